From an optimization exercise on the open Yosys and OpenROAD flow, aimed at small area and a short achievable clock period; shortcuts taken in it are not production practice. RTL that was checked went through simulation tests only; none was proved equivalent to the original. The runs stand in the order in which they began. Some may have run side by side, so a run need not build on the results above it, and the first need not be the original design. Some runs may be left out. An edit can pass the tests and still lose a function that they never use. No functional check of the RTL was part of runs 2, 3, 6, 7, 9, 11, 16, 18 and 22 to 24.

### constraint.sdc
create_clock -name core_clock -period 11.0 [get_ports {clk}]
set_input_delay 2.2000 -clock core_clock [delete_from_list [all_inputs] [get_ports {clk}]]
set_output_delay 2.2000 -clock core_clock [all_outputs]
set_load 0.01 [all_outputs]
### config.mk
export PLATFORM = sky130hd
export DESIGN_NAME = inexact_filter
export DESIGN_NICKNAME = inexact_filter
export VERILOG_FILES = /design/flow/design.v
export SDC_FILE = /design/flow/constraint.sdc
export NUM_CORES = 4
export LEC_CHECK = 0
export CAP_MARGIN = 20
export CORE_MARGIN = 2
export CORE_UTILIZATION = 40
export SLEW_MARGIN = 20
### run.sh
#!/bin/bash
# synth_recipe.tcl (not shown) runs the flow's synth.tcl, then flattens the netlist and writes it again
# the make line also repeats each setting of config.mk as NAME=value (left out here)
make -C /OpenROAD-flow-scripts/flow DESIGN_CONFIG=/design/flow/config.mk WORK_HOME=/design/flow/orfs CLKGATE_MAP_FILE= SYNTH_SCRIPT=/design/flow/synth_recipe.tcl finish
### design.v
`timescale 1ns / 1ps
module EC(
input H0,L0,EC_prev,H1,  
output EC_out,EC_next 
    );
wire w;  
assign w = ~(H0 | L0);
assign EC_next = (w & EC_prev);
assign EC_out = (EC_next & H1);
endmodule
`timescale 1ns / 1ps
module TBC(
input X0,X1,Y0,Y1,  
output H,L  
    );
assign H = ((X0) & (!Y1)) | (X1 & (!Y1)) | (X1 & (!Y0));
assign L = (!X1) & Y1;
endmodule
`timescale 1ns / 1ps
module mux8bit(
input sel,
input [7:0]I1,I0,
output [7:0]Y
    );
assign Y = sel ? I1 : I0;
endmodule
`timescale 1ns / 1ps
module TDS(
input [7:0]P0,P1,P2,
output [7:0]Min,Med,Max
    );
wire [20:0]w;
wire [5:0]EC_next;
wire [8:0]EC_out;
wire [2:0]mux_sel;
wire [7:0]Temp_max,Temp_min_1,Temp_min_2;
TBC TBC_1_MSB_67(.X0(P0[6]),.X1(P0[7]),.Y0(P1[6]),.Y1(P1[7]),.H(w[0]),.L(w[1]));
TBC TBC_1_BITS45(.X0(P0[4]),.X1(P0[5]),.Y0(P1[4]),.Y1(P1[5]),.H(w[2]),.L(w[3]));
TBC TBC_1_BITS23(.X0(P0[2]),.X1(P0[3]),.Y0(P1[2]),.Y1(P1[3]),.H(w[4]),.L(w[5]));
TBC TBC_1_LSB_01(.X0(P0[0]),.X1(P0[1]),.Y0(P1[0]),.Y1(P1[1]),.H(w[6]),.L());
EC EC_1_MSB_45(.H0(w[0]),.L0(w[1]),.EC_prev(1'b1),.H1(w[2]),.EC_next(EC_next[0]),.EC_out(EC_out[0]));
EC EC_1_BITS23(.H0(w[2]),.L0(w[3]),.EC_prev(EC_next[0]),.H1(w[4]),.EC_next(EC_next[1]),.EC_out(EC_out[1]));
EC EC_1_LSB_01(.H0(w[4]),.L0(w[5]),.EC_prev(EC_next[1]),.H1(w[6]),.EC_next(),.EC_out(EC_out[2]));
assign mux_sel[0] = EC_out[0] | EC_out[1] | EC_out[2] | w[0];  
mux8bit m_1_min(.sel(mux_sel[0]),.I1(P1),.I0(P0),.Y(Temp_min_1));
mux8bit m_1_max(.sel(mux_sel[0]),.I1(P0),.I0(P1),.Y(Temp_max));
TBC TBC_2_MSB_67(.X0(Temp_max[6]),.X1(Temp_max[7]),.Y0(P2[6]),.Y1(P2[7]),.H(w[7]),.L(w[8]));
TBC TBC_2_BITS45(.X0(Temp_max[4]),.X1(Temp_max[5]),.Y0(P2[4]),.Y1(P2[5]),.H(w[9]),.L(w[10]));
TBC TBC_2_BITS23(.X0(Temp_max[2]),.X1(Temp_max[3]),.Y0(P2[2]),.Y1(P2[3]),.H(w[11]),.L(w[12]));
TBC TBC_2_LSB_01(.X0(Temp_max[0]),.X1(Temp_max[1]),.Y0(P2[0]),.Y1(P2[1]),.H(w[13]),.L());
EC EC_2_MSB_45(.H0(w[7]),.L0(w[8]),.EC_prev(1'b1),.H1(w[9]),.EC_next(EC_next[2]),.EC_out(EC_out[3]));
EC EC_2_BITS23(.H0(w[9]),.L0(w[10]),.EC_prev(EC_next[2]),.H1(w[11]),.EC_next(EC_next[3]),.EC_out(EC_out[4]));
EC EC_2_LSB_01(.H0(w[11]),.L0(w[12]),.EC_prev(EC_next[3]),.H1(w[13]),.EC_next(),.EC_out(EC_out[5]));
assign mux_sel[1] = EC_out[3] | EC_out[4] | EC_out[5] | w[7];
mux8bit m_2_min(.sel(mux_sel[1]),.I1(P2),.I0(Temp_max),.Y(Temp_min_2));
mux8bit m_2_max(.sel(mux_sel[1]),.I1(Temp_max),.I0(P2),.Y(Max));  
TBC TBC_3_MSB_67(.X0(Temp_min_1[6]),.X1(Temp_min_1[7]),.Y0(Temp_min_2[6]),.Y1(Temp_min_2[7]),.H(w[14]),.L(w[15]));
TBC TBC_3_BITS45(.X0(Temp_min_1[4]),.X1(Temp_min_1[5]),.Y0(Temp_min_2[4]),.Y1(Temp_min_2[5]),.H(w[16]),.L(w[17]));
TBC TBC_3_BITS23(.X0(Temp_min_1[2]),.X1(Temp_min_1[3]),.Y0(Temp_min_2[2]),.Y1(Temp_min_2[3]),.H(w[18]),.L(w[19]));
TBC TBC_3_LSB_01(.X0(Temp_min_1[0]),.X1(Temp_min_1[1]),.Y0(Temp_min_2[0]),.Y1(Temp_min_2[1]),.H(w[20]),.L());
EC EC_3_MSB_45(.H0(w[14]),.L0(w[15]),.EC_prev(1'b1),.H1(w[16]),.EC_next(EC_next[4]),.EC_out(EC_out[6]));
EC EC_3_BITS23(.H0(w[16]),.L0(w[17]),.EC_prev(EC_next[4]),.H1(w[18]),.EC_next(EC_next[5]),.EC_out(EC_out[7]));
EC EC_3_LSB_01(.H0(w[18]),.L0(w[19]),.EC_prev(EC_next[5]),.H1(w[20]),.EC_next(),.EC_out(EC_out[8]));
assign mux_sel[2] = EC_out[6] | EC_out[7] | EC_out[8] | w[14];
mux8bit m_3_min(.sel(mux_sel[2]),.I1(Temp_min_2),.I0(Temp_min_1),.Y(Min));  
mux8bit m_3_max(.sel(mux_sel[2]),.I1(Temp_min_1),.I0(Temp_min_2),.Y(Med));  
endmodule
`timescale 1ns / 1ps
module inexact_filter
# (parameter COUNT= 256) 
(input [7:0] Pixel_in,
input  clk,
output [7:0] Median
);
    reg [7:0]  line_buff1 [COUNT-1:0];
    reg [7:0]  line_buff2 [COUNT-1:0];
    reg [7:0]  R1_Max,R1_Med,R1_Min,R2_Max,R2_Med,R2_Min,Buffer_reg;
    wire [7:0] Min,Max,Med,Last_Max,Last_Med,Last_Min;
    integer i;
    always @(posedge clk)begin
    Buffer_reg <= Pixel_in;
    end
    always @ (posedge clk)
    begin
    line_buff2[COUNT-1] <= Buffer_reg;
    line_buff1[COUNT-1] <= line_buff2[0];
    for ( i=0 ; i<COUNT-1; i=i+1 )
        line_buff2[i] <= line_buff2[i+1];
    for ( i=0 ; i<COUNT-1; i=i+1 )
         line_buff1[i] <= line_buff1[i+1];
    end 
    TDS tds1_1(.P0(line_buff1[0]),.P1(line_buff2[0]),.P2(Buffer_reg),.Min(Min),.Max(Max),.Med(Med));
    always @(posedge clk) begin
    R1_Max <= Max;
    R1_Med <= Med;
    R1_Min <= Min;
    end
    always @(posedge clk) begin
    R2_Max <= R1_Max;
    R2_Med <= R1_Med;
    R2_Min <= R1_Min;
    end
    TDS tds2_1(.P0(Max),.P1(R1_Max),.P2(R2_Max),.Min(Last_Min),.Max(),.Med());
    TDS tds2_2(.P0(Med),.P1(R1_Med),.P2(R2_Med),.Min(),.Max(),.Med(Last_Med));
    TDS tds2_3(.P0(Min),.P1(R1_Min),.P2(R2_Min),.Min(),.Max(Last_Max),.Med());
    TDS tds_f(.P0(Last_Min),.P1(Last_Med),.P2(Last_Max),.Min(),.Max(),.Med(Median));
    endmodule
==> key figures, run 1 <==
GRT
  – Global Route Usage Sum: 0.106
  – Grt total ovfl: 0
  – Initial antenna violation count: 1
  – Vias in the first global route: 35,800
  – Global-route wire length before repair: about 190,000 um
  – Largest net degree at the start of global routing: 17

Job
  – Max-cap violations: 0

Min path
  – Hold Crit Class: reg2reg

STA
  – # setup viols final: 0
  – Clock skew: between 0.07 and 0.08 ns
  – Final Cycle Share: 0.969
  – Fmax: approximately 94 MHz
  – Relative slew slack: 0.572
  – RSZ-0062 raised after global routing: true
  – Max Slew Vio Count: 0
  – Hold violation total from the final report: 0
  – Final critical-path required period: 10.66 ns
  – Measured slew at the worst slew-check pin: approximately 0.64 ns

Clock network
  – Hold_buf cts: 0
  – TritonCTS Sinks: 4,152
  – H-tree depth: 5
  – CTS tree: built
  – Worst skew pair latency: 0.92 ns
  – TritonCTS buffer count: approximately 380
  – Clock tree buffer depth: 4
  – Root Driver: clkbuf_16
  – Clk slew on worst S/H paths: about 0.060 ns

Final layout
  – Commonest non-fill, non-tap cell in the layout: dfxtp_1
  – Commonest cells after routing, fill and taps aside: dfxtp_1, clkbuf_16, buf_4
  – Total Nets Final: about 5,600
  – Share of cells above drive strength 1: 0.172
  – Fill cells: ~18,000
  – Post-route cell area: approximately 110,000 um^2
  – Area grow syn2layout: 21.1%

Synthesis
  – Post-Synth XOR/XNOR Area: 0.000198
  – Register bit total from synthesis: 4,152
  – Async SR Flop Fraction: 0
  – Synth Area in Simple Gates: 0.0185
  – Synth Area in Compound Gates: 0.0302
  – Syn avg cell area: roughly 18 um^2
  – Post-synth top flop: dfxtp_1
  – Main combinational cell family by area after synthesis: compound AO/OA/AOI/OAI gates
  – Count of different cell masters after synthesis: about 100
  – Ys Warns: 5
  – Mux share of post-synthesis cell area: 0.00775
  – Cell area after synthesis: a little under 90,000 um^2
  – Synth Instances: 5,008
  – Post-synth EDFFs: 0
  – Post-Synth Adder-Cell Area: 0.000113
  – Net Count, Synth: 5,017
  – Seq/Total Area, Yosys: 0.938

Critical path
  – Slowest-stage cell, CP: or4_1
  – Buf/Inv on CP: 10
  – CP dominant cell by count: buf_6
  – WP data arrival: around 8.5 ns
  – Worst path required time: 8.80 ns
  – Worst Setup Start Kind: register
  – Largest stage delay on the critical path: between 0.4 and 0.5 ns
  – Worst Setup End Kind: output pin
  – Maximum fanout along the worst path: 6
  – Cell class contributing the biggest share of worst-path delay: compound AO/OA/AOI/OAI gates
  – Worst Setup Path Type: reg2out

Die
  – Chip width: about 470 um
  – Starting Density: 0.403
  – Die height: 475 um
  – Core Region: 220,000 um^2
  – # rows: about 170
  – Full die area: 225,000 um^2
  – # IOs: 17

Route
  – Detailed-route DRC error count: 0
  – 1st-iter DRT viols: 1,417
  – Drt first pass iters: 5
  – Wire length per cell: between 10 and 15 um
  – Routed vias: 34,600
  – WL final: approximately 120,000 um
  – Routed Antenna Nets: 0
  – Via density per instance: 3.91

Run status
  – Status: timing/DRC/antenna clean

Place
  – GP Congestion: 0.764
  – DP HPWL: 63,800 um
  – Post-DP Area: 93,900 um^2
  – PortBufs: 16
final timing paths:
check                   startpoint                to  slack, ns  depth (start not counted)
hold / removal    line_buff2[2][0]  line_buff2[1][0]       0.26                          0
setup reg to reg  line_buff1[0][5]         R1_Min[2]       7.46                         15
hold reg to reg   line_buff2[2][0]  line_buff2[1][0]       0.26                          0
setup / recovery  line_buff1[0][5]         Median[6]       0.34                         35
timing repair:
| item | in CTS | in global routing |
|---|---|---|
| endpoints found under the setup margin | 7 | 7 |
| pin swaps | 13 | 34 |
| gates resized for setup | 45 | 98 |
| hold endpoints to repair | 0 | 0 |
| setup buffers | 11 | 24 |
layer usage:
layer | wire length (um) | global-route usage | up-vias | share of wire
met5 | 0 | 0 | - | 0
met4 | 3700 | 0.0434 | 0 | 0.031
met3 | 5500 | 0.0295 | 295 | 0.047
met2 | 46100 | 0.146 | 536 | 0.39
met1 | 62300 | 0.157 | 16400 | 0.53
li1 | - | - | 17400 | -
layout make-up:
class,count,area (um^2),share of cell area
Antenna cell,1,2.50,0.0000233
Clock buffer,532,10900,0.102
Clock inverter,133,1700,0.0158
Inverter,46,173,0.00161
Multi-Input combinational cell,757,5500,0.0513
Sequential cell,4152,83100,0.775
Tap cell,2958,3700,0.0345
Timing Repair Buffer,280,2200,0.0205
cells by family after synthesis:
group	after synthesis
and+or+nand+nor	331
buffers and inverters	99
adders and majority gates	1
xor gates and xnor gates	2
muxes	64
AOI/OAI and AO/OA	359
DFF	4152
Yosys cell counts (5+ instances only):
master,number,share of area
a211o_1,6,0.00059
a211oi_1,13,0.0011
a21o_1,7,0.00059
a21oi_1,63,0.0036
a221oi_1,10,0.00099
a22oi_1,9,0.00076
a311oi_1,5,0.00049
a31o_2,5,0.00049
a31oi_1,15,0.0011
and2_1,14,0.00099
and3_1,7,0.00049
buf_2,14,0.00079
clkbuf_1,28,0.0012
dfxtp_1,4152,0.94
inv_1,43,0.0018
mux2_2,19,0.0024
mux2i_1,40,0.0045
nand2_1,87,0.0037
nand2b_1,10,0.00071
nand3_1,29,0.0016
nand4_1,11,0.00078
nor2_1,81,0.0034
nor2b_1,8,0.00056
nor3_1,36,0.0020
nor3b_1,6,0.00051
nor4_1,6,0.00042
o211ai_1,18,0.0015
o21a_1,10,0.00085
o21ai_0,62,0.0035
o21ai_1,12,0.00068
o21ai_2,5,0.00049
o21bai_1,8,0.00068
o221ai_1,8,0.00079
o22ai_1,16,0.0011
o31ai_1,5,0.00042
o32ai_1,5,0.00049
or2_2,9,0.00064
or3_1,7,0.00049
or4_1,5,0.00042
through the flow:
step           TNS, ns  cells  hold slack [ns]   util  worst slack [ns]
2_1_floorplan        0   5008            0.310      -              1.63
3_3_place_gp         0   8159            0.310  0.427             0.134
3_5_place_dp         0   8159            0.312  0.427           0.00739
4_1_cts         -0.223   8835            0.260  0.485            -0.223
5_1_grt         -0.290   8859            0.262  0.488            -0.119
6_report             0   8859            0.256  0.488             0.339
Power of run 1 is not shown: the default activity estimate is doubtful for this run.
==> run 2, diff against run 1 <==
--- a/design.v
+++ b/design.v
@@ -67,41 +67,125 @@
 endmodule
 `timescale 1ns / 1ps
 module inexact_filter
-# (parameter COUNT= 256) 
+# (parameter COUNT = 256)  
 (input [7:0] Pixel_in,
 input  clk,
 output [7:0] Median
 );
-    reg [7:0]  line_buff1 [COUNT-1:0];
-    reg [7:0]  line_buff2 [COUNT-1:0];
-    reg [7:0]  R1_Max,R1_Med,R1_Min,R2_Max,R2_Med,R2_Min,Buffer_reg;
-    wire [7:0] Min,Max,Med,Last_Max,Last_Med,Last_Min;
+    function cmp;
+        input [7:0] X, Y;
+        reg [3:0] H, L;
+        integer k;
+        begin
+            for (k = 0; k < 4; k = k + 1) begin
+                H[k] = (X[2*k] & ~Y[2*k+1]) | (X[2*k+1] & ~Y[2*k+1]) | (X[2*k+1] & ~Y[2*k]);
+                L[k] = ~X[2*k+1] & Y[2*k+1];
+            end
+            cmp = H[3] | (~(H[3] | L[3]) & H[2])
+                       | (~(H[3] | L[3]) & ~(H[2] | L[2]) & H[1])
+                       | (~(H[3] | L[3]) & ~(H[2] | L[2]) & ~(H[1] | L[1]) & H[0]);
+        end
+    endfunction
+    reg [7:0] lb [0:2*COUNT-2];
     integer i;
-    always @(posedge clk)begin
-    Buffer_reg <= Pixel_in;
+    always @(posedge clk) begin
+        lb[0] <= Pixel_in;
+        for (i = 1; i < 2*COUNT-1; i = i + 1)
+            lb[i] <= lb[i-1];
     end
-    always @ (posedge clk)
-    begin
-    line_buff2[COUNT-1] <= Buffer_reg;
-    line_buff1[COUNT-1] <= line_buff2[0];
-    for ( i=0 ; i<COUNT-1; i=i+1 )
-        line_buff2[i] <= line_buff2[i+1];
-    for ( i=0 ; i<COUNT-1; i=i+1 )
-         line_buff1[i] <= line_buff1[i+1];
-    end 
-    TDS tds1_1(.P0(line_buff1[0]),.P1(line_buff2[0]),.P2(Buffer_reg),.Min(Min),.Max(Max),.Med(Med));
+    wire [7:0] A = lb[2*COUNT-2];
+    wire [7:0] B = lb[COUNT-2];
+    wire       s0 = cmp(A, B);
+    reg  [7:0] T1, Tx;   
     always @(posedge clk) begin
-    R1_Max <= Max;
-    R1_Med <= Med;
-    R1_Min <= Min;
+        T1 <= s0 ? B : A;
+        Tx <= s0 ? A : B;
     end
+    reg [7:0] M1, D1, N1, M2, D2, N2;
+    reg [7:0] Med_r;
+    wire [7:0] X = Pixel_in;
+    wire [7:0] v [0:8];
+    assign v[0] = X;  assign v[1] = T1; assign v[2] = Tx;
+    assign v[3] = M1; assign v[4] = M2; assign v[5] = D1;
+    assign v[6] = D2; assign v[7] = N1; assign v[8] = N2;
+    wire [80:0] G;   
+    genvar gi, gj;
+    generate
+        for (gi = 0; gi < 9; gi = gi + 1) begin : gr
+            for (gj = 0; gj < 9; gj = gj + 1) begin : gc
+                assign G[9*gi+gj] = cmp(v[gi], v[gj]);
+            end
+        end
+    endgenerate
+    function icmp;
+        input [8:0] u, w;
+        input [80:0] g;
+        integer a, b;
+        begin
+            icmp = 1'b0;
+            for (a = 0; a < 9; a = a + 1)
+                for (b = 0; b < 9; b = b + 1)
+                    icmp = icmp | (u[a] & w[b] & g[9*a+b]);
+        end
+    endfunction
+    function [8:0] isel;
+        input s;
+        input [8:0] u, w;
+        isel = s ? u : w;
+    endfunction
+    function [26:0] itds;   
+        input [8:0] P0, P1, P2;
+        input [80:0] g;
+        reg t0, t1, t2;
+        reg [8:0] m1, mx, m2, mn, md, mxo;
+        begin
+            t0  = icmp(P0, P1, g);
+            m1  = isel(t0, P1, P0);
+            mx  = isel(t0, P0, P1);
+            t1  = icmp(mx, P2, g);
+            m2  = isel(t1, P2, mx);
+            mxo = isel(t1, mx, P2);
+            t2  = icmp(m1, m2, g);
+            mn  = isel(t2, m2, m1);
+            md  = isel(t2, m1, m2);
+            itds = {mn, md, mxo};
+        end
+    endfunction
+    localparam [8:0] IX = 9'd1, IT1 = 9'd2, ITx = 9'd4, IM1 = 9'd8, IM2 = 9'd16,
+                     ID1 = 9'd32, ID2 = 9'd64, IN1 = 9'd128, IN2 = 9'd256;
+    wire p = G[9*2+0];   
+    wire [8:0] cmx = p ? ITx : IX;
+    wire [8:0] ct2 = p ? IX : ITx;
+    wire q  = icmp(IT1, ct2, G);
+    wire [8:0] cmn = q ? ct2 : IT1;
+    wire [8:0] cmd = q ? IT1 : ct2;
+    wire [26:0] ra = itds(cmx, IM1, IM2, G);
+    wire [26:0] rb = itds(cmd, ID1, ID2, G);
+    wire [26:0] rc = itds(cmn, IN1, IN2, G);
+    wire [8:0] ia = ra[26:18];   
+    wire [8:0] ib = rb[17:9];    
+    wire [8:0] ic = rc[8:0];     
+    wire [26:0] rf = itds(ia, ib, ic, G);
+    wire [8:0] im = rf[17:9];
+    function [7:0] ival;
+        input [8:0] u;
+        input [71:0] vv;
+        integer a;
+        begin
+            ival = 8'd0;
+            for (a = 0; a < 9; a = a + 1)
+                ival = ival | ({8{u[a]}} & vv[8*a +: 8]);
+        end
+    endfunction
+    wire [71:0] vall = {N2, N1, D2, D1, M2, M1, Tx, T1, X};
     always @(posedge clk) begin
-    R2_Max <= R1_Max;
-    R2_Med <= R1_Med;
-    R2_Min <= R1_Min;
+        M1 <= ival(cmx, vall);
+        D1 <= ival(cmd, vall);
+        N1 <= ival(cmn, vall);
+        M2 <= M1;
+        D2 <= D1;
+        N2 <= N1;
+        Med_r <= ival(im, vall);
     end
-    TDS tds2_1(.P0(Max),.P1(R1_Max),.P2(R2_Max),.Min(Last_Min),.Max(),.Med());
-    TDS tds2_2(.P0(Med),.P1(R1_Med),.P2(R2_Med),.Min(),.Max(),.Med(Last_Med));
-    TDS tds2_3(.P0(Min),.P1(R1_Min),.P2(R2_Min),.Min(),.Max(Last_Max),.Med());
-    TDS tds_f(.P0(Last_Min),.P1(Last_Med),.P2(Last_Max),.Min(),.Max(),.Med(Median));
-    endmodule
+    assign Median = Med_r;
+endmodule
==> key figures, run 2 <==
Synthesis
  – Top post-synthesis cells by area: dfxtp_1, nand2_1, o21ai_0
  – Synth Area in Compound Gates: 0.0441 (+0.0139)
  – Net Count, Synth: 5,323 (+6.1%)
  – Post-synth top area cell: dfxtp_1
  – Ys Warns: 2 (-3)
  – Seq/Total Area, Yosys: 0.921 (-0.0173)
  – Post-Synth Adder-Cell Area: 0 (-0.000113)
  – Commonest cells post-synth: dfxtp_1, nand2_1, o21ai_0
  – Post-synth top area share: 0.921 (-0.0173)
  – Syn avg cell area: 17.0 um^2 (-3.8%)
  – Synth Area in Simple Gates: 0.0239 (+0.00535)
  – Register bit total from synthesis: 4,160 (+0.19%)
  – Most numerous cell in the Yosys netlist: dfxtp_1
  – Main combinational cell family by area after synthesis: compound AO/OA/AOI/OAI gates
  – Synth Instances: 5,314 (+6.1%)
  – Post-synth top flop: dfxtp_1
  – Mux share of post-synthesis cell area: 0.00379 (-0.00396)
  – Count of different cell masters after synthesis: 105 (+1.9%)
  – Post-Synth XOR/XNOR Area: 0.000291 (+0.0000928)
  – Post-synth EDFFs: 0 (unchanged)
  – Cell area after synthesis: 90,400 um^2 (+2.1%)
  – Async SR Flop Fraction: 0 (unchanged)

Min path
  – Hold Crit Class: reg2reg
  – Worst Hold Path Cells: 0 (unchanged)

STA
  – Hold violation total from the final report: 0 (unchanged)
  – Final WS setup: 2.37 ns (+2.03 ns)
  – Relative slew slack: 0.206 (-0.366)
  – Max Slew Vio Count: 0 (unchanged)
  – Clock skew: 0.0970 ns (+0.0241 ns)
  – # setup viols final: 0 (unchanged)
  – TNS Setup: 0 ns (unchanged)
  – Fmax: 116 MHz (+24%)
  – Final critical-path required period: 8.63 ns (-2.03 ns)
  – Measured slew at the worst slew-check pin: 1.18 ns (+0.539 ns)
  – RSZ-0062 raised after global routing: false
  – Final Cycle Share: 0.784 (-0.185)

Final layout
  – Share of cells above drive strength 1: 0.126 (-0.0457)
  – Commonest cells after routing, fill and taps aside: dfxtp_1, clkbuf_16, nand2_1
  – Area grow syn2layout: 18.4%
  – Top reg by flops: lb
  – Layout Utilization: 0.477 (-0.0113)
  – Max FFs per register: 4,088
  – Post-route cell area: 107,000 um^2 (-0.22%)
  – Total Nets Final: 5,693 (+1.2%)
  – Commonest non-fill, non-tap cell in the layout: dfxtp_1
  – Fill cells: 18,800 (+2.1%)

Place
  – PortBufs: 16 (unchanged)
  – Post-Place Setup Slack: 1.38 ns (+1.37 ns)
  – DP HPWL: 92,700 um (+45%)
  – Post-DP Area: 94,500 um^2 (+0.58%)
  – GP Congestion: 0.879 (+15%)

Die
  – Starting Density: 0.402 (about the same)
  – # rows: 174 (+1.2%)
  – Core Region: 225,000 um^2 (+2.2%)
  – Chip width: 479 um (+1.0%)
  – # IOs: 17 (unchanged)
  – Full die area: 230,000 um^2 (+2.1%)
  – Die height: 479 um (+1.0%)

GRT
  – Initial antenna violation count: 12 (+11)
  – Global Route Usage Sum: 0.140 (+0.0338)
  – Vias in the first global route: 38,200 (+6.7%)
  – Grt total ovfl: 0 (unchanged)
  – Global-route wire length before repair: 243,000 um (+25%)
  – Largest net degree at the start of global routing: 28 (+11)

Critical path
  – Worst Setup Start Kind: input pin
  – WP data arrival: 9.45 ns (+0.99 ns)
  – Worst R2R Path Depth: 20 (+5)
  – Worst Setup Path Type: in2reg
  – Maximum fanout along the worst path: 17 (+11)
  – Worst path required time: 11.83 ns (+3.03 ns)
  – Worst Setup End Kind: register

Clock network
  – CTS tree: built
  – Worst skew pair latency: 0.95 ns (+0.03 ns)
  – Clk slew on worst S/H paths: 0.06 ns (about the same)
  – Hold_buf cts: 0 (unchanged)
  – Root Driver: clkbuf_16
  – Clock tree buffer depth: 4 (unchanged)
  – Post-CTS Repair Setup Buffers: 0 (-11)
  – TritonCTS buffer count: 377 (-0.53%)
  – H-tree depth: 5 (unchanged)
  – Post-cts resize count: 0 (-100%)
  – TritonCTS Sinks: 4,160 (+0.19%)

Route
  – Routed vias: 37,300 (+7.7%)
  – Drt first pass iters: 7 (+2)
  – WL final: 160,000 um (+36%)
  – 1st-iter DRT viols: 2,208 (+56%)
  – Wire length per cell: 17.9 um (+34%)
  – Via density per instance: 4.17 (+6.6%)
  – Routed Antenna Nets: 0 (unchanged)
  – Detailed-route DRC error count: 0 (unchanged)

Job
  – Max-cap violations: 0 (unchanged)

Run status
  – Status: timing/DRC/antenna clean
-- run 2: area by class of cell --
type	count	area (um^2)	area share
sequential	4160	83300	0.778
clock buffer	524	10800	0.101
multi-input combinational	1002	6520	0.0609
tap	2992	3740	0.0350
clock inverter	132	1760	0.0164
timing repair buffer	91	718	0.00671
inverter	52	195	0.00182
antenna	2	5.00	0.0000467
-- run 2: logic make-up after synthesis --
| logic type | after synthesis |
|---|---|
| AOI/OAI and AO/OA | 544 |
| DFF | 4160 |
| buffers and inverters | 152 |
| xor gates and xnor gates | 3 |
| and+or+nand+nor | 424 |
| muxes | 31 |
-- run 2: worst max-delay path: stages --
cell and delay, ns:
clkdlybuf4s50_1 0.71, and2_4 0.34, o2111ai_2 0.32, a31o_2 0.49
nor2_1 0.30, a32o_1 0.38, a2111oi_4 0.69, mux2i_1 0.38
mux2_2 0.48, and4_1 0.43, buf_4 0.26, nor3_2 0.72
o211ai_1 0.17, o31a_1 0.16, nor3_1 0.32, or2_1 0.24
buf_4 0.21, mux2_1 0.33, o21ai_1 0.14, a211o_1 0.12
-- run 2: final timing paths --
kind,from,endpoint,slack [ns]
max reg2reg,T1[3],Med_r[3],3.31
min reg2reg,lb[336][3],lb[337][3],0.25
max,Pixel_in[5],Med_r[3],2.37
min,lb[336][3],lb[337][3],0.25
-- run 2: stage by stage --
step,hold slack [ns],cells
6_report,0.254,8955
2_1_floorplan,0.310,5314
3_3_place_gp,0.310,8297
5_1_grt,0.256,8953
3_5_place_dp,0.312,8297
4_1_cts,0.241,8953
-- run 2: layer usage --
metal  part of all wire  up-vias  wire, um  track usage
met1               0.50    18000     79500        0.200
met2               0.42      831     66600        0.203
met5                  0        -         0            0
li1                   -    18100         -            -
met4              0.036        0      5770       0.0587
met3              0.050      353      8020       0.0324
Power of run 2 is not shown: the default activity estimate is doubtful for this run.
==> run 3, diff against run 2 <==
--- a/config.mk
+++ b/config.mk
@@ -5,7 +5,9 @@
 export SDC_FILE = /design/flow/constraint.sdc
 export NUM_CORES = 4
 export LEC_CHECK = 0
+export ABC_CLOCK_PERIOD_IN_PS = 2000
 export CAP_MARGIN = 20
 export CORE_MARGIN = 2
 export CORE_UTILIZATION = 40
+export SETUP_SLACK_MARGIN = 5
 export SLEW_MARGIN = 20
==> key figures, run 3 <==
Run status
  – Status: timing/DRC/antenna clean

Final layout
  – Area grow syn2layout: 19.9%
  – Sequential Area: 83,300 um^2 (unchanged)
  – Total Nets Final: 5,759 (+1.2%)
  – Top reg by flops: lb
  – Commonest non-fill, non-tap cell in the layout: dfxtp_1
  – Commonest cells after routing, fill and taps aside: dfxtp_1, clkbuf_16, nand2_1
  – Share of cells above drive strength 1: 0.147 (+0.0216)
  – Multi-input logic area: 7060 um^2 (+8.3%)
  – Fill cells: 18,800 (+0.075%)
  – Max FFs per register: 4,088 (unchanged)

Job
  – Max-cap violations: 0 (unchanged)

Clock network
  – Worst skew pair latency: 0.96 ns (about the same)
  – TritonCTS Sinks: 4,160 (unchanged)
  – TritonCTS buffer count: 382 (+1.3%)
  – Clk slew on worst S/H paths: 0.06 ns (about the same)
  – CTS tree: built
  – Root Driver: clkbuf_16
  – H-tree depth: 5 (unchanged)
  – Clock tree buffer depth: 4 (unchanged)

Synthesis
  – Ys Warns: 2 (unchanged)
  – Post-synth top area cell: dfxtp_1
  – Post-synth top flop: dfxtp_1
  – Top post-synthesis cells by area: dfxtp_1, nand2_1, o21ai_0
  – Commonest cells post-synth: dfxtp_1, nand2_1, o21ai_0
  – Seq/Total Area, Yosys: 0.921 (unchanged)
  – Count of different cell masters after synthesis: 105 (unchanged)
  – Async SR Flop Fraction: 0 (unchanged)
  – Synth Instances: 5,314 (unchanged)
  – Post-synth top area share: 0.921 (unchanged)
  – Most numerous cell in the Yosys netlist: dfxtp_1
  – Syn avg cell area: 17.0 um^2 (unchanged)
  – Cell area after synthesis: 90,400 um^2 (unchanged)
  – Net Count, Synth: 5,323 (unchanged)
  – Register bit total from synthesis: 4,160 (unchanged)
  – Post-synth EDFFs: 0 (unchanged)

Critical path
  – Worst Setup Path Type: in2reg
  – Worst Setup End Kind: register
  – Cell breakdown of the critical path: buf_4, buf_12, buf_4, a21boi_0, a2111oi_2, o22ai_4, buf_4, nand3_1, o211ai_1, mux2i_4, and2_4, buf_4, o31a_1, or2_2, o2111ai_1, mux2i_1, o221ai_4, a32oi_2, o2111ai_4, or2_4, o311a_4, a22o_1, a211o_1
  – Slowest-stage cell, CP: o31a_1
  – Buf/Inv on CP: 5 (+2)
  – Maximum fanout along the worst path: 7 (-10)
  – Largest stage delay on the critical path: 0.42 ns (-0.30 ns)
  – Worst Setup Start Kind: input pin
  – CP dominant cell by count: buf_4
  – Worst path required time: 11.75 ns (-0.08 ns)
  – WP data arrival: 7.37 ns (-2.08 ns)
  – Cell class contributing the biggest share of worst-path delay: compound AO/OA/AOI/OAI gates

STA
  – Relative slew slack: 0.302 (+0.0966)
  – # setup viols final: 0 (unchanged)
  – Hold violation total from the final report: 0 (unchanged)
  – Final WS setup: 4.38 ns (+2.01 ns)
  – TNS Setup: 0 ns (unchanged)
  – Max Slew Vio Count: 0 (unchanged)
  – Fmax: 151 MHz (+30%)
  – RSZ-0062 raised after global routing: true
  – Clock skew: 0.0971 ns (+0.000118 ns)
  – Final critical-path required period: 6.62 ns (-2.01 ns)
  – Measured slew at the worst slew-check pin: 1.05 ns (-0.132 ns)
  – Final Cycle Share: 0.602 (-0.182)
  – Worst hold margin: 0.247 ns (-0.00790 ns)

Place
  – GP Congestion: 0.857 (-2.5%)
  – Post-Place Setup Slack: 1.01 ns (-0.370 ns)
  – PortBufs: 16 (unchanged)
  – DP HPWL: 91,100 um (-1.7%)

Route
  – Routed Antenna Nets: 0 (unchanged)
  – 1st-iter DRT viols: 2,287 (+3.6%)
  – Drt first pass iters: 7 (unchanged)
  – WL final: 161,000 um (+0.52%)
  – Routed vias: 37,900 (+1.6%)
  – Via density per instance: 4.19 (+0.66%)
  – Wire length per cell: 17.8 um (-0.39%)
  – Detailed-route DRC error count: 0 (unchanged)

GRT
  – Global Route Usage Sum: 0.141 (+0.00116)
  – Vias in the first global route: 38,800 (+1.4%)
  – Grt total ovfl: 0 (unchanged)
  – Global-route wire length before repair: 246,000 um (+1.6%)
  – Largest net degree at the start of global routing: 26 (-7.1%)
  – Initial antenna violation count: 8 (-4)

Die
  – Full die area: 230,000 um^2 (unchanged)
  – # rows: 174 (unchanged)
  – # IOs: 17 (unchanged)
  – Die height: 479 um (unchanged)
  – Chip width: 479 um (unchanged)
  – Core Region: 225,000 um^2 (unchanged)
  – Starting Density: 0.402 (unchanged)

Min path
  – Hold Crit Class: reg2reg
-- run 3: cell counts after synthesis --
Identical to the previous run, type by type.
-- run 3: timing repair --
item | in CTS | in global routing
hold buffers | 0 | 0
setup buffers | 51 | 15
gates cloned | 1 | 1
setup endpoints to repair | 8 | 8
hold endpoints to repair | 0 | 0
pin swaps | 35 | 5
gates resized for setup | 152 | 17
-- run 3: final cells by class --
cell class,instances,share of cell area
clock inverter,120,0.0149
multi-input combinational,1003,0.0652
inverter,52,0.00185
clock buffer,557,0.103
antenna,2,0.0000462
timing repair buffer,151,0.0121
sequential,4160,0.768
tap,2992,0.0345
-- run 3: kinds of logic after synthesis --
logic type,count (synthesis),synth area share
xor gates and xnor gates,3,0.000291
DFF,4160,0.921
AOI/OAI and AO/OA,544,0.0441
and+or+nand+nor,424,0.0239
muxes,31,0.00379
buffers and inverters,152,0.00696
-- run 3: worst paths after layout --
path | depth (start not counted) | endpoint | slack (ns) | start
min reg2reg | 0 | lb[225][5] | 0.25 | lb[224][5]
max reg2reg | 20 | Med_r[6] | 4.55 | T1[7]
min | 0 | lb[225][5] | 0.25 | lb[224][5]
max | 23 | Med_r[6] | 4.38 | Pixel_in[1]
-- run 3: routing by layer --
layer	global-route usage	share of wire
met3	0.0324	0.053
met2	0.209	0.42
met1	0.198	0.48
met5	0	0.000075
met4	0.0616	0.038
-- run 3: through the flow --
step,area [um^2],cells,utilization
6_report,108000,9037,0.482
5_1_grt,108000,9035,0.482
4_1_cts,108000,9019,0.481
3_5_place_dp,94500,8290,0.421
3_3_place_gp,94500,8290,0.421
2_1_floorplan,90600,5314,-
Power of run 3 is not shown: the default activity estimate is doubtful for this run.
==> run 4, diff against run 3 <==
--- a/design.v
+++ b/design.v
@@ -97,9 +97,11 @@
     wire [7:0] B = lb[COUNT-2];
     wire       s0 = cmp(A, B);
     reg  [7:0] T1, Tx;   
+    reg        r;        
     always @(posedge clk) begin
         T1 <= s0 ? B : A;
         Tx <= s0 ? A : B;
+        r  <= s0 ? cmp(B, A) : cmp(A, B);
     end
     reg [7:0] M1, D1, N1, M2, D2, N2;
     reg [7:0] Med_r;
@@ -153,20 +155,42 @@
     endfunction
     localparam [8:0] IX = 9'd1, IT1 = 9'd2, ITx = 9'd4, IM1 = 9'd8, IM2 = 9'd16,
                      ID1 = 9'd32, ID2 = 9'd64, IN1 = 9'd128, IN2 = 9'd256;
-    wire p = G[9*2+0];   
+    wire p = G[9*2+0];
+    wire q = G[9*1+0];
     wire [8:0] cmx = p ? ITx : IX;
-    wire [8:0] ct2 = p ? IX : ITx;
-    wire q  = icmp(IT1, ct2, G);
-    wire [8:0] cmn = q ? ct2 : IT1;
-    wire [8:0] cmd = q ? IT1 : ct2;
-    wire [26:0] ra = itds(cmx, IM1, IM2, G);
-    wire [26:0] rb = itds(cmd, ID1, ID2, G);
-    wire [26:0] rc = itds(cmn, IN1, IN2, G);
-    wire [8:0] ia = ra[26:18];   
-    wire [8:0] ib = rb[17:9];    
-    wire [8:0] ic = rc[8:0];     
-    wire [26:0] rf = itds(ia, ib, ic, G);
-    wire [8:0] im = rf[17:9];
+    wire [8:0] cmd = p ? (q ? IT1 : IX) : (r ? IT1 : ITx);
+    wire [8:0] cmn = p ? (q ? IX : IT1) : (r ? ITx : IT1);
+    wire [8:0] md0 = r ? IT1 : ITx;
+    wire [8:0] mn0 = r ? ITx : IT1;
+    wire [26:0] raK  = itds(ITx, IM1, IM2, G);
+    wire [26:0] rbK0 = itds(md0, ID1, ID2, G);
+    wire [26:0] rcK0 = itds(mn0, IN1, IN2, G);
+    wire [26:0] rbK1 = itds(IT1, ID1, ID2, G);
+    wire [26:0] rcK1 = itds(IT1, IN1, IN2, G);
+    wire [8:0] aK  = raK[26:18];
+    wire [8:0] bK0 = rbK0[17:9];
+    wire [8:0] cK0 = rcK0[8:0];
+    wire [8:0] bK1 = rbK1[17:9];
+    wire [8:0] cK1 = rcK1[8:0];
+    wire [26:0] raX = itds(IX, IM1, IM2, G);
+    wire [26:0] rbX = itds(IX, ID1, ID2, G);
+    wire [26:0] rcX = itds(IX, IN1, IN2, G);
+    wire [8:0] aX = raX[26:18];
+    wire [8:0] bX = rbX[17:9];
+    wire [8:0] cX = rcX[8:0];
+    wire [26:0] f0X  = itds(IX,  bK0, cK0, G);
+    wire [26:0] f0M1 = itds(IM1, bK0, cK0, G);
+    wire [26:0] f0M2 = itds(IM2, bK0, cK0, G);
+    wire [8:0] m0 = aX[0] ? f0X[17:9] : (aX[3] ? f0M1[17:9] : f0M2[17:9]);
+    wire [26:0] f1X  = itds(aK, bK1, IX,  G);
+    wire [26:0] f1N1 = itds(aK, bK1, IN1, G);
+    wire [26:0] f1N2 = itds(aK, bK1, IN2, G);
+    wire [8:0] m1 = cX[0] ? f1X[17:9] : (cX[7] ? f1N1[17:9] : f1N2[17:9]);
+    wire [26:0] f2X  = itds(aK, IX,  cK1, G);
+    wire [26:0] f2D1 = itds(aK, ID1, cK1, G);
+    wire [26:0] f2D2 = itds(aK, ID2, cK1, G);
+    wire [8:0] m2 = bX[0] ? f2X[17:9] : (bX[5] ? f2D1[17:9] : f2D2[17:9]);
+    wire [8:0] im = p ? (q ? m1 : m2) : m0;
     function [7:0] ival;
         input [8:0] u;
         input [71:0] vv;
==> key figures, run 4 <==
Synthesis
  – Net Count, Synth: 5,718 (+7.4%)
  – Commonest cells post-synth: dfxtp_1, nand2_1, nor2_1
  – Synth Instances: 5,709 (+7.4%)
  – Post-synth top flop: dfxtp_1
  – Seq/Total Area, Yosys: 0.895 (-0.0261)
  – Ys Warns: 2 (unchanged)
  – Post-synth top area share: 0.895 (-0.0261)
  – Async SR Flop Fraction: 0 (unchanged)
  – Register bit total from synthesis: 4,161 (+0.024%)
  – Post-synth EDFFs: 0 (unchanged)
  – Post-synth top area cell: dfxtp_1
  – Cell area after synthesis: 93,100 um^2 (+2.9%)
  – Top post-synthesis cells by area: dfxtp_1, nand2_1, nor2_1
  – Syn avg cell area: 16.3 um^2 (-4.2%)
  – Most numerous cell in the Yosys netlist: dfxtp_1
  – Count of different cell masters after synthesis: 115 (+9.5%)

Final layout
  – Area grow syn2layout: 19.0%
  – Commonest cells after routing, fill and taps aside: dfxtp_1, clkbuf_16, nand2_1
  – Top reg by flops: lb
  – Max FFs per register: 4,088 (unchanged)
  – Commonest non-fill, non-tap cell in the layout: dfxtp_1
  – Total Nets Final: 6,131 (+6.5%)
  – Share of cells above drive strength 1: 0.144 (-0.00300)

STA
  – Max Slew Vio Count: 0 (unchanged)
  – Final Cycle Share: 0.537 (-0.0646)
  – Clock skew: 0.106 ns (+0.00885 ns)
  – RSZ-0062 raised after global routing: false
  – TNS Setup: 0 ns (unchanged)
  – Final critical-path required period: 5.91 ns (-0.711 ns)
  – Fmax: 169 MHz (+12%)
  – Hold violation total from the final report: 0 (unchanged)
  – Relative slew slack: 0.268 (-0.0343)
  – # setup viols final: 0 (unchanged)
  – Measured slew at the worst slew-check pin: 1.08 ns (+0.0372 ns)

Job
  – Max-cap violations: 0 (unchanged)

Route
  – Met2 WL: 77,000 um (+13%)
  – DR WL met3: 9800 um (+16%)
  – Routed Antenna Nets: 0 (unchanged)
  – Drt first pass iters: 6 (-1)
  – Routed vias: 41,800 (+10%)
  – Uppermost routed layer: met5
  – Via density per instance: 4.42 (+5.4%)
  – Detailed-route DRC error count: 0 (unchanged)
  – 1st-iter DRT viols: 2,651 (+16%)
  – Wire length per cell: 19.8 um (+11%)
  – WL final: 187,000 um (+16%)
  – Metal-1 WL: 93,700 um (+20%)

Critical path
  – Worst Setup Start Kind: register
  – Worst Setup Path Type: reg2reg
  – WP data arrival: 6.65 ns (-0.72 ns)
  – Worst path required time: 11.74 ns (about the same)
  – Maximum fanout along the worst path: 33 (+26)
  – Worst Setup End Kind: register

GRT
  – Global-route wire length before repair: 280,000 um (+14%)
  – Largest net degree at the start of global routing: 34 (+31%)
  – Global Route Usage Sum: 0.158 (+0.0172)
  – Grt total ovfl: 0 (unchanged)
  – Initial antenna violation count: 12 (+4)
  – Vias in the first global route: 42,700 (+10%)

Place
  – GP Congestion: 0.893 (+4.2%)
  – PortBufs: 16 (unchanged)
  – DP HPWL: 115,000 um (+27%)

Clock network
  – TritonCTS buffer count: 376 (-1.6%)
  – Root Driver: clkbuf_16
  – H-tree depth: 5 (unchanged)
  – Clk slew on worst S/H paths: 0.06 ns (about the same)
  – TritonCTS Sinks: 4,161 (+0.024%)
  – CTS tree: built
  – Hold_buf cts: 0 (unchanged)
  – Clock tree buffer depth: 4 (unchanged)
  – Worst skew pair latency: 0.97 ns (about the same)

Min path
  – Hold Crit Class: reg2reg

Die
  – # rows: 177 (+1.7%)
  – Full die area: 237,000 um^2 (+2.9%)
  – Core Region: 232,000 um^2 (+3.3%)
  – Die height: 486 um (+1.4%)
  – # IOs: 17 (unchanged)
  – Chip width: 486 um (+1.4%)
  – Starting Density: 0.401 (-0.00140)

Run status
  – Status: timing/DRC/antenna clean
==> run 4: final timing paths <==
check,from,end,slack [ns],cells after the start
hold / removal,lb[258][1],lb[259][1],0.26,0
hold reg to reg,lb[258][1],lb[259][1],0.26,0
setup reg to reg,T1[3],Med_r[4],5.09,17
setup / recovery,T1[3],Med_r[4],5.09,17
==> run 4: cell families (layout without fill, tap and decap cells) <==
| logic type | count (synthesis) | in the layout | synth area share |
|---|---|---|---|
| multiplexers | 24 | 24 | 0.00281 |
| buffers and inverters | 177 | 865 | 0.00790 |
| AO/OA/AOI/OAI | 721 | 721 | 0.0596 |
| AND/OR/NAND/NOR | 624 | 624 | 0.0346 |
| flip-flops | 4161 | 4161 | 0.895 |
| XOR/XNOR | 2 | 2 | 0.000188 |
| other | 0 | 6 | 0 |
==> run 4: final cells by class <==
cell class | count | area (um^2)
tap | 3043 | 3810
multi-input combinational | 1371 | 9680
clock inverter | 102 | 1270
timing repair buffer | 152 | 1260
inverter | 60 | 241
antenna | 6 | 15.0
clock buffer | 551 | 11100
fill | 19500 | 121000
sequential | 4161 | 83300
==> run 4: repair_timing <==
action,CTS,global route
pin swaps,15,11
gates resized for setup,88,61
buffers inserted,18,12
setup endpoints to repair,8,8
cloned,0,1
==> run 4: metrics by stage <==
step	hold WS, ns	worst slack (ns)	area [um^2]	util	std cells
floorplan	0.310	5.22	93100	-	5709
global placement	0.310	3.11	97400	0.420	8754
detailed placement	0.312	3.20	97400	0.420	8756
CTS	0.266	5.01	110000	0.475	9427
global route	0.256	5.00	111000	0.477	9441
finish	0.258	5.09	111000	0.477	9446
==> run 4: critical path: stages (launching register included) <==
cell	delay [ns]
dfxtp_2	0.33
buf_6	0.36
nand2_1	0.34
a2111oi_4	0.62
o21a_4	0.32
nor3_1	0.09
or4_4	0.47
a21o_1	0.27
or3_1	0.43
or4_4	0.47
a311oi_4	0.42
nand4b_2	0.24
a21oi_2	0.26
o2111a_1	0.25
nor4_2	0.05
buf_4	0.21
a2111oi_2	0.38
o221ai_1	0.20
==> run 4: metal layers <==
layer  up-vias  GRT usage
met5         -          0
li1      19900          -
met3       371     0.0334
met2      1045      0.229
met4         2     0.0584
met1     20500      0.233
Power of run 4 is not shown: the default activity estimate is doubtful for this run.
==> run 5, diff against run 4 <==
==> flow/run.sh (new file) <==
#!/bin/bash
set -euo pipefail
MARGIN=${MARGIN:-7.5}
bash standard.sh SETUP_SLACK_MARGIN=$MARGIN finish > standard_flow.log 2>&1
==> standard.sh (new file) <==
#!/bin/bash
# synth_recipe.tcl (not shown) runs the flow's synth.tcl, then flattens the netlist and writes it again
# the make line also repeats each setting of config.mk as NAME=value (left out here)
make -C /OpenROAD-flow-scripts/flow DESIGN_CONFIG=/design/flow/config.mk WORK_HOME=/design/flow/orfs CLKGATE_MAP_FILE= SYNTH_SCRIPT=/design/flow/synth_recipe.tcl "${@:-finish}"
removed: run.sh
==> key figures, run 5 <==
Run status
  – Status: timing/DRC/antenna clean

Clock network
  – Clk slew on worst S/H paths: 0.06 ns (about the same)
  – CTS tree: built
  – TritonCTS buffer count: 377 (+0.27%)
  – Worst skew pair latency: 0.96 ns (about the same)
  – Root Driver: clkbuf_16
  – Hold_buf cts: 0 (unchanged)
  – H-tree depth: 5 (unchanged)
  – Clock tree buffer depth: 4 (unchanged)
  – TritonCTS Sinks: 4,161 (unchanged)

Final layout
  – Max FFs per register: 4,088 (unchanged)
  – Area grow syn2layout: 21.3%
  – Commonest cells after routing, fill and taps aside: dfxtp_1, clkbuf_16, buf_4
  – Share of cells above drive strength 1: 0.178 (+0.0338)
  – Top reg by flops: lb
  – Post-route cell area: 113,000 um^2 (+2.0%)
  – Total Nets Final: 6,217 (+1.4%)
  – Commonest non-fill, non-tap cell in the layout: dfxtp_1

Synthesis
  – Most numerous cell in the Yosys netlist: dfxtp_1
  – Synth Area in Compound Gates: 0.0596 (unchanged)
  – Seq/Total Area, Yosys: 0.895 (unchanged)
  – Post-Synth XOR/XNOR Area: 0.000188 (unchanged)
  – Net Count, Synth: 5,718 (unchanged)
  – Post-synth top area cell: dfxtp_1
  – Mux share of post-synthesis cell area: 0.00281 (unchanged)
  – Synth Instances: 5,709 (unchanged)
  – Count of different cell masters after synthesis: 115 (unchanged)
  – Cell area after synthesis: 93,100 um^2 (unchanged)
  – Ys Warns: 2 (unchanged)
  – Post-Synth Adder-Cell Area: 0 (unchanged)
  – Async SR Flop Fraction: 0 (unchanged)
  – Post-synth top flop: dfxtp_1
  – Syn avg cell area: 16.3 um^2 (unchanged)
  – Post-synth EDFFs: 0 (unchanged)
  – Commonest cells post-synth: dfxtp_1, nand2_1, nor2_1
  – Register bit total from synthesis: 4,161 (unchanged)
  – Post-synth top area share: 0.895 (unchanged)
  – Synth Area in Simple Gates: 0.0346 (unchanged)
  – Top post-synthesis cells by area: dfxtp_1, nand2_1, nor2_1
  – Main combinational cell family by area after synthesis: compound AO/OA/AOI/OAI gates

STA
  – TNS Setup: 0 ns (unchanged)
  – Relative slew slack: 0.233 (-0.0353)
  – Worst hold margin: 0.246 ns (-0.0115 ns)
  – RSZ-0062 raised after global routing: true
  – Hold violation total from the final report: 0 (unchanged)
  – Measured slew at the worst slew-check pin: 1.15 ns (+0.0673 ns)
  – Final critical-path required period: 5.42 ns (-0.484 ns)
  – Fmax: 184 MHz (+8.9%)
  – # setup viols final: 0 (unchanged)
  – Max Slew Vio Count: 0 (unchanged)
  – Final Cycle Share: 0.493 (-0.0440)
  – Clock skew: 0.104 ns (-0.00197 ns)

Critical path
  – Worst R2R Path Depth: 18 (+1)
  – R2R Path End: Med_r[4]
  – CP endpoint: Med_r[3]
  – Flop-to-flop setup slack: 5.65 ns (+0.56 ns)
  – WP data arrival: 6.18 ns (-0.47 ns)
  – Maximum fanout along the worst path: 7 (-79%)
  – Worst path required time: 11.75 ns (about the same)
  – Crit path from: Pixel_in[1]
  – Worst Setup End Kind: register
  – Worst Setup Start Kind: input pin
  – Worst Setup Path Type: in2reg
  – Reg2reg start: T1[1]

Place
  – Post-DP Area: 97,400 um^2 (about the same)
  – DP HPWL: 113,000 um (-1.9%)
  – PortBufs: 16 (unchanged)
  – GP Congestion: 0.883 (-1.2%)

GRT
  – Initial antenna violation count: 8 (-4)
  – Grt total ovfl: 0 (unchanged)
  – Global-route wire length before repair: 279,000 um (-0.14%)
  – Largest net degree at the start of global routing: 34 (unchanged)
  – Vias in the first global route: 42,700 (-0.089%)
  – Global Route Usage Sum: 0.157 (-0.000919)

Die
  – Full die area: 237,000 um^2 (unchanged)
  – Chip width: 486 um (unchanged)
  – Die height: 486 um (unchanged)
  – Core Region: 232,000 um^2 (unchanged)
  – Starting Density: 0.401 (unchanged)
  – # rows: 177 (unchanged)
  – # IOs: 17 (unchanged)

Min path
  – Start point of the worst hold path: lb[491][3]
  – Hold Crit Class: reg2reg

Route
  – Wire length per cell: 19.5 um (-1.5%)
  – Detailed-route DRC error count: 0 (unchanged)
  – Routed Antenna Nets: 0 (unchanged)
  – Via density per instance: 4.41 (-0.26%)
  – 1st-iter DRT viols: 2,494 (-5.9%)
  – Drt first pass iters: 5 (-1)
  – Routed vias: 42,100 (+0.78%)
  – WL final: 186,000 um (-0.46%)

Job
  – Max-cap violations: 0 (unchanged)
## run 5: cell types whose count changed in the layout (fill, tap and decap cells not counted), moves of 8 or more
cell / previous run / this run
a2111oi_4: 5 / 13
buf_4: 126 / 165
buf_6: 6 / 31
buf_12: 3 / 24
inv_6: 16 / 7
clkinv_2: 43 / 60
clkinvlp_4: 14 / 28
inv_1: 51 / 42
nand2_1: 158 / 145
o22ai_2: 0 / 8
clkdlybuf4s50_1: 14 / 0
dfxtp_4: 0 / 9
o22ai_1: 37 / 29
dfxtp_1: 4146 / 4134
## run 5: kinds of logic after synthesis
family                 after synthesis
flip-flops                        4161
AO/OA/AOI/OAI                      721
AND/OR/NAND/NOR                    624
buffers and inverters              177
multiplexers                        24
XOR/XNOR                             2
## run 5: final cells by class
type	count	area [um^2]
fill	19400	119000
sequential	4161	83400
timing repair buffer	236	2320
tap	3043	3810
clock inverter	119	1410
clock buffer	550	11200
multi-input combinational	1372	10500
antenna	3	7.51
inverter	60	280
## run 5: worst min-delay path by stage
stage | to | cells past startpoint
CTS | lb[245][6] | 0
global placement | lb[483][7] | 0
global route | lb[496][1] | 0
finish | lb[492][3] | 0
floorplan | lb[100][0] | 0
detailed placement | lb[156][7] | 0
## run 5: what timing repair did
action | CTS | global route
endpoints found under the hold margin | 0 | 0
setup endpoints to repair | 39 | 36
gates cloned | 3 | 2
pin swaps | 69 | 38
gates resized for setup | 389 | 71
buffers inserted | 105 | 20
## run 5: critical path, cell delays in order
cell and delay, ns:
buf_8 0.10, buf_12 0.13, a21boi_4 0.13, or4_1 0.54, a22o_1 0.22, a22oi_2 0.17
buf_6 0.17, nor2_4 0.05, buf_4 0.16, nand2_1 0.10, and3_4 0.24, nand4_1 0.14
a31oi_2 0.25, and2_4 0.20, and4_4 0.22, nor4_4 0.04, buf_12 0.14, buf_12 0.12
a221o_1 0.36, a2111oi_2 0.30, o221ai_1 0.17
## run 5: through the flow
step / setup WS, ns / util / cells
6_report: 5.58 / 0.486 / 9544
3_5_place_dp: 3.31 / 0.420 / 8742
5_1_grt: 5.49 / 0.486 / 9541
2_1_floorplan: 5.42 / - / 5709
3_3_place_gp: 3.08 / 0.419 / 8741
4_1_cts: 5.70 / 0.484 / 9519
## run 5: metal layers
| layer | up-vias | wire, um | GRT usage |
|---|---|---|---|
| li1 | 20100 | - | - |
| met1 | 20600 | 93900 | 0.233 |
| met2 | 1031 | 74900 | 0.221 |
| met3 | 384 | 10000 | 0.0356 |
| met4 | 2 | 7030 | 0.0654 |
| met5 | - | 13 | 0 |
Power of run 5 is not shown: the default activity estimate is doubtful for this run.
==> run 6, diff against run 5 <==
==> design.v (replaced) <==
`timescale 1ns / 1ps
module EC(
input H0,L0,EC_prev,H1,  
output EC_out,EC_next 
    );
wire w;  
assign w = ~(H0 | L0);
assign EC_next = (w & EC_prev);
assign EC_out = (EC_next & H1);
endmodule
`timescale 1ns / 1ps
module TBC(
input X0,X1,Y0,Y1,  
output H,L  
    );
assign H = ((X0) & (!Y1)) | (X1 & (!Y1)) | (X1 & (!Y0));
assign L = (!X1) & Y1;
endmodule
`timescale 1ns / 1ps
module mux8bit(
input sel,
input [7:0]I1,I0,
output [7:0]Y
    );
assign Y = sel ? I1 : I0;
endmodule
`timescale 1ns / 1ps
module TDS(
input [7:0]P0,P1,P2,
output [7:0]Min,Med,Max
    );
wire [20:0]w;
wire [5:0]EC_next;
wire [8:0]EC_out;
wire [2:0]mux_sel;
wire [7:0]Temp_max,Temp_min_1,Temp_min_2;
TBC TBC_1_MSB_67(.X0(P0[6]),.X1(P0[7]),.Y0(P1[6]),.Y1(P1[7]),.H(w[0]),.L(w[1]));
TBC TBC_1_BITS45(.X0(P0[4]),.X1(P0[5]),.Y0(P1[4]),.Y1(P1[5]),.H(w[2]),.L(w[3]));
TBC TBC_1_BITS23(.X0(P0[2]),.X1(P0[3]),.Y0(P1[2]),.Y1(P1[3]),.H(w[4]),.L(w[5]));
TBC TBC_1_LSB_01(.X0(P0[0]),.X1(P0[1]),.Y0(P1[0]),.Y1(P1[1]),.H(w[6]),.L());
EC EC_1_MSB_45(.H0(w[0]),.L0(w[1]),.EC_prev(1'b1),.H1(w[2]),.EC_next(EC_next[0]),.EC_out(EC_out[0]));
EC EC_1_BITS23(.H0(w[2]),.L0(w[3]),.EC_prev(EC_next[0]),.H1(w[4]),.EC_next(EC_next[1]),.EC_out(EC_out[1]));
EC EC_1_LSB_01(.H0(w[4]),.L0(w[5]),.EC_prev(EC_next[1]),.H1(w[6]),.EC_next(),.EC_out(EC_out[2]));
assign mux_sel[0] = EC_out[0] | EC_out[1] | EC_out[2] | w[0];  
mux8bit m_1_min(.sel(mux_sel[0]),.I1(P1),.I0(P0),.Y(Temp_min_1));
mux8bit m_1_max(.sel(mux_sel[0]),.I1(P0),.I0(P1),.Y(Temp_max));
TBC TBC_2_MSB_67(.X0(Temp_max[6]),.X1(Temp_max[7]),.Y0(P2[6]),.Y1(P2[7]),.H(w[7]),.L(w[8]));
TBC TBC_2_BITS45(.X0(Temp_max[4]),.X1(Temp_max[5]),.Y0(P2[4]),.Y1(P2[5]),.H(w[9]),.L(w[10]));
TBC TBC_2_BITS23(.X0(Temp_max[2]),.X1(Temp_max[3]),.Y0(P2[2]),.Y1(P2[3]),.H(w[11]),.L(w[12]));
TBC TBC_2_LSB_01(.X0(Temp_max[0]),.X1(Temp_max[1]),.Y0(P2[0]),.Y1(P2[1]),.H(w[13]),.L());
EC EC_2_MSB_45(.H0(w[7]),.L0(w[8]),.EC_prev(1'b1),.H1(w[9]),.EC_next(EC_next[2]),.EC_out(EC_out[3]));
EC EC_2_BITS23(.H0(w[9]),.L0(w[10]),.EC_prev(EC_next[2]),.H1(w[11]),.EC_next(EC_next[3]),.EC_out(EC_out[4]));
EC EC_2_LSB_01(.H0(w[11]),.L0(w[12]),.EC_prev(EC_next[3]),.H1(w[13]),.EC_next(),.EC_out(EC_out[5]));
assign mux_sel[1] = EC_out[3] | EC_out[4] | EC_out[5] | w[7];
mux8bit m_2_min(.sel(mux_sel[1]),.I1(P2),.I0(Temp_max),.Y(Temp_min_2));
mux8bit m_2_max(.sel(mux_sel[1]),.I1(Temp_max),.I0(P2),.Y(Max));  
TBC TBC_3_MSB_67(.X0(Temp_min_1[6]),.X1(Temp_min_1[7]),.Y0(Temp_min_2[6]),.Y1(Temp_min_2[7]),.H(w[14]),.L(w[15]));
TBC TBC_3_BITS45(.X0(Temp_min_1[4]),.X1(Temp_min_1[5]),.Y0(Temp_min_2[4]),.Y1(Temp_min_2[5]),.H(w[16]),.L(w[17]));
TBC TBC_3_BITS23(.X0(Temp_min_1[2]),.X1(Temp_min_1[3]),.Y0(Temp_min_2[2]),.Y1(Temp_min_2[3]),.H(w[18]),.L(w[19]));
TBC TBC_3_LSB_01(.X0(Temp_min_1[0]),.X1(Temp_min_1[1]),.Y0(Temp_min_2[0]),.Y1(Temp_min_2[1]),.H(w[20]),.L());
EC EC_3_MSB_45(.H0(w[14]),.L0(w[15]),.EC_prev(1'b1),.H1(w[16]),.EC_next(EC_next[4]),.EC_out(EC_out[6]));
EC EC_3_BITS23(.H0(w[16]),.L0(w[17]),.EC_prev(EC_next[4]),.H1(w[18]),.EC_next(EC_next[5]),.EC_out(EC_out[7]));
EC EC_3_LSB_01(.H0(w[18]),.L0(w[19]),.EC_prev(EC_next[5]),.H1(w[20]),.EC_next(),.EC_out(EC_out[8]));
assign mux_sel[2] = EC_out[6] | EC_out[7] | EC_out[8] | w[14];
mux8bit m_3_min(.sel(mux_sel[2]),.I1(Temp_min_2),.I0(Temp_min_1),.Y(Min));  
mux8bit m_3_max(.sel(mux_sel[2]),.I1(Temp_min_1),.I0(Temp_min_2),.Y(Med));  
endmodule
`timescale 1ns / 1ps
module inexact_filter
# (parameter COUNT = 256)  
(input [7:0] Pixel_in,
input  clk,
output [7:0] Median
);
    function cmp;
        input [7:0] X, Y;
        reg [3:0] H, L;
        integer i;
        begin
            for (i = 0; i < 4; i = i + 1) begin
                H[i] = (X[2*i] & ~Y[2*i+1]) | (X[2*i+1] & ~Y[2*i+1]) | (X[2*i+1] & ~Y[2*i]);
                L[i] = ~X[2*i+1] & Y[2*i+1];
            end
            cmp = H[3] | (~(H[3] | L[3]) & H[2])
                       | (~(H[3] | L[3]) & ~(H[2] | L[2]) & H[1])
                       | (~(H[3] | L[3]) & ~(H[2] | L[2]) & ~(H[1] | L[1]) & H[0]);
        end
    endfunction
    function [2:0] tmin;
        input c01, c02, c12, c10;
        tmin = { c01 & c02 & c12 | ~c01 & c12 & c02,
                 c01 & c02 & ~c12 | c01 & ~c02 & ~c10,
                 c01 & ~c02 & c10 | ~c01 & c12 & ~c02 | ~c01 & ~c12 };
    endfunction
    function [2:0] tmed;
        input c01, c02, c12, c10;
        tmed = { c01 & c02 & ~c12 | ~c01 & c12 & ~c02,
                 c01 & c02 & c12 | c01 & ~c02 & c10 | ~c01 & ~c12,
                 c01 & ~c02 & ~c10 | ~c01 & c12 & c02 };
    endfunction
    function [2:0] tmax;
        input c01, c02, c12, c10;
        tmax = { c01 & ~c02 | ~c01 & ~c12,
                 ~c01 & c12,
                 c01 & c02 };
    endfunction
    localparam T1_ = 0, Tx_ = 1, M1_ = 2, M2_ = 3, D1_ = 4, D2_ = 5, N1_ = 6, N2_ = 7;
    function kk;
        input [7:0] u, w;
        input [63:0] k;
        integer i, j;
        begin
            kk = 1'b0;
            for (i = 0; i < 8; i = i + 1)
                for (j = 0; j < 8; j = j + 1)
                    if (i != j) kk = kk | (u[i] & w[j] & k[8*i+j]);
        end
    endfunction
    function kx;
        input [7:0] u, c;
        kx = |(u & c);
    endfunction
    function [7:0] val;
        input [7:0] u;
        input [63:0] v;
        integer i;
        begin
            val = 8'd0;
            for (i = 0; i < 8; i = i + 1)
                val = val | ({8{u[i]}} & v[8*i +: 8]);
        end
    endfunction
    function [7:0] pick;
        input [2:0] s;
        input [7:0] p0, p1, p2;
        pick = ({8{s[0]}} & p0) | ({8{s[1]}} & p1) | ({8{s[2]}} & p2);
    endfunction
    reg [7:0] lb [0:2*COUNT-2];
    integer li;
    always @(posedge clk) begin
        lb[0] <= Pixel_in;
        for (li = 1; li < 2*COUNT-1; li = li + 1)
            lb[li] <= lb[li-1];
    end
    reg [7:0] T1, Tx, M1, M2, D1, D2, N1, N2;
    reg [63:0] k;
    reg [7:0] Med_r;
    wire [7:0] X = Pixel_in;
    wire [63:0] vk = {N2, N1, D2, D1, M2, M1, Tx, T1};
    localparam [7:0] ET1 = 8'd1, ETx = 8'd2, EM1 = 8'd4, EM2 = 8'd8,
                     ED1 = 8'd16, ED2 = 8'd32, EN1 = 8'd64, EN2 = 8'd128;
    wire [7:0] xg, gx;   
    genvar gi;
    generate
        for (gi = 0; gi < 8; gi = gi + 1) begin : gxc
            assign xg[gi] = cmp(X, vk[8*gi +: 8]);
            assign gx[gi] = cmp(vk[8*gi +: 8], X);
        end
    endgenerate
    wire p = gx[Tx_];          
    wire q = gx[T1_];          
    wire r = k[8*T1_+Tx_];     
    wire [7:0] md0 = r ? ET1 : ETx;    
    wire [7:0] mn0 = r ? ETx : ET1;    
    wire [7:0] aK  = pick(tmin(k[8*Tx_+M1_], k[8*Tx_+M2_], k[8*M1_+M2_], k[8*M1_+Tx_]), ETx, EM1, EM2);
    wire [7:0] bK1 = pick(tmed(k[8*T1_+D1_], k[8*T1_+D2_], k[8*D1_+D2_], k[8*D1_+T1_]), ET1, ED1, ED2);
    wire [7:0] cK1 = pick(tmax(k[8*T1_+N1_], k[8*T1_+N2_], k[8*N1_+N2_], k[8*N1_+T1_]), ET1, EN1, EN2);
    wire [7:0] bK0 = pick(tmed(kk(md0, ED1, k), kk(md0, ED2, k), k[8*D1_+D2_], kk(ED1, md0, k)), md0, ED1, ED2);
    wire [7:0] cK0 = pick(tmax(kk(mn0, EN1, k), kk(mn0, EN2, k), k[8*N1_+N2_], kk(EN1, mn0, k)), mn0, EN1, EN2);
    wire [2:0] aX = tmin(xg[M1_], xg[M2_], k[8*M1_+M2_], gx[M1_]);
    wire [2:0] bX = tmed(xg[D1_], xg[D2_], k[8*D1_+D2_], gx[D1_]);
    wire [2:0] cX = tmax(xg[N1_], xg[N2_], k[8*N1_+N2_], gx[N1_]);
    wire [2:0] f0X  = tmed(kx(bK0, xg), kx(cK0, xg), kk(bK0, cK0, k), kx(bK0, gx));
    wire [2:0] f0M1 = tmed(kk(EM1, bK0, k), kk(EM1, cK0, k), kk(bK0, cK0, k), kk(bK0, EM1, k));
    wire [2:0] f0M2 = tmed(kk(EM2, bK0, k), kk(EM2, cK0, k), kk(bK0, cK0, k), kk(bK0, EM2, k));
    wire [2:0] f1X  = tmed(kk(aK, bK1, k), kx(aK, gx), kx(bK1, gx), kk(bK1, aK, k));
    wire [2:0] f1N1 = tmed(kk(aK, bK1, k), kk(aK, EN1, k), kk(bK1, EN1, k), kk(bK1, aK, k));
    wire [2:0] f1N2 = tmed(kk(aK, bK1, k), kk(aK, EN2, k), kk(bK1, EN2, k), kk(bK1, aK, k));
    wire [2:0] f2X  = tmed(kx(aK, gx), kk(aK, cK1, k), kx(cK1, xg), kx(aK, xg));
    wire [2:0] f2D1 = tmed(kk(aK, ED1, k), kk(aK, cK1, k), kk(ED1, cK1, k), kk(ED1, aK, k));
    wire [2:0] f2D2 = tmed(kk(aK, ED2, k), kk(aK, cK1, k), kk(ED2, cK1, k), kk(ED2, aK, k));
    wire [7:0] VaK  = val(aK, vk);
    wire [7:0] VbK0 = val(bK0, vk);
    wire [7:0] VcK0 = val(cK0, vk);
    wire [7:0] VbK1 = val(bK1, vk);
    wire [7:0] VcK1 = val(cK1, vk);
    wire [7:0] R0M1 = val(pick(f0M1, EM1, bK0, cK0), vk);
    wire [7:0] R0M2 = val(pick(f0M2, EM2, bK0, cK0), vk);
    wire [7:0] R1N1 = val(pick(f1N1, aK, bK1, EN1), vk);
    wire [7:0] R1N2 = val(pick(f1N2, aK, bK1, EN2), vk);
    wire [7:0] R2D1 = val(pick(f2D1, aK, ED1, cK1), vk);
    wire [7:0] R2D2 = val(pick(f2D2, aK, ED2, cK1), vk);
    wire c0 = ~p, c1 = p & q, c2 = p & ~q;
    wire sX    = c0 & aX[0] & f0X[0] | c1 & cX[0] & f1X[2] | c2 & bX[0] & f2X[1];
    wire sbK0  = c0 & aX[0] & f0X[1];
    wire scK0  = c0 & aX[0] & f0X[2];
    wire sR0M1 = c0 & aX[1];
    wire sR0M2 = c0 & aX[2];
    wire saK   = c1 & cX[0] & f1X[0] | c2 & bX[0] & f2X[0];
    wire sbK1  = c1 & cX[0] & f1X[1];
    wire sR1N1 = c1 & cX[1];
    wire sR1N2 = c1 & cX[2];
    wire scK1  = c2 & bX[0] & f2X[2];
    wire sR2D1 = c2 & bX[1];
    wire sR2D2 = c2 & bX[2];
    wire [7:0] med = {8{sX}} & X | {8{sbK0}} & VbK0 | {8{scK0}} & VcK0
                   | {8{sR0M1}} & R0M1 | {8{sR0M2}} & R0M2
                   | {8{saK}} & VaK | {8{sbK1}} & VbK1 | {8{sR1N1}} & R1N1 | {8{sR1N2}} & R1N2
                   | {8{scK1}} & VcK1 | {8{sR2D1}} & R2D1 | {8{sR2D2}} & R2D2;
    wire [7:0] A = lb[2*COUNT-2];
    wire [7:0] B = lb[COUNT-2];
    wire       s0 = cmp(A, B);
    wire [7:0] T1n = s0 ? B : A;
    wire [7:0] Txn = s0 ? A : B;
    wire [2:0] cmx = p ? 3'b100 : 3'b001;
    wire [2:0] cmd = p ? (q ? 3'b010 : 3'b001) : (r ? 3'b010 : 3'b100);
    wire [2:0] cmn = p ? (q ? 3'b001 : 3'b010) : (r ? 3'b100 : 3'b010);
    wire [63:0] vn = {Txn, T1n, N1, D1, M1, Tx, T1, X};
    wire [63:0] cn;
    genvar ga, gb;
    generate
        for (ga = 0; ga < 8; ga = ga + 1) begin : gna
            for (gb = 0; gb < 8; gb = gb + 1) begin : gnb
                if (ga == gb) begin : gd
                    assign cn[8*ga+gb] = 1'b0;
                end else if (ga == 0 && gb <= 5) begin : gxa
                    assign cn[8*ga+gb] = xg[gb == 1 ? T1_ : gb == 2 ? Tx_ : gb == 3 ? M1_ : gb == 4 ? D1_ : N1_];
                end else if (gb == 0 && ga <= 5) begin : gxb
                    assign cn[8*ga+gb] = gx[ga == 1 ? T1_ : ga == 2 ? Tx_ : ga == 3 ? M1_ : ga == 4 ? D1_ : N1_];
                end else if (ga >= 1 && ga <= 5 && gb >= 1 && gb <= 5) begin : gkk
                    localparam integer KA = ga == 1 ? T1_ : ga == 2 ? Tx_ : ga == 3 ? M1_ : ga == 4 ? D1_ : N1_;
                    localparam integer KB = gb == 1 ? T1_ : gb == 2 ? Tx_ : gb == 3 ? M1_ : gb == 4 ? D1_ : N1_;
                    assign cn[8*ga+gb] = k[8*KA+KB];
                end else begin : gnew
                    assign cn[8*ga+gb] = cmp(vn[8*ga +: 8], vn[8*gb +: 8]);
                end
            end
        end
    endgenerate
    wire [7:0] nsel [0:7];
    assign nsel[T1_] = 8'b0100_0000;
    assign nsel[Tx_] = 8'b1000_0000;
    assign nsel[M1_] = {5'd0, cmx};
    assign nsel[M2_] = 8'b0000_1000;
    assign nsel[D1_] = {5'd0, cmd};
    assign nsel[D2_] = 8'b0001_0000;
    assign nsel[N1_] = {5'd0, cmn};
    assign nsel[N2_] = 8'b0010_0000;
    function nc;
        input [7:0] u, w;
        input [63:0] c;
        integer i, j;
        begin
            nc = 1'b0;
            for (i = 0; i < 8; i = i + 1)
                for (j = 0; j < 8; j = j + 1)
                    if (i != j) nc = nc | (u[i] & w[j] & c[8*i+j]);
        end
    endfunction
    wire [63:0] kn;
    genvar gu, gw;
    generate
        for (gu = 0; gu < 8; gu = gu + 1) begin : gku
            for (gw = 0; gw < 8; gw = gw + 1) begin : gkw
                if (gu == gw) begin : gd
                    assign kn[8*gu+gw] = 1'b0;
                end else begin : gc
                    assign kn[8*gu+gw] = nc(nsel[gu], nsel[gw], cn);
                end
            end
        end
    endgenerate
    always @(posedge clk) begin
        T1 <= T1n;
        Tx <= Txn;
        M1 <= p ? Tx : X;
        D1 <= p ? (q ? T1 : X) : (r ? T1 : Tx);
        N1 <= p ? (q ? X : T1) : (r ? Tx : T1);
        M2 <= M1;
        D2 <= D1;
        N2 <= N1;
        k  <= kn;
        Med_r <= med;
    end
    assign Median = Med_r;
endmodule
==> run.sh (new file) <==
#!/bin/bash
# synth_recipe.tcl (not shown) runs the flow's synth.tcl, then flattens the netlist and writes it again
# the make line also repeats each setting of config.mk as NAME=value (left out here)
make -C /OpenROAD-flow-scripts/flow DESIGN_CONFIG=/design/flow/config.mk WORK_HOME=/design/flow/orfs CLKGATE_MAP_FILE= SYNTH_SCRIPT=/design/flow/synth_recipe.tcl finish
removed: flow/run.sh
removed: standard.sh
==> key figures, run 6 <==
Run status
  – Status: timing/DRC/antenna clean

Final layout
  – Commonest cells after routing, fill and taps aside: dfxtp_1, clkbuf_16, nand2_1
  – Share of cells above drive strength 1: 0.125 (-0.0528)
  – Top reg by flops: lb
  – Commonest non-fill, non-tap cell in the layout: dfxtp_1
  – Area grow syn2layout: 18.7%
  – Total Nets Final: 6,029 (-3.0%)
  – Max FFs per register: 4,088 (unchanged)

Critical path
  – Worst Setup Start Kind: input pin
  – Largest stage delay on the critical path: 0.76 ns (+0.22 ns)
  – WP data arrival: 6.79 ns (+0.61 ns)
  – Cell breakdown of the critical path: clkdlybuf4s50_1, buf_4, o21ba_2, a2111oi_1, o21ai_1, o21ai_0, o221a_2, a2111oi_1, o21ai_1, nand3_1, a2111oi_0, nand4_1
  – Cell class contributing the biggest share of worst-path delay: compound AO/OA/AOI/OAI gates
  – Worst Setup Path Type: in2reg
  – Slowest-stage cell, CP: a2111oi_0
  – Worst path required time: 11.83 ns (+0.08 ns)
  – Buf/Inv on CP: 2 (-4)
  – Worst Setup End Kind: register
  – Maximum fanout along the worst path: 17 (+10)

Synthesis
  – Ys Warns: 2 (unchanged)
  – Register bit total from synthesis: 4,201 (+0.96%)
  – Seq/Total Area, Yosys: 0.904 (+0.00928)
  – Post-synth EDFFs: 0 (unchanged)
  – Commonest cells post-synth: dfxtp_1, nand2_1, nor2_1
  – Count of different cell masters after synthesis: 91 (-21%)
  – Net Count, Synth: 5,647 (-1.2%)
  – Synth Instances: 5,638 (-1.2%)
  – Most numerous cell in the Yosys netlist: dfxtp_1
  – Cell area after synthesis: 93,000 um^2 (about the same)
  – Post-synth top flop: dfxtp_1
  – Syn avg cell area: 16.5 um^2 (+1.2%)
  – Post-synth top area cell: dfxtp_1
  – Async SR Flop Fraction: 0 (unchanged)
  – Top post-synthesis cells by area: dfxtp_1, nand2_1, a21oi_1
  – Post-synth top area share: 0.904 (+0.00928)

Clock network
  – TritonCTS Sinks: 4,201 (+0.96%)
  – CTS tree: built
  – Hold_buf cts: 0 (unchanged)
  – Root Driver: clkbuf_16
  – Clk slew on worst S/H paths: 0.06 ns (about the same)
  – Worst skew pair latency: 0.98 ns (+0.02 ns)
  – H-tree depth: 5 (unchanged)
  – TritonCTS buffer count: 387 (+2.7%)
  – Post-CTS Repair Setup Buffers: 0 (-100%)
  – Clock tree buffer depth: 4 (unchanged)

STA
  – Relative slew slack: 0.204 (-0.0289)
  – # setup viols final: 0 (unchanged)
  – Fmax: 168 MHz (-8.9%)
  – TNS Setup: 0 ns (unchanged)
  – Max Slew Vio Count: 0 (unchanged)
  – RSZ-0062 raised after global routing: true
  – Final Cycle Share: 0.542 (+0.0485)
  – Final critical-path required period: 5.96 ns (+0.533 ns)
  – Clock skew: 0.125 ns (+0.0209 ns)
  – Measured slew at the worst slew-check pin: 1.19 ns (+0.0381 ns)
  – Hold violation total from the final report: 0 (unchanged)

GRT
  – Grt total ovfl: 0 (unchanged)
  – Global Route Usage Sum: 0.162 (+0.00429)
  – Vias in the first global route: 41,200 (-3.5%)
  – Global-route wire length before repair: 281,000 um (+0.64%)
  – Initial antenna violation count: 14 (+6)
  – Largest net degree at the start of global routing: 30 (-12%)

Route
  – Routed vias: 40,900 (-2.8%)
  – Drt first pass iters: 10 (+5)
  – Routed Antenna Nets: 0 (unchanged)
  – Via density per instance: 4.37 (-0.98%)
  – WL final: 191,000 um (+3.0%)
  – Detailed-route DRC error count: 0 (unchanged)
  – 1st-iter DRT viols: 2,491 (-0.12%)
  – Wire length per cell: 20.4 um (+5.0%)

Die
  – Full die area: 236,000 um^2 (about the same)
  – Chip width: 486 um (about the same)
  – # rows: 177 (unchanged)
  – Starting Density: 0.401 (about the same)
  – Die height: 486 um (about the same)
  – # IOs: 17 (unchanged)
  – Core Region: 232,000 um^2 (about the same)

Place
  – GP Congestion: 0.856 (-3.0%)
  – PortBufs: 16 (unchanged)
  – DP HPWL: 119,000 um (+5.4%)

Min path
  – Hold Crit Class: reg2reg

Job
  – Max-cap violations: 0 (unchanged)
[run 6: repair_timing]
| action | CTS | global route |
|---|---|---|
| endpoints found under the setup margin | 8 | 6 |
| resized for setup | 12 | 8 |
| endpoints found under the hold margin | 0 | 0 |
| pin swaps | 0 | 0 |
[run 6: area by class of cell]
type / instances / area (um^2)
fillers: 19600 / 121000
clock inverters: 142 / 1770
flip-flops and latches: 4201 / 84100
diodes: 8 / 20.0
clock buffers: 542 / 11200
well taps: 3043 / 3810
inverters: 46 / 173
repair buffers: 127 / 973
multi-input cells: 1257 / 8360
[run 6: layer usage]
metal  wire length, um  vias up  global-route usage
met5                13        -                   0
met1             95600    20100               0.234
li1                  -    19500                   -
met4              5990        2              0.0595
met3              7770      388              0.0288
met2             82200      916               0.243
[run 6: kinds of logic after synthesis]
logic type | after synthesis | share of synthesized area
flops | 4201 | 0.904
compound gates | 676 | 0.0536
simple gates | 527 | 0.0285
buf+inv | 180 | 0.00759
mux | 53 | 0.00604
fa+ha+maj | 1 | 0.000108
[run 6: path summary, 6_finish.rpt]
| path | to | start | slack, ns | depth (start not counted) |
|---|---|---|---|---|
| worst max-delay path | Med_r[6] | Pixel_in[0] | 5.04 | 12 |
| worst max register to register | Med_r[6] | cn[10] | 5.33 | 10 |
| worst min register to register | lb[497][5] | lb[496][5] | 0.25 | 0 |
| worst min-delay path | lb[497][5] | lb[496][5] | 0.25 | 0 |
[run 6: stage by stage]
| stage | area [um^2] | utilization | instances | hold WS (ns) | worst slack (ns) |
|---|---|---|---|---|---|
| 6_report | 110000 | 0.476 | 9366 | 0.246 | 5.04 |
| 5_1_grt | 110000 | 0.476 | 9359 | 0.237 | 4.99 |
| 4_1_cts | 110000 | 0.476 | 9358 | 0.231 | 5.01 |
| 3_5_place_dp | 97400 | 0.420 | 8674 | 0.312 | 3.16 |
| 3_3_place_gp | 97400 | 0.420 | 8674 | 0.310 | 3.11 |
| 2_1_floorplan | 93000 | - | 5638 | 0.310 | 5.46 |
Power of run 6 is not shown: the default activity estimate is doubtful for this run.
==> run 7, diff against run 6 <==
==> flow/run.sh (new file) <==
#!/bin/bash
set -euo pipefail
MARGIN=${MARGIN:-7.5}
bash standard.sh SETUP_SLACK_MARGIN=$MARGIN finish > standard_flow.log 2>&1
==> standard.sh (new file) <==
#!/bin/bash
# synth_recipe.tcl (not shown) runs the flow's synth.tcl, then flattens the netlist and writes it again
# the make line also repeats each setting of config.mk as NAME=value (left out here)
make -C /OpenROAD-flow-scripts/flow DESIGN_CONFIG=/design/flow/config.mk WORK_HOME=/design/flow/orfs CLKGATE_MAP_FILE= SYNTH_SCRIPT=/design/flow/synth_recipe.tcl "${@:-finish}"
removed: run.sh
==> key figures, run 7 <==
Critical path
  – Worst Setup End Kind: register
  – Worst R2R Path Depth: 12 (+2)
  – WP data arrival: 5.45 ns (-1.34 ns)
  – Flop-to-flop setup slack: 6.32 ns (+0.99 ns)
  – Worst Setup Path Type: in2reg
  – Reg2reg start: cn[10]
  – Maximum fanout along the worst path: 11 (-6)
  – Worst Setup Start Kind: input pin
  – R2R Path End: Med_r[3]
  – Worst path required time: 11.76 ns (-0.07 ns)

Run status
  – Status: timing/DRC/antenna clean

STA
  – Final critical-path required period: 4.69 ns (-1.26 ns)
  – Hold violation total from the final report: 0 (unchanged)
  – # setup viols final: 0 (unchanged)
  – Clock skew: 0.0794 ns (-0.0455 ns)
  – Max Slew Vio Count: 0 (unchanged)
  – Final Cycle Share: 0.427 (-0.115)
  – Relative slew slack: 0.208 (+0.00429)
  – RSZ-0062 raised after global routing: true
  – Measured slew at the worst slew-check pin: 1.19 ns (-0.00120 ns)
  – TNS Setup: 0 ns (unchanged)
  – Fmax: 213 MHz (+27%)

Place
  – DP HPWL: 118,000 um (-0.63%)
  – PortBufs: 16 (unchanged)
  – GP Congestion: 0.870 (+1.6%)

Clock network
  – Worst skew pair latency: 0.93 ns (-0.05 ns)
  – TritonCTS Sinks: 4,201 (unchanged)
  – H-tree depth: 5 (unchanged)
  – Root Driver: clkbuf_16
  – CTS tree: built
  – Hold_buf cts: 0 (unchanged)
  – Clock tree buffer depth: 4 (unchanged)
  – TritonCTS buffer count: 383 (-1.0%)
  – Clk slew on worst S/H paths: 0.06 ns (about the same)

Route
  – Routed vias: 41,600 (+1.7%)
  – Via density per instance: 4.40 (+0.85%)
  – WL final: 195,000 um (+2.0%)
  – Routed Antenna Nets: 0 (unchanged)
  – Detailed-route DRC error count: 0 (unchanged)
  – Drt first pass iters: 9 (-1)
  – Wire length per cell: 20.7 um (+1.2%)
  – 1st-iter DRT viols: 2,586 (+3.8%)

GRT
  – Global Route Usage Sum: 0.165 (+0.00335)
  – Initial antenna violation count: 15 (+1)
  – Grt total ovfl: 0 (unchanged)
  – Global-route wire length before repair: 288,000 um (+2.3%)
  – Vias in the first global route: 41,800 (+1.6%)
  – Largest net degree at the start of global routing: 29 (-3.3%)

Synthesis
  – Seq/Total Area, Yosys: 0.904 (unchanged)
  – Register bit total from synthesis: 4,201 (unchanged)
  – Post-synth top area share: 0.904 (unchanged)
  – Async SR Flop Fraction: 0 (unchanged)
  – Syn avg cell area: 16.5 um^2 (unchanged)
  – Post-synth top area cell: dfxtp_1
  – Net Count, Synth: 5,647 (unchanged)
  – Cell area after synthesis: 93,000 um^2 (unchanged)
  – Top post-synthesis cells by area: dfxtp_1, nand2_1, a21oi_1
  – Synth Instances: 5,638 (unchanged)
  – Ys Warns: 2 (unchanged)
  – Commonest cells post-synth: dfxtp_1, nand2_1, nor2_1
  – Post-synth top flop: dfxtp_1
  – Most numerous cell in the Yosys netlist: dfxtp_1
  – Post-synth EDFFs: 0 (unchanged)
  – Count of different cell masters after synthesis: 91 (unchanged)

Final layout
  – Max FFs per register: 4,088 (unchanged)
  – Commonest cells after routing, fill and taps aside: dfxtp_1, clkbuf_16, buf_4
  – Commonest non-fill, non-tap cell in the layout: dfxtp_1
  – Fill cells: 19,400 (-0.66%)
  – Total Nets Final: 6,116 (+1.4%)
  – Share of cells above drive strength 1: 0.164 (+0.0387)
  – Top reg by flops: lb
  – Area grow syn2layout: 21.0%

Job
  – Max-cap violations: 0 (unchanged)

Min path
  – Hold Crit Class: reg2reg
  – Min-Delay Endpoint: lb[472][2]
  – Start point of the worst hold path: lb[471][2]
  – Worst Hold Path Cells: 0 (unchanged)

Die
  – Full die area: 236,000 um^2 (unchanged)
  – # IOs: 17 (unchanged)
  – # rows: 177 (unchanged)
  – Starting Density: 0.401 (unchanged)
  – Chip width: 486 um (unchanged)
  – Die height: 486 um (unchanged)
  – Core Region: 232,000 um^2 (unchanged)
==> run 7: cell type report <==
| class | instances | area (um^2) | share of cell area |
|---|---|---|---|
| diodes | 8 | 20.0 | 0.000178 |
| clock buffers | 564 | 11400 | 0.101 |
| clock inverters | 107 | 1270 | 0.0113 |
| inverters | 46 | 185 | 0.00165 |
| multi-input cells | 1257 | 9580 | 0.0851 |
| flip-flops and latches | 4201 | 84100 | 0.748 |
| well taps | 3043 | 3810 | 0.0338 |
| repair buffers | 218 | 2140 | 0.0190 |
==> run 7: metal layers <==
layer  track usage  routed length (um)  share of wire  vias to the layer above
met5             0                  26        0.00013                        -
met1         0.243               97400           0.50                    20400
met2         0.235               79400           0.41                     1093
met3        0.0346               11100          0.057                      438
met4        0.0687                7460          0.038                        4
li1              -                   -              -                    19700
==> run 7: how the worst max path moves through the flow <==
stage                 from       end  slack, ns
6_report       Pixel_in[0]  Med_r[3]       6.31
3_3_place_gp   Pixel_in[5]  Med_r[3]       3.71
3_5_place_dp   Pixel_in[5]  Med_r[6]       3.62
4_1_cts             cn[10]  Med_r[3]       6.39
5_1_grt        Pixel_in[4]  Med_r[3]       6.26
2_1_floorplan  Pixel_in[4]  Med_r[3]       5.90
==> run 7: stage by stage <==
| stage | worst slack (ns) | area [um^2] | cells | util | hold slack (ns) |
|---|---|---|---|---|---|
| global placement | 3.71 | 97600 | 8659 | 0.421 | 0.310 |
| finish | 6.31 | 113000 | 9444 | 0.485 | 0.270 |
| CTS | 6.39 | 112000 | 9401 | 0.482 | 0.265 |
| floorplan | 5.90 | 93600 | 5638 | - | 0.310 |
| global route | 6.26 | 112000 | 9437 | 0.485 | 0.284 |
| detailed placement | 3.62 | 97600 | 8660 | 0.421 | 0.312 |
==> run 7: logic make-up after synthesis <==
| logic type | after synthesis | share of synthesized area |
|---|---|---|
| fa+ha+maj | 1 | 0.000108 |
| compound gates | 676 | 0.0536 |
| simple gates | 527 | 0.0285 |
| mux | 53 | 0.00604 |
| flops | 4201 | 0.904 |
| buf+inv | 180 | 0.00759 |
==> run 7: timing repair <==
| item | CTS | global route |
|---|---|---|
| pin swaps | 48 | 54 |
| resized for setup | 280 | 64 |
| setup endpoints to repair | 76 | 51 |
| setup buffers | 63 | 32 |
| cloned | 7 | 3 |
==> run 7: worst max-delay path, cell delays in order <==
cell	delay (ns)
buf_2	0.21
buf_12	0.19
nor2b_1	0.23
a2111oi_4	0.08
o41ai_4	0.53
nand2_1	0.19
and3_4	0.23
mux2i_4	0.21
o22a_2	0.20
o22ai_1	0.06
or4_1	0.57
or4b_4	0.52
Power of run 7 is not shown: the default activity estimate is doubtful for this run.
==> run 8, diff against run 7 <==
--- a/design.v
+++ b/design.v
@@ -170,20 +170,23 @@
     wire [2:0] aX = tmin(xg[M1_], xg[M2_], k[8*M1_+M2_], gx[M1_]);
     wire [2:0] bX = tmed(xg[D1_], xg[D2_], k[8*D1_+D2_], gx[D1_]);
     wire [2:0] cX = tmax(xg[N1_], xg[N2_], k[8*N1_+N2_], gx[N1_]);
-    wire [2:0] f0X  = tmed(kx(bK0, xg), kx(cK0, xg), kk(bK0, cK0, k), kx(bK0, gx));
-    wire [2:0] f0M1 = tmed(kk(EM1, bK0, k), kk(EM1, cK0, k), kk(bK0, cK0, k), kk(bK0, EM1, k));
-    wire [2:0] f0M2 = tmed(kk(EM2, bK0, k), kk(EM2, cK0, k), kk(bK0, cK0, k), kk(bK0, EM2, k));
-    wire [2:0] f1X  = tmed(kk(aK, bK1, k), kx(aK, gx), kx(bK1, gx), kk(bK1, aK, k));
-    wire [2:0] f1N1 = tmed(kk(aK, bK1, k), kk(aK, EN1, k), kk(bK1, EN1, k), kk(bK1, aK, k));
-    wire [2:0] f1N2 = tmed(kk(aK, bK1, k), kk(aK, EN2, k), kk(bK1, EN2, k), kk(bK1, aK, k));
-    wire [2:0] f2X  = tmed(kx(aK, gx), kk(aK, cK1, k), kx(cK1, xg), kx(aK, xg));
-    wire [2:0] f2D1 = tmed(kk(aK, ED1, k), kk(aK, cK1, k), kk(ED1, cK1, k), kk(ED1, aK, k));
-    wire [2:0] f2D2 = tmed(kk(aK, ED2, k), kk(aK, cK1, k), kk(ED2, cK1, k), kk(ED2, aK, k));
     wire [7:0] VaK  = val(aK, vk);
     wire [7:0] VbK0 = val(bK0, vk);
     wire [7:0] VcK0 = val(cK0, vk);
     wire [7:0] VbK1 = val(bK1, vk);
     wire [7:0] VcK1 = val(cK1, vk);
+    wire xbK0 = cmp(X, VbK0), bK0x = cmp(VbK0, X), xcK0 = cmp(X, VcK0);
+    wire aKx  = cmp(VaK, X),  xaK  = cmp(X, VaK);
+    wire bK1x = cmp(VbK1, X), xcK1 = cmp(X, VcK1);
+    wire [2:0] f0X  = tmed(xbK0, xcK0, kk(bK0, cK0, k), bK0x);
+    wire [2:0] f0M1 = tmed(kk(EM1, bK0, k), kk(EM1, cK0, k), kk(bK0, cK0, k), kk(bK0, EM1, k));
+    wire [2:0] f0M2 = tmed(kk(EM2, bK0, k), kk(EM2, cK0, k), kk(bK0, cK0, k), kk(bK0, EM2, k));
+    wire [2:0] f1X  = tmed(kk(aK, bK1, k), aKx, bK1x, kk(bK1, aK, k));
+    wire [2:0] f1N1 = tmed(kk(aK, bK1, k), kk(aK, EN1, k), kk(bK1, EN1, k), kk(bK1, aK, k));
+    wire [2:0] f1N2 = tmed(kk(aK, bK1, k), kk(aK, EN2, k), kk(bK1, EN2, k), kk(bK1, aK, k));
+    wire [2:0] f2X  = tmed(aKx, kk(aK, cK1, k), xcK1, xaK);
+    wire [2:0] f2D1 = tmed(kk(aK, ED1, k), kk(aK, cK1, k), kk(ED1, cK1, k), kk(ED1, aK, k));
+    wire [2:0] f2D2 = tmed(kk(aK, ED2, k), kk(aK, cK1, k), kk(ED2, cK1, k), kk(ED2, aK, k));
     wire [7:0] R0M1 = val(pick(f0M1, EM1, bK0, cK0), vk);
     wire [7:0] R0M2 = val(pick(f0M2, EM2, bK0, cK0), vk);
     wire [7:0] R1N1 = val(pick(f1N1, aK, bK1, EN1), vk);
==> key figures, run 8 <==
Run status
  – Status: timing/DRC/antenna clean

Clock network
  – CTS tree: built
  – H-tree depth: 5 (unchanged)
  – Clock tree buffer depth: 4 (unchanged)
  – TritonCTS Sinks: 4,201 (unchanged)
  – Clk slew on worst S/H paths: 0.06 ns (about the same)
  – Root Driver: clkbuf_16
  – TritonCTS buffer count: 382 (-0.26%)
  – Worst skew pair latency: 1.01 ns (+0.08 ns)

Critical path
  – Maximum fanout along the worst path: 15 (+4)
  – Worst Setup Path Type: reg2reg
  – WP data arrival: 5.10 ns (-0.35 ns)
  – Crit path from: cn[10]
  – Worst path required time: 11.88 ns (+0.12 ns)
  – Worst Setup End Kind: register
  – Flop-to-flop setup slack: 6.78 ns (+0.46 ns)
  – CP endpoint: Med_r[4]
  – Worst Setup Start Kind: register
  – Reg2reg start: cn[10]
  – Worst R2R Path Depth: 13 (+1)
  – R2R Path End: Med_r[4]

Synthesis
  – Main combinational cell family by area after synthesis: compound AO/OA/AOI/OAI gates
  – Top post-synthesis cells by area: dfxtp_1, nand2_1, o21ai_0
  – Synth Instances: 5,662 (+0.43%)
  – Post-synth top area share: 0.903 (-0.00154)
  – Commonest cells post-synth: dfxtp_1, nand2_1, o21ai_0
  – Post-synth EDFFs: 0 (unchanged)
  – Cell area after synthesis: 93,200 um^2 (+0.17%)
  – Post-Synth XOR/XNOR Area: 0 (unchanged)
  – Syn avg cell area: 16.5 um^2 (-0.25%)
  – Count of different cell masters after synthesis: 96 (+5.5%)
  – Register bit total from synthesis: 4,201 (unchanged)
  – Most numerous cell in the Yosys netlist: dfxtp_1
  – Ys Warns: 2 (unchanged)
  – Seq/Total Area, Yosys: 0.903 (-0.00154)
  – Async SR Flop Fraction: 0 (unchanged)
  – Net Count, Synth: 5,671 (+0.43%)
  – Post-Synth Adder-Cell Area: 0 (-0.000108)
  – Synth Area in Compound Gates: 0.0541 (+0.000473)
  – Post-synth top area cell: dfxtp_1
  – Mux share of post-synthesis cell area: 0.00748 (+0.00144)
  – Synth Area in Simple Gates: 0.0276 (-0.000962)
  – Post-synth top flop: dfxtp_1

STA
  – Hold violation total from the final report: 0 (unchanged)
  – Final critical-path required period: 4.22 ns (-0.479 ns)
  – Fmax: 237 MHz (+11%)
  – Final Cycle Share: 0.383 (-0.0435)
  – Max Slew Vio Count: 0 (unchanged)
  – Measured slew at the worst slew-check pin: 1.11 ns (-0.0748 ns)
  – TNS Setup: 0 ns (unchanged)
  – Clock skew: 0.140 ns (+0.0604 ns)
  – RSZ-0062 raised after global routing: true
  – # setup viols final: 0 (unchanged)
  – Relative slew slack: 0.258 (+0.0499)

Die
  – Chip width: 487 um (about the same)
  – # IOs: 17 (unchanged)
  – # rows: 177 (unchanged)
  – Die height: 487 um (about the same)
  – Full die area: 237,000 um^2 (+0.17%)
  – Core Region: 232,000 um^2 (about the same)
  – Starting Density: 0.401 (about the same)

Route
  – Via density per instance: 4.39 (-0.43%)
  – WL final: 197,000 um (+0.67%)
  – Wire length per cell: 20.6 um (-0.54%)
  – 1st-iter DRT viols: 2,355 (-8.9%)
  – Routed Antenna Nets: 0 (unchanged)
  – Routed vias: 41,900 (+0.78%)
  – Drt first pass iters: 9 (unchanged)
  – Detailed-route DRC error count: 0 (unchanged)

Place
  – GP Congestion: 0.858 (-1.4%)
  – DP HPWL: 118,000 um (-0.64%)
  – PortBufs: 16 (unchanged)

Final layout
  – Commonest non-fill, non-tap cell in the layout: dfxtp_1
  – Total Nets Final: 6,223 (+1.7%)
  – Top reg by flops: lb
  – Commonest cells after routing, fill and taps aside: dfxtp_1, clkbuf_16, buf_4
  – Area grow syn2layout: 22.4%
  – Max FFs per register: 4,088 (unchanged)
  – Share of cells above drive strength 1: 0.182 (+0.0183)

Min path
  – Worst Hold Path Cells: 0 (unchanged)
  – Hold Crit Class: reg2reg

Job
  – Max-cap violations: 0 (unchanged)

GRT
  – Global-route wire length before repair: 289,000 um (+0.50%)
  – Initial antenna violation count: 13 (-2)
  – Vias in the first global route: 42,000 (+0.53%)
  – Largest net degree at the start of global routing: 26 (-10%)
  – Grt total ovfl: 0 (unchanged)
  – Global Route Usage Sum: 0.166 (+0.00104)
## run 8: logic make-up (layout without fill, tap and decap cells)
| family | after synthesis | in the layout |
|---|---|---|
| other | 0 | 3 |
| DFF | 4201 | 4201 |
| and+or+nand+nor | 510 | 511 |
| AOI/OAI and AO/OA | 695 | 695 |
| buffers and inverters | 189 | 1039 |
| muxes | 67 | 67 |
## run 8: what timing repair did
| action | in CTS | in global routing |
|---|---|---|
| hold buffers | 0 | 0 |
| resized for setup | 369 | 111 |
| setup endpoints to repair | 76 | 63 |
| setup buffers | 140 | 28 |
| cloned | 19 | 0 |
| pin swaps | 82 | 71 |
## run 8: critical path, cell delays in order, from the launching register on
cell      delay [ns]
dfxtp_1         0.32
buf_6           0.27
inv_4           0.18
a32o_4          0.37
buf_12          0.16
a221oi_1        0.93
o21ai_0         0.22
a21oi_1         0.25
a21oi_2         0.09
a21boi_0        0.15
a22oi_1         0.35
o221ai_4        0.26
a221oi_1        0.58
nand2b_4        0.07
## run 8: per-layer routing
layer / global-route usage / wire [um] / up-vias / part of all wire
li1: - / - / 19900 / -
met2: 0.250 / 85000 / 961 / 0.43
met1: 0.235 / 95300 / 20600 / 0.48
met3: 0.0315 / 9200 / 386 / 0.047
met4: 0.0667 / 7210 / 0 / 0.037
met5: 0 / 0 / - / 0
## run 8: worst min-delay path by stage
stage / endpoint / start
floorplan: lb[100][0] / lb[99][0]
global placement: lb[346][7] / lb[345][7]
detailed placement: lb[114][3] / lb[113][3]
CTS: lb[297][7] / lb[296][7]
global route: lb[263][0] / lb[262][0]
finish: lb[297][7] / lb[296][7]
## run 8: layout make-up
type | instances | area [um^2]
multi-input combinational | 1273 | 9750
fill | 19400 | 118000
tap | 3043 | 3810
inverter | 54 | 233
clock inverter | 134 | 1640
clock buffer | 549 | 11200
sequential | 4201 | 84200
timing repair buffer | 302 | 3210
antenna | 3 | 7.51
## run 8: through the flow
| stage | instance area, um^2 | util | hold WS [ns] | worst slack [ns] | cells |
|---|---|---|---|---|---|
| floorplan | 93500 | - | 0.310 | 6.34 | 5662 |
| global placement | 97600 | 0.420 | 0.310 | 3.56 | 8686 |
| detailed placement | 97600 | 0.420 | 0.312 | 3.57 | 8686 |
| CTS | 113000 | 0.489 | 0.236 | 6.82 | 9528 |
| global route | 114000 | 0.491 | 0.253 | 6.70 | 9556 |
| finish | 114000 | 0.491 | 0.235 | 6.78 | 9559 |
Power of run 8 is not shown: the default activity estimate is doubtful for this run.
==> run 9, diff against run 8 <==
--- a/design.v
+++ b/design.v
@@ -170,23 +170,20 @@
     wire [2:0] aX = tmin(xg[M1_], xg[M2_], k[8*M1_+M2_], gx[M1_]);
     wire [2:0] bX = tmed(xg[D1_], xg[D2_], k[8*D1_+D2_], gx[D1_]);
     wire [2:0] cX = tmax(xg[N1_], xg[N2_], k[8*N1_+N2_], gx[N1_]);
+    wire [2:0] f0X  = tmed(kx(bK0, xg), kx(cK0, xg), kk(bK0, cK0, k), kx(bK0, gx));
+    wire [2:0] f0M1 = tmed(kk(EM1, bK0, k), kk(EM1, cK0, k), kk(bK0, cK0, k), kk(bK0, EM1, k));
+    wire [2:0] f0M2 = tmed(kk(EM2, bK0, k), kk(EM2, cK0, k), kk(bK0, cK0, k), kk(bK0, EM2, k));
+    wire [2:0] f1X  = tmed(kk(aK, bK1, k), kx(aK, gx), kx(bK1, gx), kk(bK1, aK, k));
+    wire [2:0] f1N1 = tmed(kk(aK, bK1, k), kk(aK, EN1, k), kk(bK1, EN1, k), kk(bK1, aK, k));
+    wire [2:0] f1N2 = tmed(kk(aK, bK1, k), kk(aK, EN2, k), kk(bK1, EN2, k), kk(bK1, aK, k));
+    wire [2:0] f2X  = tmed(kx(aK, gx), kk(aK, cK1, k), kx(cK1, xg), kx(aK, xg));
+    wire [2:0] f2D1 = tmed(kk(aK, ED1, k), kk(aK, cK1, k), kk(ED1, cK1, k), kk(ED1, aK, k));
+    wire [2:0] f2D2 = tmed(kk(aK, ED2, k), kk(aK, cK1, k), kk(ED2, cK1, k), kk(ED2, aK, k));
     wire [7:0] VaK  = val(aK, vk);
     wire [7:0] VbK0 = val(bK0, vk);
     wire [7:0] VcK0 = val(cK0, vk);
     wire [7:0] VbK1 = val(bK1, vk);
     wire [7:0] VcK1 = val(cK1, vk);
-    wire xbK0 = cmp(X, VbK0), bK0x = cmp(VbK0, X), xcK0 = cmp(X, VcK0);
-    wire aKx  = cmp(VaK, X),  xaK  = cmp(X, VaK);
-    wire bK1x = cmp(VbK1, X), xcK1 = cmp(X, VcK1);
-    wire [2:0] f0X  = tmed(xbK0, xcK0, kk(bK0, cK0, k), bK0x);
-    wire [2:0] f0M1 = tmed(kk(EM1, bK0, k), kk(EM1, cK0, k), kk(bK0, cK0, k), kk(bK0, EM1, k));
-    wire [2:0] f0M2 = tmed(kk(EM2, bK0, k), kk(EM2, cK0, k), kk(bK0, cK0, k), kk(bK0, EM2, k));
-    wire [2:0] f1X  = tmed(kk(aK, bK1, k), aKx, bK1x, kk(bK1, aK, k));
-    wire [2:0] f1N1 = tmed(kk(aK, bK1, k), kk(aK, EN1, k), kk(bK1, EN1, k), kk(bK1, aK, k));
-    wire [2:0] f1N2 = tmed(kk(aK, bK1, k), kk(aK, EN2, k), kk(bK1, EN2, k), kk(bK1, aK, k));
-    wire [2:0] f2X  = tmed(aKx, kk(aK, cK1, k), xcK1, xaK);
-    wire [2:0] f2D1 = tmed(kk(aK, ED1, k), kk(aK, cK1, k), kk(ED1, cK1, k), kk(ED1, aK, k));
-    wire [2:0] f2D2 = tmed(kk(aK, ED2, k), kk(aK, cK1, k), kk(ED2, cK1, k), kk(ED2, aK, k));
     wire [7:0] R0M1 = val(pick(f0M1, EM1, bK0, cK0), vk);
     wire [7:0] R0M2 = val(pick(f0M2, EM2, bK0, cK0), vk);
     wire [7:0] R1N1 = val(pick(f1N1, aK, bK1, EN1), vk);
--- a/config.mk
+++ b/config.mk
@@ -9,5 +9,7 @@
 export CAP_MARGIN = 20
 export CORE_MARGIN = 2
 export CORE_UTILIZATION = 40
+export CTS_CLUSTER_DIAMETER = 100
+export CTS_CLUSTER_SIZE = 32
 export SETUP_SLACK_MARGIN = 5
 export SLEW_MARGIN = 20
==> key figures, run 9 <==
Synthesis
  – Post-synth EDFFs: 0 (unchanged)
  – Post-synth top area share: 0.904 (+0.00154)
  – Count of different cell masters after synthesis: 91 (-5.2%)
  – Seq/Total Area, Yosys: 0.904 (+0.00154)
  – Most numerous cell in the Yosys netlist: dfxtp_1
  – Register bit total from synthesis: 4,201 (unchanged)
  – Synth Instances: 5,638 (-0.42%)
  – Async SR Flop Fraction: 0 (unchanged)
  – Cell area after synthesis: 93,000 um^2 (-0.17%)
  – Ys Warns: 2 (unchanged)
  – Top post-synthesis cells by area: dfxtp_1, nand2_1, a21oi_1
  – Syn avg cell area: 16.5 um^2 (+0.25%)
  – Post-synth top flop: dfxtp_1
  – Commonest cells post-synth: dfxtp_1, nand2_1, nor2_1
  – Post-synth top area cell: dfxtp_1
  – Net Count, Synth: 5,647 (-0.42%)

Die
  – # IOs: 17 (unchanged)
  – Chip width: 486 um (about the same)
  – Core Region: 232,000 um^2 (about the same)
  – Full die area: 236,000 um^2 (-0.17%)
  – # rows: 177 (unchanged)
  – Starting Density: 0.401 (about the same)
  – Die height: 486 um (about the same)

Route
  – WL final: 189,000 um (-3.6%)
  – 1st-iter DRT viols: 2,617 (+11%)
  – Detailed-route DRC error count: 0 (unchanged)
  – Drt first pass iters: 7 (-2)
  – Routed Antenna Nets: 0 (unchanged)
  – Routed vias: 40,000 (-4.7%)
  – Via density per instance: 4.45 (+1.4%)
  – Wire length per cell: 21.1 um (+2.5%)

Final layout
  – Final std cells w/o fill: 8,985 (-6.0%)
  – Multi-input logic area: 9650 um^2 (-1.0%)
  – Top reg by flops: lb
  – Fill cells: 20,100 (+3.5%)
  – Total Nets Final: 5,918 (-4.9%)
  – Share of cells above drive strength 1: 0.112 (-0.0707)
  – Sequential Area: 84,100 um^2 (about the same)
  – Commonest cells after routing, fill and taps aside: dfxtp_1, buf_4, clkbuf_16
  – Commonest non-fill, non-tap cell in the layout: dfxtp_1
  – Max FFs per register: 4,088 (unchanged)
  – Area grow syn2layout: 12.5%

Place
  – DP HPWL: 118,000 um (+0.64%)
  – GP Congestion: 0.870 (+1.4%)
  – Placed instance count: 8,660 (-0.30%)
  – PortBufs: 16 (unchanged)

GRT
  – Grt total ovfl: 0 (unchanged)
  – Top Usage Layer GRT: met1
  – Met2 usage: 0.229 (-0.0216)
  – Met1 Resource Use GR: 0.240 (+0.00482)
  – Initial antenna violation count: 12 (-1)
  – Met3 Use GR: 0.0274 (-0.00409)
  – Largest net degree at the start of global routing: 33 (+27%)
  – Global-route wire length before repair: 276,000 um (-4.6%)
  – Global Route Usage Sum: 0.159 (-0.00705)
  – Vias in the first global route: 39,100 (-6.9%)

Critical path
  – Worst path required time: 11.67 ns (-0.21 ns)
  – WP data arrival: 5.43 ns (+0.33 ns)
  – Slowest-stage cell, CP: or4_1
  – Maximum fanout along the worst path: 6 (-9)
  – Worst R2R Path Depth: 11 (-2)
  – Crit. path cell count: 14 (+1)
  – Reg2reg start: cn[10]
  – Flop-to-flop setup slack: 6.33 ns (-0.45 ns)
  – R2R Path End: Med_r[3]
  – Largest stage delay on the critical path: 0.57 ns (-0.36 ns)
  – Buf/Inv on CP: 4 (+1)
  – Worst Setup Start Kind: input pin
  – Cell class contributing the biggest share of worst-path delay: simple AND/OR/NAND/NOR gates
  – CP dominant cell by count: buf_12
  – Worst Setup Path Type: in2reg
  – Worst Setup End Kind: register
  – Cell breakdown of the critical path: buf_12, buf_12, buf_12, or2_4, a2111oi_4, buf_4, nor4_2, a211oi_2, a21oi_2, mux2i_4, o22a_2, o22ai_1, or4_1, or4b_4

Clock network
  – Clk slew on worst S/H paths: 0.10 ns (+0.04 ns)
  – Worst skew pair latency: 0.84 ns (-0.17 ns)
  – Root Driver: clkbuf_16
  – Clock tree buffer depth: 3 (-1)
  – H-tree depth: 4 (-1)
  – TritonCTS buffer count: 157 (-59%)
  – TritonCTS Sinks: 4,201 (unchanged)
  – CTS tree: built

STA
  – # setup viols final: 0 (unchanged)
  – Fmax: 210 MHz (-11%)
  – Measured slew at the worst slew-check pin: 1.19 ns (+0.0818 ns)
  – RSZ-0062 raised after global routing: true
  – Final Cycle Share: 0.432 (+0.0488)
  – Final critical-path required period: 4.75 ns (+0.537 ns)
  – Max Slew Vio Count: 0 (unchanged)
  – Hold violation total from the final report: 0 (unchanged)
  – Relative slew slack: 0.203 (-0.0545)
  – TNS Setup: 0 ns (unchanged)
  – Clock skew: 0.0562 ns (-0.0836 ns)

Min path
  – Start point of the worst hold path: lb[468][2]
  – Worst Hold Path Cells: 0 (unchanged)
  – Hold Crit Class: reg2reg
  – Min-Delay Endpoint: lb[469][2]

Job
  – Max-cap violations: 0 (unchanged)

Run status
  – Status: timing/DRC/antenna clean
[run 9: changes by cell type in the layout (fill, tap and decap cells not counted), sizes merged, moves of 23 or more]
cell    previous run  this run
clkbuf           550       167
buf              292       234
clkinv            74        16
o21ai            130        95
bufinv            31         0
a22oi             64        39
nor2              94       117
[run 9: timing repair]
action | in CTS | in global routing
pin swaps | 58 | 59
buffers inserted | 75 | 45
gates cloned | 7 | 6
setup endpoints to repair | 76 | 41
hold buffers | 0 | 0
gates resized for setup | 292 | 90
[run 9: kinds of logic (layout without fill, tap and decap cells)]
group,after synthesis,in the layout,share of synthesized area
flip-flops,4201,4201,0.904
AO/OA/AOI/OAI,676,676,0.0536
AND/OR/NAND/NOR,527,527,0.0285
buffers and inverters,180,475,0.00759
multiplexers,53,53,0.00604
adder cells (fa/ha/maj),1,1,0.000108
other,0,9,0
[run 9: worst max-delay path by stage]
stage,from,slack (ns),to
global route,Pixel_in[0],6.23,Med_r[3]
CTS,cn[10],6.31,Med_r[3]
global placement,Pixel_in[5],3.71,Med_r[3]
detailed placement,Pixel_in[5],3.62,Med_r[6]
finish,Pixel_in[4],6.25,Med_r[3]
floorplan,Pixel_in[4],5.90,Med_r[3]
[run 9: metrics by stage]
step           instance area (um^2)  setup WS (ns)  hold WS (ns)   util
2_1_floorplan                 93600           5.90         0.310      -
3_3_place_gp                  97600           3.71         0.310  0.421
3_5_place_dp                  97600           3.62         0.312  0.421
4_1_cts                      104000           6.31         0.311  0.447
5_1_grt                      105000           6.23         0.319  0.451
6_report                     105000           6.25         0.313  0.451
[run 9: area by class of cell]
cell class	count	share of cell area
inverter	46	0.00177
clock buffer	160	0.0382
clock inverter	23	0.00379
multi-input combinational	1257	0.0922
timing repair buffer	246	0.0238
tap	3043	0.0364
sequential	4201	0.804
antenna	9	0.000215
[run 9: routing by layer]
| layer | vias up | routed length (um) |
|---|---|---|
| met5 | - | 13 |
| met2 | 838 | 77000 |
| li1 | 19000 | - |
| met1 | 19800 | 97000 |
| met3 | 298 | 8850 |
| met4 | 2 | 6600 |
Power of run 9 is not shown: the default activity estimate is doubtful for this run.
==> run 10, diff against run 9 <==
--- a/design.v
+++ b/design.v
@@ -170,20 +170,23 @@
     wire [2:0] aX = tmin(xg[M1_], xg[M2_], k[8*M1_+M2_], gx[M1_]);
     wire [2:0] bX = tmed(xg[D1_], xg[D2_], k[8*D1_+D2_], gx[D1_]);
     wire [2:0] cX = tmax(xg[N1_], xg[N2_], k[8*N1_+N2_], gx[N1_]);
-    wire [2:0] f0X  = tmed(kx(bK0, xg), kx(cK0, xg), kk(bK0, cK0, k), kx(bK0, gx));
-    wire [2:0] f0M1 = tmed(kk(EM1, bK0, k), kk(EM1, cK0, k), kk(bK0, cK0, k), kk(bK0, EM1, k));
-    wire [2:0] f0M2 = tmed(kk(EM2, bK0, k), kk(EM2, cK0, k), kk(bK0, cK0, k), kk(bK0, EM2, k));
-    wire [2:0] f1X  = tmed(kk(aK, bK1, k), kx(aK, gx), kx(bK1, gx), kk(bK1, aK, k));
-    wire [2:0] f1N1 = tmed(kk(aK, bK1, k), kk(aK, EN1, k), kk(bK1, EN1, k), kk(bK1, aK, k));
-    wire [2:0] f1N2 = tmed(kk(aK, bK1, k), kk(aK, EN2, k), kk(bK1, EN2, k), kk(bK1, aK, k));
-    wire [2:0] f2X  = tmed(kx(aK, gx), kk(aK, cK1, k), kx(cK1, xg), kx(aK, xg));
-    wire [2:0] f2D1 = tmed(kk(aK, ED1, k), kk(aK, cK1, k), kk(ED1, cK1, k), kk(ED1, aK, k));
-    wire [2:0] f2D2 = tmed(kk(aK, ED2, k), kk(aK, cK1, k), kk(ED2, cK1, k), kk(ED2, aK, k));
     wire [7:0] VaK  = val(aK, vk);
     wire [7:0] VbK0 = val(bK0, vk);
     wire [7:0] VcK0 = val(cK0, vk);
     wire [7:0] VbK1 = val(bK1, vk);
     wire [7:0] VcK1 = val(cK1, vk);
+    wire xbK0 = cmp(X, VbK0), bK0x = cmp(VbK0, X), xcK0 = cmp(X, VcK0);
+    wire aKx  = cmp(VaK, X),  xaK  = cmp(X, VaK);
+    wire bK1x = cmp(VbK1, X), xcK1 = cmp(X, VcK1);
+    wire [2:0] f0X  = tmed(xbK0, xcK0, kk(bK0, cK0, k), bK0x);
+    wire [2:0] f0M1 = tmed(kk(EM1, bK0, k), kk(EM1, cK0, k), kk(bK0, cK0, k), kk(bK0, EM1, k));
+    wire [2:0] f0M2 = tmed(kk(EM2, bK0, k), kk(EM2, cK0, k), kk(bK0, cK0, k), kk(bK0, EM2, k));
+    wire [2:0] f1X  = tmed(kk(aK, bK1, k), aKx, bK1x, kk(bK1, aK, k));
+    wire [2:0] f1N1 = tmed(kk(aK, bK1, k), kk(aK, EN1, k), kk(bK1, EN1, k), kk(bK1, aK, k));
+    wire [2:0] f1N2 = tmed(kk(aK, bK1, k), kk(aK, EN2, k), kk(bK1, EN2, k), kk(bK1, aK, k));
+    wire [2:0] f2X  = tmed(aKx, kk(aK, cK1, k), xcK1, xaK);
+    wire [2:0] f2D1 = tmed(kk(aK, ED1, k), kk(aK, cK1, k), kk(ED1, cK1, k), kk(ED1, aK, k));
+    wire [2:0] f2D2 = tmed(kk(aK, ED2, k), kk(aK, cK1, k), kk(ED2, cK1, k), kk(ED2, aK, k));
     wire [7:0] R0M1 = val(pick(f0M1, EM1, bK0, cK0), vk);
     wire [7:0] R0M2 = val(pick(f0M2, EM2, bK0, cK0), vk);
     wire [7:0] R1N1 = val(pick(f1N1, aK, bK1, EN1), vk);
==> key figures, run 10 <==
STA
  – RSZ-0062 raised after global routing: true
  – Final critical-path required period: 4.41 ns (-0.343 ns)
  – Fmax: 227 MHz (+7.8%)
  – Clock skew: 0.0658 ns (+0.00953 ns)
  – Max Slew Vio Count: 0 (unchanged)
  – Hold violation total from the final report: 0 (unchanged)
  – # setup viols final: 0 (unchanged)
  – TNS Setup: 0 ns (unchanged)
  – Relative slew slack: 0.210 (+0.00643)
  – Measured slew at the worst slew-check pin: 1.19 ns (-0.00965 ns)
  – Final Cycle Share: 0.401 (-0.0312)

Final layout
  – Total Nets Final: 5,962 (+0.74%)
  – Top reg by flops: lb
  – Commonest cells after routing, fill and taps aside: dfxtp_1, buf_4, nand2_1, clkbuf_16, o21ai_0
  – Share of cells above drive strength 1: 0.117 (+0.00531)
  – Area grow syn2layout: 12.9%
  – Fill cells: 20,100 (+0.25%)
  – Max FFs per register: 4,088 (unchanged)
  – Commonest non-fill, non-tap cell in the layout: dfxtp_1

Synthesis
  – Post-synth top area cell: dfxtp_1
  – Synth Instances: 5,662 (+0.43%)
  – Async SR Flop Fraction: 0 (unchanged)
  – Seq/Total Area, Yosys: 0.903 (-0.00154)
  – Most numerous cell in the Yosys netlist: dfxtp_1
  – Commonest cells post-synth: dfxtp_1, nand2_1, o21ai_0
  – Count of different cell masters after synthesis: 96 (+5.5%)
  – Register bit total from synthesis: 4,201 (unchanged)
  – Net Count, Synth: 5,671 (+0.43%)
  – Ys Warns: 2 (unchanged)
  – Post-synth top flop: dfxtp_1
  – Cell area after synthesis: 93,200 um^2 (+0.17%)
  – Syn avg cell area: 16.5 um^2 (-0.25%)
  – Post-synth top area share: 0.903 (-0.00154)
  – Top post-synthesis cells by area: dfxtp_1, nand2_1, o21ai_0
  – Post-synth EDFFs: 0 (unchanged)

Route
  – Detailed-route DRC error count: 0 (unchanged)
  – Via density per instance: 4.43 (-0.44%)
  – Routed Antenna Nets: 0 (unchanged)
  – Drt first pass iters: 8 (+1)
  – Wire length per cell: 20.9 um (-0.68%)
  – Routed vias: 40,000 (+0.12%)
  – 1st-iter DRT viols: 2,458 (-6.1%)
  – WL final: 189,000 um (-0.11%)

Die
  – Core Region: 232,000 um^2 (about the same)
  – Chip width: 487 um (about the same)
  – Full die area: 237,000 um^2 (+0.17%)
  – Starting Density: 0.401 (about the same)
  – # rows: 177 (unchanged)
  – Die height: 487 um (about the same)
  – # IOs: 17 (unchanged)

GRT
  – Global Route Usage Sum: 0.159 (about the same)
  – Largest net degree at the start of global routing: 33 (unchanged)
  – Initial antenna violation count: 12 (unchanged)
  – Vias in the first global route: 39,300 (+0.41%)
  – Top Usage Layer GRT: met2
  – Met2 usage: 0.239 (+0.0106)
  – Met3 Use GR: 0.0262 (-0.00119)
  – Global-route wire length before repair: 275,000 um (-0.17%)
  – Grt total ovfl: 0 (unchanged)
  – Met1 Resource Use GR: 0.232 (-0.00862)

Critical path
  – Worst Setup End Kind: register
  – Worst Setup Start Kind: input pin
  – Slowest-stage cell, CP: a31oi_1
  – Worst path required time: 11.75 ns (+0.08 ns)
  – Maximum fanout along the worst path: 9 (+3)
  – Cell breakdown of the critical path: buf_6, buf_12, buf_4, buf_4, a21oi_1, a31oi_1, nor3_1, o21ai_1, buf_6, a41oi_1, a211oi_2, nand4_1, a2111o_1, a211o_1
  – WP data arrival: 5.16 ns (-0.27 ns)
  – Largest stage delay on the critical path: 0.40 ns (-0.17 ns)
  – Worst Setup Path Type: in2reg

Clock network
  – Clock tree buffer depth: 3 (unchanged)
  – CTS tree: built
  – H-tree depth: 4 (unchanged)
  – Clk slew on worst S/H paths: 0.11 ns (about the same)
  – Hold_buf cts: 0 (unchanged)
  – Root Driver: clkbuf_16
  – Worst skew pair latency: 0.87 ns (+0.03 ns)
  – TritonCTS buffer count: 157 (unchanged)
  – TritonCTS Sinks: 4,201 (unchanged)

Job
  – Max-cap violations: 0 (unchanged)

Place
  – DP HPWL: 118,000 um (-0.64%)
  – PortBufs: 16 (unchanged)
  – GP Congestion: 0.858 (-1.4%)

Min path
  – Hold Crit Class: reg2reg

Run status
  – Status: timing/DRC/antenna clean
[run 10: cell types whose count changed in the layout (fill, tap and decap cells not counted), moves of 9 or more]
cell	previous run	this run
o21ai_0	57	97
nor2_1	107	86
buf_6	25	44
a22oi_1	36	54
a221o_1	27	10
a22o_1	27	41
nand4_1	12	22
a2111oi_4	12	3
mux2i_1	27	36
o21bai_1	12	3
[run 10: final timing paths]
kind                             startpoint          to  slack, ns  cells after the start
worst max-delay path            Pixel_in[7]    Med_r[5]       6.59                     14
worst max register to register        k[19]    Med_r[3]       6.74                     13
worst min-delay path             lb[490][3]  lb[491][3]       0.31                      0
worst min register to register   lb[490][3]  lb[491][3]       0.31                      0
[run 10: what timing repair did]
action	CTS	global route
gates resized for setup	352	79
endpoints found under the setup margin	76	65
cloned	18	1
pin swaps	76	51
buffers inserted	104	28
[run 10: routing by layer]
| layer | up-vias | part of all wire |
|---|---|---|
| met5 | - | 0 |
| met4 | 0 | 0.033 |
| met3 | 303 | 0.043 |
| met2 | 759 | 0.43 |
| met1 | 19800 | 0.50 |
| li1 | 19100 | - |
[run 10: final cells by class]
cell class                      instances  area (um^2)  share of cell area
Antenna cell                           13         32.5            0.000309
Clock buffer                          158         3950              0.0376
Clock inverter                         28          567             0.00539
Timing Repair Buffer                  265         2870              0.0273
Inverter                               54          230             0.00219
Multi-Input combinational cell       1274         9550              0.0908
Tap cell                             3043         3810              0.0362
Sequential cell                      4201        84200               0.800
[run 10: worst max-delay path, delay by kind of cell]
kind                   cells  cell delay, ns
and+or+nand+nor            2            0.41
buffers and inverters      5            0.93
AOI/OAI and AO/OA          7            1.56
[run 10: cell families after synthesis]
| kind of cell | share of synthesized area |
|---|---|
| flip-flops | 0.903 |
| AO/OA/AOI/OAI | 0.0541 |
| multiplexers | 0.00748 |
| buffers and inverters | 0.00828 |
| AND/OR/NAND/NOR | 0.0276 |
[run 10: through the flow]
stage	area, um^2	utilization	hold WS [ns]	worst slack, ns	cells
detailed placement	97600	0.420	0.312	3.57	8686
global route	105000	0.453	0.299	6.53	9023
floorplan	93500	-	0.310	6.34	5662
global placement	97600	0.420	0.310	3.56	8686
CTS	105000	0.451	0.304	6.65	8994
finish	105000	0.453	0.307	6.59	9036
Power of run 10 is not shown: the default activity estimate is doubtful for this run.
==> run 11, diff against run 10 <==
==> design.v (replaced) <==
`timescale 1ns / 1ps
module EC(
input H0,L0,EC_prev,H1,  
output EC_out,EC_next 
    );
wire w;  
assign w = ~(H0 | L0);
assign EC_next = (w & EC_prev);
assign EC_out = (EC_next & H1);
endmodule
`timescale 1ns / 1ps
module TBC(
input X0,X1,Y0,Y1,  
output H,L  
    );
assign H = ((X0) & (!Y1)) | (X1 & (!Y1)) | (X1 & (!Y0));
assign L = (!X1) & Y1;
endmodule
`timescale 1ns / 1ps
module mux8bit(
input sel,
input [7:0]I1,I0,
output [7:0]Y
    );
assign Y = sel ? I1 : I0;
endmodule
`timescale 1ns / 1ps
module TDS(
input [7:0]P0,P1,P2,
output [7:0]Min,Med,Max
    );
wire [20:0]w;
wire [5:0]EC_next;
wire [8:0]EC_out;
wire [2:0]mux_sel;
wire [7:0]Temp_max,Temp_min_1,Temp_min_2;
TBC TBC_1_MSB_67(.X0(P0[6]),.X1(P0[7]),.Y0(P1[6]),.Y1(P1[7]),.H(w[0]),.L(w[1]));
TBC TBC_1_BITS45(.X0(P0[4]),.X1(P0[5]),.Y0(P1[4]),.Y1(P1[5]),.H(w[2]),.L(w[3]));
TBC TBC_1_BITS23(.X0(P0[2]),.X1(P0[3]),.Y0(P1[2]),.Y1(P1[3]),.H(w[4]),.L(w[5]));
TBC TBC_1_LSB_01(.X0(P0[0]),.X1(P0[1]),.Y0(P1[0]),.Y1(P1[1]),.H(w[6]),.L());
EC EC_1_MSB_45(.H0(w[0]),.L0(w[1]),.EC_prev(1'b1),.H1(w[2]),.EC_next(EC_next[0]),.EC_out(EC_out[0]));
EC EC_1_BITS23(.H0(w[2]),.L0(w[3]),.EC_prev(EC_next[0]),.H1(w[4]),.EC_next(EC_next[1]),.EC_out(EC_out[1]));
EC EC_1_LSB_01(.H0(w[4]),.L0(w[5]),.EC_prev(EC_next[1]),.H1(w[6]),.EC_next(),.EC_out(EC_out[2]));
assign mux_sel[0] = EC_out[0] | EC_out[1] | EC_out[2] | w[0];  
mux8bit m_1_min(.sel(mux_sel[0]),.I1(P1),.I0(P0),.Y(Temp_min_1));
mux8bit m_1_max(.sel(mux_sel[0]),.I1(P0),.I0(P1),.Y(Temp_max));
TBC TBC_2_MSB_67(.X0(Temp_max[6]),.X1(Temp_max[7]),.Y0(P2[6]),.Y1(P2[7]),.H(w[7]),.L(w[8]));
TBC TBC_2_BITS45(.X0(Temp_max[4]),.X1(Temp_max[5]),.Y0(P2[4]),.Y1(P2[5]),.H(w[9]),.L(w[10]));
TBC TBC_2_BITS23(.X0(Temp_max[2]),.X1(Temp_max[3]),.Y0(P2[2]),.Y1(P2[3]),.H(w[11]),.L(w[12]));
TBC TBC_2_LSB_01(.X0(Temp_max[0]),.X1(Temp_max[1]),.Y0(P2[0]),.Y1(P2[1]),.H(w[13]),.L());
EC EC_2_MSB_45(.H0(w[7]),.L0(w[8]),.EC_prev(1'b1),.H1(w[9]),.EC_next(EC_next[2]),.EC_out(EC_out[3]));
EC EC_2_BITS23(.H0(w[9]),.L0(w[10]),.EC_prev(EC_next[2]),.H1(w[11]),.EC_next(EC_next[3]),.EC_out(EC_out[4]));
EC EC_2_LSB_01(.H0(w[11]),.L0(w[12]),.EC_prev(EC_next[3]),.H1(w[13]),.EC_next(),.EC_out(EC_out[5]));
assign mux_sel[1] = EC_out[3] | EC_out[4] | EC_out[5] | w[7];
mux8bit m_2_min(.sel(mux_sel[1]),.I1(P2),.I0(Temp_max),.Y(Temp_min_2));
mux8bit m_2_max(.sel(mux_sel[1]),.I1(Temp_max),.I0(P2),.Y(Max));  
TBC TBC_3_MSB_67(.X0(Temp_min_1[6]),.X1(Temp_min_1[7]),.Y0(Temp_min_2[6]),.Y1(Temp_min_2[7]),.H(w[14]),.L(w[15]));
TBC TBC_3_BITS45(.X0(Temp_min_1[4]),.X1(Temp_min_1[5]),.Y0(Temp_min_2[4]),.Y1(Temp_min_2[5]),.H(w[16]),.L(w[17]));
TBC TBC_3_BITS23(.X0(Temp_min_1[2]),.X1(Temp_min_1[3]),.Y0(Temp_min_2[2]),.Y1(Temp_min_2[3]),.H(w[18]),.L(w[19]));
TBC TBC_3_LSB_01(.X0(Temp_min_1[0]),.X1(Temp_min_1[1]),.Y0(Temp_min_2[0]),.Y1(Temp_min_2[1]),.H(w[20]),.L());
EC EC_3_MSB_45(.H0(w[14]),.L0(w[15]),.EC_prev(1'b1),.H1(w[16]),.EC_next(EC_next[4]),.EC_out(EC_out[6]));
EC EC_3_BITS23(.H0(w[16]),.L0(w[17]),.EC_prev(EC_next[4]),.H1(w[18]),.EC_next(EC_next[5]),.EC_out(EC_out[7]));
EC EC_3_LSB_01(.H0(w[18]),.L0(w[19]),.EC_prev(EC_next[5]),.H1(w[20]),.EC_next(),.EC_out(EC_out[8]));
assign mux_sel[2] = EC_out[6] | EC_out[7] | EC_out[8] | w[14];
mux8bit m_3_min(.sel(mux_sel[2]),.I1(Temp_min_2),.I0(Temp_min_1),.Y(Min));  
mux8bit m_3_max(.sel(mux_sel[2]),.I1(Temp_min_1),.I0(Temp_min_2),.Y(Med));  
endmodule
`timescale 1ns / 1ps
module inexact_filter
# (parameter COUNT = 256)  
(input [7:0] Pixel_in,
input  clk,
output [7:0] Median
);
    function cmp;
        input [7:0] X, Y;
        reg [3:0] H, L;
        integer i;
        begin
            for (i = 0; i < 4; i = i + 1) begin
                H[i] = (X[2*i] & ~Y[2*i+1]) | (X[2*i+1] & ~Y[2*i+1]) | (X[2*i+1] & ~Y[2*i]);
                L[i] = ~X[2*i+1] & Y[2*i+1];
            end
            cmp = H[3] | (~(H[3] | L[3]) & H[2])
                       | (~(H[3] | L[3]) & ~(H[2] | L[2]) & H[1])
                       | (~(H[3] | L[3]) & ~(H[2] | L[2]) & ~(H[1] | L[1]) & H[0]);
        end
    endfunction
    function [2:0] tmin;
        input c01, c02, c12, c10;
        tmin = { c01 & c02 & c12 | ~c01 & c12 & c02,
                 c01 & c02 & ~c12 | c01 & ~c02 & ~c10,
                 c01 & ~c02 & c10 | ~c01 & c12 & ~c02 | ~c01 & ~c12 };
    endfunction
    function [2:0] tmed;
        input c01, c02, c12, c10;
        tmed = { c01 & c02 & ~c12 | ~c01 & c12 & ~c02,
                 c01 & c02 & c12 | c01 & ~c02 & c10 | ~c01 & ~c12,
                 c01 & ~c02 & ~c10 | ~c01 & c12 & c02 };
    endfunction
    function [2:0] tmax;
        input c01, c02, c12, c10;
        tmax = { c01 & ~c02 | ~c01 & ~c12,
                 ~c01 & c12,
                 c01 & c02 };
    endfunction
    function [7:0] pick;
        input [2:0] s;
        input [7:0] p0, p1, p2;
        pick = ({8{s[0]}} & p0) | ({8{s[1]}} & p1) | ({8{s[2]}} & p2);
    endfunction
    function [7:0] minv;
        input [7:0] p0, p1, p2;
        minv = pick(tmin(cmp(p0, p1), cmp(p0, p2), cmp(p1, p2), cmp(p1, p0)), p0, p1, p2);
    endfunction
    function [7:0] medv;
        input [7:0] p0, p1, p2;
        medv = pick(tmed(cmp(p0, p1), cmp(p0, p2), cmp(p1, p2), cmp(p1, p0)), p0, p1, p2);
    endfunction
    function [7:0] maxv;
        input [7:0] p0, p1, p2;
        maxv = pick(tmax(cmp(p0, p1), cmp(p0, p2), cmp(p1, p2), cmp(p1, p0)), p0, p1, p2);
    endfunction
    reg [7:0] lb [0:2*COUNT-3];
    integer li;
    always @(posedge clk) begin
        lb[0] <= Pixel_in;
        for (li = 1; li < 2*COUNT-2; li = li + 1)
            lb[li] <= lb[li-1];
    end
    reg [7:0] T1n, Txn;           
    reg [7:0] T1, Tx;             
    reg       r;                  
    reg [7:0] M1, D1, N1;         
    reg [7:0] M2, D2, N2;         
    reg [7:0] aK, bK0, cK0, bK1, cK1;
    reg [7:0] Med_r;
    wire [7:0] X = Pixel_in;
    wire p = cmp(Tx, X);
    wire q = cmp(T1, X);
    wire [2:0] aX = tmin(cmp(X, M1), cmp(X, M2), cmp(M1, M2), cmp(M1, X));
    wire [2:0] bX = tmed(cmp(X, D1), cmp(X, D2), cmp(D1, D2), cmp(D1, X));
    wire [2:0] cX = tmax(cmp(X, N1), cmp(X, N2), cmp(N1, N2), cmp(N1, X));
    wire [2:0] f0X  = tmed(cmp(X, bK0), cmp(X, cK0), cmp(bK0, cK0), cmp(bK0, X));
    wire [7:0] R0M1 = medv(M1, bK0, cK0);
    wire [7:0] R0M2 = medv(M2, bK0, cK0);
    wire [2:0] f1X  = tmed(cmp(aK, bK1), cmp(aK, X), cmp(bK1, X), cmp(bK1, aK));
    wire [7:0] R1N1 = medv(aK, bK1, N1);
    wire [7:0] R1N2 = medv(aK, bK1, N2);
    wire [2:0] f2X  = tmed(cmp(aK, X), cmp(aK, cK1), cmp(X, cK1), cmp(X, aK));
    wire [7:0] R2D1 = medv(aK, D1, cK1);
    wire [7:0] R2D2 = medv(aK, D2, cK1);
    wire c0 = ~p, c1 = p & q, c2 = p & ~q;
    wire sX    = c0 & aX[0] & f0X[0] | c1 & cX[0] & f1X[2] | c2 & bX[0] & f2X[1];
    wire sbK0  = c0 & aX[0] & f0X[1];
    wire scK0  = c0 & aX[0] & f0X[2];
    wire sR0M1 = c0 & aX[1];
    wire sR0M2 = c0 & aX[2];
    wire saK   = c1 & cX[0] & f1X[0] | c2 & bX[0] & f2X[0];
    wire sbK1  = c1 & cX[0] & f1X[1];
    wire sR1N1 = c1 & cX[1];
    wire sR1N2 = c1 & cX[2];
    wire scK1  = c2 & bX[0] & f2X[2];
    wire sR2D1 = c2 & bX[1];
    wire sR2D2 = c2 & bX[2];
    wire [7:0] med = {8{sX}} & X | {8{sbK0}} & bK0 | {8{scK0}} & cK0
                   | {8{sR0M1}} & R0M1 | {8{sR0M2}} & R0M2
                   | {8{saK}} & aK | {8{sbK1}} & bK1 | {8{sR1N1}} & R1N1 | {8{sR1N2}} & R1N2
                   | {8{scK1}} & cK1 | {8{sR2D1}} & R2D1 | {8{sR2D2}} & R2D2;
    wire [7:0] mx = p ? Tx : X;
    wire [7:0] md = p ? (q ? T1 : X) : (r ? T1 : Tx);
    wire [7:0] mn = p ? (q ? X : T1) : (r ? Tx : T1);
    wire md_X = p & ~q;              
    wire md_T = p | r;               
    wire mn_X = p & q;               
    wire mn_T = ~p & r;              
    wire       rn   = cmp(T1n, Txn);
    wire [7:0] md0n = rn ? T1n : Txn;
    wire [7:0] mn0n = rn ? Txn : T1n;
    wire [7:0] aKn  = p ? minv(Txn, Tx, M1) : minv(Txn, X, M1);
    wire [7:0] bK1n = md_X ? medv(T1n, X, D1) : md_T ? medv(T1n, T1, D1) : medv(T1n, Tx, D1);
    wire [7:0] cK1n = mn_X ? maxv(T1n, X, N1) : mn_T ? maxv(T1n, Tx, N1) : maxv(T1n, T1, N1);
    wire [7:0] bK0n = md_X ? medv(md0n, X, D1) : md_T ? medv(md0n, T1, D1) : medv(md0n, Tx, D1);
    wire [7:0] cK0n = mn_X ? maxv(mn0n, X, N1) : mn_T ? maxv(mn0n, Tx, N1) : maxv(mn0n, T1, N1);
    wire [7:0] A = lb[2*COUNT-3];
    wire [7:0] B = lb[COUNT-3];
    wire       s0 = cmp(A, B);
    always @(posedge clk) begin
        T1n <= s0 ? B : A;
        Txn <= s0 ? A : B;
        T1  <= T1n;
        Tx  <= Txn;
        r   <= rn;
        M1  <= mx;
        D1  <= md;
        N1  <= mn;
        M2  <= M1;
        D2  <= D1;
        N2  <= N1;
        aK  <= aKn;
        bK0 <= bK0n;
        cK0 <= cK0n;
        bK1 <= bK1n;
        cK1 <= cK1n;
        Med_r <= med;
    end
    assign Median = Med_r;
endmodule
==> key figures, run 11 <==
STA
  – Measured slew at the worst slew-check pin: 1.21 ns (+0.0234 ns)
  – Worst hold margin: 0.286 ns (-0.0208 ns)
  – Fmax: 229 MHz (+1.1%)
  – TNS Setup: 0 ns (unchanged)
  – Clock skew: 0.0803 ns (+0.0145 ns)
  – RSZ-0062 raised after global routing: true
  – # setup viols final: 0 (unchanged)
  – Final critical-path required period: 4.36 ns (-0.0477 ns)
  – Relative slew slack: 0.173 (-0.0365)
  – Hold violation total from the final report: 0 (unchanged)
  – Max Slew Vio Count: 0 (unchanged)
  – Final Cycle Share: 0.397 (-0.00433)

Route
  – WL final: 205,000 um (+8.2%)
  – Routed vias: 43,600 (+9.0%)
  – 1st-iter DRT viols: 3,102 (+26%)
  – Detailed-route DRC error count: 0 (unchanged)
  – Wire length per cell: 21.4 um (+2.1%)
  – Routed Antenna Nets: 0 (unchanged)
  – Drt first pass iters: 9 (+1)
  – Via density per instance: 4.55 (+2.8%)

GRT
  – Global Route Usage Sum: 0.167 (+0.00838)
  – Initial antenna violation count: 7 (-5)
  – Global-route wire length before repair: 299,000 um (+8.7%)
  – Largest net degree at the start of global routing: 33 (unchanged)
  – Grt total ovfl: 0 (unchanged)
  – Vias in the first global route: 42,800 (+8.8%)

Synthesis
  – Post-synth EDFFs: 0 (unchanged)
  – Commonest cells post-synth: dfxtp_1, nand2_1, clkbuf_1
  – Count of different cell masters after synthesis: 95 (-1.0%)
  – Register bit total from synthesis: 4,209 (+0.19%)
  – Post-synth top flop: dfxtp_1
  – Synth Instances: 6,019 (+6.3%)
  – Async SR Flop Fraction: 0 (unchanged)
  – Most numerous cell in the Yosys netlist: dfxtp_1
  – Cell area after synthesis: 95,400 um^2 (+2.4%)
  – Post-synth top area cell: dfxtp_1
  – Ys Warns: 2 (unchanged)
  – Syn avg cell area: 15.9 um^2 (-3.7%)
  – Net Count, Synth: 6,028 (+6.3%)
  – Post-synth top area share: 0.883 (-0.0194)
  – Seq/Total Area, Yosys: 0.883 (-0.0194)
  – Top post-synthesis cells by area: dfxtp_1, nand2_1, o21ai_0

Place
  – PortBufs: 16 (unchanged)
  – DP HPWL: 119,000 um (+1.1%)
  – GP Congestion: 0.870 (+1.4%)

Final layout
  – Area grow syn2layout: 14.7%
  – Sequential Area: 84,300 um^2 (+0.18%)
  – Fill cells: 20,500 (+1.8%)
  – Share of cells above drive strength 1: 0.144 (+0.0274)
  – Top reg by flops: lb
  – Layout Utilization: 0.460 (+0.00724)
  – Max FFs per register: 4,080 (-0.20%)
  – Commonest non-fill, non-tap cell in the layout: dfxtp_1
  – Multi-input logic area: 11,900 um^2 (+25%)
  – Total Nets Final: 6,388 (+7.1%)
  – Commonest cells after routing, fill and taps aside: dfxtp_1, buf_4, nand2_1

Critical path
  – Crit path from: Pixel_in[5]
  – WP data arrival: 5.05 ns (-0.11 ns)
  – Worst Setup Path Type: in2reg
  – Worst Setup End Kind: register
  – Worst path required time: 11.69 ns (-0.06 ns)
  – Worst Setup Start Kind: input pin
  – Reg2reg start: aK[1]
  – Maximum fanout along the worst path: 6 (-3)

Clock network
  – H-tree depth: 4 (unchanged)
  – CTS tree: built
  – Worst skew pair latency: 0.85 ns (-0.02 ns)
  – TritonCTS buffer count: 162 (+3.2%)
  – Root Driver: clkbuf_16
  – TritonCTS Sinks: 4,209 (+0.19%)
  – Clk slew on worst S/H paths: 0.11 ns (about the same)
  – Clock tree buffer depth: 3 (unchanged)

Die
  – Starting Density: 0.401 (about the same)
  – # rows: 179 (+1.1%)
  – Full die area: 242,000 um^2 (+2.4%)
  – # IOs: 17 (unchanged)
  – Die height: 492 um (+1.2%)
  – Chip width: 492 um (+1.2%)
  – Core Region: 238,000 um^2 (+2.4%)

Min path
  – Start point of the worst hold path: lb[249][6]
  – Hold Crit Class: reg2reg

Run status
  – Status: timing/DRC/antenna clean

Job
  – Max-cap violations: 0 (unchanged)
## run 11: cell count changes in the layout (fill, tap and decap cells not counted), moves of 25 or more
cell	delta
inv_1	+35
nand2_1	+25
a22o_1	-30
o21ai_0	-29
buf_4	+58
a221oi_2	+31
nor2_1	+36
## run 11: metrics by stage
step	area [um^2]	setup WS, ns	std cells
floorplan	96100	6.42	6019
global placement	99800	4.16	9106
detailed placement	99900	4.24	9107
CTS	109000	6.72	9542
global route	109000	6.57	9578
finish	109000	6.64	9581
## run 11: layout make-up
class / instances / area share
Clock inverter: 31 / 0.00598
Timing Repair inverter: 2 / 0.000160
Antenna cell: 3 / 0.0000686
Sequential cell: 4209 / 0.771
Inverter: 94 / 0.00364
Timing Repair Buffer: 370 / 0.0371
Tap cell: 3167 / 0.0362
Multi-Input combinational cell: 1540 / 0.109
Clock buffer: 165 / 0.0373
## run 11: cells by family (layout without fill, tap and decap cells)
family	Yosys count	after routing	synth area share
DFF	4209	4209	0.883
other	0	3	0
muxes	70	70	0.00817
and+or+nand+nor	635	639	0.0322
buffers and inverters	274	662	0.0114
AOI/OAI and AO/OA	831	831	0.0650
## run 11: layer usage
metal / track usage / part of all wire / wire, um / vias up
met2: 0.241 / 0.41 / 83200 / 1121
met3: 0.0331 / 0.056 / 11400 / 364
met1: 0.251 / 0.50 / 103000 / 21500
met4: 0.0546 / 0.034 / 6920 / 2
met5: 0 / 0.000063 / 13 / -
li1: - / - / - / 20700
## run 11: path summary, 6_finish.rpt
path / end / slack, ns / cells after the start
worst min register to register: lb[250][6] / 0.29 / 0
worst min-delay path: lb[250][6] / 0.29 / 0
worst max-delay path: Med_r[3] / 6.64 / 17
worst max register to register: Med_r[7] / 6.78 / 12
## run 11: timing repair
item / CTS / global route
setup buffers: 219 / 35
cloned: 20 / 1
endpoints found under the setup margin: 79 / 69
hold buffers: 0 / 0
gates resized for setup: 466 / 90
hold endpoints to repair: 0 / 0
pin swaps: 119 / 76
## run 11: critical path, stage by stage
cell,delay (ns)
buf_8,0.10
buf_12,0.12
buf_16,0.13
or2_4,0.25
buf_12,0.13
buf_6,0.11
a22oi_2,0.10
o21ai_1,0.10
o221ai_2,0.23
and3b_1,0.22
o21ai_2,0.21
buf_4,0.15
o31a_1,0.12
buf_6,0.14
o22ai_1,0.09
or3_1,0.30
or3_1,0.33
Power of run 11 is not shown: the default activity estimate is doubtful for this run.
==> run 12, diff against run 11 <==
--- a/design.v
+++ b/design.v
@@ -104,54 +104,96 @@
                  ~c01 & c12,
                  c01 & c02 };
     endfunction
+    localparam T1_ = 0, Tx_ = 1, M1_ = 2, M2_ = 3, D1_ = 4, D2_ = 5, N1_ = 6, N2_ = 7;
+    function kk;
+        input [7:0] u, w;
+        input [63:0] k;
+        integer i, j;
+        begin
+            kk = 1'b0;
+            for (i = 0; i < 8; i = i + 1)
+                for (j = 0; j < 8; j = j + 1)
+                    if (i != j) kk = kk | (u[i] & w[j] & k[8*i+j]);
+        end
+    endfunction
+    function kx;
+        input [7:0] u, c;
+        kx = |(u & c);
+    endfunction
+    function [7:0] val;
+        input [7:0] u;
+        input [63:0] v;
+        integer i;
+        begin
+            val = 8'd0;
+            for (i = 0; i < 8; i = i + 1)
+                val = val | ({8{u[i]}} & v[8*i +: 8]);
+        end
+    endfunction
     function [7:0] pick;
         input [2:0] s;
         input [7:0] p0, p1, p2;
         pick = ({8{s[0]}} & p0) | ({8{s[1]}} & p1) | ({8{s[2]}} & p2);
     endfunction
-    function [7:0] minv;
-        input [7:0] p0, p1, p2;
-        minv = pick(tmin(cmp(p0, p1), cmp(p0, p2), cmp(p1, p2), cmp(p1, p0)), p0, p1, p2);
-    endfunction
-    function [7:0] medv;
-        input [7:0] p0, p1, p2;
-        medv = pick(tmed(cmp(p0, p1), cmp(p0, p2), cmp(p1, p2), cmp(p1, p0)), p0, p1, p2);
-    endfunction
-    function [7:0] maxv;
-        input [7:0] p0, p1, p2;
-        maxv = pick(tmax(cmp(p0, p1), cmp(p0, p2), cmp(p1, p2), cmp(p1, p0)), p0, p1, p2);
-    endfunction
-    reg [7:0] lb [0:2*COUNT-3];
+    reg [7:0] lb [0:2*COUNT-2];
     integer li;
     always @(posedge clk) begin
         lb[0] <= Pixel_in;
-        for (li = 1; li < 2*COUNT-2; li = li + 1)
+        for (li = 1; li < 2*COUNT-1; li = li + 1)
             lb[li] <= lb[li-1];
     end
-    reg [7:0] T1n, Txn;           
-    reg [7:0] T1, Tx;             
-    reg       r;                  
-    reg [7:0] M1, D1, N1;         
-    reg [7:0] M2, D2, N2;         
-    reg [7:0] aK, bK0, cK0, bK1, cK1;
-    reg [7:0] Med_r;
+    reg [7:0] T1, Tx, M1, M2, D1, D2, N1, N2;
+    reg [63:0] k;
+    reg [7:0] MedA_r, MedB_r;
     wire [7:0] X = Pixel_in;
-    wire p = cmp(Tx, X);
-    wire q = cmp(T1, X);
-    wire [2:0] aX = tmin(cmp(X, M1), cmp(X, M2), cmp(M1, M2), cmp(M1, X));
-    wire [2:0] bX = tmed(cmp(X, D1), cmp(X, D2), cmp(D1, D2), cmp(D1, X));
-    wire [2:0] cX = tmax(cmp(X, N1), cmp(X, N2), cmp(N1, N2), cmp(N1, X));
-    wire [2:0] f0X  = tmed(cmp(X, bK0), cmp(X, cK0), cmp(bK0, cK0), cmp(bK0, X));
-    wire [7:0] R0M1 = medv(M1, bK0, cK0);
-    wire [7:0] R0M2 = medv(M2, bK0, cK0);
-    wire [2:0] f1X  = tmed(cmp(aK, bK1), cmp(aK, X), cmp(bK1, X), cmp(bK1, aK));
-    wire [7:0] R1N1 = medv(aK, bK1, N1);
-    wire [7:0] R1N2 = medv(aK, bK1, N2);
-    wire [2:0] f2X  = tmed(cmp(aK, X), cmp(aK, cK1), cmp(X, cK1), cmp(X, aK));
-    wire [7:0] R2D1 = medv(aK, D1, cK1);
-    wire [7:0] R2D2 = medv(aK, D2, cK1);
+    wire [63:0] vk = {N2, N1, D2, D1, M2, M1, Tx, T1};
+    localparam [7:0] ET1 = 8'd1, ETx = 8'd2, EM1 = 8'd4, EM2 = 8'd8,
+                     ED1 = 8'd16, ED2 = 8'd32, EN1 = 8'd64, EN2 = 8'd128;
+    wire [7:0] xg, gx;   
+    genvar gi;
+    generate
+        for (gi = 0; gi < 8; gi = gi + 1) begin : gxc
+            assign xg[gi] = cmp(X, vk[8*gi +: 8]);
+            assign gx[gi] = cmp(vk[8*gi +: 8], X);
+        end
+    endgenerate
+    wire p = gx[Tx_];          
+    wire q = gx[T1_];          
+    wire r = k[8*T1_+Tx_];     
+    wire [7:0] md0 = r ? ET1 : ETx;    
+    wire [7:0] mn0 = r ? ETx : ET1;    
+    wire [7:0] aK  = pick(tmin(k[8*Tx_+M1_], k[8*Tx_+M2_], k[8*M1_+M2_], k[8*M1_+Tx_]), ETx, EM1, EM2);
+    wire [7:0] bK1 = pick(tmed(k[8*T1_+D1_], k[8*T1_+D2_], k[8*D1_+D2_], k[8*D1_+T1_]), ET1, ED1, ED2);
+    wire [7:0] cK1 = pick(tmax(k[8*T1_+N1_], k[8*T1_+N2_], k[8*N1_+N2_], k[8*N1_+T1_]), ET1, EN1, EN2);
+    wire [7:0] bK0 = pick(tmed(kk(md0, ED1, k), kk(md0, ED2, k), k[8*D1_+D2_], kk(ED1, md0, k)), md0, ED1, ED2);
+    wire [7:0] cK0 = pick(tmax(kk(mn0, EN1, k), kk(mn0, EN2, k), k[8*N1_+N2_], kk(EN1, mn0, k)), mn0, EN1, EN2);
+    wire [2:0] aX = tmin(xg[M1_], xg[M2_], k[8*M1_+M2_], gx[M1_]);
+    wire [2:0] bX = tmed(xg[D1_], xg[D2_], k[8*D1_+D2_], gx[D1_]);
+    wire [2:0] cX = tmax(xg[N1_], xg[N2_], k[8*N1_+N2_], gx[N1_]);
+    wire [7:0] VaK  = val(aK, vk);
+    wire [7:0] VbK0 = val(bK0, vk);
+    wire [7:0] VcK0 = val(cK0, vk);
+    wire [7:0] VbK1 = val(bK1, vk);
+    wire [7:0] VcK1 = val(cK1, vk);
+    wire xbK0 = cmp(X, VbK0), bK0x = cmp(VbK0, X), xcK0 = cmp(X, VcK0);
+    wire aKx  = cmp(VaK, X),  xaK  = cmp(X, VaK);
+    wire bK1x = cmp(VbK1, X), xcK1 = cmp(X, VcK1);
+    wire [2:0] f0X  = tmed(xbK0, xcK0, kk(bK0, cK0, k), bK0x);
+    wire [2:0] f0M1 = tmed(kk(EM1, bK0, k), kk(EM1, cK0, k), kk(bK0, cK0, k), kk(bK0, EM1, k));
+    wire [2:0] f0M2 = tmed(kk(EM2, bK0, k), kk(EM2, cK0, k), kk(bK0, cK0, k), kk(bK0, EM2, k));
+    wire [2:0] f1X  = tmed(kk(aK, bK1, k), aKx, bK1x, kk(bK1, aK, k));
+    wire [2:0] f1N1 = tmed(kk(aK, bK1, k), kk(aK, EN1, k), kk(bK1, EN1, k), kk(bK1, aK, k));
+    wire [2:0] f1N2 = tmed(kk(aK, bK1, k), kk(aK, EN2, k), kk(bK1, EN2, k), kk(bK1, aK, k));
+    wire [2:0] f2X  = tmed(aKx, kk(aK, cK1, k), xcK1, xaK);
+    wire [2:0] f2D1 = tmed(kk(aK, ED1, k), kk(aK, cK1, k), kk(ED1, cK1, k), kk(ED1, aK, k));
+    wire [2:0] f2D2 = tmed(kk(aK, ED2, k), kk(aK, cK1, k), kk(ED2, cK1, k), kk(ED2, aK, k));
+    wire [7:0] R0M1 = val(pick(f0M1, EM1, bK0, cK0), vk);
+    wire [7:0] R0M2 = val(pick(f0M2, EM2, bK0, cK0), vk);
+    wire [7:0] R1N1 = val(pick(f1N1, aK, bK1, EN1), vk);
+    wire [7:0] R1N2 = val(pick(f1N2, aK, bK1, EN2), vk);
+    wire [7:0] R2D1 = val(pick(f2D1, aK, ED1, cK1), vk);
+    wire [7:0] R2D2 = val(pick(f2D2, aK, ED2, cK1), vk);
     wire c0 = ~p, c1 = p & q, c2 = p & ~q;
-    wire sX    = c0 & aX[0] & f0X[0] | c1 & cX[0] & f1X[2] | c2 & bX[0] & f2X[1];
     wire sbK0  = c0 & aX[0] & f0X[1];
     wire scK0  = c0 & aX[0] & f0X[2];
     wire sR0M1 = c0 & aX[1];
@@ -163,46 +205,88 @@
     wire scK1  = c2 & bX[0] & f2X[2];
     wire sR2D1 = c2 & bX[1];
     wire sR2D2 = c2 & bX[2];
-    wire [7:0] med = {8{sX}} & X | {8{sbK0}} & bK0 | {8{scK0}} & cK0
-                   | {8{sR0M1}} & R0M1 | {8{sR0M2}} & R0M2
-                   | {8{saK}} & aK | {8{sbK1}} & bK1 | {8{sR1N1}} & R1N1 | {8{sR1N2}} & R1N2
-                   | {8{scK1}} & cK1 | {8{sR2D1}} & R2D1 | {8{sR2D2}} & R2D2;
-    wire [7:0] mx = p ? Tx : X;
-    wire [7:0] md = p ? (q ? T1 : X) : (r ? T1 : Tx);
-    wire [7:0] mn = p ? (q ? X : T1) : (r ? Tx : T1);
-    wire md_X = p & ~q;              
-    wire md_T = p | r;               
-    wire mn_X = p & q;               
-    wire mn_T = ~p & r;              
-    wire       rn   = cmp(T1n, Txn);
-    wire [7:0] md0n = rn ? T1n : Txn;
-    wire [7:0] mn0n = rn ? Txn : T1n;
-    wire [7:0] aKn  = p ? minv(Txn, Tx, M1) : minv(Txn, X, M1);
-    wire [7:0] bK1n = md_X ? medv(T1n, X, D1) : md_T ? medv(T1n, T1, D1) : medv(T1n, Tx, D1);
-    wire [7:0] cK1n = mn_X ? maxv(T1n, X, N1) : mn_T ? maxv(T1n, Tx, N1) : maxv(T1n, T1, N1);
-    wire [7:0] bK0n = md_X ? medv(md0n, X, D1) : md_T ? medv(md0n, T1, D1) : medv(md0n, Tx, D1);
-    wire [7:0] cK0n = mn_X ? maxv(mn0n, X, N1) : mn_T ? maxv(mn0n, Tx, N1) : maxv(mn0n, T1, N1);
-    wire [7:0] A = lb[2*COUNT-3];
-    wire [7:0] B = lb[COUNT-3];
+    wire sX0  = c0 & aX[0] & f0X[0];
+    wire sX12 = c1 & cX[0] & f1X[2] | c2 & bX[0] & f2X[1];
+    wire [7:0] medA = {8{sX0}} & X | {8{sbK0}} & VbK0 | {8{scK0}} & VcK0
+                    | {8{sR0M1}} & R0M1 | {8{sR0M2}} & R0M2
+                    | {8{sR1N1}} & R1N1 | {8{sR1N2}} & R1N2;
+    wire [7:0] medB = {8{sX12}} & X | {8{saK}} & VaK | {8{sbK1}} & VbK1
+                    | {8{scK1}} & VcK1 | {8{sR2D1}} & R2D1 | {8{sR2D2}} & R2D2;
+    wire [7:0] A = lb[2*COUNT-2];
+    wire [7:0] B = lb[COUNT-2];
     wire       s0 = cmp(A, B);
+    wire [7:0] T1n = s0 ? B : A;
+    wire [7:0] Txn = s0 ? A : B;
+    wire [2:0] cmx = p ? 3'b100 : 3'b001;
+    wire [2:0] cmd = p ? (q ? 3'b010 : 3'b001) : (r ? 3'b010 : 3'b100);
+    wire [2:0] cmn = p ? (q ? 3'b001 : 3'b010) : (r ? 3'b100 : 3'b010);
+    wire [63:0] vn = {Txn, T1n, N1, D1, M1, Tx, T1, X};
+    wire [63:0] cn;
+    genvar ga, gb;
+    generate
+        for (ga = 0; ga < 8; ga = ga + 1) begin : gna
+            for (gb = 0; gb < 8; gb = gb + 1) begin : gnb
+                if (ga == gb) begin : gd
+                    assign cn[8*ga+gb] = 1'b0;
+                end else if (ga == 0 && gb <= 5) begin : gxa
+                    assign cn[8*ga+gb] = xg[gb == 1 ? T1_ : gb == 2 ? Tx_ : gb == 3 ? M1_ : gb == 4 ? D1_ : N1_];
+                end else if (gb == 0 && ga <= 5) begin : gxb
+                    assign cn[8*ga+gb] = gx[ga == 1 ? T1_ : ga == 2 ? Tx_ : ga == 3 ? M1_ : ga == 4 ? D1_ : N1_];
+                end else if (ga >= 1 && ga <= 5 && gb >= 1 && gb <= 5) begin : gkk
+                    localparam integer KA = ga == 1 ? T1_ : ga == 2 ? Tx_ : ga == 3 ? M1_ : ga == 4 ? D1_ : N1_;
+                    localparam integer KB = gb == 1 ? T1_ : gb == 2 ? Tx_ : gb == 3 ? M1_ : gb == 4 ? D1_ : N1_;
+                    assign cn[8*ga+gb] = k[8*KA+KB];
+                end else begin : gnew
+                    assign cn[8*ga+gb] = cmp(vn[8*ga +: 8], vn[8*gb +: 8]);
+                end
+            end
+        end
+    endgenerate
+    wire [7:0] nsel [0:7];
+    assign nsel[T1_] = 8'b0100_0000;
+    assign nsel[Tx_] = 8'b1000_0000;
+    assign nsel[M1_] = {5'd0, cmx};
+    assign nsel[M2_] = 8'b0000_1000;
+    assign nsel[D1_] = {5'd0, cmd};
+    assign nsel[D2_] = 8'b0001_0000;
+    assign nsel[N1_] = {5'd0, cmn};
+    assign nsel[N2_] = 8'b0010_0000;
+    function nc;
+        input [7:0] u, w;
+        input [63:0] c;
+        integer i, j;
+        begin
+            nc = 1'b0;
+            for (i = 0; i < 8; i = i + 1)
+                for (j = 0; j < 8; j = j + 1)
+                    if (i != j) nc = nc | (u[i] & w[j] & c[8*i+j]);
+        end
+    endfunction
+    wire [63:0] kn;
+    genvar gu, gw;
+    generate
+        for (gu = 0; gu < 8; gu = gu + 1) begin : gku
+            for (gw = 0; gw < 8; gw = gw + 1) begin : gkw
+                if (gu == gw) begin : gd
+                    assign kn[8*gu+gw] = 1'b0;
+                end else begin : gc
+                    assign kn[8*gu+gw] = nc(nsel[gu], nsel[gw], cn);
+                end
+            end
+        end
+    endgenerate
     always @(posedge clk) begin
-        T1n <= s0 ? B : A;
-        Txn <= s0 ? A : B;
-        T1  <= T1n;
-        Tx  <= Txn;
-        r   <= rn;
-        M1  <= mx;
-        D1  <= md;
-        N1  <= mn;
-        M2  <= M1;
-        D2  <= D1;
-        N2  <= N1;
-        aK  <= aKn;
-        bK0 <= bK0n;
-        cK0 <= cK0n;
-        bK1 <= bK1n;
-        cK1 <= cK1n;
-        Med_r <= med;
+        T1 <= T1n;
+        Tx <= Txn;
+        M1 <= p ? Tx : X;
+        D1 <= p ? (q ? T1 : X) : (r ? T1 : Tx);
+        N1 <= p ? (q ? X : T1) : (r ? Tx : T1);
+        M2 <= M1;
+        D2 <= D1;
+        N2 <= N1;
+        k  <= kn;
+        MedA_r <= medA;
+        MedB_r <= medB;
     end
-    assign Median = Med_r;
-endmodule
+    assign Median = MedA_r | MedB_r;
+endmodule
==> key figures, run 12 <==
Run status
  – Status: timing/DRC/antenna clean

Critical path
  – Reg2reg start: k[37]
  – Worst Setup End Kind: register
  – CP endpoint: MedA_r[2]
  – Worst Setup Start Kind: input pin
  – R2R Path End: MedA_r[2]
  – Maximum fanout along the worst path: 6 (unchanged)
  – Worst R2R Path Depth: 11 (-1)
  – Crit path from: Pixel_in[3]
  – WP data arrival: 5.13 ns (+0.08 ns)
  – Flop-to-flop setup slack: 6.71 ns (-0.07 ns)
  – Worst path required time: 11.74 ns (+0.05 ns)
  – Worst Setup Path Type: in2reg

STA
  – Clock skew: 0.0655 ns (-0.0148 ns)
  – # setup viols final: 0 (unchanged)
  – Max Slew Vio Count: 0 (unchanged)
  – Relative slew slack: 0.261 (+0.0879)
  – RSZ-0062 raised after global routing: true
  – TNS Setup: 0 ns (unchanged)
  – Fmax: 228 MHz (-0.64%)
  – Hold violation total from the final report: 0 (unchanged)
  – Final critical-path required period: 4.39 ns (+0.0281 ns)
  – Final Cycle Share: 0.399 (+0.00255)
  – Measured slew at the worst slew-check pin: 1.11 ns (-0.102 ns)

Die
  – Chip width: 487 um (-1.0%)
  – Starting Density: 0.402 (about the same)
  – Core Region: 233,000 um^2 (-2.1%)
  – # IOs: 17 (unchanged)
  – # rows: 177 (-1.1%)
  – Die height: 487 um (-1.0%)
  – Full die area: 237,000 um^2 (-2.0%)

Synthesis
  – Async SR Flop Fraction: 0 (unchanged)
  – Post-synth EDFFs: 0 (unchanged)
  – Mux share of post-synthesis cell area: 0.00619 (-0.00198)
  – Synth Instances: 5,660 (-6.0%)
  – Post-synth top area share: 0.902 (+0.0186)
  – Net Count, Synth: 5,669 (-6.0%)
  – Synth Area in Compound Gates: 0.0566 (-0.00833)
  – Seq/Total Area, Yosys: 0.902 (+0.0186)
  – Commonest cells post-synth: dfxtp_1, nor2_1, nand2_1
  – Most numerous cell in the Yosys netlist: dfxtp_1
  – Ys Warns: 2 (unchanged)
  – Cell area after synthesis: 93,400 um^2 (-2.1%)
  – Post-synth top area cell: dfxtp_1
  – Synth Area in Simple Gates: 0.0268 (-0.00549)
  – Main combinational cell family by area after synthesis: compound AO/OA/AOI/OAI gates
  – Post-Synth XOR/XNOR Area: 0 (unchanged)
  – Syn avg cell area: 16.5 um^2 (+4.1%)
  – Top post-synthesis cells by area: dfxtp_1, nor2_1, o21ai_0
  – Register bit total from synthesis: 4,209 (unchanged)
  – Post-synth top flop: dfxtp_1
  – Post-Synth Adder-Cell Area: 0 (unchanged)
  – Count of different cell masters after synthesis: 97 (+2.1%)

Final layout
  – Max FFs per register: 4,088 (+0.20%)
  – Fill cells: 20,200 (-1.5%)
  – Commonest non-fill, non-tap cell in the layout: dfxtp_1
  – Top reg by flops: lb
  – Area grow syn2layout: 13.1%
  – Share of cells above drive strength 1: 0.124 (-0.0201)
  – Total Nets Final: 5,978 (-6.4%)
  – Commonest cells after routing, fill and taps aside: dfxtp_1, buf_4, clkbuf_16
  – Sequential Area: 84,300 um^2 (about the same)
  – Multi-input logic area: 9790 um^2 (-18%)

Clock network
  – H-tree depth: 4 (unchanged)
  – CTS tree: built
  – Clk slew on worst S/H paths: 0.11 ns (about the same)
  – Hold_buf cts: 0 (unchanged)
  – Root Driver: clkbuf_16
  – Clock tree buffer depth: 3 (unchanged)
  – TritonCTS Sinks: 4,209 (unchanged)
  – TritonCTS buffer count: 160 (-1.2%)
  – Worst skew pair latency: 0.86 ns (about the same)

GRT
  – Largest net degree at the start of global routing: 33 (unchanged)
  – Initial antenna violation count: 12 (+5)
  – Vias in the first global route: 39,200 (-8.4%)
  – Global-route wire length before repair: 272,000 um (-9.3%)
  – Global Route Usage Sum: 0.157 (-0.0104)
  – Grt total ovfl: 0 (unchanged)

Place
  – DP HPWL: 117,000 um (-1.9%)
  – GP Congestion: 0.888 (+2.2%)
  – PortBufs: 16 (unchanged)

Job
  – Max-cap violations: 0 (unchanged)

Route
  – Routed vias: 40,000 (-8.3%)
  – Via density per instance: 4.42 (-2.9%)
  – Drt first pass iters: 6 (-3)
  – WL final: 188,000 um (-8.3%)
  – 1st-iter DRT viols: 2,700 (-13%)
  – Detailed-route DRC error count: 0 (unchanged)
  – Routed Antenna Nets: 0 (unchanged)
  – Wire length per cell: 20.8 um (-2.9%)

Min path
  – Hold Crit Class: reg2reg
[run 12: changes by cell type after synthesis, sizes merged, moves of 15 or more]
cell / previous run / this run
o21bai: 19 / 4
nor3: 50 / 18
a22oi: 67 / 45
inv: 87 / 61
clkbuf: 149 / 98
a22o: 14 / 29
o21ai: 132 / 110
o22a: 1 / 17
a221oi: 62 / 47
a21oi: 118 / 92
nand2: 198 / 135
nand3: 52 / 26
a222oi: 50 / 21
[run 12: worst min-delay path by stage]
stage,endpoint,from,depth (start not counted)
floorplan,lb[100][0],lb[99][0],0
global route,lb[487][3],lb[486][3],0
finish,lb[487][3],lb[486][3],0
CTS,lb[487][3],lb[486][3],0
detailed placement,lb[106][6],lb[105][6],0
global placement,lb[262][0],lb[261][0],0
[run 12: timing repair]
item	in CTS	in global routing
endpoints found under the hold margin	0	0
resized for setup	369	94
gates cloned	11	1
pin swaps	60	59
endpoints found under the setup margin	82	68
buffers inserted	131	35
[run 12: cell families (layout without fill, tap and decap cells)]
group / Yosys count / count (layout)
compound gates: 705 / 707
buf+inv: 191 / 526
flops: 4209 / 4209
mux: 54 / 54
other cells: 0 / 5
simple gates: 501 / 503
[run 12: metrics by stage]
step	hold slack, ns	setup slack [ns]	cell area [um^2]	cells	util
final	0.299	6.61	106000	9047	0.454
after global routing	0.291	6.63	106000	9043	0.454
after CTS	0.297	6.75	105000	9006	0.452
after detailed placement	0.312	3.96	97700	8672	0.420
after global placement	0.310	3.89	97700	8670	0.420
after floorplan	0.310	6.33	93800	5660	-
[run 12: worst max-delay path, cell delays in order]
cell and delay, ns:
buf_16 0.13, buf_12 0.15, buf_4 0.15, or3b_2 0.44
a21oi_1 0.20, o32ai_2 0.11, o21ai_2 0.17, buf_4 0.22
or4_4 0.15, buf_12 0.13, nor2_4 0.04, or2_4 0.28
a221o_1 0.34, or4_1 0.39
[run 12: layer usage]
metal	global-route usage	vias up	wire length, um
met5	0	-	0
met4	0.0634	0	7310
met3	0.0269	327	8250
met2	0.222	824	75600
met1	0.236	19700	96800
li1	-	19200	-
[run 12: layout make-up]
class,count,area share
flip-flops and latches,4209,0.798
clock buffers,166,0.0389
clock inverters,26,0.00512
repair buffers,272,0.0271
multi-input cells,1264,0.0926
diodes,5,0.000118
inverters,62,0.00234
well taps,3043,0.0360
Power of run 12 is not shown: the default activity estimate is doubtful for this run.
==> run 13, diff against run 12 <==
==> flow/run.sh (replaced) <==
#!/bin/bash
# Layout flow: the standard synthesis, then the combinational logic of the
# synthesized netlist is re-mapped by ABC for delay (the flip-flops are kept as
# they are: same instances, names and cells), then the standard layout
# (floorplan to final) with a larger setup margin for ORFS's timing repair.
# The SDC is the design's, unchanged. Each tool's output goes to a log here.
set -euo pipefail
MARGIN=${MARGIN:-7.5}
ABCSCRIPT=$(cat flow/abc.script)
RES=orfs/results/${FLOW_PLATFORM:-sky130hd}/inexact_filter/base
LIB=$FLOW_HOME/platforms/sky130hd/lib/sky130_fd_sc_hd__tt_025C_1v80.lib
YOSYS=$FLOW_HOME/../tools/install/yosys/bin/yosys
[[ -x $YOSYS ]] || YOSYS=yosys

bash standard.sh SETUP_SLACK_MARGIN=$MARGIN synth > 1_standard_synth.log 2>&1
cp $RES/1_2_yosys.v 1_2_yosys_standard.v

# cells the re-mapping may not use: the platform's don't-use cells, delay
# cells, and slow wide gates
DU=$(grep -o 'cell ("sky130_fd_sc_hd__[a-z0-9_]*")' $LIB | sed 's/cell ("//; s/")//' \
     | grep -E "__(probe|lpflow|clkdly|dlygate|dlymetal|einv|ebuf|or3|or4|nor4|and4|a2111|o2111|a222|a311|o311|a41|o41|a32|o32)" \
     | sed 's/^/-dont_use /' | tr '\n' ' ')
FLOPS=$(grep -o 'sky130_fd_sc_hd__df[a-z0-9_]*' 1_2_yosys_standard.v | sort -u | tr '\n' ' ')
cat > remap.ys <<EOS
read_liberty -ignore_miss_func $LIB
blackbox $FLOPS
read_verilog 1_2_yosys_standard.v
hierarchy -top $FLOW_TOP
flatten
opt_clean
abc -script +$ABCSCRIPT -liberty $LIB $DU -D 100
opt_clean -purge
stat -liberty $LIB
write_verilog -noattr -noexpr 1_2_yosys_remap.v
EOS
$YOSYS -s remap.ys > 2_remap_yosys.log 2>&1
cp 1_2_yosys_remap.v $RES/1_2_yosys.v

bash standard.sh SETUP_SLACK_MARGIN=$MARGIN finish > 3_standard_layout.log 2>&1
==> flow/abc.script (new file) <==
strash;dc2;dch,-f;map,-D,100;buffer,-c;upsize,-c;dnsize,-c
==> key figures, run 13 <==
Critical path
  – WP data arrival: 4.76 ns (-0.37 ns)
  – Flop-to-flop setup slack: 7.08 ns (+0.37 ns)
  – Worst Setup Start Kind: input pin
  – Maximum fanout along the worst path: 8 (+2)
  – R2R Path End: MedA_r[5]
  – Worst path required time: 11.72 ns (-0.02 ns)
  – Worst Setup Path Type: in2reg
  – Reg2reg start: cn[10]
  – Worst R2R Path Depth: 15 (+4)
  – Worst Setup End Kind: register

Synthesis
  – Syn avg cell area: 15.9 um^2 (-3.4%)
  – Synth Instances: 5,844 (+3.3%)
  – Ys Warns: 2 (unchanged)
  – Cell area after synthesis: 93,200 um^2 (-0.29%)
  – Net Count, Synth: 5,853 (+3.2%)

Die
  – Die height: 487 um (-0.14%)
  – Starting Density: 0.401 (about the same)
  – Core Region: 232,000 um^2 (-0.19%)
  – # IOs: 17 (unchanged)
  – Full die area: 237,000 um^2 (-0.29%)
  – Chip width: 487 um (-0.14%)
  – # rows: 177 (unchanged)

Route
  – WL final: 197,000 um (+4.7%)
  – Wire length per cell: 21.3 um (+2.3%)
  – Detailed-route DRC error count: 0 (unchanged)
  – Drt first pass iters: 5 (-1)
  – Via density per instance: 4.32 (-2.3%)
  – Routed vias: 40,000 (-0.028%)
  – 1st-iter DRT viols: 2,378 (-12%)
  – Routed Antenna Nets: 0 (unchanged)

Place
  – Post-DP Area: 97,400 um^2 (-0.37%)
  – DP HPWL: 129,000 um (+10%)
  – GP Congestion: 0.857 (-3.5%)
  – PortBufs: 16 (unchanged)
  – Post-Place Setup Slack: 5.03 ns (+1.07 ns)

Final layout
  – Total Nets Final: 6,189 (+3.5%)
  – Max FFs per register: 4,088 (unchanged)
  – Area grow syn2layout: 12.6%
  – Top reg by flops: lb
  – Commonest non-fill, non-tap cell in the layout: dfxtp_1
  – Commonest cells after routing, fill and taps aside: dfxtp_1, nand2_1, clkbuf_16
  – Share of cells above drive strength 1: 0.115 (-0.00934)
  – Post-route cell area: 105,000 um^2 (-0.76%)
  – Layout Utilization: 0.452 (-0.00261)

STA
  – # setup viols final: 0 (unchanged)
  – Relative slew slack: 0.223 (-0.0389)
  – Max Slew Vio Count: 0 (unchanged)
  – Final critical-path required period: 4.04 ns (-0.351 ns)
  – Final WS setup: 6.96 ns (+0.351 ns)
  – Fmax: 248 MHz (+8.7%)
  – RSZ-0062 raised after global routing: true
  – Final Cycle Share: 0.367 (-0.0319)
  – Clock skew: 0.0985 ns (+0.0330 ns)
  – Hold violation total from the final report: 0 (unchanged)
  – Measured slew at the worst slew-check pin: 1.16 ns (+0.0555 ns)
  – TNS Setup: 0 ns (unchanged)

Min path
  – Hold Crit Class: reg2reg
  – Start point of the worst hold path: lb[485][1]
  – Worst Hold Path Cells: 0 (unchanged)
  – Min-Delay Endpoint: lb[486][1]

Run status
  – Status: timing/DRC/antenna clean

GRT
  – Vias in the first global route: 39,700 (+1.2%)
  – Global-route wire length before repair: 284,000 um (+4.5%)
  – Grt total ovfl: 0 (unchanged)
  – Initial antenna violation count: 21 (+9)
  – Largest net degree at the start of global routing: 33 (unchanged)
  – Global Route Usage Sum: 0.166 (+0.00898)

Clock network
  – TritonCTS Sinks: 4,209 (unchanged)
  – Worst skew pair latency: 0.87 ns (about the same)
  – TritonCTS buffer count: 158 (-1.3%)
  – Clock tree buffer depth: 3 (unchanged)
  – Hold_buf cts: 0 (unchanged)
  – Clk slew on worst S/H paths: 0.11 ns (about the same)
  – Root Driver: clkbuf_16
  – H-tree depth: 4 (unchanged)
  – CTS tree: built

Job
  – Max-cap violations: 0 (unchanged)
run 13: worst max-delay path: stages:
cell	delay (ns)
buf_12	0.10
buf_16	0.15
buf_12	0.15
o21bai_1	0.12
o211ai_1	0.13
nand2_1	0.14
nand2_2	0.13
o211ai_4	0.16
nor3b_4	0.36
nand4_1	0.24
a31oi_2	0.27
a21oi_4	0.09
buf_12	0.15
o221a_1	0.25
nand3_1	0.08
run 13: layer usage:
| metal | global-route usage | wire (um) | up-vias |
|---|---|---|---|
| li1 | - | - | 19500 |
| met1 | 0.241 | 97600 | 19400 |
| met2 | 0.250 | 82900 | 778 |
| met5 | 0 | 0 | - |
| met4 | 0.0591 | 7740 | 0 |
| met3 | 0.0265 | 8450 | 327 |
run 13: final cells by class:
class	count	area (um^2)
well taps	3043	3810
fillers	20300	127000
repair buffers	209	2270
clock buffers	160	4000
repair inverters	1	8.76
diodes	6	15.0
inverters	190	800
multi-input cells	1411	9080
flip-flops and latches	4209	84300
clock inverters	28	598
run 13: how the worst max path moves through the flow:
stage	startpoint	to	slack (ns)
2_1_floorplan	Pixel_in[1]	MedB_r[4]	7.17
3_3_place_gp	Pixel_in[2]	MedA_r[1]	4.99
3_5_place_dp	Pixel_in[2]	MedA_r[1]	5.03
4_1_cts	Pixel_in[1]	MedA_r[7]	7.07
5_1_grt	Pixel_in[5]	MedA_r[7]	6.96
6_report	Pixel_in[1]	MedA_r[7]	6.96
run 13: through the flow:
stage                     hold slack [ns]  instances
after floorplan                     0.310       5844
after global placement              0.310       8914
after detailed placement            0.312       8914
after CTS                           0.266       9234
after global routing                0.276       9252
final                               0.271       9257
run 13: repair_timing:
| item | CTS | global route |
|---|---|---|
| cloned | 14 | 0 |
| buffers inserted | 118 | 17 |
| resized for setup | 330 | 66 |
| pin swaps | 73 | 36 |
| endpoints found under the setup margin | 78 | 68 |
Power of run 13 is not shown: the default activity estimate is doubtful for this run.
==> run 14, diff against run 13 <==
==> flow/abc.script (replaced) <==
strash;dch;map,-D,100;buffer,-c;upsize,-c;dnsize,-c
==> key figures, run 14 <==
STA
  – Fmax: 257 MHz (+3.9%)
  – # setup viols final: 0 (unchanged)
  – RSZ-0062 raised after global routing: true
  – Relative slew slack: 0.183 (-0.0400)
  – Clock skew: 0.0611 ns (-0.0375 ns)
  – Hold violation total from the final report: 0 (unchanged)
  – Final critical-path required period: 3.89 ns (-0.153 ns)
  – TNS Setup: 0 ns (unchanged)
  – Max Slew Vio Count: 0 (unchanged)
  – Worst hold margin: 0.304 ns (+0.0330 ns)
  – Measured slew at the worst slew-check pin: 1.22 ns (+0.0626 ns)
  – Final Cycle Share: 0.353 (-0.0139)

Die
  – Starting Density: 0.401 (about the same)
  – Core Region: 235,000 um^2 (+1.1%)
  – Full die area: 239,000 um^2 (+1.1%)
  – Chip width: 489 um (+0.55%)
  – # rows: 178 (+0.56%)
  – Die height: 489 um (+0.55%)
  – # IOs: 17 (unchanged)

Clock network
  – Root Driver: clkbuf_16
  – H-tree depth: 4 (unchanged)
  – Clock tree buffer depth: 3 (unchanged)
  – Worst skew pair latency: 0.85 ns (-0.02 ns)
  – Clk slew on worst S/H paths: 0.11 ns (about the same)
  – Hold_buf cts: 0 (unchanged)
  – TritonCTS Sinks: 4,209 (unchanged)
  – TritonCTS buffer count: 158 (unchanged)
  – CTS tree: built

Synthesis
  – Net Count, Synth: 6,009 (+2.7%)
  – Syn avg cell area: 15.7 um^2 (-1.5%)
  – Synth Instances: 6,000 (+2.7%)
  – Ys Warns: 2 (unchanged)
  – Cell area after synthesis: 94,200 um^2 (+1.1%)

Final layout
  – Commonest non-fill, non-tap cell in the layout: dfxtp_1
  – Share of cells above drive strength 1: 0.124 (+0.00924)
  – Total Nets Final: 6,371 (+2.9%)
  – Max FFs per register: 4,088 (unchanged)
  – Top reg by flops: lb
  – Commonest cells after routing, fill and taps aside: dfxtp_1, nand2_1, nand3_1
  – Post-route cell area: 107,000 um^2 (+1.8%)
  – Area grow syn2layout: 13.3%
  – Final std cells w/o fill: 9,545 (+3.1%)

Route
  – Routed Antenna Nets: 0 (unchanged)
  – WL final: 202,000 um (+2.6%)
  – 1st-iter DRT viols: 2,950 (+24%)
  – Via density per instance: 4.42 (+2.4%)
  – Routed vias: 42,200 (+5.6%)
  – Detailed-route DRC error count: 0 (unchanged)
  – Drt first pass iters: 6 (+1)
  – Wire length per cell: 21.1 um (-0.54%)

Critical path
  – Worst Setup Start Kind: input pin
  – Worst path required time: 11.67 ns (-0.05 ns)
  – Flop-to-flop setup slack: 7.18 ns (+0.10 ns)
  – Maximum fanout along the worst path: 5 (-3)
  – WP data arrival: 4.56 ns (-0.20 ns)
  – Worst Setup Path Type: in2reg
  – Worst Setup End Kind: register

Place
  – GP Congestion: 0.896 (+4.6%)
  – Placed instance count: 9,172 (+2.9%)
  – Post-DP Area: 98,500 um^2 (+1.1%)
  – PortBufs: 16 (unchanged)
  – DP HPWL: 132,000 um (+2.4%)

GRT
  – Initial antenna violation count: 12 (-43%)
  – Grt total ovfl: 0 (unchanged)
  – Largest net degree at the start of global routing: 37 (+12%)
  – Vias in the first global route: 41,300 (+4.2%)
  – Global Route Usage Sum: 0.169 (+0.00259)
  – Global-route wire length before repair: 293,000 um (+3.4%)

Run status
  – Status: timing/DRC/antenna clean

Job
  – Max-cap violations: 0 (unchanged)

Min path
  – Hold Crit Class: reg2reg
## run 14: layer usage
metal,vias up,GRT usage,part of all wire
met5,-,0,0
met4,0,0.0458,0.026
met3,273,0.0256,0.040
met2,900,0.251,0.42
met1,20800,0.254,0.51
li1,20200,-,-
## run 14: worst paths after layout
kind / start / end / cells after the start
hold / removal: lb[281][0] / lb[282][0] / 0
setup / recovery: Pixel_in[3] / MedA_r[6] / 17
hold reg to reg: lb[281][0] / lb[282][0] / 0
setup reg to reg: k[55] / MedB_r[1] / 11
## run 14: final cells by class
| class | count | area (um^2) |
|---|---|---|
| Fill cell | 20600 | 128000 |
| Sequential cell | 4209 | 84300 |
| Multi-Input combinational cell | 1566 | 10500 |
| Clock buffer | 159 | 3980 |
| Tap cell | 3150 | 3940 |
| Timing Repair Buffer | 242 | 2550 |
| Inverter | 184 | 812 |
| Clock inverter | 29 | 598 |
| Antenna cell | 5 | 12.5 |
| Timing Repair inverter | 1 | 8.76 |
## run 14: timing repair
action                                  4_1_cts  5_1_grt
gates cloned                                  7        2
pin swaps                                   123       70
endpoints found under the setup margin       76       54
resized for setup                           438       78
setup buffers                               135       36
hold endpoints to repair                      0        0
## run 14: per-stage QoR
step | utilization | setup WS (ns)
finish | 0.455 | 7.11
floorplan | - | 7.16
global route | 0.455 | 7.07
CTS | 0.452 | 7.10
detailed placement | 0.420 | 4.45
global placement | 0.420 | 4.46
## run 14: critical path: stages
cell     delay (ns)
buf_12         0.10
buf_12         0.13
buf_12         0.14
and2_4         0.16
o22ai_4        0.20
nand2_4        0.13
a31oi_4        0.21
buf_6          0.13
nor3b_4        0.03
buf_6          0.13
buf_4          0.15
nand3_1        0.08
nand3_1        0.11
nor2_2         0.20
nand3_2        0.13
nor3_4         0.20
nand4_1        0.09
Power of run 14 is not shown: the default activity estimate is doubtful for this run.
==> run 15, diff against run 14 <==
--- a/flow/run.sh
+++ b/flow/run.sh
@@ -5,7 +5,7 @@
 # (floorplan to final) with a larger setup margin for ORFS's timing repair.
 # The SDC is the design's, unchanged. Each tool's output goes to a log here.
 set -euo pipefail
-MARGIN=${MARGIN:-7.5}
+MARGIN=${MARGIN:-8.5}
 ABCSCRIPT=$(cat flow/abc.script)
 RES=orfs/results/${FLOW_PLATFORM:-sky130hd}/inexact_filter/base
 LIB=$FLOW_HOME/platforms/sky130hd/lib/sky130_fd_sc_hd__tt_025C_1v80.lib
==> key figures, run 15 <==
Final layout
  – Area grow syn2layout: 15.3%
  – Commonest cells after routing, fill and taps aside: dfxtp_1, nand2_1, buf_4
  – Commonest non-fill, non-tap cell in the layout: dfxtp_1
  – Total Nets Final: 6,456 (+1.3%)
  – Share of cells above drive strength 1: 0.160 (+0.0358)
  – Fill cells: 20,500 (-0.59%)
  – Top reg by flops: lb
  – Max FFs per register: 4,088 (unchanged)

STA
  – RSZ-0062 raised after global routing: true
  – TNS Setup: 0 ns (unchanged)
  – Fmax: 262 MHz (+2.0%)
  – # setup viols final: 0 (unchanged)
  – Clock skew: 0.0448 ns (-0.0163 ns)
  – Relative slew slack: 0.223 (+0.0405)
  – Hold violation total from the final report: 0 (unchanged)
  – Measured slew at the worst slew-check pin: 1.16 ns (-0.0607 ns)
  – Final critical-path required period: 3.81 ns (-0.0746 ns)
  – Max Slew Vio Count: 0 (unchanged)
  – Final Cycle Share: 0.347 (-0.00678)

Critical path
  – Worst path required time: 11.69 ns (+0.02 ns)
  – Worst Setup Path Type: in2reg
  – Worst Setup Start Kind: input pin
  – Maximum fanout along the worst path: 5 (unchanged)
  – Worst Setup End Kind: register
  – WP data arrival: 4.50 ns (-0.06 ns)

GRT
  – Grt total ovfl: 0 (unchanged)
  – Global-route wire length before repair: 295,000 um (+0.41%)
  – Vias in the first global route: 41,800 (+1.1%)
  – Largest net degree at the start of global routing: 33 (-11%)
  – Global Route Usage Sum: 0.169 (+0.000718)
  – Initial antenna violation count: 7 (-5)

Clock network
  – Clock tree buffer depth: 3 (unchanged)
  – Clk slew on worst S/H paths: 0.10 ns (about the same)
  – TritonCTS Sinks: 4,209 (unchanged)
  – TritonCTS buffer count: 160 (+1.3%)
  – H-tree depth: 4 (unchanged)
  – Root Driver: clkbuf_16
  – Hold_buf cts: 0 (unchanged)
  – CTS tree: built
  – Worst skew pair latency: 0.83 ns (-0.02 ns)

Synthesis
  – Cell area after synthesis: 94,200 um^2 (unchanged)
  – Synth Instances: 6,000 (unchanged)
  – Syn avg cell area: 15.7 um^2 (unchanged)
  – Net Count, Synth: 6,009 (unchanged)
  – Ys Warns: 2 (unchanged)

Route
  – Metal-1 WL: 100,000 um (-2.8%)
  – Via density per instance: 4.42 (about the same)
  – Wire length per cell: 21.1 um (-0.27%)
  – Drt first pass iters: 5 (-1)
  – Uppermost routed layer: met5
  – Met2 WL: 85,000 um (-0.17%)
  – WL final: 203,000 um (+0.63%)
  – Routed Antenna Nets: 0 (unchanged)
  – 1st-iter DRT viols: 2,905 (-1.5%)
  – Detailed-route DRC error count: 0 (unchanged)
  – Routed vias: 42,600 (+0.90%)
  – DR WL met3: 8660 um (+6.3%)

Place
  – PortBufs: 16 (unchanged)
  – DP HPWL: 131,000 um (-0.84%)
  – GP Congestion: 0.898 (+0.20%)

Die
  – Full die area: 239,000 um^2 (unchanged)
  – Die height: 489 um (unchanged)
  – # IOs: 17 (unchanged)
  – # rows: 178 (unchanged)
  – Chip width: 489 um (unchanged)
  – Starting Density: 0.401 (unchanged)
  – Core Region: 235,000 um^2 (unchanged)

Run status
  – Status: timing/DRC/antenna clean

Job
  – Max-cap violations: 0 (unchanged)

Min path
  – Hold Crit Class: reg2reg
run 15: worst paths after layout:
path	from	end	slack, ns	depth (start not counted)
min reg2reg	lb[412][0]	lb[413][0]	0.32	0
min	lb[412][0]	lb[413][0]	0.32	0
max	Pixel_in[5]	MedA_r[2]	7.19	15
max reg2reg	D1[7]	MedB_r[1]	7.27	13
run 15: final cells by class:
cell class	instances	area [um^2]	area share
multi-input cells	1572	11500	0.106
inverters	184	830	0.00764
flip-flops and latches	4209	84300	0.777
repair buffers	319	3440	0.0317
diodes	8	20.0	0.000184
well taps	3150	3940	0.0363
repair inverters	1	8.76	0.0000806
clock buffers	166	4130	0.0381
clock inverters	22	362	0.00333
run 15: repair_timing:
item                                    CTS  global route
endpoints found under the hold margin     0             0
cloned                                   19             1
pin swaps                               139           129
buffers inserted                        172            75
gates resized for setup                 589           214
endpoints found under the setup margin   88            84
run 15: critical path: stages:
cell and delay [ns]:
buf_12 0.11, buf_4 0.14, buf_16 0.14, nor2_4 0.11
o221ai_2 0.12, a21oi_2 0.26, nor2_4 0.10, nor3b_4 0.17
buf_6 0.13, buf_2 0.16, nand3_1 0.10, o211a_1 0.18
nand4_1 0.21, nor3_4 0.26, nand4_1 0.11
run 15: per-layer routing:
layer | track usage | vias up
met4 | 0.0650 | 2
met1 | 0.245 | 20900
met2 | 0.254 | 901
met3 | 0.0266 | 425
met5 | 0 | -
li1 | - | 20400
run 15: stage by stage:
step / hold WS [ns] / cells / worst slack (ns) / utilization / instance area [um^2]
final: 0.317 / 9631 / 7.19 / 0.463 / 109000
after global routing: 0.293 / 9623 / 7.16 / 0.463 / 109000
after CTS: 0.296 / 9547 / 7.15 / 0.456 / 107000
after detailed placement: 0.312 / 9168 / 4.63 / 0.420 / 98500
after global placement: 0.310 / 9168 / 4.52 / 0.420 / 98500
after floorplan: 0.310 / 6000 / 7.16 / - / 94400
Power of run 15 is not shown: the default activity estimate is doubtful for this run.
==> run 16, diff against run 15 <==
--- a/design.v
+++ b/design.v
@@ -160,13 +160,25 @@
     wire p = gx[Tx_];          
     wire q = gx[T1_];          
     wire r = k[8*T1_+Tx_];     
-    wire [7:0] md0 = r ? ET1 : ETx;    
-    wire [7:0] mn0 = r ? ETx : ET1;    
-    wire [7:0] aK  = pick(tmin(k[8*Tx_+M1_], k[8*Tx_+M2_], k[8*M1_+M2_], k[8*M1_+Tx_]), ETx, EM1, EM2);
-    wire [7:0] bK1 = pick(tmed(k[8*T1_+D1_], k[8*T1_+D2_], k[8*D1_+D2_], k[8*D1_+T1_]), ET1, ED1, ED2);
-    wire [7:0] cK1 = pick(tmax(k[8*T1_+N1_], k[8*T1_+N2_], k[8*N1_+N2_], k[8*N1_+T1_]), ET1, EN1, EN2);
-    wire [7:0] bK0 = pick(tmed(kk(md0, ED1, k), kk(md0, ED2, k), k[8*D1_+D2_], kk(ED1, md0, k)), md0, ED1, ED2);
-    wire [7:0] cK0 = pick(tmax(kk(mn0, EN1, k), kk(mn0, EN2, k), k[8*N1_+N2_], kk(EN1, mn0, k)), mn0, EN1, EN2);
+    function [39:0] stage2;
+        input [63:0] kv;
+        reg [7:0] md0, mn0;
+        begin
+            md0 = kv[8*T1_+Tx_] ? ET1 : ETx;    
+            mn0 = kv[8*T1_+Tx_] ? ETx : ET1;    
+            stage2[7:0]   = pick(tmin(kv[8*Tx_+M1_], kv[8*Tx_+M2_], kv[8*M1_+M2_], kv[8*M1_+Tx_]), ETx, EM1, EM2);
+            stage2[15:8]  = pick(tmed(kv[8*T1_+D1_], kv[8*T1_+D2_], kv[8*D1_+D2_], kv[8*D1_+T1_]), ET1, ED1, ED2);
+            stage2[23:16] = pick(tmax(kv[8*T1_+N1_], kv[8*T1_+N2_], kv[8*N1_+N2_], kv[8*N1_+T1_]), ET1, EN1, EN2);
+            stage2[31:24] = pick(tmed(kk(md0, ED1, kv), kk(md0, ED2, kv), kv[8*D1_+D2_], kk(ED1, md0, kv)), md0, ED1, ED2);
+            stage2[39:32] = pick(tmax(kk(mn0, EN1, kv), kk(mn0, EN2, kv), kv[8*N1_+N2_], kk(EN1, mn0, kv)), mn0, EN1, EN2);
+        end
+    endfunction
+    reg  [39:0] s2;
+    wire [7:0] aK  = s2[7:0];
+    wire [7:0] bK1 = s2[15:8];
+    wire [7:0] cK1 = s2[23:16];
+    wire [7:0] bK0 = s2[31:24];
+    wire [7:0] cK0 = s2[39:32];
     wire [2:0] aX = tmin(xg[M1_], xg[M2_], k[8*M1_+M2_], gx[M1_]);
     wire [2:0] bX = tmed(xg[D1_], xg[D2_], k[8*D1_+D2_], gx[D1_]);
     wire [2:0] cX = tmax(xg[N1_], xg[N2_], k[8*N1_+N2_], gx[N1_]);
@@ -187,31 +199,25 @@
     wire [2:0] f2X  = tmed(aKx, kk(aK, cK1, k), xcK1, xaK);
     wire [2:0] f2D1 = tmed(kk(aK, ED1, k), kk(aK, cK1, k), kk(ED1, cK1, k), kk(ED1, aK, k));
     wire [2:0] f2D2 = tmed(kk(aK, ED2, k), kk(aK, cK1, k), kk(ED2, cK1, k), kk(ED2, aK, k));
-    wire [7:0] R0M1 = val(pick(f0M1, EM1, bK0, cK0), vk);
-    wire [7:0] R0M2 = val(pick(f0M2, EM2, bK0, cK0), vk);
-    wire [7:0] R1N1 = val(pick(f1N1, aK, bK1, EN1), vk);
-    wire [7:0] R1N2 = val(pick(f1N2, aK, bK1, EN2), vk);
-    wire [7:0] R2D1 = val(pick(f2D1, aK, ED1, cK1), vk);
-    wire [7:0] R2D2 = val(pick(f2D2, aK, ED2, cK1), vk);
     wire c0 = ~p, c1 = p & q, c2 = p & ~q;
-    wire sbK0  = c0 & aX[0] & f0X[1];
-    wire scK0  = c0 & aX[0] & f0X[2];
-    wire sR0M1 = c0 & aX[1];
-    wire sR0M2 = c0 & aX[2];
-    wire saK   = c1 & cX[0] & f1X[0] | c2 & bX[0] & f2X[0];
-    wire sbK1  = c1 & cX[0] & f1X[1];
-    wire sR1N1 = c1 & cX[1];
-    wire sR1N2 = c1 & cX[2];
-    wire scK1  = c2 & bX[0] & f2X[2];
-    wire sR2D1 = c2 & bX[1];
-    wire sR2D2 = c2 & bX[2];
-    wire sX0  = c0 & aX[0] & f0X[0];
-    wire sX12 = c1 & cX[0] & f1X[2] | c2 & bX[0] & f2X[1];
+    wire sX0   = c0 & aX[0] & f0X[0];
+    wire sX12  = c1 & cX[0] & f1X[2] | c2 & bX[0] & f2X[1];
+    wire sbK0  = c0 & (aX[0] & f0X[1] | aX[1] & f0M1[1] | aX[2] & f0M2[1]);
+    wire scK0  = c0 & (aX[0] & f0X[2] | aX[1] & f0M1[2] | aX[2] & f0M2[2]);
+    wire sM1   = c0 & aX[1] & f0M1[0];
+    wire sM2   = c0 & aX[2] & f0M2[0];
+    wire saK   = c1 & (cX[0] & f1X[0] | cX[1] & f1N1[0] | cX[2] & f1N2[0])
+               | c2 & (bX[0] & f2X[0] | bX[1] & f2D1[0] | bX[2] & f2D2[0]);
+    wire sbK1  = c1 & (cX[0] & f1X[1] | cX[1] & f1N1[1] | cX[2] & f1N2[1]);
+    wire sN1   = c1 & cX[1] & f1N1[2];
+    wire sN2   = c1 & cX[2] & f1N2[2];
+    wire scK1  = c2 & (bX[0] & f2X[2] | bX[1] & f2D1[2] | bX[2] & f2D2[2]);
+    wire sD1   = c2 & bX[1] & f2D1[1];
+    wire sD2   = c2 & bX[2] & f2D2[1];
     wire [7:0] medA = {8{sX0}} & X | {8{sbK0}} & VbK0 | {8{scK0}} & VcK0
-                    | {8{sR0M1}} & R0M1 | {8{sR0M2}} & R0M2
-                    | {8{sR1N1}} & R1N1 | {8{sR1N2}} & R1N2;
+                    | {8{sM1}} & M1 | {8{sM2}} & M2 | {8{sN1}} & N1 | {8{sN2}} & N2;
     wire [7:0] medB = {8{sX12}} & X | {8{saK}} & VaK | {8{sbK1}} & VbK1
-                    | {8{scK1}} & VcK1 | {8{sR2D1}} & R2D1 | {8{sR2D2}} & R2D2;
+                    | {8{scK1}} & VcK1 | {8{sD1}} & D1 | {8{sD2}} & D2;
     wire [7:0] A = lb[2*COUNT-2];
     wire [7:0] B = lb[COUNT-2];
     wire       s0 = cmp(A, B);
@@ -285,6 +291,7 @@
         D2 <= D1;
         N2 <= N1;
         k  <= kn;
+        s2 <= stage2(kn);
         MedA_r <= medA;
         MedB_r <= medB;
     end
--- a/flow/run.sh
+++ b/flow/run.sh
@@ -5,7 +5,7 @@
 # (floorplan to final) with a larger setup margin for ORFS's timing repair.
 # The SDC is the design's, unchanged. Each tool's output goes to a log here.
 set -euo pipefail
-MARGIN=${MARGIN:-8.5}
+MARGIN=${MARGIN:-7.5}
 ABCSCRIPT=$(cat flow/abc.script)
 RES=orfs/results/${FLOW_PLATFORM:-sky130hd}/inexact_filter/base
 LIB=$FLOW_HOME/platforms/sky130hd/lib/sky130_fd_sc_hd__tt_025C_1v80.lib
==> key figures, run 16 <==
Run status
  – Status: timing/DRC/antenna clean

Die
  – Core Region: 229,000 um^2 (-2.2%)
  – Starting Density: 0.401 (about the same)
  – Full die area: 234,000 um^2 (-2.2%)
  – Chip width: 484 um (-1.1%)
  – Die height: 484 um (-1.1%)
  – # rows: 176 (-1.1%)
  – # IOs: 17 (unchanged)

Synthesis
  – Ys Warns: 2 (unchanged)
  – Synth Instances: 5,621 (-6.3%)
  – Net Count, Synth: 5,630 (-6.3%)
  – Cell area after synthesis: 92,100 um^2 (-2.2%)
  – Syn avg cell area: 16.4 um^2 (+4.3%)

Critical path
  – R2R Path End: MedB_r[4]
  – Worst Setup Start Kind: input pin
  – Buf/Inv on CP: 3 (-2)
  – Crit. path cell count: 16 (+1)
  – Flop-to-flop setup slack: 7.15 ns (-0.12 ns)
  – CP endpoint: MedB_r[1]
  – Worst Setup End Kind: register
  – Worst path required time: 11.66 ns (-0.03 ns)
  – Cell breakdown of the critical path: buf_6, buf_12, nor2_4, buf_12, o22ai_2, o22ai_1, nand2_1, o221ai_2, o21ai_2, a21oi_4, nand2_4, o211ai_1, a2bb2oi_2, nand4_4, nand2_2, nand4_1
  – Cell class contributing the biggest share of worst-path delay: compound AO/OA/AOI/OAI gates
  – Worst Setup Path Type: in2reg
  – Crit path from: Pixel_in[1]
  – Slowest-stage cell, CP: nand4_4
  – Maximum fanout along the worst path: 8 (+3)
  – Largest stage delay on the critical path: 0.24 ns (-0.02 ns)
  – WP data arrival: 4.58 ns (+0.08 ns)
  – Reg2reg start: s2[1]
  – Worst R2R Path Depth: 10 (-3)
  – CP dominant cell by count: buf_12

Route
  – Detailed-route DRC error count: 0 (unchanged)
  – 1st-iter DRT viols: 2,361 (-19%)
  – Routed Antenna Nets: 0 (unchanged)
  – Wire length per cell: 18.4 um (-13%)
  – WL final: 166,000 um (-18%)
  – Via density per instance: 4.23 (-4.3%)
  – Routed vias: 38,100 (-11%)
  – Drt first pass iters: 5 (unchanged)

STA
  – Final Cycle Share: 0.356 (+0.00988)
  – RSZ-0062 raised after global routing: true
  – Fmax: 255 MHz (-2.8%)
  – Hold violation total from the final report: 0 (unchanged)
  – # setup viols final: 0 (unchanged)
  – Final critical-path required period: 3.92 ns (+0.109 ns)
  – Clock skew: 0.0481 ns (+0.00333 ns)
  – Relative slew slack: 0.278 (+0.0552)
  – Measured slew at the worst slew-check pin: 1.08 ns (-0.0813 ns)
  – TNS Setup: 0 ns (unchanged)
  – Max Slew Vio Count: 0 (unchanged)

Clock network
  – Worst skew pair latency: 0.83 ns (about the same)
  – Root Driver: clkbuf_16
  – CTS tree: built
  – TritonCTS Sinks: 4,225 (+0.38%)
  – TritonCTS buffer count: 160 (unchanged)
  – Clk slew on worst S/H paths: 0.10 ns (about the same)
  – H-tree depth: 4 (unchanged)
  – Clock tree buffer depth: 3 (unchanged)
  – Hold_buf cts: 0 (unchanged)

Place
  – GP Congestion: 0.842 (-6.2%)
  – PortBufs: 16 (unchanged)
  – DP HPWL: 103,000 um (-21%)

Final layout
  – Share of cells above drive strength 1: 0.107 (-0.0526)
  – Commonest cells after routing, fill and taps aside: dfxtp_1, nand2_1, clkbuf_16
  – Top reg by flops: lb
  – Area grow syn2layout: 12.1%
  – Commonest non-fill, non-tap cell in the layout: dfxtp_1
  – Total Nets Final: 5,946 (-7.9%)
  – Max FFs per register: 4,088 (unchanged)

GRT
  – Global-route wire length before repair: 249,000 um (-16%)
  – Global Route Usage Sum: 0.141 (-0.0280)
  – Grt total ovfl: 0 (unchanged)
  – Initial antenna violation count: 6 (-1)
  – Largest net degree at the start of global routing: 50 (+52%)
  – Vias in the first global route: 37,600 (-10%)

Min path
  – Hold Crit Class: reg2reg

Job
  – Max-cap violations: 0 (unchanged)
run 16: routing by layer:
| layer | vias to the layer above | track usage | wire length [um] |
|---|---|---|---|
| met5 | - | 0 | 0 |
| met4 | 0 | 0.0472 | 5270 |
| met3 | 267 | 0.0226 | 6830 |
| met2 | 685 | 0.203 | 66800 |
| met1 | 18500 | 0.215 | 86700 |
| li1 | 18600 | - | - |
run 16: stage by stage:
step,instance area (um^2),setup WS [ns],hold slack [ns],util,instances
2_1_floorplan,92400,7.06,0.310,-,5621
3_3_place_gp,96300,4.57,0.309,0.420,8659
3_5_place_dp,96300,4.57,0.312,0.420,8659
4_1_cts,103000,7.12,0.311,0.447,8964
5_1_grt,103000,7.00,0.316,0.450,8990
6_report,103000,7.08,0.318,0.450,8993
run 16: layout make-up:
cell class	count	area [um^2]
Timing Repair inverter	1	8.76
Clock buffer	161	4030
Sequential cell	4225	84600
Tap cell	3026	3790
Clock inverter	28	474
Antenna cell	3	7.51
Multi-Input combinational cell	1180	7640
Timing Repair Buffer	183	1850
Inverter	186	790
Fill cell	20000	126000
run 16: what timing repair did:
action / CTS / global route
pin swaps: 83 / 63
setup endpoints to repair: 98 / 67
setup buffers: 112 / 25
gates resized for setup: 259 / 104
cloned: 4 / 1
run 16: how the worst min path moves through the flow:
stage,start,to,slack [ns],cells past startpoint
6_report,lb[344][3],lb[345][3],0.32,0
5_1_grt,lb[426][2],lb[427][2],0.32,0
2_1_floorplan,lb[99][0],lb[100][0],0.31,0
3_5_place_dp,lb[9][0],lb[10][0],0.31,0
3_3_place_gp,lb[417][1],lb[418][1],0.31,0
4_1_cts,lb[426][2],lb[427][2],0.31,0
Power of run 16 is not shown: the default activity estimate is doubtful for this run.
==> run 17, diff against run 16 <==
--- a/design.v
+++ b/design.v
@@ -199,25 +199,31 @@
     wire [2:0] f2X  = tmed(aKx, kk(aK, cK1, k), xcK1, xaK);
     wire [2:0] f2D1 = tmed(kk(aK, ED1, k), kk(aK, cK1, k), kk(ED1, cK1, k), kk(ED1, aK, k));
     wire [2:0] f2D2 = tmed(kk(aK, ED2, k), kk(aK, cK1, k), kk(ED2, cK1, k), kk(ED2, aK, k));
+    wire [7:0] R0M1 = val(pick(f0M1, EM1, bK0, cK0), vk);
+    wire [7:0] R0M2 = val(pick(f0M2, EM2, bK0, cK0), vk);
+    wire [7:0] R1N1 = val(pick(f1N1, aK, bK1, EN1), vk);
+    wire [7:0] R1N2 = val(pick(f1N2, aK, bK1, EN2), vk);
+    wire [7:0] R2D1 = val(pick(f2D1, aK, ED1, cK1), vk);
+    wire [7:0] R2D2 = val(pick(f2D2, aK, ED2, cK1), vk);
     wire c0 = ~p, c1 = p & q, c2 = p & ~q;
-    wire sX0   = c0 & aX[0] & f0X[0];
-    wire sX12  = c1 & cX[0] & f1X[2] | c2 & bX[0] & f2X[1];
-    wire sbK0  = c0 & (aX[0] & f0X[1] | aX[1] & f0M1[1] | aX[2] & f0M2[1]);
-    wire scK0  = c0 & (aX[0] & f0X[2] | aX[1] & f0M1[2] | aX[2] & f0M2[2]);
-    wire sM1   = c0 & aX[1] & f0M1[0];
-    wire sM2   = c0 & aX[2] & f0M2[0];
-    wire saK   = c1 & (cX[0] & f1X[0] | cX[1] & f1N1[0] | cX[2] & f1N2[0])
-               | c2 & (bX[0] & f2X[0] | bX[1] & f2D1[0] | bX[2] & f2D2[0]);
-    wire sbK1  = c1 & (cX[0] & f1X[1] | cX[1] & f1N1[1] | cX[2] & f1N2[1]);
-    wire sN1   = c1 & cX[1] & f1N1[2];
-    wire sN2   = c1 & cX[2] & f1N2[2];
-    wire scK1  = c2 & (bX[0] & f2X[2] | bX[1] & f2D1[2] | bX[2] & f2D2[2]);
-    wire sD1   = c2 & bX[1] & f2D1[1];
-    wire sD2   = c2 & bX[2] & f2D2[1];
+    wire sbK0  = c0 & aX[0] & f0X[1];
+    wire scK0  = c0 & aX[0] & f0X[2];
+    wire sR0M1 = c0 & aX[1];
+    wire sR0M2 = c0 & aX[2];
+    wire saK   = c1 & cX[0] & f1X[0] | c2 & bX[0] & f2X[0];
+    wire sbK1  = c1 & cX[0] & f1X[1];
+    wire sR1N1 = c1 & cX[1];
+    wire sR1N2 = c1 & cX[2];
+    wire scK1  = c2 & bX[0] & f2X[2];
+    wire sR2D1 = c2 & bX[1];
+    wire sR2D2 = c2 & bX[2];
+    wire sX0  = c0 & aX[0] & f0X[0];
+    wire sX12 = c1 & cX[0] & f1X[2] | c2 & bX[0] & f2X[1];
     wire [7:0] medA = {8{sX0}} & X | {8{sbK0}} & VbK0 | {8{scK0}} & VcK0
-                    | {8{sM1}} & M1 | {8{sM2}} & M2 | {8{sN1}} & N1 | {8{sN2}} & N2;
+                    | {8{sR0M1}} & R0M1 | {8{sR0M2}} & R0M2
+                    | {8{sR1N1}} & R1N1 | {8{sR1N2}} & R1N2;
     wire [7:0] medB = {8{sX12}} & X | {8{saK}} & VaK | {8{sbK1}} & VbK1
-                    | {8{scK1}} & VcK1 | {8{sD1}} & D1 | {8{sD2}} & D2;
+                    | {8{scK1}} & VcK1 | {8{sR2D1}} & R2D1 | {8{sR2D2}} & R2D2;
     wire [7:0] A = lb[2*COUNT-2];
     wire [7:0] B = lb[COUNT-2];
     wire       s0 = cmp(A, B);
==> key figures, run 17 <==
STA
  – Final Cycle Share: 0.341 (-0.0157)
  – Fmax: 267 MHz (+4.6%)
  – Relative slew slack: 0.270 (-0.00878)
  – Hold violation total from the final report: 0 (unchanged)
  – Measured slew at the worst slew-check pin: 1.09 ns (+0.00587 ns)
  – TNS Setup: 0 ns (unchanged)
  – Clock skew: 0.0600 ns (+0.0119 ns)
  – RSZ-0062 raised after global routing: true
  – Max Slew Vio Count: 0 (unchanged)
  – # setup viols final: 0 (unchanged)
  – Worst hold margin: 0.292 ns (-0.0261 ns)
  – Final critical-path required period: 3.75 ns (-0.173 ns)

Clock network
  – H-tree depth: 4 (unchanged)
  – Hold_buf cts: 0 (unchanged)
  – Root Driver: clkbuf_16
  – Clk slew on worst S/H paths: 0.11 ns (about the same)
  – Clock tree buffer depth: 3 (unchanged)
  – TritonCTS buffer count: 161 (+0.63%)
  – CTS tree: built
  – Worst skew pair latency: 0.84 ns (about the same)
  – TritonCTS Sinks: 4,225 (unchanged)

Route
  – WL final: 184,000 um (+11%)
  – Wire length per cell: 19.9 um (+8.2%)
  – 1st-iter DRT viols: 2,732 (+16%)
  – Detailed-route DRC error count: 0 (unchanged)
  – Via density per instance: 4.32 (+2.1%)
  – Drt first pass iters: 5 (unchanged)
  – Routed Antenna Nets: 0 (unchanged)
  – Routed vias: 39,900 (+4.7%)

Final layout
  – Top reg by flops: lb
  – Commonest non-fill, non-tap cell in the layout: dfxtp_1
  – Commonest cells after routing, fill and taps aside: dfxtp_1, nand2_1, clkbuf_16
  – Total Nets Final: 6,156 (+3.5%)
  – Share of cells above drive strength 1: 0.120 (+0.0121)
  – Post-route cell area: 105,000 um^2 (+2.0%)
  – Area grow syn2layout: 13.1%
  – Fill cells: 20,100 (+0.57%)
  – Max FFs per register: 4,088 (unchanged)

Critical path
  – Worst Setup Start Kind: register
  – Worst Setup End Kind: output pin
  – Reg2reg start: lb[510][3]
  – R2R Path End: s2[28]
  – WP data arrival: 1.55 ns (-3.03 ns)
  – Worst Setup Path Type: reg2out
  – Flop-to-flop setup slack: 7.55 ns (+0.40 ns)
  – Maximum fanout along the worst path: 1 (-7)
  – Worst R2R Path Depth: 13 (+3)
  – Worst path required time: 8.80 ns (-2.86 ns)

Place
  – PortBufs: 16 (unchanged)
  – GP Congestion: 0.868 (+3.1%)
  – Post-DP Area: 97,600 um^2 (+1.3%)
  – DP HPWL: 115,000 um (+11%)

Die
  – # IOs: 17 (unchanged)
  – Core Region: 232,000 um^2 (+1.1%)
  – Full die area: 237,000 um^2 (+1.1%)
  – Chip width: 486 um (+0.56%)
  – # rows: 177 (+0.57%)
  – Starting Density: 0.401 (about the same)
  – Die height: 486 um (+0.56%)

Min path
  – Min-Delay Endpoint: lb[2][4]
  – Start point of the worst hold path: lb[1][4]
  – Worst Hold Path Cells: 0 (unchanged)
  – Hold Crit Class: reg2reg

Synthesis
  – Ys Warns: 2 (unchanged)
  – Syn avg cell area: 16.1 um^2 (-1.8%)
  – Net Count, Synth: 5,798 (+3.0%)
  – Cell area after synthesis: 93,100 um^2 (+1.1%)
  – Synth Instances: 5,789 (+3.0%)

GRT
  – Largest net degree at the start of global routing: 46 (-8.0%)
  – Vias in the first global route: 39,400 (+4.5%)
  – Global-route wire length before repair: 270,000 um (+8.5%)
  – Global Route Usage Sum: 0.154 (+0.0127)
  – Initial antenna violation count: 6 (unchanged)
  – Grt total ovfl: 0 (unchanged)

Job
  – Max-cap violations: 0 (unchanged)

Run status
  – Status: timing/DRC/antenna clean
-- run 17: cell types whose count changed in the layout (fill, tap and decap cells not counted), moves of 11 or more --
cell | before | now
nand3_2 | 19 | 30
a21oi_1 | 62 | 90
o221ai_1 | 19 | 41
nand3_1 | 74 | 132
o22ai_1 | 61 | 48
nor2_1 | 127 | 115
o21ai_2 | 10 | 37
o211a_1 | 3 | 18
buf_4 | 128 | 158
nand2_2 | 25 | 12
-- run 17: stage by stage --
step	setup WS (ns)	utilization	cells
2_1_floorplan	7.33	-	5789
6_report	7.25	0.454	9224
4_1_cts	7.16	0.447	9145
5_1_grt	7.17	0.454	9223
3_5_place_dp	4.92	0.420	8864
3_3_place_gp	4.87	0.420	8864
-- run 17: layer usage --
| metal | part of all wire | wire length, um | up-vias | GRT usage |
|---|---|---|---|---|
| met1 | 0.52 | 94700 | 19400 | 0.233 |
| met3 | 0.047 | 8670 | 275 | 0.0297 |
| met4 | 0.030 | 5580 | 2 | 0.0486 |
| met5 | 0.000071 | 13 | - | 0 |
| li1 | - | - | 19400 | - |
| met2 | 0.41 | 74800 | 753 | 0.221 |
-- run 17: worst max-delay path, cell delays in order, from the launching register on --
cell and delay [ns]:
dfxtp_4 0.38, or2_4 0.25, buf_6 0.12
-- run 17: layout make-up --
class                   count  area [um^2]  area share
multi-input cells        1335         9070      0.0862
clock buffers             163         4060      0.0385
repair buffers            223         2260      0.0215
repair inverters            1         11.3    0.000107
inverters                 200          898     0.00853
diodes                      2         5.00   0.0000475
clock inverters            32          578     0.00549
flip-flops and latches   4225        84600       0.804
well taps                3043         3810      0.0361
-- run 17: worst max path at each step --
stage | slack (ns) | cells past startpoint | from | endpoint
after global routing | 7.17 | 2 | MedB_r[1] | Median[1]
after floorplan | 7.33 | 11 | Pixel_in[3] | MedB_r[0]
after global placement | 4.87 | 11 | Pixel_in[4] | MedB_r[3]
after CTS | 7.16 | 2 | MedB_r[7] | Median[7]
final | 7.25 | 2 | MedB_r[7] | Median[7]
after detailed placement | 4.92 | 11 | Pixel_in[4] | MedB_r[3]
-- run 17: timing repair --
action                                  CTS  global route
resized for setup                       279           154
setup buffers                            82            73
pin swaps                                47            87
gates cloned                              4             4
endpoints found under the setup margin   98            43
Power of run 17 is not shown: the default activity estimate is doubtful for this run.
==> run 18, diff against run 17 <==
--- a/design.v
+++ b/design.v
@@ -199,12 +199,12 @@
     wire [2:0] f2X  = tmed(aKx, kk(aK, cK1, k), xcK1, xaK);
     wire [2:0] f2D1 = tmed(kk(aK, ED1, k), kk(aK, cK1, k), kk(ED1, cK1, k), kk(ED1, aK, k));
     wire [2:0] f2D2 = tmed(kk(aK, ED2, k), kk(aK, cK1, k), kk(ED2, cK1, k), kk(ED2, aK, k));
-    wire [7:0] R0M1 = val(pick(f0M1, EM1, bK0, cK0), vk);
-    wire [7:0] R0M2 = val(pick(f0M2, EM2, bK0, cK0), vk);
-    wire [7:0] R1N1 = val(pick(f1N1, aK, bK1, EN1), vk);
-    wire [7:0] R1N2 = val(pick(f1N2, aK, bK1, EN2), vk);
-    wire [7:0] R2D1 = val(pick(f2D1, aK, ED1, cK1), vk);
-    wire [7:0] R2D2 = val(pick(f2D2, aK, ED2, cK1), vk);
+    wire [7:0] R0M1 = pick(f0M1, M1, VbK0, VcK0);
+    wire [7:0] R0M2 = pick(f0M2, M2, VbK0, VcK0);
+    wire [7:0] R1N1 = pick(f1N1, VaK, VbK1, N1);
+    wire [7:0] R1N2 = pick(f1N2, VaK, VbK1, N2);
+    wire [7:0] R2D1 = pick(f2D1, VaK, D1, VcK1);
+    wire [7:0] R2D2 = pick(f2D2, VaK, D2, VcK1);
     wire c0 = ~p, c1 = p & q, c2 = p & ~q;
     wire sbK0  = c0 & aX[0] & f0X[1];
     wire scK0  = c0 & aX[0] & f0X[2];
--- a/flow/run.sh
+++ b/flow/run.sh
@@ -6,7 +6,6 @@
 # The SDC is the design's, unchanged. Each tool's output goes to a log here.
 set -euo pipefail
 MARGIN=${MARGIN:-7.5}
-ABCSCRIPT=$(cat flow/abc.script)
 RES=orfs/results/${FLOW_PLATFORM:-sky130hd}/inexact_filter/base
 LIB=$FLOW_HOME/platforms/sky130hd/lib/sky130_fd_sc_hd__tt_025C_1v80.lib
 YOSYS=$FLOW_HOME/../tools/install/yosys/bin/yosys
@@ -21,6 +20,7 @@
      | grep -E "__(probe|lpflow|clkdly|dlygate|dlymetal|einv|ebuf|or3|or4|nor4|and4|a2111|o2111|a222|a311|o311|a41|o41|a32|o32)" \
      | sed 's/^/-dont_use /' | tr '\n' ' ')
 FLOPS=$(grep -o 'sky130_fd_sc_hd__df[a-z0-9_]*' 1_2_yosys_standard.v | sort -u | tr '\n' ' ')
+remap() {  # remap ABC_SCRIPT LOG
 cat > remap.ys <<EOS
 read_liberty -ignore_miss_func $LIB
 blackbox $FLOPS
@@ -28,12 +28,24 @@
 hierarchy -top $FLOW_TOP
 flatten
 opt_clean
-abc -script +$ABCSCRIPT -liberty $LIB $DU -D 100
+abc -script +$1 -liberty $LIB $DU -D 100
 opt_clean -purge
 stat -liberty $LIB
 write_verilog -noattr -noexpr 1_2_yosys_remap.v
 EOS
-$YOSYS -s remap.ys > 2_remap_yosys.log 2>&1
-cp 1_2_yosys_remap.v $RES/1_2_yosys.v
+$YOSYS -s remap.ys > $2 2>&1
+}
+# the ABC scripts to try, in order (flow/abc.script first); if none works the
+# standard netlist is kept
+mapfile -t SCRIPTS < <(cat flow/abc.script; echo; echo 'strash;dc2;dch,-f;map,-D,100;topo;buffer,-c;upsize,-c;dnsize,-c'; echo 'strash;dch;map,-D,100')
+i=0
+for sc in "${SCRIPTS[@]}"; do
+  [[ -n $sc ]] || continue
+  i=$((i+1))
+  if remap "$sc" 2_remap_yosys_$i.log; then
+    cp 1_2_yosys_remap.v $RES/1_2_yosys.v
+    break
+  fi
+done
 
 bash standard.sh SETUP_SLACK_MARGIN=$MARGIN finish > 3_standard_layout.log 2>&1
==> flow/abc.script (replaced) <==
strash;dch;map,-D,100;topo;buffer,-c;upsize,-c;dnsize,-c
==> key figures, run 18 <==
Run status
  – Status: timing/DRC/antenna clean

Place
  – GP Congestion: 0.877 (+1.0%)
  – PortBufs: 16 (unchanged)
  – DP HPWL: 114,000 um (-0.63%)

Critical path
  – Worst Setup End Kind: output pin
  – Slowest-stage cell, CP: dfxtp_4
  – Flop-to-flop setup slack: 7.59 ns (+0.04 ns)
  – Crit. path cell count: 2 (unchanged)
  – Worst Setup Start Kind: register
  – Worst path required time: 8.80 ns (about the same)
  – Largest stage delay on the critical path: 0.39 ns (about the same)
  – Buf/Inv on CP: 1 (unchanged)
  – Worst Setup Path Type: reg2out
  – Maximum fanout along the worst path: 1 (unchanged)
  – Worst R2R Path Depth: 12 (-1)
  – Reg2reg start: s2[2]
  – R2R Path End: MedA_r[5]
  – Cell breakdown of the critical path: or2_4, buf_6
  – Cell class contributing the biggest share of worst-path delay: flip-flops
  – WP data arrival: 1.63 ns (+0.08 ns)

STA
  – Final Cycle Share: 0.348 (+0.00747)
  – Max Slew Vio Count: 0 (unchanged)
  – # setup viols final: 0 (unchanged)
  – Final critical-path required period: 3.83 ns (+0.0822 ns)
  – Hold violation total from the final report: 0 (unchanged)
  – RSZ-0062 raised after global routing: true
  – Relative slew slack: 0.402 (+0.133)
  – TNS Setup: 0 ns (unchanged)
  – Measured slew at the worst slew-check pin: 0.887 ns (-0.201 ns)
  – Fmax: 261 MHz (-2.1%)
  – Clock skew: 0.0488 ns (-0.0112 ns)

Min path
  – Min-Delay Endpoint: lb[9][7]
  – Start point of the worst hold path: lb[8][7]
  – Worst Hold Path Cells: 0 (unchanged)
  – Hold Crit Class: reg2reg

GRT
  – Global-route wire length before repair: 266,000 um (-1.4%)
  – Global Route Usage Sum: 0.151 (-0.00285)
  – Grt total ovfl: 0 (unchanged)
  – Initial antenna violation count: 8 (+2)
  – Largest net degree at the start of global routing: 35 (-24%)
  – Vias in the first global route: 39,600 (+0.51%)

Die
  – Full die area: 238,000 um^2 (+0.54%)
  – Chip width: 488 um (+0.27%)
  – Starting Density: 0.402 (+0.00102)
  – # IOs: 17 (unchanged)
  – Core Region: 233,000 um^2 (+0.29%)
  – Die height: 488 um (+0.27%)
  – # rows: 177 (unchanged)

Synthesis
  – Net Count, Synth: 5,889 (+1.6%)
  – Syn avg cell area: 15.9 um^2 (-1.0%)
  – Cell area after synthesis: 93,600 um^2 (+0.54%)
  – Synth Instances: 5,880 (+1.6%)
  – Ys Warns: 2 (unchanged)

Final layout
  – Sequential Area: 84,600 um^2 (unchanged)
  – Area grow syn2layout: 12.1%
  – Multi-input logic area: 9030 um^2 (-0.44%)
  – Commonest cells after routing, fill and taps aside: dfxtp_1, nand2_1, inv_1, clkbuf_16, nand3_1
  – Top reg by flops: lb
  – Share of cells above drive strength 1: 0.109 (-0.0105)
  – Total Nets Final: 6,213 (+0.93%)
  – Commonest non-fill, non-tap cell in the layout: dfxtp_1
  – Max FFs per register: 4,088 (unchanged)
  – Fill cells: 20,300 (+0.72%)

Route
  – Routed vias: 40,200 (+0.92%)
  – WL final: 180,000 um (-2.1%)
  – Detailed-route DRC error count: 0 (unchanged)
  – Wire length per cell: 19.2 um (-3.7%)
  – Via density per instance: 4.29 (-0.66%)
  – Routed Antenna Nets: 0 (unchanged)
  – 1st-iter DRT viols: 2,724 (-0.29%)
  – Drt first pass iters: 6 (+1)

Clock network
  – Worst skew pair latency: 0.87 ns (+0.03 ns)
  – H-tree depth: 4 (unchanged)
  – Clock tree buffer depth: 3 (unchanged)
  – TritonCTS Sinks: 4,225 (unchanged)
  – Clk slew on worst S/H paths: 0.11 ns (about the same)
  – CTS tree: built
  – TritonCTS buffer count: 160 (-0.62%)
  – Root Driver: clkbuf_16

Job
  – Max-cap violations: 0 (unchanged)
-- run 18: cell types whose count changed in the layout (fill, tap and decap cells not counted), moves of 15 or more --
cell | previous run | this run
buf_4 | 158 | 141
o22ai_1 | 48 | 63
nand3_1 | 132 | 155
nand2_2 | 12 | 29
nand2_1 | 235 | 335
o221ai_1 | 41 | 21
nand4_1 | 47 | 85
-- run 18: worst max-delay path by stage --
stage | startpoint | to | slack (ns)
after detailed placement | Pixel_in[2] | MedB_r[4] | 4.86
after CTS | MedA_r[5] | Median[5] | 7.08
final | MedA_r[5] | Median[5] | 7.17
after global routing | MedA_r[5] | Median[5] | 7.09
after floorplan | Pixel_in[4] | s2[28] | 7.20
after global placement | Pixel_in[2] | MedB_r[4] | 4.84
-- run 18: cell type report --
cell class              count  share of cell area
diodes                      6            0.000143
clock buffers             161              0.0384
clock inverters            30             0.00458
inverters                 196             0.00816
multi-input cells        1425              0.0861
flip-flops and latches   4225               0.807
well taps                3132              0.0374
repair buffers            195              0.0184
repair inverters            1           0.0000835
-- run 18: worst register-to-register path, delay by kind of cell (launching register included) --
family	cells	cell delay (ns)
AO/OA/AOI/OAI	3	1.19
flip-flops	1	0.69
buffers and inverters	1	0.29
AND/OR/NAND/NOR	8	1.17
-- run 18: stage by stage --
stage / utilization / setup slack [ns] / hold WS, ns / cells / cell area (um^2)
final: 0.451 / 7.17 / 0.300 / 9371 / 105000
after global routing: 0.451 / 7.09 / 0.304 / 9366 / 105000
after CTS: 0.448 / 7.08 / 0.294 / 9334 / 104000
after detailed placement: 0.421 / 4.86 / 0.312 / 9033 / 97900
after global placement: 0.421 / 4.84 / 0.309 / 9033 / 97900
after floorplan: - / 7.20 / 0.310 / 5880 / 93800
-- run 18: per-layer routing --
| layer | global-route usage | vias to the layer above | wire length [um] |
|---|---|---|---|
| li1 | - | 19600 | - |
| met5 | 0 | - | 33 |
| met3 | 0.0293 | 297 | 8330 |
| met1 | 0.227 | 19600 | 92500 |
| met4 | 0.0455 | 6 | 5180 |
| met2 | 0.219 | 735 | 73900 |
-- run 18: timing repair --
action,CTS,global route
pin swaps,55,74
cloned,5,1
hold buffers,0,0
buffers inserted,105,30
setup endpoints to repair,99,41
gates resized for setup,294,84
Power of run 18 is not shown: the default activity estimate is doubtful for this run.
==> run 19, diff against run 18 <==
--- a/design.v
+++ b/design.v
@@ -199,12 +199,12 @@
     wire [2:0] f2X  = tmed(aKx, kk(aK, cK1, k), xcK1, xaK);
     wire [2:0] f2D1 = tmed(kk(aK, ED1, k), kk(aK, cK1, k), kk(ED1, cK1, k), kk(ED1, aK, k));
     wire [2:0] f2D2 = tmed(kk(aK, ED2, k), kk(aK, cK1, k), kk(ED2, cK1, k), kk(ED2, aK, k));
-    wire [7:0] R0M1 = pick(f0M1, M1, VbK0, VcK0);
-    wire [7:0] R0M2 = pick(f0M2, M2, VbK0, VcK0);
-    wire [7:0] R1N1 = pick(f1N1, VaK, VbK1, N1);
-    wire [7:0] R1N2 = pick(f1N2, VaK, VbK1, N2);
-    wire [7:0] R2D1 = pick(f2D1, VaK, D1, VcK1);
-    wire [7:0] R2D2 = pick(f2D2, VaK, D2, VcK1);
+    wire [7:0] R0M1 = val(pick(f0M1, EM1, bK0, cK0), vk);
+    wire [7:0] R0M2 = val(pick(f0M2, EM2, bK0, cK0), vk);
+    wire [7:0] R1N1 = val(pick(f1N1, aK, bK1, EN1), vk);
+    wire [7:0] R1N2 = val(pick(f1N2, aK, bK1, EN2), vk);
+    wire [7:0] R2D1 = val(pick(f2D1, aK, ED1, cK1), vk);
+    wire [7:0] R2D2 = val(pick(f2D2, aK, ED2, cK1), vk);
     wire c0 = ~p, c1 = p & q, c2 = p & ~q;
     wire sbK0  = c0 & aX[0] & f0X[1];
     wire scK0  = c0 & aX[0] & f0X[2];
==> key figures, run 19 <==
Critical path
  – Worst path required time: 8.80 ns (about the same)
  – WP data arrival: 1.55 ns (-0.08 ns)
  – Slowest-stage cell, CP: dfxtp_4
  – Crit. path cell count: 2 (unchanged)
  – Worst Setup Path Type: reg2out
  – Worst R2R Path Depth: 13 (+1)
  – Cell class contributing the biggest share of worst-path delay: flip-flops
  – Maximum fanout along the worst path: 1 (unchanged)
  – Worst Setup Start Kind: register
  – Largest stage delay on the critical path: 0.38 ns (about the same)
  – Buf/Inv on CP: 1 (unchanged)
  – Cell breakdown of the critical path: or2_4, buf_6
  – Worst Setup End Kind: output pin
  – Flop-to-flop setup slack: 7.55 ns (-0.04 ns)

Final layout
  – Share of cells above drive strength 1: 0.120 (+0.0105)
  – Fill cells: 20,100 (-0.72%)
  – Area grow syn2layout: 13.1%
  – Commonest cells after routing, fill and taps aside: dfxtp_1, nand2_1, clkbuf_16
  – Top reg by flops: lb
  – Final std cells w/o fill: 9,224 (-1.6%)
  – Sequential Area: 84,600 um^2 (unchanged)
  – Max FFs per register: 4,088 (unchanged)
  – Total Nets Final: 6,156 (-0.92%)
  – Commonest non-fill, non-tap cell in the layout: dfxtp_1
  – Multi-input logic area: 9070 um^2 (+0.44%)

Route
  – 1st-iter DRT viols: 2,732 (+0.29%)
  – Wire length per cell: 19.9 um (+3.8%)
  – Via density per instance: 4.32 (+0.67%)
  – Routed vias: 39,900 (-0.91%)
  – Drt first pass iters: 5 (-1)
  – Routed Antenna Nets: 0 (unchanged)
  – WL final: 184,000 um (+2.2%)
  – Detailed-route DRC error count: 0 (unchanged)

STA
  – Worst hold margin: 0.292 ns (-0.00791 ns)
  – Final critical-path required period: 3.75 ns (-0.0822 ns)
  – Clock skew: 0.0600 ns (+0.0112 ns)
  – RSZ-0062 raised after global routing: true
  – Final Cycle Share: 0.341 (-0.00747)
  – # setup viols final: 0 (unchanged)
  – Hold violation total from the final report: 0 (unchanged)
  – TNS Setup: 0 ns (unchanged)
  – Max Slew Vio Count: 0 (unchanged)
  – Measured slew at the worst slew-check pin: 1.09 ns (+0.201 ns)
  – Relative slew slack: 0.270 (-0.133)
  – Fmax: 267 MHz (+2.2%)

Clock network
  – Hold_buf cts: 0 (unchanged)
  – CTS tree: built
  – H-tree depth: 4 (unchanged)
  – Root Driver: clkbuf_16
  – TritonCTS Sinks: 4,225 (unchanged)
  – TritonCTS buffer count: 161 (+0.63%)
  – Clk slew on worst S/H paths: 0.11 ns (about the same)
  – Clock tree buffer depth: 3 (unchanged)
  – Worst skew pair latency: 0.84 ns (-0.03 ns)

Synthesis
  – Synth Instances: 5,789 (-1.5%)
  – Net Count, Synth: 5,798 (-1.5%)
  – Syn avg cell area: 16.1 um^2 (+1.0%)
  – Ys Warns: 2 (unchanged)
  – Cell area after synthesis: 93,100 um^2 (-0.54%)

Die
  – # rows: 177 (unchanged)
  – Starting Density: 0.401 (-0.00102)
  – # IOs: 17 (unchanged)
  – Core Region: 232,000 um^2 (-0.29%)
  – Die height: 486 um (-0.27%)
  – Chip width: 486 um (-0.27%)
  – Full die area: 237,000 um^2 (-0.53%)

GRT
  – Global Route Usage Sum: 0.154 (+0.00285)
  – Grt total ovfl: 0 (unchanged)
  – Largest net degree at the start of global routing: 46 (+31%)
  – Initial antenna violation count: 6 (-2)
  – Vias in the first global route: 39,400 (-0.50%)
  – Global-route wire length before repair: 270,000 um (+1.4%)

Place
  – DP HPWL: 115,000 um (+0.63%)
  – GP Congestion: 0.868 (-1.0%)
  – PortBufs: 16 (unchanged)
  – Placed instance count: 8,864 (-1.9%)

Min path
  – Worst Hold Path Cells: 0 (unchanged)
  – Hold Crit Class: reg2reg

Run status
  – Status: timing/DRC/antenna clean

Job
  – Max-cap violations: 0 (unchanged)
[run 19: repair_timing]
action                                  CTS  global route
gates cloned                              4             4
gates resized for setup                 279           154
endpoints found under the setup margin   98            43
setup buffers                            82            73
pin swaps                                47            87
[run 19: final timing paths]
kind | start | end
setup / recovery | MedB_r[7] | Median[7]
hold / removal | lb[1][4] | lb[2][4]
setup reg to reg | lb[510][3] | s2[28]
hold reg to reg | lb[1][4] | lb[2][4]
[run 19: per-stage QoR]
stage / setup WS (ns) / cell area (um^2) / util
3_3_place_gp: 4.87 / 97600 / 0.420
6_report: 7.25 / 105000 / 0.454
2_1_floorplan: 7.33 / 93500 / -
3_5_place_dp: 4.92 / 97600 / 0.420
4_1_cts: 7.16 / 104000 / 0.447
5_1_grt: 7.17 / 105000 / 0.454
[run 19: routing by layer]
layer,global-route usage,share of wire
met5,0,0.000071
met4,0.0486,0.030
met3,0.0297,0.047
met2,0.221,0.41
met1,0.233,0.52
[run 19: cell type report]
type	instances	share of cell area
Timing Repair Buffer	223	0.0215
Inverter	200	0.00853
Timing Repair inverter	1	0.000107
Multi-Input combinational cell	1335	0.0862
Tap cell	3043	0.0361
Sequential cell	4225	0.804
Clock inverter	32	0.00549
Antenna cell	2	0.0000475
Clock buffer	163	0.0385
Power of run 19 is not shown: the default activity estimate is doubtful for this run.
==> run 20, diff against run 19 <==
--- a/config.mk
+++ b/config.mk
@@ -9,7 +9,7 @@
 export CAP_MARGIN = 20
 export CORE_MARGIN = 2
 export CORE_UTILIZATION = 40
-export CTS_CLUSTER_DIAMETER = 100
-export CTS_CLUSTER_SIZE = 32
+export CTS_CLUSTER_DIAMETER = 80
+export CTS_CLUSTER_SIZE = 36
 export SETUP_SLACK_MARGIN = 5
 export SLEW_MARGIN = 20
==> key figures, run 20 <==
Clock network
  – TritonCTS Sinks: 4,225 (unchanged)
  – Root Driver: clkbuf_16
  – Worst skew pair latency: 0.84 ns (about the same)
  – H-tree depth: 4 (unchanged)
  – Clk slew on worst S/H paths: 0.10 ns (about the same)
  – Hold_buf cts: 0 (unchanged)
  – CTS tree: built
  – TritonCTS buffer count: 156 (-3.1%)
  – Clock tree buffer depth: 3 (unchanged)

Final layout
  – Area grow syn2layout: 13.1% (about the same)
  – Max FFs per register: 4,088 (unchanged)
  – Total Nets Final: 6,138 (-0.29%)
  – Fill cells: 20,100 (+0.050%)
  – Commonest non-fill, non-tap cell in the layout: dfxtp_1
  – Top reg by flops: lb
  – Commonest cells after routing, fill and taps aside: dfxtp_1, nand2_1, inv_1, clkbuf_16, buf_4
  – Share of cells above drive strength 1: 0.119 (-0.000828)

Synthesis
  – Net Count, Synth: 5,798 (unchanged)
  – Syn avg cell area: 16.1 um^2 (unchanged)
  – Cell area after synthesis: 93,100 um^2 (unchanged)
  – Synth Instances: 5,789 (unchanged)
  – Ys Warns: 2 (unchanged)

STA
  – Fmax: 264 MHz (-0.97%)
  – Final critical-path required period: 3.78 ns (+0.0366 ns)
  – TNS Setup: 0 ns (unchanged)
  – # setup viols final: 0 (unchanged)
  – Final Cycle Share: 0.344 (+0.00332)
  – Clock skew: 0.0643 ns (+0.00425 ns)
  – Hold violation total from the final report: 0 (unchanged)
  – Relative slew slack: 0.312 (+0.0429)
  – Max Slew Vio Count: 0 (unchanged)
  – RSZ-0062 raised after global routing: true
  – Measured slew at the worst slew-check pin: 1.02 ns (-0.0640 ns)

GRT
  – Vias in the first global route: 39,200 (-0.52%)
  – Grt total ovfl: 0 (unchanged)
  – Global Route Usage Sum: 0.154 (-0.000325)
  – Global-route wire length before repair: 269,000 um (-0.29%)
  – Initial antenna violation count: 8 (+2)
  – Largest net degree at the start of global routing: 46 (unchanged)

Route
  – Drt first pass iters: 5 (unchanged)
  – Via density per instance: 4.32 (about the same)
  – WL final: 184,000 um (about the same)
  – 1st-iter DRT viols: 2,749 (+0.62%)
  – Detailed-route DRC error count: 0 (unchanged)
  – Routed Antenna Nets: 0 (unchanged)
  – Routed vias: 39,800 (-0.055%)
  – Wire length per cell: 19.9 um (about the same)

Die
  – Full die area: 237,000 um^2 (unchanged)
  – Starting Density: 0.401 (unchanged)
  – # rows: 177 (unchanged)
  – Die height: 486 um (unchanged)
  – # IOs: 17 (unchanged)
  – Chip width: 486 um (unchanged)
  – Core Region: 232,000 um^2 (unchanged)

Critical path
  – Worst Setup Start Kind: register
  – WP data arrival: 1.58 ns (+0.03 ns)
  – Worst Setup End Kind: output pin
  – Worst path required time: 8.80 ns (about the same)
  – Worst Setup Path Type: reg2out
  – Maximum fanout along the worst path: 1 (unchanged)
  – Flop-to-flop setup slack: 7.46 ns (-0.09 ns)

Place
  – DP HPWL: 115,000 um (unchanged)
  – PortBufs: 16 (unchanged)
  – GP Congestion: 0.868 (unchanged)

Run status
  – Status: timing/DRC/antenna clean

Min path
  – Hold Crit Class: reg2reg

Job
  – Max-cap violations: 0 (unchanged)
[run 20: cell count changes in the layout (fill, tap and decap cells not counted), moves of 4 or more]
cell and delta:
clkbuf_1 +4, buf_4 -10, inv_12 -4, inv_16 +7, clkinv_4 +4, clkinv_16 +4
[run 20: routing by layer]
layer | up-vias | routed length (um) | part of all wire | GRT usage
li1 | 19400 | - | - | -
met1 | 19500 | 95200 | 0.52 | 0.233
met2 | 717 | 74800 | 0.41 | 0.221
met3 | 270 | 8350 | 0.045 | 0.0290
met4 | 2 | 5340 | 0.029 | 0.0467
met5 | - | 13 | 0.000071 | 0
[run 20: path summary, 6_finish.rpt]
check | to | from | cells after the start
setup reg to reg | MedA_r[5] | s2[2] | 12
hold / removal | lb[11][3] | lb[10][3] | 0
hold reg to reg | lb[11][3] | lb[10][3] | 0
setup / recovery | Median[5] | MedB_r[5] | 2
[run 20: layout make-up]
class / instances / area (um^2) / area share
Antenna cell: 3 / 7.51 / 0.0000713
Inverter: 200 / 891 / 0.00846
Clock buffer: 163 / 3970 / 0.0377
Multi-Input combinational cell: 1333 / 9060 / 0.0860
Clock inverter: 46 / 803 / 0.00762
Timing Repair inverter: 1 / 11.3 / 0.000107
Timing Repair Buffer: 212 / 2170 / 0.0206
Tap cell: 3043 / 3810 / 0.0361
Sequential cell: 4225 / 84600 / 0.803
[run 20: through the flow]
stage | setup WS [ns] | hold WS (ns) | std cells | instance area (um^2) | util
floorplan | 7.33 | 0.310 | 5789 | 93500 | -
global placement | 4.87 | 0.310 | 8864 | 97600 | 0.420
detailed placement | 4.92 | 0.312 | 8864 | 97600 | 0.420
finish | 7.22 | 0.289 | 9226 | 105000 | 0.454
global route | 7.14 | 0.291 | 9224 | 105000 | 0.454
CTS | 7.12 | 0.296 | 9164 | 104000 | 0.448
[run 20: timing repair]
item,4_1_cts,5_1_grt
resized for setup,276,156
endpoints found under the setup margin,98,43
setup buffers,87,56
pin swaps,57,77
cloned,4,3
[run 20: critical path, stage by stage (launching register included)]
cell	delay, ns
dfxtp_4	0.38
or2_4	0.25
buf_6	0.13
Power of run 20 is not shown: the default activity estimate is doubtful for this run.
==> run 21, diff against run 20 <==
==> flow/abc.script (replaced) <==
strash;dch;map,-D,100;topo;buffer,-c
--- a/config.mk
+++ b/config.mk
@@ -9,7 +9,7 @@
 export CAP_MARGIN = 20
 export CORE_MARGIN = 2
 export CORE_UTILIZATION = 40
-export CTS_CLUSTER_DIAMETER = 80
-export CTS_CLUSTER_SIZE = 36
+export CTS_CLUSTER_DIAMETER = 100
+export CTS_CLUSTER_SIZE = 32
 export SETUP_SLACK_MARGIN = 5
 export SLEW_MARGIN = 20
==> key figures, run 21 <==
Synthesis
  – Net Count, Synth: 5,798 (unchanged)
  – Syn avg cell area: 16.1 um^2 (about the same)
  – Ys Warns: 2 (unchanged)
  – Cell area after synthesis: 93,100 um^2 (about the same)
  – Synth Instances: 5,789 (unchanged)

STA
  – Max Slew Vio Count: 0 (unchanged)
  – Final critical-path required period: 3.77 ns (-0.0147 ns)
  – Final Cycle Share: 0.343 (-0.00134)
  – Measured slew at the worst slew-check pin: 1.16 ns (+0.134 ns)
  – Hold violation total from the final report: 0 (unchanged)
  – Clock skew: 0.0434 ns (-0.0209 ns)
  – TNS Setup: 0 ns (unchanged)
  – Final WS setup: 7.23 ns (+0.0147 ns)
  – Relative slew slack: 0.228 (-0.0845)
  – Fmax: 265 MHz (+0.39%)
  – # setup viols final: 0 (unchanged)
  – RSZ-0062 raised after global routing: true

Job
  – Max-cap violations: 0 (unchanged)

GRT
  – Vias in the first global route: 39,300 (+0.32%)
  – Global Route Usage Sum: 0.153 (-0.000779)
  – Global-route wire length before repair: 268,000 um (-0.19%)
  – Initial antenna violation count: 10 (+2)
  – Largest net degree at the start of global routing: 46 (unchanged)
  – Grt total ovfl: 0 (unchanged)

Critical path
  – WP data arrival: 1.57 ns (about the same)
  – Worst path required time: 8.80 ns (about the same)
  – Maximum fanout along the worst path: 1 (unchanged)
  – Worst Setup Start Kind: register
  – Worst Setup End Kind: output pin
  – Worst Setup Path Type: reg2out

Route
  – WL final: 181,000 um (-1.3%)
  – Routed vias: 40,200 (+0.77%)
  – Wire length per cell: 19.7 um (-1.0%)
  – Detailed-route DRC error count: 0 (unchanged)
  – Routed Antenna Nets: 0 (unchanged)
  – 1st-iter DRT viols: 2,524 (-8.2%)
  – Drt first pass iters: 5 (unchanged)
  – Via density per instance: 4.36 (+1.0%)

Final layout
  – Max FFs per register: 4,088 (unchanged)
  – Commonest non-fill, non-tap cell in the layout: dfxtp_1
  – Final std cells w/o fill: 9,202 (-0.26%)
  – Sequential Area: 84,600 um^2 (unchanged)
  – Area grow syn2layout: 13.0%
  – Fill cells: 20,300 (+0.98%)
  – Share of cells above drive strength 1: 0.116 (-0.00244)
  – Multi-input logic area: 9180 um^2 (+1.3%)
  – Commonest cells after routing, fill and taps aside: dfxtp_1, nand2_1, inv_1
  – Top reg by flops: lb
  – Total Nets Final: 6,135 (-0.049%)
  – Post-route cell area: 105,000 um^2 (-0.14%)

Die
  – # IOs: 17 (unchanged)
  – Starting Density: 0.401 (about the same)
  – Chip width: 486 um (about the same)
  – # rows: 177 (unchanged)
  – Full die area: 237,000 um^2 (about the same)
  – Core Region: 232,000 um^2 (unchanged)
  – Die height: 486 um (about the same)

Place
  – Post-Place Setup Slack: 5.03 ns (+0.118 ns)
  – GP Congestion: 0.862 (-0.68%)
  – Post-DP Area: 97,400 um^2 (-0.18%)
  – Placed instance count: 8,868 (+0.045%)
  – DP HPWL: 116,000 um (+0.47%)
  – PortBufs: 16 (unchanged)

Clock network
  – Root Driver: clkbuf_16
  – Clk slew on worst S/H paths: 0.11 ns (about the same)
  – TritonCTS buffer count: 159 (+1.9%)
  – Worst skew pair latency: 0.84 ns (about the same)
  – Clock tree buffer depth: 3 (unchanged)
  – H-tree depth: 4 (unchanged)
  – TritonCTS Sinks: 4,225 (unchanged)
  – CTS tree: built

Run status
  – Status: timing/DRC/antenna clean

Min path
  – Hold Crit Class: reg2reg
run 21: routing by layer:
| layer | track usage | up-vias | routed length [um] |
|---|---|---|---|
| met3 | 0.0269 | 303 | 8200 |
| li1 | - | 19400 | - |
| met1 | 0.232 | 19700 | 93500 |
| met2 | 0.220 | 725 | 73700 |
| met4 | 0.0492 | 0 | 5990 |
| met5 | 0 | - | 0 |
run 21: repair_timing:
action	in CTS	in global routing
pin swaps	78	76
endpoints found under the setup margin	99	50
hold buffers	0	0
buffers inserted	91	43
resized for setup	348	172
cloned	5	1
run 21: stage by stage:
step	hold slack [ns]	util
after floorplan	0.310	-
after global routing	0.309	0.453
final	0.311	0.453
after CTS	0.307	0.448
after global placement	0.310	0.420
after detailed placement	0.312	0.420
run 21: path summary, 6_finish.rpt:
kind / from / end / slack (ns) / cells after the start
max: MedB_r[0] / Median[0] / 7.23 / 2
min: lb[3][5] / lb[4][5] / 0.31 / 0
max reg2reg: T1[4] / MedB_r[3] / 7.50 / 11
min reg2reg: lb[3][5] / lb[4][5] / 0.31 / 0
run 21: layout make-up:
cell class	count	share of cell area
Clock inverter	30	0.00521
Timing Repair Buffer	207	0.0203
Tap cell	3043	0.0362
Antenna cell	4	0.0000951
Clock buffer	160	0.0379
Multi-Input combinational cell	1332	0.0872
Inverter	200	0.00844
Timing Repair inverter	1	0.000107
Sequential cell	4225	0.804
run 21: critical path, cell delays in order (launching register included):
cell and delay, ns:
dfxtp_4 0.38, or2_4 0.25, buf_6 0.12
Power of run 21 is not shown: the default activity estimate is doubtful for this run.
==> run 22, diff against run 21 <==
--- a/design.v
+++ b/design.v
@@ -135,11 +135,11 @@
         input [7:0] p0, p1, p2;
         pick = ({8{s[0]}} & p0) | ({8{s[1]}} & p1) | ({8{s[2]}} & p2);
     endfunction
-    reg [7:0] lb [0:2*COUNT-2];
+    reg [7:0] lb [0:2*COUNT-3];
     integer li;
     always @(posedge clk) begin
         lb[0] <= Pixel_in;
-        for (li = 1; li < 2*COUNT-1; li = li + 1)
+        for (li = 1; li < 2*COUNT-2; li = li + 1)
             lb[li] <= lb[li-1];
     end
     reg [7:0] T1, Tx, M1, M2, D1, D2, N1, N2;
@@ -224,11 +224,10 @@
                     | {8{sR1N1}} & R1N1 | {8{sR1N2}} & R1N2;
     wire [7:0] medB = {8{sX12}} & X | {8{saK}} & VaK | {8{sbK1}} & VbK1
                     | {8{scK1}} & VcK1 | {8{sR2D1}} & R2D1 | {8{sR2D2}} & R2D2;
-    wire [7:0] A = lb[2*COUNT-2];
-    wire [7:0] B = lb[COUNT-2];
+    wire [7:0] A = lb[2*COUNT-3];
+    wire [7:0] B = lb[COUNT-3];
     wire       s0 = cmp(A, B);
-    wire [7:0] T1n = s0 ? B : A;
-    wire [7:0] Txn = s0 ? A : B;
+    reg  [7:0] T1n, Txn;
     wire [2:0] cmx = p ? 3'b100 : 3'b001;
     wire [2:0] cmd = p ? (q ? 3'b010 : 3'b001) : (r ? 3'b010 : 3'b100);
     wire [2:0] cmn = p ? (q ? 3'b001 : 3'b010) : (r ? 3'b100 : 3'b010);
@@ -288,6 +287,8 @@
         end
     endgenerate
     always @(posedge clk) begin
+        T1n <= s0 ? B : A;
+        Txn <= s0 ? A : B;
         T1 <= T1n;
         Tx <= Txn;
         M1 <= p ? Tx : X;
==> flow/abc.script (replaced) <==
strash;dch;map,-D,100;topo;buffer,-c;upsize,-c;dnsize,-c
==> key figures, run 22 <==
Run status
  – Status: timing/DRC/antenna clean

STA
  – Final critical-path required period: 3.77 ns (+0.00494 ns)
  – Relative slew slack: 0.327 (+0.0994)
  – Hold violation total from the final report: 0 (unchanged)
  – # setup viols final: 0 (unchanged)
  – Final Cycle Share: 0.343 (+0.000449)
  – RSZ-0062 raised after global routing: true
  – Fmax: 265 MHz (-0.13%)
  – Clock skew: 0.0620 ns (+0.0186 ns)
  – Measured slew at the worst slew-check pin: 1.01 ns (-0.150 ns)
  – TNS Setup: 0 ns (unchanged)
  – Max Slew Vio Count: 0 (unchanged)

Clock network
  – TritonCTS buffer count: 160 (+0.63%)
  – TritonCTS Sinks: 4,233 (+0.19%)
  – Hold_buf cts: 0 (unchanged)
  – Root Driver: clkbuf_16
  – H-tree depth: 4 (unchanged)
  – Clk slew on worst S/H paths: 0.10 ns (about the same)
  – Worst skew pair latency: 0.85 ns (about the same)
  – Clock tree buffer depth: 3 (unchanged)
  – CTS tree: built

Die
  – Chip width: 487 um (+0.19%)
  – Full die area: 238,000 um^2 (+0.39%)
  – # rows: 177 (unchanged)
  – Core Region: 233,000 um^2 (+0.19%)
  – # IOs: 17 (unchanged)
  – Die height: 487 um (+0.19%)
  – Starting Density: 0.402 (+0.000807)

Final layout
  – Sequential Area: 84,800 um^2 (+0.17%)
  – Max FFs per register: 4,080 (-0.20%)
  – Area grow syn2layout: 12.5%
  – Multi-input logic area: 8830 um^2 (-3.7%)
  – Commonest cells after routing, fill and taps aside: dfxtp_1, nand2_1, clkbuf_16
  – Total Nets Final: 6,228 (+1.5%)
  – Top reg by flops: lb
  – Fill cells: 20,200 (-0.54%)
  – Share of cells above drive strength 1: 0.0993 (-0.0170)
  – Commonest non-fill, non-tap cell in the layout: dfxtp_1

Synthesis
  – Cell area after synthesis: 93,500 um^2 (+0.39%)
  – Synth Instances: 5,877 (+1.5%)
  – Syn avg cell area: 15.9 um^2 (-1.1%)
  – Ys Warns: 2 (unchanged)
  – Net Count, Synth: 5,886 (+1.5%)

Critical path
  – Worst path required time: 8.80 ns (about the same)
  – Worst Setup Path Type: reg2out
  – Flop-to-flop setup slack: 7.55 ns (+0.05 ns)
  – WP data arrival: 1.57 ns (about the same)
  – Worst Setup End Kind: output pin
  – Reg2reg start: s2[3]
  – Worst Setup Start Kind: register
  – Maximum fanout along the worst path: 1 (unchanged)
  – R2R Path End: MedA_r[3]
  – Worst R2R Path Depth: 12 (+1)

GRT
  – Vias in the first global route: 39,000 (-0.72%)
  – Initial antenna violation count: 6 (-4)
  – Largest net degree at the start of global routing: 33 (-28%)
  – Global Route Usage Sum: 0.160 (+0.00697)
  – Grt total ovfl: 0 (unchanged)
  – Global-route wire length before repair: 277,000 um (+3.2%)

Place
  – PortBufs: 16 (unchanged)
  – GP Congestion: 0.854 (-0.97%)
  – DP HPWL: 118,000 um (+2.5%)

Job
  – Max-cap violations: 0 (unchanged)

Min path
  – Worst Hold Path Cells: 0 (unchanged)
  – Min-Delay Endpoint: lb[6][1]
  – Start point of the worst hold path: lb[5][1]
  – Hold Crit Class: reg2reg

Route
  – Detailed-route DRC error count: 0 (unchanged)
  – 1st-iter DRT viols: 2,717 (+7.6%)
  – WL final: 190,000 um (+5.0%)
  – Via density per instance: 4.31 (-1.2%)
  – Routed Antenna Nets: 0 (unchanged)
  – Drt first pass iters: 5 (unchanged)
  – Routed vias: 40,100 (-0.14%)
  – Wire length per cell: 20.5 um (+3.9%)
==> run 22: layout make-up <==
| class | instances | share of cell area |
|---|---|---|
| Sequential cell | 4233 | 0.806 |
| Clock buffer | 165 | 0.0387 |
| Antenna cell | 6 | 0.000143 |
| Clock inverter | 29 | 0.00665 |
| Multi-Input combinational cell | 1462 | 0.0840 |
| Timing Repair Buffer | 202 | 0.0221 |
| Tap cell | 3043 | 0.0362 |
| Inverter | 160 | 0.00613 |
==> run 22: routing by layer <==
| layer | wire length, um | vias up | GRT usage |
|---|---|---|---|
| met1 | 97500 | 19400 | 0.242 |
| met2 | 77800 | 758 | 0.232 |
| met5 | 7 | - | 0 |
| met4 | 6520 | 2 | 0.0517 |
| met3 | 8550 | 311 | 0.0251 |
| li1 | - | 19600 | - |
==> run 22: worst max-delay path by stage <==
stage,slack (ns),cells after the start,from,to
6_report,7.23,2,MedA_r[2],Median[2]
5_1_grt,7.14,2,MedA_r[1],Median[1]
4_1_cts,7.12,2,MedA_r[6],Median[6]
3_5_place_dp,4.79,12,Pixel_in[5],MedA_r[1]
3_3_place_gp,4.86,12,Pixel_in[5],MedA_r[1]
2_1_floorplan,7.35,11,Pixel_in[3],MedA_r[7]
==> run 22: worst max-delay path, cell delays in order, from the launching register on <==
cell     delay, ns
dfxtp_4       0.38
or2_4         0.24
buf_6         0.13
==> run 22: timing repair <==
action,CTS,global route
setup endpoints to repair,88,37
gates cloned,12,3
gates resized for setup,227,114
pin swaps,47,75
setup buffers,84,31
==> run 22: per-stage QoR <==
stage,hold slack (ns),setup WS (ns),utilization,cells,cell area (um^2)
floorplan,0.310,7.35,-,5877,93500
global placement,0.310,4.86,0.421,8970,97800
detailed placement,0.312,4.79,0.421,8970,97800
CTS,0.298,7.12,0.449,9260,104000
global route,0.296,7.14,0.452,9294,105000
finish,0.300,7.23,0.452,9300,105000
Power of run 22 is not shown: the default activity estimate is doubtful for this run.
==> run 23, diff against run 22 <==
--- a/design.v
+++ b/design.v
@@ -135,16 +135,16 @@
         input [7:0] p0, p1, p2;
         pick = ({8{s[0]}} & p0) | ({8{s[1]}} & p1) | ({8{s[2]}} & p2);
     endfunction
-    reg [7:0] lb [0:2*COUNT-3];
+    reg [7:0] lb [0:2*COUNT-2];
     integer li;
     always @(posedge clk) begin
         lb[0] <= Pixel_in;
-        for (li = 1; li < 2*COUNT-2; li = li + 1)
+        for (li = 1; li < 2*COUNT-1; li = li + 1)
             lb[li] <= lb[li-1];
     end
     reg [7:0] T1, Tx, M1, M2, D1, D2, N1, N2;
     reg [63:0] k;
-    reg [7:0] MedA_r, MedB_r;
+    reg [7:0] MedA_n, MedB_n;    
     wire [7:0] X = Pixel_in;
     wire [63:0] vk = {N2, N1, D2, D1, M2, M1, Tx, T1};
     localparam [7:0] ET1 = 8'd1, ETx = 8'd2, EM1 = 8'd4, EM2 = 8'd8,
@@ -224,10 +224,11 @@
                     | {8{sR1N1}} & R1N1 | {8{sR1N2}} & R1N2;
     wire [7:0] medB = {8{sX12}} & X | {8{saK}} & VaK | {8{sbK1}} & VbK1
                     | {8{scK1}} & VcK1 | {8{sR2D1}} & R2D1 | {8{sR2D2}} & R2D2;
-    wire [7:0] A = lb[2*COUNT-3];
-    wire [7:0] B = lb[COUNT-3];
+    wire [7:0] A = lb[2*COUNT-2];
+    wire [7:0] B = lb[COUNT-2];
     wire       s0 = cmp(A, B);
-    reg  [7:0] T1n, Txn;
+    wire [7:0] T1n = s0 ? B : A;
+    wire [7:0] Txn = s0 ? A : B;
     wire [2:0] cmx = p ? 3'b100 : 3'b001;
     wire [2:0] cmd = p ? (q ? 3'b010 : 3'b001) : (r ? 3'b010 : 3'b100);
     wire [2:0] cmn = p ? (q ? 3'b001 : 3'b010) : (r ? 3'b100 : 3'b010);
@@ -287,8 +288,6 @@
         end
     endgenerate
     always @(posedge clk) begin
-        T1n <= s0 ? B : A;
-        Txn <= s0 ? A : B;
         T1 <= T1n;
         Tx <= Txn;
         M1 <= p ? Tx : X;
@@ -299,8 +298,8 @@
         N2 <= N1;
         k  <= kn;
         s2 <= stage2(kn);
-        MedA_r <= medA;
-        MedB_r <= medB;
+        MedA_n <= ~medA;
+        MedB_n <= ~medB;
     end
-    assign Median = MedA_r | MedB_r;
+    assign Median = ~(MedA_n & MedB_n);
 endmodule
==> key figures, run 23 <==
Run status
  – Status: timing/DRC/antenna clean

Clock network
  – Root Driver: clkbuf_16
  – H-tree depth: 4 (unchanged)
  – CTS tree: built
  – Clk slew on worst S/H paths: 0.10 ns (about the same)
  – Worst skew pair latency: 0.84 ns (about the same)
  – Clock tree buffer depth: 3 (unchanged)
  – TritonCTS buffer count: 158 (-1.3%)
  – TritonCTS Sinks: 4,225 (-0.19%)

Final layout
  – Final std cells w/o fill: 9,269 (-0.33%)
  – Max FFs per register: 4,088 (+0.20%)
  – Layout Utilization: 0.453 (+0.000679)
  – Top reg by flops: lb
  – Area grow syn2layout: 12.8%
  – Total Nets Final: 6,202 (-0.42%)
  – Commonest non-fill, non-tap cell in the layout: dfxtp_1
  – Commonest cells after routing, fill and taps aside: dfxtp_1, nand2_1, buf_4
  – Share of cells above drive strength 1: 0.120 (+0.0204)
  – Post-route cell area: 105,000 um^2 (about the same)

Die
  – Die height: 487 um (about the same)
  – # IOs: 17 (unchanged)
  – Core Region: 232,000 um^2 (about the same)
  – Full die area: 237,000 um^2 (-0.19%)
  – Starting Density: 0.402 (about the same)
  – # rows: 177 (unchanged)
  – Chip width: 487 um (about the same)

Critical path
  – Cell breakdown of the critical path: clkdlybuf4s15_2, buf_12, nand2_8, nand2_1, o211ai_1, buf_4, o21bai_4, nand2_8, clkinv_16, nand2_8, o31ai_4, buf_12, nand4_4, a31oi_4, nor3_2
  – Maximum fanout along the worst path: 8 (+7)
  – Largest stage delay on the critical path: 0.24 ns (-0.14 ns)
  – Cell class contributing the biggest share of worst-path delay: buffers and inverters
  – Worst path required time: 11.70 ns (+2.90 ns)
  – Slowest-stage cell, CP: a31oi_4
  – Buf/Inv on CP: 5 (+4)
  – WP data arrival: 4.42 ns (+2.85 ns)
  – CP dominant cell by count: nand2_8
  – Worst Setup Path Type: in2reg
  – Worst Setup End Kind: register
  – Worst Setup Start Kind: input pin

STA
  – Final critical-path required period: 3.72 ns (-0.0527 ns)
  – Max Slew Vio Count: 0 (unchanged)
  – # setup viols final: 0 (unchanged)
  – Measured slew at the worst slew-check pin: 1.13 ns (+0.120 ns)
  – TNS Setup: 0 ns (unchanged)
  – Fmax: 269 MHz (+1.4%)
  – Final Cycle Share: 0.338 (-0.00479)
  – Hold violation total from the final report: 0 (unchanged)
  – Clock skew: 0.0422 ns (-0.0198 ns)
  – Relative slew slack: 0.247 (-0.0802)
  – RSZ-0062 raised after global routing: true

GRT
  – Global-route wire length before repair: 265,000 um (-4.4%)
  – Grt total ovfl: 0 (unchanged)
  – Initial antenna violation count: 2 (-4)
  – Vias in the first global route: 38,900 (-0.31%)
  – Largest net degree at the start of global routing: 33 (unchanged)
  – Global Route Usage Sum: 0.151 (-0.00932)

Place
  – GP Congestion: 0.885 (+3.7%)
  – DP HPWL: 113,000 um (-4.7%)
  – PortBufs: 16 (unchanged)
  – Post-DP Area: 97,500 um^2 (-0.32%)
  – Placed instance count: 8,898 (-0.80%)

Synthesis
  – Ys Warns: 2 (unchanged)
  – Syn avg cell area: 16.0 um^2 (+0.56%)
  – Cell area after synthesis: 93,300 um^2 (-0.19%)
  – Net Count, Synth: 5,842 (-0.75%)
  – Synth Instances: 5,833 (-0.75%)

Route
  – Routed Antenna Nets: 0 (unchanged)
  – WL final: 179,000 um (-5.8%)
  – 1st-iter DRT viols: 2,699 (-0.66%)
  – Detailed-route DRC error count: 0 (unchanged)
  – Drt first pass iters: 6 (+1)
  – Via density per instance: 4.33 (+0.51%)
  – Wire length per cell: 19.4 um (-5.4%)
  – Routed vias: 40,200 (+0.18%)

Job
  – Max-cap violations: 0 (unchanged)

Min path
  – Hold Crit Class: reg2reg
[run 23: worst paths after layout]
check,startpoint,cells past startpoint,slack [ns],end
setup / recovery,Pixel_in[4],15,7.28,MedB_n[3]
hold / removal,lb[102][5],0,0.31,lb[103][5]
setup reg to reg,lb[254][5],14,7.46,s2[28]
hold reg to reg,lb[102][5],0,0.31,lb[103][5]
[run 23: final cells by class]
class / instances / area, um^2
fill: 20300 / 127000
antenna: 5 / 12.5
tap: 3043 / 3810
sequential: 4225 / 84600
timing repair buffer: 232 / 2300
multi-input combinational: 1379 / 9120
clock buffer: 160 / 3990
inverter: 197 / 856
clock inverter: 28 / 513
[run 23: repair_timing]
item | 4_1_cts | 5_1_grt
hold buffers | 0 | 0
endpoints found under the hold margin | 0 | 0
cloned | 8 | 0
pin swaps | 96 | 54
gates resized for setup | 344 | 95
buffers inserted | 138 | 32
setup endpoints to repair | 99 | 45
[run 23: per-layer routing]
| layer | global-route usage | part of all wire |
|---|---|---|
| met5 | 0 | 0 |
| met4 | 0.0505 | 0.035 |
| met3 | 0.0239 | 0.042 |
| met2 | 0.219 | 0.41 |
| met1 | 0.227 | 0.51 |
[run 23: metrics by stage]
stage                     setup slack (ns)  hold slack [ns]
after floorplan                       7.09            0.310
after global placement                4.36            0.310
after detailed placement              4.40            0.312
after CTS                             7.28            0.307
after global routing                  7.23            0.305
final                                 7.28            0.310
Power of run 23 is not shown: the default activity estimate is doubtful for this run.
==> run 24, diff against run 23 <==
--- a/design.v
+++ b/design.v
@@ -144,7 +144,7 @@
     end
     reg [7:0] T1, Tx, M1, M2, D1, D2, N1, N2;
     reg [63:0] k;
-    reg [7:0] MedA_n, MedB_n;    
+    reg [7:0] Med0_n, Med1_n, Med2_n;    
     wire [7:0] X = Pixel_in;
     wire [63:0] vk = {N2, N1, D2, D1, M2, M1, Tx, T1};
     localparam [7:0] ET1 = 8'd1, ETx = 8'd2, EM1 = 8'd4, EM2 = 8'd8,
@@ -206,24 +206,18 @@
     wire [7:0] R2D1 = val(pick(f2D1, aK, ED1, cK1), vk);
     wire [7:0] R2D2 = val(pick(f2D2, aK, ED2, cK1), vk);
     wire c0 = ~p, c1 = p & q, c2 = p & ~q;
-    wire sbK0  = c0 & aX[0] & f0X[1];
-    wire scK0  = c0 & aX[0] & f0X[2];
-    wire sR0M1 = c0 & aX[1];
-    wire sR0M2 = c0 & aX[2];
-    wire saK   = c1 & cX[0] & f1X[0] | c2 & bX[0] & f2X[0];
-    wire sbK1  = c1 & cX[0] & f1X[1];
-    wire sR1N1 = c1 & cX[1];
-    wire sR1N2 = c1 & cX[2];
-    wire scK1  = c2 & bX[0] & f2X[2];
-    wire sR2D1 = c2 & bX[1];
-    wire sR2D2 = c2 & bX[2];
-    wire sX0  = c0 & aX[0] & f0X[0];
-    wire sX12 = c1 & cX[0] & f1X[2] | c2 & bX[0] & f2X[1];
-    wire [7:0] medA = {8{sX0}} & X | {8{sbK0}} & VbK0 | {8{scK0}} & VcK0
-                    | {8{sR0M1}} & R0M1 | {8{sR0M2}} & R0M2
-                    | {8{sR1N1}} & R1N1 | {8{sR1N2}} & R1N2;
-    wire [7:0] medB = {8{sX12}} & X | {8{saK}} & VaK | {8{sbK1}} & VbK1
-                    | {8{scK1}} & VcK1 | {8{sR2D1}} & R2D1 | {8{sR2D2}} & R2D2;
+    wire [7:0] med0 = {8{c0 & aX[0] & f0X[0]}} & X
+                    | {8{c0 & aX[0] & f0X[1]}} & VbK0
+                    | {8{c0 & aX[0] & f0X[2]}} & VcK0
+                    | {8{c0 & aX[1]}} & R0M1 | {8{c0 & aX[2]}} & R0M2;
+    wire [7:0] med1 = {8{c1 & cX[0] & f1X[2]}} & X
+                    | {8{c1 & cX[0] & f1X[0]}} & VaK
+                    | {8{c1 & cX[0] & f1X[1]}} & VbK1
+                    | {8{c1 & cX[1]}} & R1N1 | {8{c1 & cX[2]}} & R1N2;
+    wire [7:0] med2 = {8{c2 & bX[0] & f2X[1]}} & X
+                    | {8{c2 & bX[0] & f2X[0]}} & VaK
+                    | {8{c2 & bX[0] & f2X[2]}} & VcK1
+                    | {8{c2 & bX[1]}} & R2D1 | {8{c2 & bX[2]}} & R2D2;
     wire [7:0] A = lb[2*COUNT-2];
     wire [7:0] B = lb[COUNT-2];
     wire       s0 = cmp(A, B);
@@ -298,8 +292,9 @@
         N2 <= N1;
         k  <= kn;
         s2 <= stage2(kn);
-        MedA_n <= ~medA;
-        MedB_n <= ~medB;
+        Med0_n <= ~med0;
+        Med1_n <= ~med1;
+        Med2_n <= ~med2;
     end
-    assign Median = ~(MedA_n & MedB_n);
+    assign Median = ~(Med0_n & Med1_n & Med2_n);
 endmodule
==> key figures, run 24 <==
Run status
  – Status: timing/DRC/antenna clean

Critical path
  – WP data arrival: 1.48 ns (-2.94 ns)
  – CP endpoint: Median[6]
  – R2R Path End: Med0_n[7]
  – Cell breakdown of the critical path: nand3_4, buf_6
  – Crit path from: Med0_n[6]
  – Worst path required time: 8.80 ns (-2.90 ns)
  – Worst Setup Path Type: reg2out
  – Reg2reg start: s2[28]
  – Buf/Inv on CP: 1 (-4)
  – Worst Setup Start Kind: register
  – Cell class contributing the biggest share of worst-path delay: flip-flops
  – Worst R2R Path Depth: 10 (-4)
  – Worst Setup End Kind: output pin
  – Crit. path cell count: 2 (-13)
  – Flop-to-flop setup slack: 7.42 ns (-0.04 ns)
  – Largest stage delay on the critical path: 0.42 ns (+0.18 ns)
  – Slowest-stage cell, CP: dfxtp_4
  – Maximum fanout along the worst path: 1 (-7)

Place
  – PortBufs: 16 (unchanged)
  – GP Congestion: 0.867 (-2.0%)
  – DP HPWL: 121,000 um (+7.1%)

Synthesis
  – Cell area after synthesis: 94,100 um^2 (+0.89%)
  – Syn avg cell area: 15.7 um^2 (-1.6%)
  – Net Count, Synth: 5,988 (+2.5%)
  – Synth Instances: 5,979 (+2.5%)
  – Ys Warns: 2 (unchanged)

Route
  – Met2 WL: 79,100 um (+6.7%)
  – Detailed-route DRC error count: 0 (unchanged)
  – Via density per instance: 4.38 (+0.98%)
  – Routed vias: 41,600 (+3.7%)
  – Metal-1 WL: 98,500 um (+7.8%)
  – 1st-iter DRT viols: 2,686 (-0.48%)
  – Wire length per cell: 20.2 um (+4.2%)
  – Drt first pass iters: 5 (-1)
  – Uppermost routed layer: met4
  – DR WL met3: 7470 um (-2.0%)
  – WL final: 192,000 um (+7.0%)
  – Routed Antenna Nets: 0 (unchanged)

STA
  – Relative slew slack: 0.187 (-0.0596)
  – Final critical-path required period: 3.68 ns (-0.0417 ns)
  – Max Slew Vio Count: 0 (unchanged)
  – Hold violation total from the final report: 0 (unchanged)
  – TNS Setup: 0 ns (unchanged)
  – # setup viols final: 0 (unchanged)
  – Worst hold margin: 0.309 ns (-0.000826 ns)
  – RSZ-0062 raised after global routing: true
  – Measured slew at the worst slew-check pin: 1.22 ns (+0.0893 ns)
  – Final Cycle Share: 0.335 (-0.00379)
  – Fmax: 272 MHz (+1.1%)
  – Clock skew: 0.0482 ns (+0.00607 ns)

Clock network
  – Root Driver: clkbuf_16
  – CTS tree: built
  – TritonCTS buffer count: 159 (+0.63%)
  – Worst skew pair latency: 0.85 ns (about the same)
  – TritonCTS Sinks: 4,233 (+0.19%)
  – Clock tree buffer depth: 3 (unchanged)
  – Clk slew on worst S/H paths: 0.10 ns (about the same)
  – H-tree depth: 4 (unchanged)

Final layout
  – Multi-input logic area: 9750 um^2 (+6.9%)
  – Max FFs per register: 4,088 (unchanged)
  – Top reg by flops: lb
  – Commonest cells after routing, fill and taps aside: dfxtp_1, nand2_1, inv_1, buf_4, clkbuf_16
  – Fill cells: 20,500 (+0.77%)
  – Area grow syn2layout: 13.0%
  – Commonest non-fill, non-tap cell in the layout: dfxtp_1
  – Sequential Area: 84,800 um^2 (+0.23%)
  – Share of cells above drive strength 1: 0.117 (-0.00279)
  – Total Nets Final: 6,344 (+2.3%)

GRT
  – Global-route wire length before repair: 283,000 um (+6.9%)
  – Vias in the first global route: 41,000 (+5.6%)
  – Initial antenna violation count: 11 (+9)
  – Global Route Usage Sum: 0.161 (+0.0106)
  – Largest net degree at the start of global routing: 46 (+39%)
  – Grt total ovfl: 0 (unchanged)

Die
  – Full die area: 239,000 um^2 (+0.88%)
  – # IOs: 17 (unchanged)
  – # rows: 178 (+0.56%)
  – Starting Density: 0.401 (about the same)
  – Die height: 489 um (+0.44%)
  – Chip width: 489 um (+0.44%)
  – Core Region: 235,000 um^2 (+0.95%)

Job
  – Max-cap violations: 0 (unchanged)

Min path
  – Hold Crit Class: reg2reg
## run 24: how the worst min path moves through the flow
| stage | from | endpoint | slack (ns) | cells after the start |
|---|---|---|---|---|
| final | lb[176][7] | lb[177][7] | 0.31 | 0 |
| after global routing | lb[427][5] | lb[428][5] | 0.31 | 0 |
| after CTS | lb[427][5] | lb[428][5] | 0.31 | 0 |
| after detailed placement | lb[105][4] | lb[106][4] | 0.31 | 0 |
| after global placement | lb[160][5] | lb[161][5] | 0.31 | 0 |
| after floorplan | lb[99][0] | lb[100][0] | 0.31 | 0 |
## run 24: final cells by class
class,count,area share
well taps,3150,0.0371
inverters,195,0.00765
clock inverters,27,0.00486
flip-flops and latches,4233,0.798
multi-input cells,1506,0.0917
clock buffers,160,0.0377
repair inverters,1,0.000106
diodes,5,0.000118
repair buffers,239,0.0233
## run 24: what timing repair did
item | in CTS | in global routing
gates cloned | 8 | 1
endpoints found under the setup margin | 108 | 52
setup buffers | 120 | 47
resized for setup | 289 | 159
hold buffers | 0 | 0
pin swaps | 52 | 81
## run 24: per-layer routing
layer / vias up / global-route usage
li1: 20100 / -
met1: 20500 / 0.242
met2: 757 / 0.234
met3: 323 / 0.0253
met4: 0 / 0.0573
met5: - / 0
## run 24: metrics by stage
step / setup slack, ns / util / instance area [um^2] / std cells
after CTS: 7.22 / 0.449 / 105000 / 9463
after detailed placement: 5.20 / 0.420 / 98500 / 9148
after global placement: 5.27 / 0.420 / 98500 / 9146
after global routing: 7.24 / 0.453 / 106000 / 9513
after floorplan: 7.22 / - / 94300 / 5979
final: 7.32 / 0.453 / 106000 / 9516
Power of run 24 is not shown: the default activity estimate is doubtful for this run.

[port drivers added, routing unchanged]
In the flow no input, the clock included, has a driving cell. The finished layouts below were timed again as built, in two steps. Step 1: set_driving_cell puts a clkbuf_16 on clk and a buf_2 on each other input, an assumption about the parent block. Step 2 also shifts input and output timing later by t, the mid clock arrival at the registers, as if the neighbouring blocks saw the same clock. Three values: ideal, step 1, step 2; two values: the first two.
run | t (ns) | slack for setup (ns) | latest minus earliest clock arrival (ns) | slew at the worst register clock pin (ns) | cell pins on the clock port's net
run 1 | 0.962 | 0.339 / 0.259 / 1.221 | 0.075 / 0.076 | 0.07 / 0.07 | 1
run 2 | 1.006 | 2.374 / 2.416 / 1.409 | 0.133 / 0.133 | 0.07 / 0.07 | 1
run 3 | 0.994 | 4.381 / 4.254 / 3.260 | 0.100 / 0.100 | 0.07 / 0.07 | 1
run 4 | 0.995 | 5.092 / 5.092 / 4.193 | 0.140 / 0.140 | 0.07 / 0.07 | 1
run 5 | 0.997 | 5.576 / 5.625 / 4.628 | 0.106 / 0.106 | 0.08 / 0.08 | 1
run 6 | 0.995 | 5.042 / 5.096 / 4.101 | 0.128 / 0.128 | 0.08 / 0.08 | 1
run 7 | 0.987 | 6.305 / 6.317 / 5.348 | 0.112 / 0.112 | 0.08 / 0.08 | 1
run 8 | 1.036 | 6.784 / 6.784 / 5.785 | 0.144 / 0.143 | 0.07 / 0.07 | 1
run 9 | 0.892 | 6.247 / 6.282 / 5.390 | 0.064 / 0.064 | 0.12 / 0.12 | 1
run 10 | 0.936 | 6.590 / 6.643 / 5.707 | 0.071 / 0.070 | 0.12 / 0.12 | 1
run 11 | 0.910 | 6.637 / 6.697 / 5.787 | 0.091 / 0.092 | 0.12 / 0.12 | 1
run 12 | 0.908 | 6.609 / 6.628 / 5.719 | 0.094 / 0.095 | 0.12 / 0.12 | 1
run 13 | 0.896 | 6.960 / 6.982 / 6.086 | 0.099 / 0.099 | 0.11 / 0.11 | 1
run 14 | 0.896 | 7.114 / 7.096 / 6.251 | 0.066 / 0.066 | 0.12 / 0.12 | 1
run 15 | 0.891 | 7.188 / 7.161 / 6.320 | 0.048 / 0.048 | 0.12 / 0.12 | 1
run 16 | 0.893 | 7.080 / 7.123 / 6.231 | 0.049 / 0.049 | 0.12 / 0.12 | 1
run 17 | 0.895 | 7.253 / 7.172 / 6.462 | 0.065 / 0.065 | 0.12 / 0.12 | 1
run 18 | 0.919 | 7.171 / 7.092 / 6.505 | 0.050 / 0.051 | 0.12 / 0.12 | 1
run 19 | 0.895 | 7.253 / 7.172 / 6.462 | 0.065 / 0.065 | 0.12 / 0.12 | 1
run 20 | 0.891 | 7.216 / 7.136 / 6.456 | 0.079 / 0.079 | 0.12 / 0.12 | 1
run 21 | 0.903 | 7.231 / 7.149 / 6.566 | 0.051 / 0.051 | 0.11 / 0.11 | 1
run 22 | 0.907 | 7.226 / 7.146 / 6.549 | 0.070 / 0.070 | 0.12 / 0.12 | 1
run 23 | 0.901 | 7.279 / 7.295 / 6.394 | 0.047 / 0.046 | 0.12 / 0.12 | 1
run 24 | 0.907 | 7.320 / 7.238 / 6.449 | 0.052 / 0.053 | 0.12 / 0.12 | 1
After both steps every run listed still meets setup and hold. For run 3, which loses most, drivers alone change the setup slack by -0.127 ns; drivers and shift together by -1.121 ns.
